From an optimization exercise on the open Yosys and OpenROAD flow, aimed at small area; shortcuts taken in it are not production practice. Where RTL was checked, it was by simulation tests only, not by an equivalence proof against the original. The runs stand in the order in which they began. Some may have run side by side, so a run need not build on the results above it, and the first need not be the original design. Not every run is shown, and edits may drop behaviour that the tests do not exercise. For run 18, only the layout was checked, not whether the RTL still works. Power figures rest on the tool's default switching activity, not on a simulated workload.

[flow/design.v]
module dff #(
  parameter FLOP_WIDTH  = 3,
  parameter RESET_VALUE = 'b0
)(
  input logic  clk,
  input logic  reset_b,
  input logic  [FLOP_WIDTH-1 : 0]d,
  output logic [FLOP_WIDTH-1 : 0]q
);
  always @(posedge clk or negedge reset_b) begin
    if(~reset_b) begin
      q[FLOP_WIDTH-1 : 0] <= RESET_VALUE;
    end
    else begin
      q[FLOP_WIDTH-1 : 0] <= d[FLOP_WIDTH-1 : 0];
    end
  end
endmodule
module dffs #(
  parameter FLOP_WIDTH  = 3,
  parameter RESET_VALUE = 'b0
)(
  input logic  clk,
  input logic  reset_b,
  input logic  [FLOP_WIDTH-1 : 0]d,
  output logic [FLOP_WIDTH-1 : 0]q
);
  always @(posedge clk) begin
    if(~reset_b) begin
      q[FLOP_WIDTH-1 : 0] <= RESET_VALUE;
    end
    else begin
      q[FLOP_WIDTH-1 : 0] <= d[FLOP_WIDTH-1 : 0];
    end
  end
endmodule
module tff #(
	parameter 													RESET_VALUE = 1'b0
)(
  input logic  clk,
  input logic  reset_b,
  input logic  t,
  input logic  clear,
  output logic q
);
  always @(posedge clk or negedge reset_b) begin
    if(~reset_b) begin
      q <= RESET_VALUE;
    end
    else begin
      q <= clear ? 1'b0 : (t ? ~q : q);
    end
  end
endmodule
module counter #(
	parameter 													RESET_VALUE = 1'b0,
	parameter														COUNTER_WIDTH = 1
)(
	input logic 												clk,
	input logic 												reset_b,
	input logic 												clear,
	input logic                         en,
	output logic[COUNTER_WIDTH - 1 : 0] count
);
	always@(posedge clk or negedge reset_b) begin
		if(~reset_b)begin
			count[COUNTER_WIDTH-1 : 0] <= {COUNTER_WIDTH{RESET_VALUE}};
		end
		else begin
			count[COUNTER_WIDTH-1 : 0] <= clear ? {COUNTER_WIDTH{RESET_VALUE}} : count + en;
		end
	end
endmodule
module mod_n_counter #(
	parameter RESET_VALUE = 1'b0,
	parameter	COUNTER_WIDTH = 1
)(
	input logic 												clk,
	input logic 												reset_b,
	input logic[COUNTER_WIDTH - 1 : 0] 	n,
	input logic 												clear,
	output logic[COUNTER_WIDTH - 1 : 0] count
);
	always@(posedge clk or negedge reset_b) begin
		if(~reset_b)begin
			count[COUNTER_WIDTH-1 : 0] <= {COUNTER_WIDTH{RESET_VALUE}};
		end
		else begin
			count[COUNTER_WIDTH-1 : 0] <= clear | (count + 1'b1 == n) ? {COUNTER_WIDTH{RESET_VALUE}} : count + 1'b1;
		end
	end
endmodule
module mux8to1 (
  input logic  in0,
  input logic  in1,
  input logic  in2,
  input logic  in3,
  input logic  in4,
  input logic  in5,
  input logic  in6,
  input logic  in7, 
  input logic [2:0] sel,      
  output logic data_out        
);
  always @(*) begin
    casez (sel)
      3'b000: data_out = in0;
      3'b001: data_out = in1;
      3'b010: data_out = in2;
      3'b011: data_out = in3;
      3'b100: data_out = in4;
      3'b101: data_out = in5;
      3'b110: data_out = in6;
      3'b111: data_out = in7;
      default: data_out = 'bx;
    endcase
  end
endmodule
module updown_counter #(
	parameter 													RESET_VALUE = 1'b0,
	parameter														COUNTER_WIDTH = 1
)(
	input logic 												clk,
	input logic 												reset_b,
	input logic 												clear,
	input logic                         en,
	input logic                         dir,
	output logic[COUNTER_WIDTH - 1 : 0] count
);
	always@(posedge clk or negedge reset_b) begin
		if(~reset_b)begin
			count[COUNTER_WIDTH-1 : 0] <= {COUNTER_WIDTH{RESET_VALUE}};
		end
		else begin
			count[COUNTER_WIDTH-1 : 0] <= clear ? {COUNTER_WIDTH{RESET_VALUE}} :  (dir  ? count-en : count+en) ;
		end
	end
endmodule
module counter_ld #(
	parameter 													RESET_VALUE = 1'b0,
	parameter														COUNTER_WIDTH = 1
)(
	input logic 												clk,
	input logic 												reset_b,
	input logic 												clear,
	input logic                         load,
	input logic                         en,
	input logic[COUNTER_WIDTH - 1 : 0] load_data,
	output logic[COUNTER_WIDTH - 1 : 0] count
);
	always@(posedge clk or negedge reset_b) begin
		if(~reset_b)begin
			count[COUNTER_WIDTH-1 : 0] <= {COUNTER_WIDTH{RESET_VALUE}};
		end
		else begin
			count[COUNTER_WIDTH-1 : 0] <= clear ? {COUNTER_WIDTH{RESET_VALUE}} : load ? load_data : count - en;
		end
	end
endmodule
  module posedge_detector (
  input logic clk,
  input logic reset,
  input logic in,
  output logic pos_edge
);
  logic q;
  dff #(
    .FLOP_WIDTH ( 1     ),
    .RESET_VALUE( 1'b0 )
  )u_psr(  
    .clk     ( clk     ),
    .reset_b ( reset  ),
    .d       ( in  ),
    .q       ( q  )
  );
  assign pos_edge = in & ~q;
  endmodule
 module negedge_detector (
  input logic clk,
  input logic reset,
  input logic in,
  output logic neg_edge
);
  logic q;
  dff #(
    .FLOP_WIDTH ( 1     ),
    .RESET_VALUE( 1'b0 )
  )u_psr(  
    .clk     ( clk     ),
    .reset_b ( reset  ),
    .d       ( in  ),
    .q       ( q  )
  );
  assign neg_edge = ~in & q;
  endmodule
 module edge_detector (
  input logic clk,
  input logic reset_b,
  input logic in,
  output logic out
);
  logic q;
  dff #(
    .FLOP_WIDTH ( 1     ),
    .RESET_VALUE( 1'b0 )
  )u_psr(  
    .clk     ( clk     ),
    .reset_b ( reset_b ),
    .d       ( in      ),
    .q       ( q       )
  );
  assign out = in ^ q;
  endmodule
module right_shift_register #(
    parameter WIDTH = 8  
)(
    input logic              clk,              
    input logic              reset_b,            
    input logic              shift_en,            
    input logic              serial_in,        
    input logic  [WIDTH-1:0] load_data, 
    input logic              load_en,    
    output logic [WIDTH-1:0] q,
    output logic             serial_out
);
    always @(posedge clk or negedge reset_b) begin
        if (~reset_b) begin
            q[WIDTH-1 : 0] <= {WIDTH{1'b0}};  
        end 
        else begin
            q[WIDTH-1 : 0] <= load_en ? load_data[WIDTH-1 : 0] : ( shift_en ? {serial_in, q[WIDTH-1:1]} : q[WIDTH-1:0] ) ;  
        end
    end
    assign serial_out = q[0];
endmodule
module shift_reg #(
	parameter 													RESET_VALUE = 'b0,
	parameter														REG_WIDTH = 8
)(
	input logic 												clk,
	input logic 												reset_b,
	input logic 												clear,
	input logic                         shift_en,
	input logic                         dir,
	output logic[REG_WIDTH - 1 : 0] q
);
	always@(posedge clk or negedge reset_b) begin
		if(~reset_b)begin
			q[REG_WIDTH-1 : 0] <= {REG_WIDTH{RESET_VALUE}};
		end
		else begin
			q[REG_WIDTH-1 : 0] <= clear ? {REG_WIDTH{RESET_VALUE}} :  (dir  ? q << shift_en : q >> shift_en) ;
		end
	end
endmodule
module shift_reg_wload #(
	parameter 													RESET_VALUE = 'b0,
	parameter														REG_WIDTH = 8
)(
	input logic 												clk,
	input logic 												reset_b,
	input logic 												load,
	input logic                         shift_en,
	input logic                         dir,
	input logic       [REG_WIDTH-1 : 0] data_in,
	output logic    [REG_WIDTH - 1 : 0] q
);
	always@(posedge clk or negedge reset_b) begin
		if(~reset_b)begin
			q[REG_WIDTH-1 : 0] <= {REG_WIDTH{RESET_VALUE}};
		end
		else begin
			q[REG_WIDTH-1 : 0] <= load ? data_in[REG_WIDTH-1 : 0]  :  (dir  ? q << shift_en : q >> shift_en) ;
		end
	end
endmodule
module register #(
	parameter 													RESET_VALUE = 'b0,
	parameter														REG_WIDTH = 8
)(
	input logic 												clk,
	input logic 												reset_b,
	input logic 												load_en,
	input logic       [REG_WIDTH-1 : 0] load_data,
	output logic    [REG_WIDTH - 1 : 0] q
);
	always@(posedge clk or negedge reset_b) begin
		if(~reset_b)begin
			q[REG_WIDTH-1 : 0] <= {REG_WIDTH{RESET_VALUE}};
		end
		else begin
			q[REG_WIDTH-1 : 0] <= load_en ? load_data[REG_WIDTH-1:0] : q[REG_WIDTH-1:0]; 
    end
	end
endmodule
module two_flop_sync (
  input logic clk,
  input logic reset_b,
  input logic in,
  output logic out
);
  logic q1;
  dff #(                      
    .FLOP_WIDTH ( 1     ),
    .RESET_VALUE( 1'b0 )
  )u1(  
    .clk     ( clk     ),
    .reset_b ( reset_b ),
    .d       ( in      ),
    .q       ( q1      )
  );
  dff #(                      
    .FLOP_WIDTH ( 1     ),
    .RESET_VALUE( 1'b0 )
  )u2(  
    .clk     ( clk     ),
    .reset_b ( reset_b ),
    .d       ( q1      ),
    .q       ( out      )
  );   
endmodule
module full_adder #(
  parameter N = 4
)(
  input logic [N-1:0]a,
  input logic [N-1:0]b,
  input logic cin,
  output logic [N-1:0]sum,
  output logic cout,
  output logic [N:0] data_count
); 
 logic [N:0] total;
  assign total[N:0] = a[N-1:0] + b[N-1:0] ; 
  assign sum[N-1:0] = total[N-1:0];
  assign cout = total[N];
endmodule
module fifo_sync #( 
     parameter FIFO_DEPTH = 8,
	   parameter DATA_WIDTH = 32,
     parameter FIFO_DEPTH_LOG = 3
	   )(
	     input logic clk, 
       input logic rst_n,
       input logic wr_en, 
       input logic rd_en, 
       input logic clear,
       input logic [DATA_WIDTH-1:0] data_in, 
       output logic [DATA_WIDTH-1:0] data_out, 
       output logic [FIFO_DEPTH_LOG:0] data_count, 
	     output logic empty,
	     output logic full
	   ); 
  logic [DATA_WIDTH-1:0] fifo [0:FIFO_DEPTH-1]; 
  logic [FIFO_DEPTH_LOG-1:0] write_pointer; 
  logic [FIFO_DEPTH_LOG-1:0] read_pointer; 
  logic fifo_wr_en;
  logic fifo_rd_en;
  assign fifo_wr_en = ~full & wr_en;
  assign fifo_rd_en = ~empty & rd_en;
    always @(posedge clk or negedge rst_n) begin
      if(~rst_n) begin
        for (int i = 0; i < FIFO_DEPTH; i++) fifo[i] <= '0;
      end
      else if (fifo_wr_en && ~full) begin
        fifo[write_pointer[FIFO_DEPTH_LOG-1:0]] <= data_in;
      end
    end
    always @(posedge clk or negedge rst_n) begin
      if(~rst_n)
		    write_pointer <= 0;
      else  begin
	       write_pointer <= clear ? ( write_pointer <= 'b0 ) : ( (fifo_wr_en && ~full) ? ( write_pointer + 1'b1 ) :  write_pointer ) ;
      end
    end
	always @(posedge clk or negedge rst_n) begin
	    if(~rst_n) begin
		    read_pointer <= 0;
		  end
      else begin
	      read_pointer <= clear ? ( write_pointer <= 'b0 ) : ((fifo_rd_en && ~empty) ?  (read_pointer + 1'b1) : read_pointer) ;
      end
	end
  assign data_out[DATA_WIDTH-1:0] =  fifo[read_pointer[FIFO_DEPTH_LOG-1:0]] ;
  always @(posedge clk or negedge rst_n) begin
        if(~rst_n) begin
		      data_count[FIFO_DEPTH_LOG:0] <= 'b0;
		    end 
        else  begin
          if(clear) begin
            data_count[FIFO_DEPTH_LOG:0] <= 'b0;
          end
          else begin
            casez({fifo_wr_en,fifo_rd_en})
              2'b00   : data_count[FIFO_DEPTH_LOG:0] <= data_count[FIFO_DEPTH_LOG:0];
              2'b01   : data_count[FIFO_DEPTH_LOG:0] <= empty ? data_count[FIFO_DEPTH_LOG:0] : data_count[FIFO_DEPTH_LOG:0] - 1;
              2'b10   : data_count[FIFO_DEPTH_LOG:0] <= full ? data_count[FIFO_DEPTH_LOG:0] : data_count[FIFO_DEPTH_LOG:0] + 1;
              2'b11   : data_count[FIFO_DEPTH_LOG:0] <= data_count[FIFO_DEPTH_LOG:0]; 
              default : data_count[FIFO_DEPTH_LOG:0] <= 'bx;            
            endcase
          end
        end
  end
  assign empty             = data_count == 0;
  assign full              = data_count == FIFO_DEPTH;
endmodule
module counter_en #(
  parameter COUNTER_WIDTH = 16
)(
  input logic                        clk,
  input logic                        reset_b,
  input logic                        counter_clear,
  input logic                        en,
  output logic [COUNTER_WIDTH-1 : 0] count
);
  always @(posedge clk or negedge reset_b) begin
    if (~reset_b) begin
      count[COUNTER_WIDTH -1 : 0] <= 'b0;
    end
    else begin
      count[COUNTER_WIDTH -1 : 0] <= counter_clear ? 'b0 : (en ? (count [COUNTER_WIDTH -1 : 'b0] + 1'b1) : count);
    end
  end
endmodule
module universal_shift_reg #(
  parameter DATA_WIDTH = 8
)(
  input  logic                      clk, 
  input  logic                      rst, 
  input  logic                [1:0] select,                         
  input  logic [DATA_WIDTH - 1 : 0] p_din,                          
  input  logic                      s_left_din,                     
  input  logic                      s_right_din,                    
  output logic [DATA_WIDTH - 1 : 0] p_dout,                         
  output logic                      s_left_dout,                    
  output logic                      s_right_dout                    
);
  always@(posedge clk or negedge rst) begin
    if(~ rst) begin
      p_dout <= 'b0;
    end
    else begin
      casez (select)
        2'b00    : p_dout <= p_dout;                                     
        2'b01    : p_dout <= {s_right_din,p_dout[DATA_WIDTH - 1 : 1]};   
        2'b10    : p_dout <= {p_dout[DATA_WIDTH - 2 : 0], s_left_din};   
        2'b11    : p_dout <= p_din;                                      
        default  : p_dout <= 'bx; 
      endcase
    end
  end
  assign s_left_dout  = p_dout[0];
  assign s_right_dout = p_dout[DATA_WIDTH - 1];
endmodule
module mux4to1#(
  parameter LINE_WIDTH = 1
)(
  input  logic [1:0]sel,
  input  logic [LINE_WIDTH-1:0] in0,
  input  logic [LINE_WIDTH-1:0] in1,
  input  logic [LINE_WIDTH-1:0] in2,
  input  logic [LINE_WIDTH-1:0] in3,
  output logic [LINE_WIDTH-1:0] out
);
  always @(*) begin
    casez(sel)
      2'b00   : out = in0;
      2'b01   : out = in1;
      2'b10   : out = in2;
      2'b11   : out = in3;
      default : out = 'bx; 
    endcase
  end
endmodule
module fifo_syncs #( 
  parameter FIFO_DEPTH = 8,
  parameter DATA_WIDTH = 32,
  parameter FIFO_DEPTH_LOG = 3
  )(
  input logic clk, 
  input logic rst_n,
  input logic wr_en, 
  input logic rd_en, 
  input logic clear,
  input logic [DATA_WIDTH-1:0] data_in, 
  output logic [DATA_WIDTH-1:0] data_out, 
  output logic [FIFO_DEPTH_LOG:0] data_count, 
  output logic empty,
  output logic full
       ); 
  logic [DATA_WIDTH-1:0] fifo [0:FIFO_DEPTH-1]; 
  logic [FIFO_DEPTH_LOG-1:0] write_pointer; 
  logic [FIFO_DEPTH_LOG-1:0] read_pointer; 
  logic fifo_wr_en;
  logic fifo_rd_en;
  assign fifo_wr_en = ~full & wr_en;
  assign fifo_rd_en = ~empty & rd_en;
    always @(posedge clk or negedge rst_n) begin
      if(~rst_n)
            write_pointer <= 0;
      else  begin
         fifo[write_pointer[FIFO_DEPTH_LOG-1:0]] <= (fifo_wr_en && ~full) ?  data_in : fifo[write_pointer[FIFO_DEPTH_LOG-1:0]];
           write_pointer <= clear ? ( write_pointer <= 'b0 ) : ( (fifo_wr_en && ~full) ? ( write_pointer + 1'b1 ) :  write_pointer ) ;
      end
    end
    always @(posedge clk or negedge rst_n) begin
        if(~rst_n) begin
            read_pointer <= 0;
          end
      else begin        
          read_pointer <= clear ? ( write_pointer <= 'b0 ) : ((fifo_rd_en && ~empty) ?  (read_pointer + 1'b1) : read_pointer) ;
      end
    end
    assign data_out =  fifo[read_pointer[FIFO_DEPTH_LOG-1:0]] ;
  always @(posedge clk or negedge rst_n) begin
        if(~rst_n) begin
              data_count[FIFO_DEPTH_LOG:0] <= 'b0;
            end 
        else  begin
          if(clear) begin
            data_count[FIFO_DEPTH_LOG:0] <= 'b0;
          end
          else begin
            casez({fifo_wr_en,fifo_rd_en})
              2'b00   : data_count[FIFO_DEPTH_LOG:0] <= data_count[FIFO_DEPTH_LOG:0];
              2'b01   : data_count[FIFO_DEPTH_LOG:0] <= empty ? data_count[FIFO_DEPTH_LOG:0] : data_count[FIFO_DEPTH_LOG:0] - 1;
              2'b10   : data_count[FIFO_DEPTH_LOG:0] <= full ? data_count[FIFO_DEPTH_LOG:0] : data_count[FIFO_DEPTH_LOG:0] + 1;
              2'b11   : data_count[FIFO_DEPTH_LOG:0] <= data_count[FIFO_DEPTH_LOG:0]; 
              default : data_count[FIFO_DEPTH_LOG:0] <= 'bx;            
            endcase
          end
        end
  end
  assign empty             = data_count == 0;
  assign full              = data_count == FIFO_DEPTH;
endmodule
module fsm_apb_protocol (
  input  logic pclk,
  input  logic preset_n,
  input  logic psel,
  input  logic pwrite,
  input  logic penable,
  output logic pready,
  output logic rd_en,
  output logic wr_en
);
  localparam IDLE   = 1'b0,
             ACCESS = 1'b1;
  logic pstate;
  logic nstate;
  always@(*) begin
    case (pstate)
      IDLE   : nstate = psel ? ACCESS : IDLE;
      ACCESS : nstate = IDLE;
    endcase
  end
  assign rd_en  = (pstate == ACCESS) ? (penable & (~pwrite)) : 0;
  assign wr_en  = (pstate == ACCESS) ? (penable & (pwrite)) : 0;
  assign pready = 1'b1;
    dff #(
    .FLOP_WIDTH(1)
  )u_dff(
    .clk(pclk),
    .reset_b(preset_n),
    .q (pstate),
    .d (nstate)
  );
endmodule
module apb_intfc(
  input  logic        pclk,
  input  logic        presetn,
  input  logic        psel,
  input  logic        pwrite,
  input  logic        penable,
  input  logic[31:0]  paddr,
  input  logic[31:0]  pwdata,
  input  logic[10:0]  rbr,
  input  logic        parity_error,
  input  logic        frame_error,
  input  logic        error_check,
  input  logic        shift_cnt_eq,
  input  logic        rx_fifo_empty,
  input  logic        tsr_load,
  input  logic        receive_done,
  input  logic        tx_fifo_empty,
  input  logic        uart_intpt,
  input  logic        uart_break,
  input  logic        rx_fifo_full,
  input  logic        rbrf,
  output logic        loop,
  output logic        thr_wr_en,
  output logic        rbr_rd_en,
  output logic[1:0]   rxfiftl,
  output logic        txclr,
  output logic        rxclr,
  output logic        fifoen,
  output logic        sp,
  output logic        eps,
  output logic        pen,
  output logic        stb,
  output logic [1:0]  wls,
  output logic [7:0]  dll,
  output logic [7:0]  dlh,
  output logic        urrst,
  output logic        utrst,
  output logic        thre,
  output logic        etbei,
  output logic        pe,
  output logic        elsi,
  output logic        fe,
  output logic        bi,
  output logic        dr,
  output logic        erbi,
  output logic        pready,
  output logic[31:0]  prdata
);
  logic ier_wr_en;
  logic fcr_wr_en;
  logic lcr_wr_en;
  logic lsr_wr_en;
  logic dll_wr_en;
  logic dlh_wr_en;
  logic pwremu_mgmt_wr_en;
  logic wr_en;
  logic rd_en;
  fsm_apb_protocol i_fsm_apb_protocol (
    .pclk    (pclk    ),
    .preset_n(presetn),
    .psel    (psel    ),
    .pwrite  (pwrite  ),
    .penable (penable ),
    .pready  (pready  ),
    .rd_en   (rd_en   ),
    .wr_en   (wr_en   )
  );
  assign thr_wr_en = (paddr[7:0] == 8'b0) & wr_en;
  assign ier_wr_en = (paddr[7:0] == 8'h4) & wr_en;
  assign fcr_wr_en = (paddr[7:0] == 8'h8) & wr_en;
  assign lcr_wr_en = (paddr[7:0] == 8'hC) & wr_en;
  assign lsr_wr_en = (paddr[7:0] == 8'h14) & wr_en;
  assign dll_wr_en = (paddr[7:0] == 8'h20) & wr_en;
  assign dlh_wr_en = (paddr[7:0] == 8'h24) & wr_en;
  assign pwremu_mgmt_wr_en = (paddr[7:0] == 8'h30) & wr_en;
  logic[2:0] ier_d;
  logic[2:0] ier_q;
  assign ier_d = ier_wr_en ? pwdata[2:0] : ier_q;
  assign erbi  = ier_q[0];
  assign etbei = ier_q[1];
  assign elsi  = ier_q[2];
  dff #(
   .RESET_VALUE ( 1'b0    ),
   .FLOP_WIDTH  ( 3       )
  )u_ier(
   .clk         ( pclk    ),
   .reset_b     ( presetn ),
   .d           ( ier_d   ),
   .q           ( ier_q   )
  );
  logic[4:0] fcr_d;
  logic[4:0] fcr_q;
  assign fcr_d   = fcr_wr_en ? {pwdata[7:6], pwdata[2:0]} : fcr_q;
  assign fifoen  = fcr_q[0];
  assign rxclr   = fcr_q[1];
  assign txclr   = fcr_q[2];
  assign rxfiftl = fcr_q[4:3];
  dff #(
   .RESET_VALUE ( 1'b0    ),
   .FLOP_WIDTH  ( 5       )
  )u_fcr(
   .clk         ( pclk    ),
   .reset_b     ( presetn ),
   .d           ( fcr_d   ),
   .q           ( fcr_q   )
  );
  logic[7:0] lcr_q;
  logic[7:0] lcr_d;
  assign lcr_d = lcr_wr_en ? pwdata[7:0] : lcr_q ;
  assign wls   = lcr_q[1:0];
  assign stb   = lcr_q[2];
  assign pen   = lcr_q[3];
  assign eps   = lcr_q[4];
  assign sp    = lcr_q[5];
  assign bc    = lcr_q[6];
  assign loop  = lcr_q[7];
  dff #(
   .RESET_VALUE ( 1'b0    ),
   .FLOP_WIDTH  ( 8       )
  )u_lcr(
   .clk         ( pclk    ),
   .reset_b     ( presetn ),
   .d           ( lcr_d   ),
   .q           ( lcr_q   )
  );
  logic parity_st_d;
  logic frame_st_d;
  logic de_st_d;
  logic thre_st_d;
  logic temt_st_d;
  logic bi_st_d;
  logic oe_st_d;
  logic rxfifoe_st_d;
  logic temt;
  logic oe;
  logic paddr_eq_rbr_thr;
  logic[7:0] lsr_d;
  logic[7:0] lsr_q;
  assign rbr_rd_en        = (paddr_eq_rbr_thr & rd_en);  
  assign paddr_eq_rbr_thr = (paddr[7:0] == 8'b0);
  assign parity_st_d      = fifoen ? (((rbr[8]) | pe)  & ( ~ (rd_en & paddr_eq_rbr_thr))) : ((parity_error & error_check) | pe) & ( ~ (rd_en & paddr_eq_rbr_thr));
  assign frame_st_d       = fifoen ? ((rbr[9] | fe) & ( ~ (rd_en & paddr_eq_rbr_thr))) : ((frame_error & error_check) | fe) & ( ~ (rd_en & paddr_eq_rbr_thr));
  assign de_st_d          = fifoen ? ~rx_fifo_empty : ((receive_done | dr) & ( ~ (rd_en & paddr_eq_rbr_thr)));
  assign thre_st_d        = ~thr_wr_en & ((~fifoen & tsr_load) | ((fifoen & tx_fifo_empty) | thre));
  assign temt_st_d        = shift_cnt_eq ? thre : temt;
  assign bi_st_d          = fifoen ? (rbr[10] & ( ~ (rd_en & paddr_eq_rbr_thr))) : ((uart_break | bi) & ( ~ (rd_en & paddr_eq_rbr_thr)));
  assign oe_st_d          = fifoen ? (((rx_fifo_full & receive_done) | oe) & (~ (rd_en & paddr_eq_rbr_thr))) : (rbrf & receive_done);
  assign rxfifoe_st_d     = |(lsr_d[4:0]);
  assign lsr_d = {temt_st_d, thre_st_d, bi_st_d, frame_st_d, parity_st_d, oe_st_d ,de_st_d};
  assign bi    = lsr_q[4];
  assign oe    = lsr_q[1];
  assign pe    = lsr_q[2];
  assign fe    = lsr_q[3];
  assign temt  = lsr_q[6];
  assign thre  = lsr_q[5];
  assign dr    = lsr_q[0];
  dff #(
   .RESET_VALUE ( 7'b1100000),
   .FLOP_WIDTH  ( 7       )
  )u_lsr(
   .clk         ( pclk    ),
   .reset_b     ( presetn ),
   .d           ( lsr_d   ),
   .q           ( lsr_q   )
  );
  logic[7:0] dll_d;
  assign dll_d = dll_wr_en ? pwdata[7:0] : dll;
  dff #(
   .RESET_VALUE ( 1'b0    ),
   .FLOP_WIDTH  ( 8       )
  )u_dll(
   .clk         ( pclk    ),
   .reset_b     ( presetn ),
   .d           ( dll_d   ),
   .q           ( dll     )
  );
  logic[7:0] dlh_d;
  assign dlh_d = dlh_wr_en ? pwdata[7:0] : dlh;
  dff #(
   .RESET_VALUE ( 1'b0    ),
   .FLOP_WIDTH  ( 8       )
  )u_dlh(
   .clk         ( pclk    ),
   .reset_b     ( presetn ),
   .d           ( dlh_d   ),
   .q           ( dlh     )
  );
  logic[1:0] pwr_d;
  logic[1:0] pwr_q;
  assign pwr_d = pwremu_mgmt_wr_en ? pwdata[14:13] : pwr_q;
  assign utrst = pwr_q[1];
  assign urrst = pwr_q[0];
  dff #(
   .RESET_VALUE ( 1'b0    ),
   .FLOP_WIDTH  ( 2       )
  )u_pwr(
   .clk         ( pclk    ),
   .reset_b     ( presetn ),
   .d           ( pwr_d   ),
   .q           ( pwr_q   )
  );
  logic[31:0] rd_data;
  always@(*)begin
    case(paddr[5:0])
      6'h00   : rd_data = {21'b0, rbr};
      6'h04   : rd_data = {29'b0, ier_q[2:0]};
      6'h08   : rd_data = {24'b0, fifoen, fifoen, 5'b0, ~ uart_intpt};
      6'h0C   : rd_data = {26'b0, lcr_q [5:0]};
      6'h14   : rd_data = {25'b0, temt, thre, bi, fe, pe, oe, dr};
      6'h20   : rd_data = {24'b0, dll};
      6'h24   : rd_data = {24'b0, dlh};
      6'h30   : rd_data = {17'b0, pwr_q[1:0], 13'b0};
      default : rd_data = 32'b0;
    endcase
  end
  assign prdata = rd_en ? rd_data : 32'b0;
endmodule
module buffers(
  input  logic        pclk,
  input  logic        presetn,
  input  logic [7:0]  rsr_data,
  input  logic [31:0] pwdata,     
  input  logic        thr_wr_en,     
  input  logic        receive_done,      
  input  logic        tsr_load,       
  input  logic        rbr_rd_en,      
  input  logic        frame_error,
  input  logic        parity_error,
  input  logic        uart_break,
  input  logic        fifoen,
  input  logic        txclr,
  input  logic        rxclr,
  input  logic [1:0]  rxfiftl,
  input  logic        dr,
  output logic [7:0]  tx_data,
  output logic [10:0] rbr,
  output logic        tx_fifo_full,
  output logic        rx_fifo_full,
  output logic        tx_fifo_empty,
  output logic        rx_fifo_empty,
  output logic        rbrf,
  output logic        below_level    
);
    logic [7:0]  fifo_tx_data;
    logic [10:0] fifo_rbr;
    logic [7:0]  tx_fifo_data_in;
    logic [7:0]  thr_data_in;                
    logic [10:0] rx_fifo_data_in;                            
    logic [7:0]  thr_data;                                  
    logic [3:0]  rx_data_cnt;
    logic [3:0]  tx_data_cnt;                
    logic [3:0]  data_level;                
    logic        fifo_tx_full;
    logic        fifo_tx_empty;
    logic wr_en_tx_fifo;
    logic rd_en_tx_fifo; 
    logic wr_en_rx_fifo;
    logic rd_en_rx_fifo;
    assign wr_en_tx_fifo = thr_wr_en & fifoen;
    assign rd_en_tx_fifo = tsr_load & fifoen;
    assign wr_en_rx_fifo = receive_done & fifoen;
    assign rd_en_rx_fifo = rbr_rd_en & fifoen;
  fifo_sync  #(
    .FIFO_DEPTH(16),
    .DATA_WIDTH(8),
    .FIFO_DEPTH_LOG(4)
  ) u_tx_fifo (  
    .clk        ( pclk            ),
    .rst_n      ( presetn         ),
    .wr_en      ( wr_en_tx_fifo   ),                
    .rd_en      ( rd_en_tx_fifo   ),                
    .data_in    ( tx_fifo_data_in ),
    .clear      ( txclr           ),
    .data_out   ( fifo_tx_data    ),
    .empty      ( fifo_tx_empty   ),
    .data_count ( tx_data_cnt     ),
    .full       ( fifo_tx_full    )
  );
dff #(
    .FLOP_WIDTH  ( 8              ),
    .RESET_VALUE ( 8'b0000000000  )
  )u_thr(  
    .clk         ( pclk           ),
    .reset_b     ( presetn        ),
    .d           ( thr_data_in    ),
    .q           ( thr_data       )
  );   
  assign thr_data_in[7:0]     = ~fifoen & thr_wr_en ? pwdata[7:0] : thr_data;
  assign tx_fifo_data_in[7:0] = fifoen ? pwdata[7:0] : 8'b0; 
  assign tx_fifo_full         = fifo_tx_full;
  assign tx_fifo_empty        = fifo_tx_empty;
  assign tx_data[7:0]         = fifoen ? fifo_tx_data[7:0] : thr_data[7:0];
   logic [10:0] in_rbr;
  assign in_rbr[10:0]          = fifoen ? 11'b0 : {3'b000,rsr_data[7:0]};
  assign rx_fifo_data_in[10:0] = fifoen ? {uart_break,frame_error,parity_error,rsr_data[7:0]} : 11'b0; 
  fifo_sync  #(
    .FIFO_DEPTH(16),
    .DATA_WIDTH(11),
    .FIFO_DEPTH_LOG(4)
  ) u_rx_fifo (  
    .clk        ( pclk               ),
    .rst_n      ( presetn            ),
    .wr_en      ( wr_en_rx_fifo      ),                
    .rd_en      ( rd_en_rx_fifo      ),                
    .data_in    ( rx_fifo_data_in    ),
    .clear      ( rxclr              ),
    .data_out   ( fifo_rbr           ),
    .empty      ( fifo_rx_empty      ),
    .data_count ( rx_data_cnt        ),
    .full       ( fifo_rx_full       )
  );
  logic [10:0] d_just_rbr;
  logic [10:0] just_rbr;
  assign d_just_rbr[10:0] = (receive_done & ~rbrf & ~fifoen) ? in_rbr[10:0] : just_rbr[10:0];
  dff #(
    .FLOP_WIDTH ( 11    ),
    .RESET_VALUE( 11'b00000000000 )
  )u_rbr(  
    .clk     ( pclk       ),
    .reset_b ( presetn    ),
    .d       ( d_just_rbr ),
    .q       ( just_rbr   )
  );   
  assign rx_fifo_full  = fifo_rx_full;
  assign rx_fifo_empty = fifo_rx_empty;
  logic d_rbrf;
  assign d_rbrf = ( receive_done | rbrf ) & (~rbr_rd_en); 
  dff #(
    .FLOP_WIDTH ( 1    ),
    .RESET_VALUE( 0 )
  )u_rbrf(  
    .clk     ( pclk     ),
    .reset_b ( presetn  ),
    .d       ( d_rbrf   ),
    .q       ( rbrf     )
  );   
  assign rbr[10:0] = fifoen ?  (dr ? fifo_rbr[10:0] : 11'b0) : just_rbr[10:0];
  always @(*) begin
    casez(rxfiftl)
      2'b00   : data_level[3:0] = 4'b0001;
      2'b01   : data_level[3:0] = 4'b0100;
      2'b10   : data_level[3:0] = 4'b1000;
      2'b11   : data_level[3:0] = 4'b1110;
      default : data_level[3:0] = 'bx; 
    endcase
  end
  assign below_level =  (rx_data_cnt[3:0] < data_level[3:0]);
endmodule
module clock_gen(
  input  logic      pclk,
  input  logic      presetn,
  input  logic      sample_clk_clr,
  input  logic      transmit_clk_clr,
  input  logic[7:0] dlh,
  input  logic[7:0] dll,
  output logic      voting_edge,
  output logic      sample_edge,
  output logic      transmit_edge
);
  logic       comp_out_tx;
  logic       comp_out_rx;
  logic       bclk_tx;
  logic       bclk_rx;
  logic[3:0]  sample_edge_cnt;
  logic[3:0]  transmit_edge_cnt;
  logic[14:0] comp_value;
  logic[14:0] counter_rx;
  logic[14:0] counter_tx;
  logic[4:0]  d_edge_detection;
  logic[4:0]  q_edge_detection;
  dff #(
      .RESET_VALUE(1'b0),
      .FLOP_WIDTH(5)
  )u_flops(
   .clk     ( pclk             ),
   .reset_b ( presetn          ),
   .d       ( d_edge_detection ),
   .q       ( q_edge_detection )
  );
  always@(posedge pclk or negedge presetn)begin
    if(~presetn)begin
      bclk_tx           <= 1'b0;
      bclk_rx           <= 1'b0;
      sample_edge_cnt   <= 3'b0;
      transmit_edge_cnt <= 4'b0;
      counter_rx        <= 16'b1;
      counter_tx        <= 16'b1;
    end
    else begin
      bclk_tx           <= comp_out_tx ? ~bclk_tx : bclk_tx;
      bclk_rx           <= comp_out_rx ? ~bclk_rx : bclk_rx;
      sample_edge_cnt   <=  (bclk_rx & comp_out_rx) + sample_edge_cnt;
      transmit_edge_cnt <= (bclk_tx & comp_out_tx) + transmit_edge_cnt;
      counter_rx        <= (sample_clk_clr | comp_out_rx) ? 16'b1 : counter_rx + 1'b1;
      counter_tx        <= (transmit_clk_clr | comp_out_tx) ? 16'b1 : counter_tx + 1'b1;
    end
  end
  assign comp_out_rx = counter_rx == comp_value;
  assign comp_out_tx = counter_tx == comp_value;
  assign comp_value  = {dlh[7:0], dll[7:1]};
  assign d_edge_detection[0] = (sample_edge_cnt == 4'b0110);   
  assign d_edge_detection[1] = (sample_edge_cnt == 4'b0111);   
  assign d_edge_detection[2] = (sample_edge_cnt == 4'b1000);   
  assign d_edge_detection[3] = transmit_edge_cnt == 4'b1111;   
  assign d_edge_detection[4] = sample_edge_cnt == 4'b1001;     
  assign voting_edge    = ((~q_edge_detection[0] & d_edge_detection[0]) | (~q_edge_detection[1] & d_edge_detection[1]) | (~q_edge_detection[2] & d_edge_detection[2])) & ~sample_clk_clr;
  assign transmit_edge  = ~q_edge_detection[3] & d_edge_detection[3] & ~transmit_clk_clr;
  assign sample_edge    = ~q_edge_detection[4] & d_edge_detection[4] & ~sample_clk_clr;
endmodule
module parity_checker (
  input  logic [7:0] rsr_data,
  input  logic       received_parity,
  input  logic       pen,
  input  logic       eps,
  input  logic       sp,
  output logic       parity_error
);
  logic computed_parity;
  logic expected_parity;
  logic parity_match;
  assign computed_parity = ^ rsr_data;
  assign expected_parity = sp ? ~ eps : (eps ? computed_parity : ~ computed_parity);
  assign parity_match    = (received_parity == expected_parity);
  assign parity_error    = pen & (~parity_match);
endmodule
module receive_frame_detector (
  input  logic pclk,
  input  logic presetn,
  input  logic receive_frame_counter_en,
  input  logic receive_frame_counter_clear,
  input  logic sample_edge,
  input  logic [1:0] wls,
  input  logic       pen,
  output logic receive_done
); 
  logic [3:0] receive_cycle_count;
  counter_en #( 
   .COUNTER_WIDTH (4)
) u_frame_counter (
  .clk           ( pclk                       ),
  .reset_b       ( presetn                    ),
  .counter_clear ( receive_frame_counter_clear),
  .en            ( receive_frame_counter_en   ),
  .count         ( receive_cycle_count        )
  );
  logic [3:0] rx_data_width;
  always @ (*) begin
    casez (wls)
      2'b00   : rx_data_width = pen ? 4'd6 : 4'd5;
      2'b01   : rx_data_width = pen ? 4'd7 : 4'd6;
      2'b10   : rx_data_width = pen ? 4'd8 : 4'd7;
      2'b11   : rx_data_width = pen ? 4'd9 : 4'd8;
      default : rx_data_width = 4'bx;
    endcase
  end
  assign receive_done = (receive_cycle_count == rx_data_width) & sample_edge;
endmodule
module transmit_fsm (
  input  logic pclk,
	input  logic presetn,
  input  logic utrst,
  input  logic thre,
  input  logic shift_cnt_eq,
  input  logic data_cnt_eq,
  input  logic pen,
  input  logic transmit_edge,
  output logic transmit_clk_clr,
  output logic shift_en,
  output logic shift_count_en,
  output logic shift_count_clr,
  output logic par,
  output logic not_op,
  output logic tsr_load
);
  parameter STATE_WIDTH = 2;
  logic [STATE_WIDTH-1:0] pstate,
                          nstate;
  localparam  IDLE      = 2'b00,
              START     = 2'b01,
              TRANSMIT  = 2'b10,
              PARITY    = 2'b11;
  always @(*) begin : NSL
    case(pstate)
      IDLE     : nstate[STATE_WIDTH-1:0] = (utrst & ~thre)? START : IDLE ;
      START    : nstate[STATE_WIDTH-1:0] = utrst? ((transmit_edge)? TRANSMIT : START) : IDLE;
      TRANSMIT : nstate[STATE_WIDTH-1:0] = utrst? ((shift_cnt_eq)? (thre? (transmit_edge? IDLE : TRANSMIT) : (START)) : (data_cnt_eq & transmit_edge & pen)? PARITY : TRANSMIT) : IDLE ;
      PARITY   : nstate[STATE_WIDTH-1:0] = utrst? (transmit_edge? TRANSMIT : PARITY) : IDLE; 
      default  : nstate[STATE_WIDTH-1:0] = 2'bx ; 
    endcase
  end
  assign transmit_clk_clr = (pstate == IDLE);
  assign shift_en         = (pstate == TRANSMIT) & (transmit_edge & ~(data_cnt_eq|shift_cnt_eq)) | (pstate == PARITY) & transmit_edge  ;
  assign shift_count_en   = (pstate == START) & transmit_edge | (pstate == TRANSMIT) & (transmit_edge & ~shift_cnt_eq) | (pstate == PARITY) & transmit_edge ;
  assign par              = (pstate == PARITY);
  assign not_op           = (pstate == IDLE) | (pstate == START);
  assign shift_count_clr  = (pstate == TRANSMIT) & (thre? shift_cnt_eq & transmit_edge : shift_cnt_eq) ;
  assign tsr_load         = (pstate == START) & transmit_edge ;
  dff #(.RESET_VALUE(IDLE),
	      .FLOP_WIDTH(STATE_WIDTH)
  ) u_psr (
    .clk     ( pclk   ),
    .reset_b ( presetn),
    .d       ( nstate ),
    .q       ( pstate )
  );
endmodule
module uart_receive_fsm (
  input  logic pclk,
  input  logic presetn,
  input  logic utrrst,        
  input  logic uart_rxd,     
  input  logic all_zero,
  input  logic rx_data,
  input  logic sample_edge,
  input  logic voting_edge,
  input  logic receive_done,
  output logic receive_shift_en,
  output logic voting_shift_en,
  output logic error_check,
  output logic receive_frame_counter_en,
  output logic receive_frame_counter_clear,
  output logic uart_break,
  output logic receive_load_en
);
  localparam [2:0] IDLE    = 3'b000,
                   START   = 3'b001,
                   RECEIVE = 3'b010,
                   WAIT    = 3'b011,
                   BREAK   = 3'b100;
  logic [2:0] pstate;
  logic [2:0] nstate;
  logic receive_st;
  logic start_st;
  logic break_st;
  logic wait_st;
  assign receive_st  = pstate == RECEIVE;
  assign start_st    = pstate == START;
  assign break_st    = pstate == BREAK;
  assign wait_st     = pstate == WAIT;
  always@(*)begin
    casez (pstate)
      IDLE    : nstate = (utrrst) ? START : IDLE;
      START   : nstate = utrrst ? (sample_edge ? (rx_data ? IDLE : RECEIVE) : START) : IDLE;
      RECEIVE : nstate = utrrst ? (receive_done ? WAIT : RECEIVE) : IDLE;
      WAIT    : nstate = all_zero ? (sample_edge ? BREAK : WAIT) : (rx_data ? IDLE : WAIT);
      BREAK   : nstate = rx_data ? IDLE : BREAK;
      default : nstate = IDLE;
    endcase
  end
  assign receive_shift_en            = receive_st & sample_edge;
  assign error_check                 = (wait_st & (~ all_zero & rx_data)) | (break_st & rx_data); 
  assign receive_frame_counter_en    = receive_st & sample_edge;
  assign receive_frame_counter_clear = ~ receive_st;
  assign voting_shift_en             = (receive_st | start_st | wait_st | break_st) & voting_edge;
  assign uart_break                  = break_st & (~ rx_data);
  assign receive_load_en             = (wait_st & (~ all_zero & rx_data)) | (break_st & rx_data); 
  dff #(
    .FLOP_WIDTH(3)
  ) u_dff (
    .clk     ( pclk   ),
    .reset_b ( presetn),
    .d       ( nstate ),
    .q       ( pstate )
  );
endmodule
module uart_receiver_shift_block (
  input  logic       pclk,              
  input  logic       presetn,           
  input  logic       receive_shift_en,  
  input  logic       voting_shift_en,
  input  logic       uart_rxd,         
  input  logic       error_check,
  input  logic       loop_txd,
  input  logic       loop,
  input  logic [1:0] wls,
  input  logic       pen,
  output logic       received_parity,
  output logic       frame_error,        
  output logic [7:0] rsr_data,
  output logic       all_zero,
  output logic       rx_data
);
  logic [1:0] shift_mode_voting_reg;
  logic       serial_in;
  logic [2:0] rx_data_for_sample;
  assign shift_mode_voting_reg = voting_shift_en ? 2'b01 : 2'b00;
  assign serial_in  = loop ? loop_txd : uart_rxd; 
  universal_shift_reg #(
    .DATA_WIDTH(3)
  ) voting_shift_inst (
    .clk          ( pclk         ),
    .rst          ( presetn      ),      
    .select       ( shift_mode_voting_reg ),
    .p_din        ( 10'b0           ),
    .s_left_din   ( 1'b0           ),
    .s_right_din  ( serial_in    ),
    .p_dout       ( rx_data_for_sample),
    .s_left_dout  (              ), 
    .s_right_dout (              )
  );
  assign rx_data = (rx_data_for_sample[0] & rx_data_for_sample[1]) | (rx_data_for_sample[1] & rx_data_for_sample[2]) | (rx_data_for_sample[0] & rx_data_for_sample[2]);
  logic [9:0] shift_reg_out;
  assign shift_mode_rx_reg = receive_shift_en ? 2'b01 : 2'b00;
  universal_shift_reg #(
    .DATA_WIDTH(10)
  ) receiver_shift_inst (
    .clk          ( pclk         ),
    .rst          ( presetn      ),      
    .select       ( shift_mode_rx_reg   ),
    .p_din        ( 10'b0           ),
    .s_left_din   ( 1'b0           ),
    .s_right_din  ( rx_data    ),
    .p_dout       ( shift_reg_out),
    .s_left_dout  (              ), 
    .s_right_dout (              )
  );
  logic [7:0] data_with_parity;
  logic [7:0] data_without_parity;
  always @ (*) begin
    casez (wls)
      2'b00   : data_with_parity = {3'b0, shift_reg_out[7:3]};
      2'b01   : data_with_parity = {2'b0, shift_reg_out[7:2]};
      2'b10   : data_with_parity = {1'b0, shift_reg_out[7:1]};
      2'b11   : data_with_parity = {shift_reg_out[7:0]};
      default : data_with_parity = 8'bx;
    endcase
  end
  always @ (*) begin
    casez (wls)
      2'b00   : data_without_parity = {3'b0, shift_reg_out[8:4]};
      2'b01   : data_without_parity = {2'b0, shift_reg_out[8:3]};
      2'b10   : data_without_parity = {1'b0, shift_reg_out[8:2]};
      2'b11   : data_without_parity = {shift_reg_out[8:1]};
      default : data_without_parity = 8'bx;
    endcase
  end
  assign rsr_data        = pen ? data_with_parity : data_without_parity;
  assign received_parity = shift_reg_out[8];
  assign frame_error     = (error_check  & (~ shift_reg_out[9]));
  assign all_zero        = ~ (| shift_reg_out);
endmodule
module uart_receiver_top (
  input  logic       pclk,
  input  logic       presetn,
  input  logic       utrrst,
  input  logic       sample_edge,
  input  logic       voting_edge,
  input  logic       uart_rxd,
  input  logic       loop_txd,
  input  logic       loop,
  input  logic [1:0] wls,
  input  logic       pen,
  input  logic       eps,
  input  logic       sp,
  output logic [7:0] rsr_data,
  output logic       frame_error,
  output logic       parity_error,
  output logic       error_check,
  output logic       receive_load_en,
  output logic       uart_break
);
  logic received_parity;
  parity_checker u_parity_checker (
    .rsr_data        ( rsr_data       ),
    .received_parity ( received_parity),
    .pen             ( pen            ),
    .eps             ( eps            ),
    .sp              ( sp             ),
    .parity_error    ( parity_error   )
  );
  logic receive_shift_en;
  logic receive_frame_counter_en;
  logic receive_frame_counter_clear;
  logic voting_shift_en;
  logic receive_done;
  logic all_zero;
  logic rx_data;
  uart_receive_fsm u_uart_receive_fsm (
    .pclk                        ( pclk                        ),
    .presetn                     ( presetn                     ),
    .utrrst                      ( utrrst                      ),
    .uart_rxd                    ( uart_rxd                    ),
    .sample_edge                 ( sample_edge                 ),
    .voting_edge                 ( voting_edge                 ),
    .receive_done                ( receive_done                ),
    .all_zero                    ( all_zero                    ),
    .rx_data                     ( rx_data                     ),
    .receive_shift_en            ( receive_shift_en            ),
    .voting_shift_en             ( voting_shift_en             ),
    .error_check                 ( error_check                 ),
    .receive_frame_counter_en    ( receive_frame_counter_en    ),
    .receive_frame_counter_clear ( receive_frame_counter_clear ),
    .receive_load_en             ( receive_load_en             ),
    .uart_break                  ( uart_break                  )
  );
  receive_frame_detector u_receive_frame_detector (
    .pclk                        ( pclk                       ),
    .presetn                     ( presetn                    ),
    .receive_frame_counter_en    ( receive_frame_counter_en   ),
    .receive_frame_counter_clear ( receive_frame_counter_clear),
    .sample_edge                 ( sample_edge                ),
    .wls                         ( wls                        ),
    .pen                         ( pen                        ),
    .receive_done                ( receive_done               )
  );
  uart_receiver_shift_block u_uart_receiver_shift_block (
    .pclk             ( pclk             ),
    .presetn          ( presetn          ),
    .receive_shift_en ( receive_shift_en ),
    .voting_shift_en  ( voting_shift_en  ),
    .uart_rxd         ( uart_rxd         ),
    .error_check      ( error_check      ),
    .loop_txd         ( loop_txd         ),
    .loop             ( loop             ),
    .wls              ( wls              ),
    .pen              ( pen              ),
    .received_parity  ( received_parity  ),
    .frame_error      ( frame_error      ),
    .rsr_data         ( rsr_data         ),
    .all_zero         ( all_zero         ),
    .rx_data          ( rx_data          )
  );
endmodule
module uart_transmitter (
  input  logic       pclk,
	input  logic       presetn,
  input  logic       utrst,
  input  logic       thre,
  input  logic       pen,
  input  logic       eps,
  input  logic       sp,
  input  logic       stb,
  input  logic       loop,
  input  logic       transmit_edge,
  input  logic [7:0] tx_data,
  input  logic [1:0] wls,
  output logic       transmit_clk_clr,
  output logic       tsr_load,
  output logic       shift_cnt_eq,
  output logic       loop_txd,
  output logic       uart_txd  
);
  logic shift_en;
  logic shift_count_en;
  logic shift_count_clr;
  logic data_cnt_eq;
  logic par;
  logic not_op;
  logic parity;
  transmit_fsm u_tx_fsm (
    .pclk             ( pclk            ),
    .presetn          ( presetn         ),
    .utrst            ( utrst           ),
    .thre             ( thre            ),
    .shift_cnt_eq     ( shift_cnt_eq    ),
    .data_cnt_eq      ( data_cnt_eq     ),
    .pen              ( pen             ),
    .transmit_edge    ( transmit_edge   ),
    .transmit_clk_clr ( transmit_clk_clr),
    .shift_en         ( shift_en        ),
    .shift_count_en   ( shift_count_en  ),
    .shift_count_clr  ( shift_count_clr ),
    .par              ( par             ),
    .not_op           ( not_op          ),
    .tsr_load         ( tsr_load        )
	);
 logic [3:0] tx_cnt;
 logic [3:0] data_cnt;
 logic [3:0] shift_cnt;
 logic [3:0] shift_cnt_i0;
 logic [3:0] shift_cnt_i1;
 logic [3:0] shift_cnt_i2;
 logic [3:0] shift_cnt_i3; 
  counter #(.RESET_VALUE(0),
            .COUNTER_WIDTH(4)
  ) u_tx_counter (
    .clk     ( pclk           ),
    .reset_b ( presetn        ),
    .clear   ( shift_count_clr),
    .en      ( shift_count_en ),
    .count   ( tx_cnt         )
  );
  mux4to1 #(.LINE_WIDTH(4)
  ) u_data_cnt_mux (
    .sel ( wls     ),
    .in0 ( 4'b0110 ),
    .in1 ( 4'b0111 ),
    .in2 ( 4'b1000 ),
    .in3 ( 4'b1001 ),
    .out ( data_cnt)
  );
  assign shift_cnt_i0 = data_cnt + 1;
  assign shift_cnt_i1 = data_cnt + 2;
  assign shift_cnt_i2 = data_cnt + 2;
  assign shift_cnt_i3 = data_cnt + 3;
  mux4to1 #(.LINE_WIDTH(4)
  ) u_shift_cnt_mux (
    .sel ( {pen,stb}    ),
    .in0 ( shift_cnt_i0 ),
    .in1 ( shift_cnt_i1 ),
    .in2 ( shift_cnt_i2 ),
    .in3 ( shift_cnt_i3 ),
    .out ( shift_cnt    )
  );
  assign data_cnt_eq = (tx_cnt == data_cnt);
  assign shift_cnt_eq= (tx_cnt == shift_cnt);
  logic [7:0] data;
  logic odd_parity;
  logic even_parity;
  logic parity_gen;
  logic parity_d;
  mux4to1 #(.LINE_WIDTH(8)
  ) u_data_len_mux (
    .sel ( wls          ),
    .in0 ( {3'b0,tx_data[4:0]} ),
    .in1 ( {2'b0,tx_data[5:0]} ),
    .in2 ( {1'b0,tx_data[6:0]} ),
    .in3 ( tx_data[7:0]        ),
    .out ( data                )
  );
  assign odd_parity = ^{data,1'b1};
  assign even_parity= ^{data,1'b0};
  mux4to1 #(.LINE_WIDTH(1)
  ) u_par_type_mux (
    .sel ( {sp,eps}    ),
    .in0 ( odd_parity  ),
    .in1 ( even_parity ),
    .in2 ( 1'b1        ),
    .in3 ( 1'b0        ),
    .out ( parity_gen  )
  );
  assign parity_d = (tsr_load & pen)? parity_gen : parity;
  dff #( .RESET_VALUE(1'b0),
	       .FLOP_WIDTH(1)
  )u_par_flop(
   .clk     ( pclk    ),
   .reset_b ( presetn ),
   .d       ( parity_d),
   .q       ( parity  )
  );
  logic [10:0] shift_data;
  logic [10:0] rsr_data_d;
  logic [10:0] rsr_data;
  mux4to1 #(.LINE_WIDTH(11)
  ) u_tx_data_mux (
    .sel ( wls                          ),
    .in0 ( {3'b0,stb,1'b1,tx_data[4:0],1'b0} ),
    .in1 ( {2'b0,stb,1'b1,tx_data[5:0],1'b0} ),
    .in2 ( {1'b0,stb,1'b1,tx_data[6:0],1'b0} ),
    .in3 ( {stb,1'b1,tx_data[7:0],1'b0}      ),
    .out ( shift_data                        )
  );
  assign rsr_data_d = tsr_load? shift_data : shift_en? {1'b0,rsr_data[10:1]} : rsr_data;
   dff #( .RESET_VALUE(0),
	       .FLOP_WIDTH(11)
  )u_rsr_flop(
   .clk     ( pclk       ),
   .reset_b ( presetn    ),
   .d       ( rsr_data_d ),
   .q       ( rsr_data   )
  );
  assign uart_txd = (loop | not_op)? 1'b1 : par? parity : rsr_data[0];
  assign loop_txd = not_op? 1'b1 : par? parity : rsr_data[0];
endmodule
module uart_intpt_gen(
		input logic       thre,
    input logic       etbei,
    input logic       pe,
    input logic       elsi,
    input logic       fe,
    input logic       bi, 
    input logic       dr,
    input logic       erbi,
    input logic       below_level, 
    output logic uart_intpt
);
  logic thre_int;
  logic rx_line_st_int;
  logic dr_int;
  assign thre_int       = thre & etbei;
  assign rx_line_st_int = (pe|fe|bi)& elsi;
  assign dr_int         = dr & erbi & ~below_level;
   assign uart_intpt = thre_int | rx_line_st_int | dr_int ;
endmodule
module uart_top (
  input  logic        pclk,
  input  logic        presetn,
  input  logic        psel,
  input  logic        penable,
  input  logic        pwrite,
  input  logic [31:0] paddr,
  input  logic [31:0] pwdata,
  input  logic        uart_rxd,
  output logic        pready,
  output logic [31:0] prdata,
  output logic        uart_txd,
  output logic        uart_intpt
);
    logic [7:0]  rsr_data;
    logic        thr_wr_en;      
    logic        tsr_load;      
    logic        rbr_rd_en;      
    logic        fifoen;
    logic        txclr;
    logic        rxclr;
    logic [1:0]  rxfiftl;
    logic [7:0]  tx_data;
    logic [10:0] rbr;
    logic        tx_fifo_full;
    logic        rx_fifo_full;
    logic        tx_fifo_empty;
    logic        rx_fifo_empty;
    logic        bi;    
    logic        below_level;
    logic        frame_error;
    logic        parity_error;
    logic        receive_done;
    logic        rbrf;
    logic        uart_break;
  buffers u_buffers (
    .pclk          ( pclk          ),
    .presetn       ( presetn       ),
    .rsr_data      ( rsr_data      ),
    .pwdata        ( pwdata        ),
    .thr_wr_en     ( thr_wr_en     ),
    .receive_done  ( receive_done  ),
    .tsr_load      ( tsr_load      ),
    .rbr_rd_en     ( rbr_rd_en     ),
    .frame_error   ( frame_error   ),
    .parity_error  ( parity_error  ),
    .uart_break    ( uart_break    ),
    .fifoen        ( fifoen        ),
    .txclr         ( txclr         ),
    .rxclr         ( rxclr         ),
    .rxfiftl       ( rxfiftl       ),
    .dr            ( dr            ),
    .tx_data       ( tx_data       ),
    .rbr           ( rbr           ),
    .tx_fifo_full  ( tx_fifo_full  ),
    .rx_fifo_full  ( rx_fifo_full  ),
    .tx_fifo_empty ( tx_fifo_empty ),
    .rx_fifo_empty ( rx_fifo_empty ),
    .below_level   ( below_level   ),
    .rbrf          ( rbrf          )
  );
    logic       urrst;
    logic       sample_edge;
    logic       loop_txd;
    logic       loop;
    logic [1:0] wls;
    logic       pen;
    logic       eps;
    logic       sp;
    logic       error_check;
    logic       voting_edge;
  uart_receiver_top u_uart_receive_top (
    .pclk            ( pclk         ),
    .presetn         ( presetn      ),
    .utrrst          ( urrst        ),
    .sample_edge     ( sample_edge  ),
    .voting_edge     ( voting_edge  ),
    .uart_rxd        ( uart_rxd     ),
    .loop_txd        ( loop_txd     ),
    .loop            ( loop         ),
    .wls             ( wls          ),
    .pen             ( pen          ),
    .eps             ( eps          ),
    .sp              ( sp           ),
    .rsr_data        ( rsr_data     ),
    .frame_error     ( frame_error  ),
    .parity_error    ( parity_error ),
    .error_check     ( error_check  ),
    .receive_load_en ( receive_done ),
    .uart_break      ( uart_break   )
  );
    logic       utrst;
    logic       thre;
    logic       stb;
    logic       transmit_edge;
    logic       transmit_clk_clr;
    logic       shift_cnt_eq;
  uart_transmitter u_uart_transmitter (
    .pclk             ( pclk            ),
    .presetn          ( presetn         ),
    .utrst            ( utrst           ),
    .thre             ( thre            ),
    .pen (pen), 
    .eps              ( eps             ),
    .sp               ( sp              ),
    .stb              ( stb             ),
    .loop             ( loop            ),
    .transmit_edge    ( transmit_edge   ),
    .tx_data          ( tx_data         ),
    .wls              ( wls             ),
    .transmit_clk_clr ( transmit_clk_clr),
    .tsr_load         ( tsr_load        ),
    .shift_cnt_eq     ( shift_cnt_eq    ),
    .loop_txd         ( loop_txd        ),
    .uart_txd         ( uart_txd        )
  );
    logic [7:0] dlh;
    logic [7:0] dll;
  clock_gen u_clock_gen(
    .pclk             ( pclk            ),
    .presetn          ( presetn         ),
    .sample_clk_clr   ( ~urrst  ),
    .transmit_clk_clr ( transmit_clk_clr),
    .dlh              ( dlh             ),
    .dll              ( dll             ),
    .sample_edge   ( sample_edge   ),
    .voting_edge   ( voting_edge   ),
    .transmit_edge ( transmit_edge )
  );
  uart_intpt_gen u_uart_intpt_gen
  (
    .thre        ( thre        ),
    .etbei       ( etbei       ),
    .pe          ( pe          ),
    .elsi        ( elsi        ),
    .bi          ( bi          ),
    .fe          ( fe          ),
    .dr          ( dr          ),
    .erbi        ( erbi        ),
    .below_level ( below_level ),
    .uart_intpt ( uart_intpt )
  );
  apb_intfc u_apb_intfc (
    .pclk          ( pclk          ),
    .presetn       ( presetn       ),
    .psel          ( psel          ),
    .pwrite        ( pwrite        ),
    .penable       ( penable       ),
    .paddr         ( paddr         ),
    .pwdata        ( pwdata        ),
    .rbr           ( rbr           ),
    .parity_error  ( parity_error  ),
    .frame_error   ( frame_error   ),
    .error_check   ( error_check   ),
    .shift_cnt_eq  ( shift_cnt_eq  ),
    .tx_fifo_empty ( tx_fifo_empty ),
    .rx_fifo_empty ( rx_fifo_empty ),
    .tsr_load      ( tsr_load      ),
    .receive_done  ( receive_done  ),
    .uart_break    ( uart_break    ),
    .rx_fifo_full  ( rx_fifo_full  ),
    .rbrf          ( rbrf          ),
    .uart_intpt    ( uart_intpt    ),
    .loop          ( loop          ),
    .thr_wr_en     ( thr_wr_en     ),
    .rbr_rd_en     ( rbr_rd_en     ),
    .rxfiftl       ( rxfiftl       ),
    .txclr         ( txclr         ),
    .rxclr         ( rxclr         ),
    .fifoen        ( fifoen        ),
    .sp            ( sp            ),
    .eps           ( eps           ),
    .pen           ( pen           ),
    .stb           ( stb           ),
    .wls           ( wls           ),
    .dll           ( dll           ),
    .dlh           ( dlh           ),
    .urrst         ( urrst         ),
    .utrst         ( utrst         ),
    .thre          ( thre          ),
    .etbei         ( etbei         ),
    .pe            ( pe            ),
    .elsi          ( elsi          ),
    .bi            ( bi            ),
    .fe            ( fe            ),
    .dr            ( dr            ),
    .erbi          ( erbi          ),
    .pready        ( pready        ),
    .prdata        ( prdata        )
  ); 
endmodule
[flow/run.sh]
#!/bin/bash
# synth_recipe.tcl (not shown) runs the flow's synth.tcl, then flattens the netlist and writes it again
# the make line also repeats each setting of config.mk as NAME=value (left out here)
make -C /OpenROAD-flow-scripts/flow DESIGN_CONFIG=/design/flow/config.mk WORK_HOME=/design/flow/orfs CLKGATE_MAP_FILE= SYNTH_SCRIPT=/design/flow/synth_recipe.tcl finish
[flow/config.mk]
export PLATFORM = sky130hd
export DESIGN_NAME = uart_top
export DESIGN_NICKNAME = uart_top
export VERILOG_FILES = /design/flow/design.v
export SDC_FILE = /design/flow/constraint.sdc
export NUM_CORES = 4
export LEC_CHECK = 0
export CAP_MARGIN = 20
export CORE_MARGIN = 2
export CORE_UTILIZATION = 40
export SLEW_MARGIN = 20
[flow/constraint.sdc]
create_clock -name core_clock -period 10.0 [get_ports {pclk}]
set_input_delay 2.0000 -clock core_clock [delete_from_list [all_inputs] [get_ports {pclk}]]
set_output_delay 2.0000 -clock core_clock [all_outputs]
set_load 0.01 [all_outputs]
==> out/qor.yml, run 1 <==
fill_cells: 5290
tightestPinTransition_ps: 1080
layout.nets: 2421
clock_sinks: 471
top_usage_layer: "met2"
status: "complete, no violations"
finalHoldViolations: 0
routed_wl_um: 62900
synthFlopType: "dfrtp_1"
grtUsageTotal: 0.213
setup_tns_ps: 0
insertion_delay_ps: 600
synth_top_cell_by_area: "dfrtp_1"
grt_pass1_wl_um: 99000
peakVddDrop_v: 0.000121
core_region_area_sq_um: 56500
use_met1: 0.298
root_buffer: "clkbuf_16"
syn_area_per_cell_sq_um: 9.80
dieArea_sq_um: 59100
postCtsHoldBufs: 0
grtUsageMet2: 0.334
vias: 17400
synthTopCellsByArea: "dfrtp_1, o21ai_0, nand2_1, mux2_2, ha_1"
whs_path_depth: 1
worstPathArrival_ps: 4820
grt_overflow: 0
rows: 87
yosysTopAreaCellShare: 0.511
dpl_worst_slack_ps: 3280
start_util: 0.405
layout-drive-gt1-share: 0.0925
drc: 0
rsz0062_at_grt: "false"
synthTopCellsByCount: "dfrtp_1, nand2_1, o21ai_0, nor2_1, clkbuf_1"
criticalPathCategory: "in2out"
die_w_um: 243
dp_cells: 3010
slew_violations: 0
grt.met3_usage: 0.0372
switching_share: 0.233
via_per_inst: 5.61
fin_ws_ps: 3180
ctsResizeCount: 0
synth_most_common_cell: "dfrtp_1"
synth.distinct_cells: 86
io_buffers: 38
setup_viol: 0
drv_cap: 0
wl_per_cell_um: 20.3
pin_count: 105
power_density_nw_per_um2: 157
post-route-min-period_ps: 6820
hold_class: "reg2reg"
ant_nets: 0
critical_path_required_ps: 8000
critPathMaxFanout: 9
p_sw_mw: 0.928
dpl.hpwl_um: 41500
cts_max_path_buffers: 3
drtIter0Drc: 1479
antennaDiodeCount: 0
antenna_found_initial: 0
intPower_mw: 3.06
leakage_nw: 11.2
dpl_cell_area_sq_um: 23800
grt_pass1_vias: 17000
critPathCaptureType: "output port"
grt_max_degree: 162
p_comb_frac: 0.054
cts_tree: "yes"
syn-cell-area_sq_um: 22900
htree_levels: 2
synth-seq-cells: 471
fin_worst_skew_ps: 24.1
fin_crit_sh: 0.682
power_frac_seq: 0.487
cts_buffers: 49
finalNonFillerCells: 3102
max_freq_mhz: 147
utilization: 0.450
drtPass1Iterations: 6
syn_inst: 2334
async_reset_ff_frac: 1.00
relSlewSlack: 0.275
finalPower_mw: 3.99
p_clk_frac: 0.459
start_kind: "input pin"
reg2regPathDepth: 12
syn2layout_area_growth_pct: 11.0
gp_congestion: 0.888
clk_pin_slew_ps: 60
stdcell_area_sq_um: 25400
holdWs_ps: 436
dieHeight_um: 243
post_cts_buffers: 0
synth_warnings: 48
synth_seq_area_share: 0.515
synth-edff-count: 0
-- kinds of logic (layout without fill, tap and decap cells) --
kind of cell,after synthesis,in the layout,share of synthesized area
flops,471,471,0.515
buf+inv,209,203,0.0399
fa+ha+maj,45,45,0.0255
compound gates,603,603,0.161
other cells,2,20,0.000328
simple gates,774,774,0.151
xor+xnor,106,106,0.0434
mux,124,124,0.0636
-- critical path: stages --
cell             delay [ps]
clkdlybuf4s50_1         470
nor2_1                  270
nand2_1                  90
nor3_1                  850
a222oi_1                330
a31oi_1                 250
clkdlybuf4s50_1         570
-- routing by layer --
metal,part of all wire,vias up
li1,-,8111
met1,0.45,8635
met2,0.45,524
met3,0.066,121
met4,0.031,0
met5,0,-
-- flip-flops by register name, summed over array words and instances, names as in the netlist, 4 cells and up, named ones only --
register	cells
u_buffers.u_tx_fifo.data_count	5
u_clock_gen.counter_tx	15
u_buffers.u_thr.q	8
u_buffers.u_tx_fifo.fifo	128
u_buffers.u_rx_fifo.fifo	176
u_buffers.u_rx_fifo.data_count	5
u_clock_gen.transmit_edge_cnt	4
u_clock_gen.sample_edge_cnt	4
u_buffers.u_rbr.q	8
u_buffers.u_tx_fifo.read_pointer	4
u_apb_intfc.u_fcr.q	5
u_clock_gen.u_flops.q	5
u_apb_intfc.u_lcr.q	7
u_apb_intfc.u_dll.q	8
u_apb_intfc.u_lsr.q	7
u_clock_gen.counter_rx	15
u_uart_transmitter.u_tx_counter.count	4
u_uart_transmitter.u_rsr_flop.q	11
u_buffers.u_rx_fifo.read_pointer	4
u_apb_intfc.u_dlh.q	8
u_buffers.u_tx_fifo.write_pointer	4
u_buffers.u_rx_fifo.write_pointer	4
-- placed cells by master (no fill, tap or decap), types with 8 or more instances in the layout --
| cell | Yosys | layout |
|---|---|---|
| nor2b_1 | 15 | 15 |
| mux2_2 | 79 | 79 |
| a21oi_1 | 53 | 53 |
| nor4_1 | 13 | 12 |
| a211oi_1 | 8 | 8 |
| clkbuf_16 | 0 | 51 |
| and3_1 | 13 | 13 |
| a222oi_1 | 24 | 24 |
| clkbuf_8 | 0 | 11 |
| clkdlybuf4s50_1 | 0 | 37 |
| nand3_1 | 75 | 75 |
| xnor2_1 | 43 | 43 |
| ha_1 | 41 | 39 |
| or3_1 | 9 | 9 |
| nand4_1 | 23 | 23 |
| a22o_1 | 10 | 10 |
| mux2_1 | 9 | 9 |
| clkbuf_1 | 105 | 18 |
| dfrtp_1 | 467 | 466 |
| a22oi_1 | 51 | 51 |
| conb_1 | 2 | 20 |
| a221oi_1 | 14 | 14 |
| inv_1 | 43 | 43 |
| buf_4 | 20 | 27 |
| mux4_2 | 8 | 8 |
| mux2i_1 | 27 | 27 |
| nand2b_1 | 14 | 14 |
| nor3_1 | 28 | 27 |
| nand3b_1 | 9 | 9 |
| a31oi_1 | 16 | 16 |
| o21ai_0 | 340 | 340 |
| xor2_1 | 58 | 58 |
| nor2_1 | 110 | 109 |
| nand2_1 | 412 | 412 |
| and2_1 | 33 | 33 |
-- final timing paths --
| kind | end | slack, ps | startpoint |
|---|---|---|---|
| max | prdata[6] | 3180 | paddr[1] |
| min | u_apb_intfc.i_fsm_apb_protocol.u_dff.q$_DFF_PN0_ | 440 | u_apb_intfc.i_fsm_apb_protocol.u_dff.q$_DFF_PN0_ |
| max reg2reg | u_buffers.u_tx_fifo.data_count[4]$_DFFE_PN0P_ | 5960 | u_apb_intfc.u_fcr.q[0]$_DFFE_PN0P_ |
| min reg2reg | u_apb_intfc.i_fsm_apb_protocol.u_dff.q$_DFF_PN0_ | 440 | u_apb_intfc.i_fsm_apb_protocol.u_dff.q$_DFF_PN0_ |
| max in group asynchronous | u_clock_gen.counter_tx[1]$_DFF_PN0_ | 6960 | presetn |
| min in group asynchronous | u_buffers.u_rx_fifo.fifo[9][10]$_DFFE_PN0P_ | 1480 | presetn |
-- power by group through the flow --
stage | clock network (mW) | registers (mW) | logic (mW)
global route | 1.94 | 1.94 | 0.240
floorplan | 0 | 1.97 | 0.125
global placement | 0 | 1.97 | 0.214
CTS | 1.87 | 1.94 | 0.219
finish | 1.83 | 1.94 | 0.216
detailed placement | 0 | 1.98 | 0.217
-- layout make-up --
type / instances / area [sq um] / area share
Sequential cell: 471 / 11800 / 0.464
Multi-Input combinational cell: 1672 / 10300 / 0.405
Clock buffer: 80 / 1500 / 0.0588
Tap cell: 756 / 946 / 0.0372
Timing Repair Buffer: 67 / 619 / 0.0244
Inverter: 46 / 173 / 0.00680
Clock inverter: 10 / 104 / 0.00409
==> run 2: changes to the inputs <==
==> flow/design.v (replaced) <==
module uart_top (
  input  logic        pclk,
  input  logic        presetn,
  input  logic        psel,
  input  logic        penable,
  input  logic        pwrite,
  input  logic [31:0] paddr,
  input  logic [31:0] pwdata,
  input  logic        uart_rxd,
  output logic        pready,
  output logic [31:0] prdata,
  output logic        uart_txd,
  output logic        uart_intpt
);
  logic apb_acc;
  always_ff @(posedge pclk or negedge presetn)
    if (!presetn) apb_acc <= 1'b0;
    else          apb_acc <= ~apb_acc & psel;
  logic rd_en, wr_en;
  assign rd_en  = apb_acc & penable & ~pwrite;
  assign wr_en  = apb_acc & penable &  pwrite;
  assign pready = 1'b1;
  logic thr_wr_en, rbr_rd_en;
  assign thr_wr_en = wr_en & (paddr[7:0] == 8'h00);
  assign rbr_rd_en = rd_en & (paddr[7:0] == 8'h00);
  logic [2:0] ier;
  logic       fifoen, rxclr, txclr;
  logic [1:0] rxfiftl;
  logic [1:0] wls;
  logic       stb, pen, eps, sp, loop;
  logic [7:0] dll, dlh;
  logic       utrst, urrst;
  always_ff @(posedge pclk or negedge presetn)
    if (!presetn) begin
      ier     <= 3'b0;
      fifoen  <= 1'b0;
      rxclr   <= 1'b0;
      txclr   <= 1'b0;
      rxfiftl <= 2'b0;
      wls     <= 2'b0;
      stb     <= 1'b0;
      pen     <= 1'b0;
      eps     <= 1'b0;
      sp      <= 1'b0;
      loop    <= 1'b0;
      dll     <= 8'b0;
      dlh     <= 8'b0;
      utrst   <= 1'b0;
      urrst   <= 1'b0;
    end else if (wr_en) begin
      case (paddr[7:0])
        8'h04: ier <= pwdata[2:0];
        8'h08: {rxfiftl, txclr, rxclr, fifoen} <= {pwdata[7:6], pwdata[2:0]};
        8'h0C: {loop, sp, eps, pen, stb, wls} <= {pwdata[7], pwdata[5:0]};
        8'h20: dll <= pwdata[7:0];
        8'h24: dlh <= pwdata[7:0];
        8'h30: {utrst, urrst} <= pwdata[14:13];
        default: ;
      endcase
    end
  logic [14:0] comp_value;
  assign comp_value = {dlh, dll[7:1]};
  logic [14:0] cnt_rx, cnt_tx;
  logic [4:0]  bc_rx, bc_tx;      
  logic        inc_rx, inc_tx;    
  logic        comp_rx, comp_tx;
  logic        tx_idle;
  assign comp_rx = (cnt_rx == comp_value);
  assign comp_tx = (cnt_tx == comp_value);
  always_ff @(posedge pclk or negedge presetn)
    if (!presetn) begin
      cnt_rx <= 15'd1;
      cnt_tx <= 15'd1;
      bc_rx  <= 5'd0;
      bc_tx  <= 5'd0;
      inc_rx <= 1'b0;
      inc_tx <= 1'b0;
    end else begin
      cnt_rx <= (~urrst | comp_rx) ? 15'd1 : cnt_rx + 15'd1;
      cnt_tx <= (tx_idle | comp_tx) ? 15'd1 : cnt_tx + 15'd1;
      bc_rx  <= bc_rx + comp_rx;
      bc_tx  <= bc_tx + comp_tx;
      inc_rx <= comp_rx & bc_rx[0];
      inc_tx <= comp_tx & bc_tx[0];
    end
  logic [3:0] sc;
  assign sc = bc_rx[4:1];
  logic voting_edge, sample_edge, transmit_edge;
  assign voting_edge   = inc_rx & urrst & ((sc == 4'd6) | (sc == 4'd7) | (sc == 4'd8));
  assign sample_edge   = inc_rx & urrst & (sc == 4'd9);
  assign transmit_edge = inc_tx & ~tx_idle & (bc_tx[4:1] == 4'd15);
  logic dr, oe, pe, fe, bi, thre, temt;
  logic shift_cnt_eq, tsr_load;
  logic receive_done, parity_error, frame_error, uart_break;
  logic rx_fifo_empty, rx_fifo_full, tx_fifo_empty;
  logic [9:0] rx_head;
  logic [10:0] rbr;
  logic rbrf;
  always_ff @(posedge pclk or negedge presetn)
    if (!presetn) begin
      dr   <= 1'b0;
      oe   <= 1'b0;
      pe   <= 1'b0;
      fe   <= 1'b0;
      bi   <= 1'b0;
      thre <= 1'b1;
      temt <= 1'b1;
    end else begin
      if (fifoen) begin
        pe <= (rbr[8] | pe) & ~rbr_rd_en;
        fe <= (rbr[9] | fe) & ~rbr_rd_en;
        dr <= ~rx_fifo_empty;
        bi <= 1'b0;
        oe <= ((rx_fifo_full & receive_done) | oe) & ~rbr_rd_en;
      end else begin
        pe <= ((parity_error & receive_done) | pe) & ~rbr_rd_en;
        fe <= ((frame_error & receive_done) | fe) & ~rbr_rd_en;
        dr <= (receive_done | dr) & ~rbr_rd_en;
        bi <= (uart_break | bi) & ~rbr_rd_en;
        oe <= rbrf & receive_done;
      end
      thre <= ~thr_wr_en & ((~fifoen & tsr_load) | (fifoen & tx_fifo_empty) | thre);
      if (shift_cnt_eq) temt <= thre;
    end
  logic [7:0] thr;
  logic [7:0] txm [0:15];
  logic [4:0] twp, trp;
  logic       t_wr, t_rd;
  assign tx_fifo_empty = (twp == trp);
  assign t_wr = thr_wr_en & fifoen & ~((twp[3:0] == trp[3:0]) & (twp[4] ^ trp[4]));
  assign t_rd = tsr_load & fifoen & ~tx_fifo_empty;
  always_ff @(posedge pclk or negedge presetn)
    if (!presetn) thr <= 8'b0;
    else if (thr_wr_en & ~fifoen) thr <= pwdata[7:0];
  always_ff @(posedge pclk or negedge presetn)
    if (!presetn) begin
      for (int i = 0; i < 16; i++) txm[i] <= 8'b0;
    end else if (t_wr) begin
      txm[twp[3:0]] <= pwdata[7:0];
    end
  always_ff @(posedge pclk or negedge presetn)
    if (!presetn) begin
      twp <= 5'd0;
      trp <= 5'd0;
    end else if (txclr) begin
      twp <= {4'd0, twp[3:0] == 4'd0};
      trp <= {4'd0, twp[3:0] == 4'd0};
    end else begin
      twp <= twp + t_wr;
      trp <= trp + t_rd;
    end
  logic [7:0] tx_data;
  assign tx_data = fifoen ? txm[trp[3:0]] : thr;
  logic [9:0] rxm [0:15];
  logic [4:0] rwp, rrp;
  logic       r_wr, r_rd;
  logic [7:0] rsr_data;
  logic [7:0] just_rbr;
  assign rx_fifo_empty = (rwp == rrp);
  assign rx_fifo_full  = (rwp[3:0] == rrp[3:0]) & (rwp[4] ^ rrp[4]);
  assign r_wr = receive_done & fifoen & ~rx_fifo_full;
  assign r_rd = rbr_rd_en & fifoen & ~rx_fifo_empty;
  always_ff @(posedge pclk or negedge presetn)
    if (!presetn) begin
      for (int i = 0; i < 16; i++) rxm[i] <= 10'b0;
    end else if (r_wr) begin
      rxm[rwp[3:0]] <= {frame_error, parity_error, rsr_data};
    end
  always_ff @(posedge pclk or negedge presetn)
    if (!presetn) begin
      rwp <= 5'd0;
      rrp <= 5'd0;
    end else if (rxclr) begin
      rwp <= {4'd0, rwp[3:0] == 4'd0};
      rrp <= {4'd0, rwp[3:0] == 4'd0};
    end else begin
      rwp <= rwp + r_wr;
      rrp <= rrp + r_rd;
    end
  always_ff @(posedge pclk or negedge presetn)
    if (!presetn) begin
      just_rbr <= 8'b0;
      rbrf     <= 1'b0;
    end else begin
      if (receive_done & ~rbrf & ~fifoen) just_rbr <= rsr_data;
      rbrf <= (receive_done | rbrf) & ~rbr_rd_en;
    end
  assign rx_head = rxm[rrp[3:0]];
  assign rbr = fifoen ? (dr ? {1'b0, rx_head} : 11'b0) : {3'b0, just_rbr};
  logic [3:0] rx_cnt;
  logic       below_level;
  assign rx_cnt = rwp[3:0] - rrp[3:0];
  always_comb
    case (rxfiftl)
      2'b00:   below_level = (rx_cnt == 4'd0);
      2'b01:   below_level = (rx_cnt[3:2] == 2'b00);
      2'b10:   below_level = ~rx_cnt[3];
      default: below_level = (rx_cnt < 4'd14);
    endcase
  assign uart_intpt = (thre & ier[1]) | ((pe | fe | bi) & ier[2]) | (dr & ier[0] & ~below_level);
  localparam logic [1:0] T_IDLE = 2'b00, T_START = 2'b01, T_TRANSMIT = 2'b10, T_PARITY = 2'b11;
  logic [1:0]  tstate;
  logic [3:0]  tx_cnt;
  logic        parity;
  logic [10:0] tsr;
  logic [3:0] data_cnt, shift_cnt;
  logic       data_cnt_eq;
  assign data_cnt  = 4'd6 + {2'b0, wls};
  assign shift_cnt = data_cnt + ((pen & stb) ? 4'd3 : (pen | stb) ? 4'd2 : 4'd1);
  assign data_cnt_eq  = (tx_cnt == data_cnt);
  assign shift_cnt_eq = (tx_cnt == shift_cnt);
  logic st_idle, st_start, st_tx, st_par;
  assign st_idle  = (tstate == T_IDLE);
  assign st_start = (tstate == T_START);
  assign st_tx    = (tstate == T_TRANSMIT);
  assign st_par   = (tstate == T_PARITY);
  assign tx_idle  = st_idle;
  logic shift_en, shift_count_en, shift_count_clr;
  assign shift_en        = (st_tx & transmit_edge & ~(data_cnt_eq | shift_cnt_eq)) | (st_par & transmit_edge);
  assign shift_count_en  = (st_start & transmit_edge) | (st_tx & transmit_edge & ~shift_cnt_eq) | (st_par & transmit_edge);
  assign shift_count_clr = st_tx & shift_cnt_eq & (~thre | transmit_edge);
  assign tsr_load        = st_start & transmit_edge;
  logic [1:0] tnext;
  always_comb
    case (tstate)
      T_IDLE:     tnext = (utrst & ~thre) ? T_START : T_IDLE;
      T_START:    tnext = ~utrst ? T_IDLE : transmit_edge ? T_TRANSMIT : T_START;
      T_TRANSMIT: tnext = ~utrst ? T_IDLE :
                          shift_cnt_eq ? (thre ? (transmit_edge ? T_IDLE : T_TRANSMIT) : T_START) :
                          (data_cnt_eq & transmit_edge & pen) ? T_PARITY : T_TRANSMIT;
      default:    tnext = ~utrst ? T_IDLE : transmit_edge ? T_TRANSMIT : T_PARITY;
    endcase
  logic [7:0]  tdata_m;
  logic [10:0] shift_data;
  always_comb
    case (wls)
      2'b00:   begin tdata_m = {3'b0, tx_data[4:0]}; shift_data = {3'b0, stb, 1'b1, tx_data[4:0], 1'b0}; end
      2'b01:   begin tdata_m = {2'b0, tx_data[5:0]}; shift_data = {2'b0, stb, 1'b1, tx_data[5:0], 1'b0}; end
      2'b10:   begin tdata_m = {1'b0, tx_data[6:0]}; shift_data = {1'b0, stb, 1'b1, tx_data[6:0], 1'b0}; end
      default: begin tdata_m = tx_data;               shift_data = {stb, 1'b1, tx_data, 1'b0}; end
    endcase
  logic parity_gen;
  assign parity_gen = sp ? ~eps : (eps ? ^tdata_m : ~^tdata_m);
  always_ff @(posedge pclk or negedge presetn)
    if (!presetn) begin
      tstate <= T_IDLE;
      tx_cnt <= 4'd0;
      parity <= 1'b0;
      tsr    <= 11'b0;
    end else begin
      tstate <= tnext;
      tx_cnt <= shift_count_clr ? 4'd0 : tx_cnt + shift_count_en;
      if (tsr_load & pen) parity <= parity_gen;
      if (tsr_load)      tsr <= shift_data;
      else if (shift_en) tsr <= {1'b0, tsr[10:1]};
    end
  logic tx_bit;
  assign tx_bit   = st_par ? parity : tsr[0];
  assign uart_txd = loop | st_idle | st_start | tx_bit;
  logic loop_txd;
  assign loop_txd = st_idle | st_start | tx_bit;
  localparam logic [2:0] R_IDLE = 3'b000, R_START = 3'b001, R_RECEIVE = 3'b010, R_WAIT = 3'b011, R_BREAK = 3'b100;
  logic [2:0] rstate, rnext;
  logic [2:0] vote;
  logic [9:0] rsh;
  logic [3:0] fcnt;
  logic       rx_data, all_zero, receive_cnt_done;
  logic rs_idle, rs_start, rs_recv, rs_wait, rs_break;
  assign rs_idle  = (rstate == R_IDLE);
  assign rs_start = (rstate == R_START);
  assign rs_recv  = (rstate == R_RECEIVE);
  assign rs_wait  = (rstate == R_WAIT);
  assign rs_break = (rstate == R_BREAK);
  assign rx_data  = (vote[0] & vote[1]) | (vote[1] & vote[2]) | (vote[0] & vote[2]);
  assign all_zero = ~|rsh;
  assign receive_cnt_done = (fcnt == ({2'b0, wls} + 4'd5 + {3'b0, pen})) & sample_edge;
  always_comb
    case (rstate)
      R_IDLE:    rnext = urrst ? R_START : R_IDLE;
      R_START:   rnext = ~urrst ? R_IDLE : sample_edge ? (rx_data ? R_IDLE : R_RECEIVE) : R_START;
      R_RECEIVE: rnext = ~urrst ? R_IDLE : receive_cnt_done ? R_WAIT : R_RECEIVE;
      R_WAIT:    rnext = all_zero ? (sample_edge ? R_BREAK : R_WAIT) : (rx_data ? R_IDLE : R_WAIT);
      R_BREAK:   rnext = rx_data ? R_IDLE : R_BREAK;
      default:   rnext = R_IDLE;
    endcase
  assign receive_done = (rs_wait & ~all_zero & rx_data) | (rs_break & rx_data);
  assign uart_break   = rs_break & ~rx_data;
  logic serial_in;
  assign serial_in = loop ? loop_txd : uart_rxd;
  always_ff @(posedge pclk or negedge presetn)
    if (!presetn) begin
      rstate <= R_IDLE;
      vote   <= 3'b0;
      rsh    <= 10'b0;
      fcnt   <= 4'd0;
    end else begin
      rstate <= rnext;
      if (~rs_idle & voting_edge)   vote <= {serial_in, vote[2:1]};
      if (rs_recv & sample_edge)    rsh  <= {rx_data, rsh[9:1]};
      fcnt <= ~rs_recv ? 4'd0 : fcnt + sample_edge;
    end
  always_comb
    case ({pen, wls})
      3'b000: rsr_data = {3'b0, rsh[8:4]};
      3'b001: rsr_data = {2'b0, rsh[8:3]};
      3'b010: rsr_data = {1'b0, rsh[8:2]};
      3'b011: rsr_data = rsh[8:1];
      3'b100: rsr_data = {3'b0, rsh[7:3]};
      3'b101: rsr_data = {2'b0, rsh[7:2]};
      3'b110: rsr_data = {1'b0, rsh[7:1]};
      default: rsr_data = rsh[7:0];
    endcase
  logic expected_parity;
  assign expected_parity = sp ? ~eps : (eps ? ^rsr_data : ~^rsr_data);
  assign parity_error    = pen & (rsh[8] != expected_parity);
  assign frame_error     = receive_done & ~rsh[9];
  logic [31:0] rd_data;
  always_comb
    case (paddr[5:0])
      6'h00:   rd_data = {21'b0, rbr};
      6'h04:   rd_data = {29'b0, ier};
      6'h08:   rd_data = {24'b0, fifoen, fifoen, 5'b0, ~uart_intpt};
      6'h0C:   rd_data = {26'b0, sp, eps, pen, stb, wls};
      6'h14:   rd_data = {25'b0, temt, thre, bi, fe, pe, oe, dr};
      6'h20:   rd_data = {24'b0, dll};
      6'h24:   rd_data = {24'b0, dlh};
      6'h30:   rd_data = {17'b0, utrst, urrst, 13'b0};
      default: rd_data = 32'b0;
    endcase
  assign prdata = rd_en ? rd_data : 32'b0;
endmodule
==> out/qor.yml, run 2 <==
status: "complete, no violations"
synthFlopType: "dfrtp_1"
critPathCaptureType: "output port"
grt_max_degree: 169
vias: 16400
grt_pass1_wl_um: 97400
syn2layout_area_growth_pct: 11.8
root_buffer: "clkbuf_16"
peakVddDrop_v: 0.000135
synth_warnings: 3
antennaDiodeCount: 0
start_kind: "input pin"
post_cts_buffers: 0
cts_buffers: 50
synth_top_family_by_area: "multiplexers"
synth.distinct_cells: 83
syn-cell-area_sq_um: 22500
finalHoldViolations: 0
core_region_area_sq_um: 55300
fin_ws_ps: 3430
dieArea_sq_um: 58100
final_cell_mix: "dfrtp_1, mux2_2, nor2_1"
r2r_slack_ps: 5570
synthTopCellsByArea: "dfrtp_1, mux2_2, nor2_1, nand2_1, o21ai_0"
rsz0062_at_grt: "false"
holdWs_ps: 433
yosys.area_share.adder: 0.0173
dpl_worst_slack_ps: 3090
criticalPathCategory: "in2out"
clk_pin_slew_ps: 60
synth-seq-cells: 446
antenna_found_initial: 0
critPathMaxFanout: 9
fin_crit_sh: 0.657
via_per_inst: 5.69
synth_most_common_cell: "dfrtp_1"
grt_pass1_vias: 16500
drtPass1Iterations: 7
dpl.hpwl_um: 40400
io_buffers: 37
start_util: 0.407
synth_mux_area_frac: 0.153
async_reset_ff_frac: 1.00
rows: 86
syn_inst: 2112
dieHeight_um: 241
drv_cap: 0
grtUsageTotal: 0.216
leakage_nw: 11.4
utilization: 0.455
power_density_nw_per_um2: 162
gp_congestion: 0.885
wl_per_cell_um: 21.4
pin_count: 105
die_w_um: 241
cts_max_path_buffers: 3
ctsResizeCount: 0
synthTopCellsByCount: "dfrtp_1, mux2_2, nor2_1, nand2_1, o21ai_0"
insertion_delay_ps: 630
worstPathArrival_ps: 4570
layout.nets: 2192
drc: 0
fin_worst_skew_ps: 40.6
hold_class: "reg2reg"
tightestPinTransition_ps: 1140
relSlewSlack: 0.237
grt_overflow: 0
htree_levels: 2
synthSimpleGateAreaFrac: 0.130
layout-drive-gt1-share: 0.193
slew_violations: 0
syn_area_per_cell_sq_um: 10.6
cts_tree: "yes"
setup_viol: 0
max_freq_mhz: 152
ant_nets: 0
synth_xor_area_frac: 0.0417
critical_path_required_ps: 8000
largest_register_ffs: 160
fill_cells: 5200
yosysTopAreaCellShare: 0.492
setup_tns_ps: 0
routed_wl_um: 61700
post-route-min-period_ps: 6570
synth-edff-count: 0
clock_sinks: 446
layout_commonest_cell: "dfrtp_1"
postCtsHoldBufs: 0
drtIter0Drc: 1551
synth_seq_area_share: 0.497
finalPower_mw: 4.07
synth_top_cell_by_area: "dfrtp_1"
synth-compound-area-share: 0.123
-- run 2: stage by stage --
| stage | cell area [sq um] | instances |
|---|---|---|
| after global placement | 23400 | 2789 |
| after global routing | 25100 | 2883 |
| after CTS | 25100 | 2883 |
| after detailed placement | 23400 | 2789 |
| after floorplan | 22600 | 2131 |
| final | 25100 | 2883 |
-- run 2: cell type report --
class	count	area, sq um	area share
Clock buffer	81	1550	0.0616
Clock inverter	13	210	0.00836
Inverter	35	131	0.00523
Multi-Input combinational cell	1495	10500	0.419
Sequential cell	446	11200	0.444
Tap cell	748	936	0.0372
Timing Repair Buffer	65	602	0.0239
-- run 2: path summary, 6_finish.rpt --
| path | from | endpoint | cells after the start |
|---|---|---|---|
| hold reg to reg | apb_acc$_DFF_PN0_ | apb_acc$_DFF_PN0_ | 1 |
| min in group asynchronous | presetn | rxm[6][8]$_DFFE_PN0P_ | 1 |
| setup / recovery | paddr[3] | prdata[0] | 7 |
| setup reg to reg | pen$_DFFE_PN0P_ | tsr[8]$_DFFE_PN0P_ | 15 |
| hold / removal | apb_acc$_DFF_PN0_ | apb_acc$_DFF_PN0_ | 1 |
| max in group asynchronous | presetn | txm[8][6]$_DFFE_PN0P_ | 3 |
-- run 2: metal layers --
| metal | up-vias | GRT usage | part of all wire |
|---|---|---|---|
| li1 | 7462 | - | - |
| met1 | 8325 | 0.301 | 0.45 |
| met2 | 505 | 0.354 | 0.47 |
| met3 | 100 | 0.0272 | 0.049 |
| met4 | 0 | 0.0643 | 0.024 |
| met5 | - | 0 | 0 |
-- run 2: critical path, stage by stage --
cell and delay [ps]:
clkdlybuf4s50_1 480, nor3_1 310, nand2_1 150, nor2_1 500, a221oi_1 240, a31oi_1 290
clkdlybuf4s50_1 590
-- run 2: cell families (layout without fill, tap and decap cells) --
logic type               after synthesis  in the layout
AO/OA/AOI/OAI                        422            422
XOR/XNOR                             103            103
adder cells (fa/ha/maj)               30             30
buffers and inverters                190            194
flip-flops                           446            446
multiplexers                         302            302
other                                  2             21
AND/OR/NAND/NOR                      617            617
-- run 2: where the power goes --
group | leakage [nW] | switching [mW] | internal (mW)
combinational | 4.41 | 0.199 | 0.0811
clock | 0.856 | 0.788 | 1.14
sequential | 6.14 | 0.0315 | 1.83
total | 11.4 | 1.02 | 3.05
==> run 3: changes to the inputs <==
--- a/flow/design.v
+++ b/flow/design.v
@@ -133,10 +133,18 @@
     if (!presetn) thr <= 8'b0;
     else if (thr_wr_en & ~fifoen) thr <= pwdata[7:0];
+  always_ff @(posedge pclk)
+    if (t_wr) txm[twp[3:0]] <= pwdata[7:0];
+  logic       t_z;
+  logic [3:0] t_h;
+  logic       tx_valid;
   always_ff @(posedge pclk or negedge presetn)
     if (!presetn) begin
-      for (int i = 0; i < 16; i++) txm[i] <= 8'b0;
+      t_z <= 1'b0;
+      t_h <= 4'd0;
     end else if (t_wr) begin
-      txm[twp[3:0]] <= pwdata[7:0];
+      if (twp[3:0] == 4'd0) t_z <= 1'b1;
+      if (twp[3:0] > t_h)   t_h <= twp[3:0];
     end
+  assign tx_valid = (trp[3:0] == 4'd0) ? t_z : (trp[3:0] <= t_h);
   always_ff @(posedge pclk or negedge presetn)
     if (!presetn) begin
@@ -151,5 +159,5 @@
     end
   logic [7:0] tx_data;
-  assign tx_data = fifoen ? txm[trp[3:0]] : thr;
+  assign tx_data = fifoen ? (tx_valid ? txm[trp[3:0]] : 8'b0) : thr;
   logic [9:0] rxm [0:15];
   logic [4:0] rwp, rrp;
@@ -161,10 +169,18 @@
   assign r_wr = receive_done & fifoen & ~rx_fifo_full;
   assign r_rd = rbr_rd_en & fifoen & ~rx_fifo_empty;
+  always_ff @(posedge pclk)
+    if (r_wr) rxm[rwp[3:0]] <= {frame_error, parity_error, rsr_data};
+  logic       r_z;
+  logic [3:0] r_h;
+  logic       rx_valid;
   always_ff @(posedge pclk or negedge presetn)
     if (!presetn) begin
-      for (int i = 0; i < 16; i++) rxm[i] <= 10'b0;
+      r_z <= 1'b0;
+      r_h <= 4'd0;
     end else if (r_wr) begin
-      rxm[rwp[3:0]] <= {frame_error, parity_error, rsr_data};
+      if (rwp[3:0] == 4'd0) r_z <= 1'b1;
+      if (rwp[3:0] > r_h)   r_h <= rwp[3:0];
     end
+  assign rx_valid = (rrp[3:0] == 4'd0) ? r_z : (rrp[3:0] <= r_h);
   always_ff @(posedge pclk or negedge presetn)
     if (!presetn) begin
@@ -187,5 +203,5 @@
     end
   assign rx_head = rxm[rrp[3:0]];
-  assign rbr = fifoen ? (dr ? {1'b0, rx_head} : 11'b0) : {3'b0, just_rbr};
+  assign rbr = fifoen ? ((dr & rx_valid) ? {1'b0, rx_head} : 11'b0) : {3'b0, just_rbr};
   logic [3:0] rx_cnt;
   logic       below_level;
==> out/qor.yml, run 3 <==
crit_chain: "clkdlybuf4s50_1 > nand2b_1 > nor2_1 > a222oi_1 > a31oi_1 > clkdlybuf4s50_1"
antenna_found_initial: 2
utilization: 0.461
clock_sinks: 456
min_from: "apb_acc$_DFF_PN0_"
synth_top_cell_by_area: "edfxtp_1"
insertion_delay_ps: 620
finalNonFillerCells: 2282
fill_cells: 4589
dpl.hpwl_um: 31900
worstReg2RegStart: "pen$_DFFE_PN0P_"
antennaDiodeCount: 0
grt_pass1_vias: 12200
synth_xor_area_frac: 0.0455
relSlewSlack: 0.254
syn-cell-area_sq_um: 20900
synth-seq-cells: 456
dieHeight_um: 233
synthTopCellsByCount: "edfxtp_1, dfrtp_1, nor2_1, nand2_1, mux2_2"
layout.nets: 1677
criticalPathCategory: "in2out"
drc: 0
synth_most_common_cell: "edfxtp_1"
finalHoldViolations: 0
drv_cap: 0
rows: 83
setup_tns_ps: 0
io_buffers: 37
dieArea_sq_um: 54100
synth-compound-area-share: 0.0587
seq_area_sq_um: 12900
post_cts_buffers: 0
fin_crit_sh: 0.683
synth_warnings: 1
dp_cells: 2189
cts_tree: "yes"
leakage_nw: 8.75
synthSimpleGateAreaFrac: 0.0936
final_cell_mix: "edfxtp_1, dfrtp_1, nor2_1"
synth_mux_area_frac: 0.129
setup_viol: 0
power_density_nw_per_um2: 173
grt_max_degree: 104
layout-drive-gt1-share: 0.166
start_kind: "input pin"
cts_buffers: 49
grt_pass1_wl_um: 73800
multi_input_area_sq_um: 7550
cpMostUsedCell: "clkdlybuf4s50_1"
largest_register_ffs: 160
hold_class: "reg2reg"
yosys.area_share.adder: 0.0286
critical_path_required_ps: 8000
syn_inst: 1496
vias: 12500
synthFlopType: "edfxtp_1"
yosysTopAreaCellShare: 0.414
synth_top_family_by_area: "multiplexers"
peakVddDrop_v: 0.000143
cp_top_family: "buffers and inverters"
fin_worst_skew_ps: 50.7
start_util: 0.406
syn2layout_area_growth_pct: 13.6
slowest_delay_ps: 670
worst-path-buf-inv: 2
synth-edff-count: 288
grtUsageTotal: 0.182
routed_wl_um: 48600
root_buffer: "clkbuf_16"
pin_count: 105
syn_area_per_cell_sq_um: 14.0
rsz0062_at_grt: "false"
slew_violations: 0
clk_pin_slew_ps: 60
ant_nets: 0
critPathMaxFanout: 12
async_reset_ff_frac: 0.368
gp_congestion: 0.837
wl_per_cell_um: 21.3
min_to: "apb_acc$_DFF_PN0_"
status: "complete, no violations"
r2r_slack_ps: 5410
core_region_area_sq_um: 51500
max_freq_mhz: 146
via_per_inst: 5.46
crit_path_top_delay_cell: "clkdlybuf4s50_1"
synthTopCellsByArea: "edfxtp_1, dfrtp_1, mux4_2, mux2_2, ha_1"
grt_overflow: 0
reg2regPathDepth: 16
critPathCaptureType: "output port"
die_w_um: 233
whs_path_depth: 1
synth_seq_area_share: 0.615
htree_levels: 2
tightestPinTransition_ps: 1120
layout_commonest_cell: "edfxtp_1"
synth.distinct_cells: 75
r2r-end: "tsr[8]$_DFFE_PN0P_"
worstPathArrival_ps: 4830
drtIter0Drc: 1266
cts_max_path_buffers: 3
post-route-min-period_ps: 6830
ctsResizeCount: 0
postCtsHoldBufs: 0
drtPass1Iterations: 6
==> run 3: cells by family after synthesis <==
family,Yosys count
AOI/OAI and AO/OA,186
xor gates and xnor gates,107
adders and majority gates,47
buffers and inverters,129
DFF,456
muxes,168
other,2
and+or+nand+nor,401
==> run 3: area by class of cell <==
cell class,count,area share
timing repair buffer,77,0.0288
clock inverter,33,0.0144
multi-input combinational,930,0.318
clock buffer,58,0.0539
inverter,48,0.00759
sequential,456,0.542
tap,680,0.0358
==> run 3: through the flow <==
| step | instance area (sq um) | hold WS [ps] | setup WS, ps | power (mW) |
|---|---|---|---|---|
| 2_1_floorplan | 21000 | 403 | 4690 | 2.25 |
| 3_5_place_dp | 22100 | 417 | 3080 | 2.34 |
| 3_3_place_gp | 22100 | 421 | 3050 | 2.34 |
| 6_report | 23700 | 432 | 3170 | 4.11 |
| 4_1_cts | 23700 | 434 | 3070 | 4.16 |
| 5_1_grt | 23700 | 445 | 3160 | 4.26 |
==> run 3: worst max path at each step <==
stage | startpoint | to | depth (start not counted)
final | paddr[4] | prdata[0] | 6
after global routing | paddr[4] | prdata[0] | 6
after CTS | paddr[1] | prdata[0] | 7
after detailed placement | paddr[1] | prdata[0] | 7
after global placement | paddr[1] | prdata[0] | 7
after floorplan | paddr[1] | prdata[6] | 5
==> run 3: layer usage <==
metal  part of all wire  wire length (um)  vias to the layer above  track usage
met3              0.053              2600                       84       0.0286
met2               0.46             22500                      336        0.284
met1               0.46             22200                     6328        0.260
met4              0.027              1300                        0       0.0593
li1                   -                 -                     5711            -
met5                  0                 0                        -            0
==> run 3: power breakdown <==
group	leakage, nW	internal, mW	switching [mW]
Combinational	3.22	0.105	0.141
Sequential	4.75	2.03	0.0274
Clock	0.776	1.03	0.780
Total	8.75	3.17	0.949
==> run 4: changes to the inputs <==
--- a/flow/config.mk
+++ b/flow/config.mk
@@ -6,6 +6,9 @@
 export NUM_CORES = 4
 export LEC_CHECK = 0
-export CAP_MARGIN = 20
+export CAP_MARGIN = 0
 export CORE_MARGIN = 2
 export CORE_UTILIZATION = 40
-export SLEW_MARGIN = 20
+export CTS_BUF_LIST = sky130_fd_sc_hd__clkbuf_4
+export CTS_CLUSTER_DIAMETER = 40
+export CTS_CLUSTER_SIZE = 10
+export SLEW_MARGIN = 0
==> out/qor.yml, run 4 <==
status: "complete, no violations"
syn_area_per_cell_sq_um: 14.0
core_region_area_sq_um: 51500
criticalPathCategory: "in2out"
critPathMaxFanout: 10
drtIter0Drc: 1250
grt_max_degree: 104
dpl_cell_area_sq_um: 22100
synthTopCellsByCount: "edfxtp_1, dfrtp_1, nor2_1, nand2_1, mux2_2"
ctsResizeCount: 0
dieHeight_um: 233
grtUsageTotal: 0.182
critPathCaptureType: "output port"
yosysTopAreaCellShare: 0.414
drc: 0
grt_pass1_vias: 12400
start_util: 0.406
antenna_found_initial: 4
switching_share: 0.247
dieArea_sq_um: 54100
synth_mux_area_frac: 0.129
largest_register_ffs: 160
syn-cell-area_sq_um: 20900
grt_pass1_wl_um: 73900
p_sw_mw: 0.896
p_comb_frac: 0.067
synth-compound-area-share: 0.0587
routed_wl_um: 48400
utilization: 0.450
vias: 12600
power_frac_seq: 0.565
syn2layout_area_growth_pct: 10.9
layout_commonest_cell: "edfxtp_1"
insertion_delay_ps: 870
slew_violations: 0
synthTopCellsByArea: "edfxtp_1, dfrtp_1, mux4_2, mux2_2, ha_1"
via_per_inst: 5.43
clk_pin_slew_ps: 80
synth-edff-count: 288
post_cts_buffers: 0
peakVddDrop_v: 0.0000986
power_density_nw_per_um2: 157
worstPathArrival_ps: 4910
setup_viol: 0
finalHoldViolations: 0
dpl.hpwl_um: 31900
setup_tns_ps: 0
clock_sinks: 456
grt_overflow: 0
cts_max_path_buffers: 3
fin_worst_skew_ps: 87.5
synth_xor_area_frac: 0.0455
relSlewSlack: 0.199
fin_crit_sh: 0.691
synth_seq_area_share: 0.615
hold_class: "reg2reg"
critical_path_required_ps: 8000
synthFlopType: "edfxtp_1"
drv_cap: 0
synth_top_family_by_area: "multiplexers"
p_clk_frac: 0.368
layout.nets: 1701
tightestPinTransition_ps: 1190
gp_congestion: 0.837
final_cell_mix: "edfxtp_1, dfrtp_1, nor2_1"
root_buffer: "clkbuf_4"
synth_top_cell_by_area: "edfxtp_1"
synth-seq-cells: 456
yosys.area_share.adder: 0.0286
cts_tree: "yes"
leakage_nw: 8.53
intPower_mw: 2.74
wl_per_cell_um: 20.9
rsz0062_at_grt: "false"
post-route-min-period_ps: 6910
max_freq_mhz: 145
htree_levels: 3
stdcell_area_sq_um: 23200
rows: 83
synth_most_common_cell: "edfxtp_1"
io_buffers: 37
ant_nets: 0
async_reset_ff_frac: 0.368
layout-drive-gt1-share: 0.186
pin_count: 105
fill_cells: 4693
start_kind: "input pin"
cts_buffers: 75
die_w_um: 233
synthSimpleGateAreaFrac: 0.0936
synth.distinct_cells: 75
syn_inst: 1496
synth_warnings: 1
postCtsHoldBufs: 0
drtPass1Iterations: 5
[run 4: cell counts after synthesis]
Identical to the previous run, type by type.
[run 4: final cells by class]
| cell class | count | area (sq um) | area share |
|---|---|---|---|
| inverter | 48 | 180 | 0.00777 |
| timing repair buffer | 75 | 657 | 0.0283 |
| clock inverter | 46 | 453 | 0.0195 |
| multi-input combinational | 930 | 7540 | 0.325 |
| sequential | 456 | 12900 | 0.555 |
| antenna | 4 | 10.0 | 0.000432 |
| clock buffer | 83 | 623 | 0.0269 |
| tap | 680 | 851 | 0.0367 |
[run 4: metrics by stage]
step / setup WS, ps / total power [mW] / hold WS (ps) / instances
after floorplan: 4690 / 2.25 / 403 / 1515
after CTS: 3050 / 3.68 / 438 / 2318
after global routing: 2920 / 3.79 / 449 / 2321
after detailed placement: 3080 / 2.34 / 417 / 2189
after global placement: 3050 / 2.34 / 421 / 2189
final: 3090 / 3.63 / 436 / 2322
[run 4: routing by layer]
metal  routed length [um]  GRT usage  up-vias
met3                 2800     0.0404       94
li1                     -          -     5791
met2                22300      0.283      354
met4                 1280     0.0589        0
met1                22100      0.256     6373
met5                    0          0        -
[run 4: critical path: stages]
cell and delay [ps]:
clkdlybuf4s50_1 440, nor3_1 320, nand2_1 120, nor3_1 860
nand2_1 100, a21oi_1 430, clkdlybuf4s50_1 630
[run 4: power by group through the flow]
stage	logic, mW	registers, mW	clock network (mW)
2_1_floorplan	0.171	2.08	0
3_3_place_gp	0.242	2.09	0
3_5_place_dp	0.246	2.10	0
4_1_cts	0.247	2.05	1.38
5_1_grt	0.269	2.06	1.46
6_report	0.244	2.05	1.34
[run 4: kinds of logic after synthesis]
family,count (synthesis)
flops,456
buf+inv,129
mux,168
simple gates,401
xor+xnor,107
compound gates,186
other cells,2
fa+ha+maj,47
[run 4: path summary, 6_finish.rpt]
| kind | start | endpoint | slack, ps | depth (start not counted) |
|---|---|---|---|---|
| min in group asynchronous | presetn | rbrf$_DFF_PN0_ | 1240 | 1 |
| hold / removal | apb_acc$_DFF_PN0_ | apb_acc$_DFF_PN0_ | 440 | 1 |
| hold reg to reg | apb_acc$_DFF_PN0_ | apb_acc$_DFF_PN0_ | 440 | 1 |
| setup / recovery | paddr[1] | prdata[1] | 3090 | 7 |
| max in group asynchronous | presetn | trp[0]$_DFF_PN0_ | 7290 | 2 |
| setup reg to reg | pen$_DFFE_PN0P_ | tsr[8]$_DFFE_PN0P_ | 5400 | 16 |
==> run 5: changes to the inputs <==
--- a/flow/config.mk
+++ b/flow/config.mk
@@ -9,6 +9,6 @@
 export CORE_MARGIN = 2
 export CORE_UTILIZATION = 40
-export CTS_BUF_LIST = sky130_fd_sc_hd__clkbuf_4
-export CTS_CLUSTER_DIAMETER = 40
-export CTS_CLUSTER_SIZE = 10
+export CTS_BUF_LIST = sky130_fd_sc_hd__clkbuf_8
+export CTS_CLUSTER_DIAMETER = 50
+export CTS_CLUSTER_SIZE = 20
 export SLEW_MARGIN = 0
==> out/qor.yml, run 5 <==
synth_top_cell_by_area: "edfxtp_1"
async_reset_ff_frac: 0.368
drv_cap: 0
dieArea_sq_um: 54100
dpl.hpwl_um: 31900
drtPass1Iterations: 5
hold_class: "reg2reg"
cts_tree: "yes"
via_per_inst: 5.43
core_region_area_sq_um: 51500
syn-cell-area_sq_um: 20900
worstPathArrival_ps: 4930
r2r-end: "tsr[8]$_DFFE_PN0P_"
clk_pin_slew_ps: 80
criticalPathCategory: "in2out"
leakage_nw: 8.45
synth_warnings: 1
slew_violations: 0
htree_levels: 2
worst-path-buf-inv: 2
cp-endpoint: "prdata[0]"
synthFlopType: "edfxtp_1"
rsz0062_at_grt: "false"
syn2layout_area_growth_pct: 10.4
max_freq_mhz: 144
largest_register_ffs: 160
syn_area_per_cell_sq_um: 14.0
status: "complete, no violations"
drc: 0
rows: 83
critPathLaunch: "paddr[1]"
ctsResizeCount: 0
slowest_delay_ps: 890
dieHeight_um: 233
synth-seq-cells: 456
die_w_um: 233
path_depth: 7
synth-edff-count: 288
final_cell_mix: "edfxtp_1, dfrtp_1, nor2_1"
synth_most_common_cell: "edfxtp_1"
postCtsHoldBufs: 0
root_buffer: "clkbuf_8"
grt_overflow: 0
layout.nets: 1671
reg2regPathDepth: 16
crit_path_top_delay_cell: "nor3_1"
layout-drive-gt1-share: 0.167
synthTopCellsByArea: "edfxtp_1, dfrtp_1, mux4_2, mux2_2, ha_1"
io_buffers: 37
ant_nets: 0
finalHoldViolations: 0
cts_buffers: 45
finalPower_mw: 3.54
crit_chain: "clkdlybuf4s50_1 > nor3_1 > nand2_1 > nor3_1 > nand2_1 > a31oi_1 > clkdlybuf4s50_1"
post-route-min-period_ps: 6930
setup_tns_ps: 0
grt_pass1_vias: 12100
post_cts_buffers: 0
start_util: 0.406
layout_commonest_cell: "edfxtp_1"
fin_crit_sh: 0.693
synth_seq_area_share: 0.615
synth.distinct_cells: 75
vias: 12300
wl_per_cell_um: 21.1
worstReg2RegStart: "pen$_DFFE_PN0P_"
syn_inst: 1496
critPathCaptureType: "output port"
clock_sinks: 456
r2r_slack_ps: 5390
yosysTopAreaCellShare: 0.414
fin_worst_skew_ps: 34.6
routed_wl_um: 47900
start_kind: "input pin"
drtIter0Drc: 1066
relSlewSlack: 0.211
pin_count: 105
cts_max_path_buffers: 3
critPathMaxFanout: 10
grt_max_degree: 104
gp_congestion: 0.837
antenna_found_initial: 2
cp_top_family: "simple AND/OR/NAND/NOR gates"
setup_viol: 0
tightestPinTransition_ps: 1180
insertion_delay_ps: 650
critical_path_required_ps: 8000
peakVddDrop_v: 0.000123
synthTopCellsByCount: "edfxtp_1, dfrtp_1, nor2_1, nand2_1, mux2_2"
grt_pass1_wl_um: 73300
power_density_nw_per_um2: 153
grtUsageTotal: 0.180
## run 5: cell counts after synthesis
No cell type changed its count.
## run 5: cell families (layout without fill, tap and decap cells)
kind of cell,count (synthesis),in the layout,share of synthesized area
compound gates,186,186,0.0587
xor+xnor,107,107,0.0455
fa+ha+maj,47,47,0.0286
buf+inv,129,207,0.0288
flops,456,456,0.615
mux,168,168,0.129
other cells,2,22,0.000359
simple gates,401,401,0.0936
## run 5: how the worst min path moves through the flow
stage	cells after the start	end	startpoint	slack [ps]
5_1_grt	1	apb_acc$_DFF_PN0_	apb_acc$_DFF_PN0_	450
2_1_floorplan	1	apb_acc$_DFF_PN0_	apb_acc$_DFF_PN0_	400
3_3_place_gp	1	apb_acc$_DFF_PN0_	apb_acc$_DFF_PN0_	420
6_report	1	apb_acc$_DFF_PN0_	apb_acc$_DFF_PN0_	440
3_5_place_dp	1	apb_acc$_DFF_PN0_	apb_acc$_DFF_PN0_	420
4_1_cts	1	apb_acc$_DFF_PN0_	apb_acc$_DFF_PN0_	440
## run 5: routing by layer
layer	track usage	up-vias	share of wire
li1	-	5695	-
met1	0.256	6240	0.46
met2	0.284	334	0.46
met3	0.0289	70	0.057
met4	0.0549	0	0.025
met5	0	-	0
## run 5: final cells by class
class | count | area (sq um)
fillers | 4675 | 28400
flip-flops and latches | 456 | 12900
multi-input cells | 930 | 7540
well taps | 680 | 851
repair buffers | 75 | 657
clock buffers | 46 | 633
clock inverters | 38 | 347
inverters | 48 | 180
diodes | 1 | 2.50
## run 5: where the power goes
| group | internal, mW | switching [mW] | total (mW) |
|---|---|---|---|
| Clock | 0.488 | 0.750 | 1.24 |
| Combinational | 0.104 | 0.140 | 0.244 |
| Sequential | 2.03 | 0.0275 | 2.05 |
## run 5: metrics by stage
step	instances	cell area [sq um]	utilization	hold slack (ps)	setup slack, ps
6_report	2274	23100	0.448	435	3070
5_1_grt	2273	23100	0.448	448	2920
4_1_cts	2273	23100	0.448	437	3070
3_5_place_dp	2189	22100	0.429	417	3080
3_3_place_gp	2189	22100	0.429	421	3050
2_1_floorplan	1515	21000	-	403	4690
## run 5: worst reg2reg max path: cells and delay by family (launching register included)
family / cells / cell delay (ps)
xor+xnor: 1 / 180
simple gates: 4 / 930
fa+ha+maj: 3 / 930
compound gates: 4 / 790
buf+inv: 4 / 680
flops: 1 / 1040
==> run 6: changes to the inputs <==
--- a/flow/design.v
+++ b/flow/design.v
@@ -66,21 +66,24 @@
   logic        comp_rx, comp_tx;
   logic        tx_idle;
-  assign comp_rx = (cnt_rx == comp_value);
-  assign comp_tx = (cnt_tx == comp_value);
+  logic first_q;
+  assign comp_rx = (cnt_rx == comp_value) & ~first_q;
+  assign comp_tx = (cnt_tx == comp_value) & ~first_q;
+  always_ff @(posedge pclk) begin
+    cnt_rx <= (~urrst | comp_rx) ? 15'd1 : cnt_rx + 15'd1;
+    cnt_tx <= (tx_idle | comp_tx) ? 15'd1 : cnt_tx + 15'd1;
+  end
   always_ff @(posedge pclk or negedge presetn)
     if (!presetn) begin
-      cnt_rx <= 15'd1;
-      cnt_tx <= 15'd1;
-      bc_rx  <= 5'd0;
-      bc_tx  <= 5'd0;
-      inc_rx <= 1'b0;
-      inc_tx <= 1'b0;
-    end else begin
-      cnt_rx <= (~urrst | comp_rx) ? 15'd1 : cnt_rx + 15'd1;
-      cnt_tx <= (tx_idle | comp_tx) ? 15'd1 : cnt_tx + 15'd1;
-      bc_rx  <= bc_rx + comp_rx;
-      bc_tx  <= bc_tx + comp_tx;
-      inc_rx <= comp_rx & bc_rx[0];
-      inc_tx <= comp_tx & bc_tx[0];
+      first_q <= 1'b1;
+      bc_rx   <= 5'd0;
+      bc_tx   <= 5'd0;
+      inc_rx  <= 1'b0;
+      inc_tx  <= 1'b0;
+    end else begin
+      first_q <= 1'b0;
+      bc_rx   <= bc_rx + comp_rx;
+      bc_tx   <= bc_tx + comp_tx;
+      inc_rx  <= comp_rx & bc_rx[0];
+      inc_tx  <= comp_tx & bc_tx[0];
     end
   logic [3:0] sc;
@@ -263,12 +266,12 @@
       tx_cnt <= 4'd0;
       parity <= 1'b0;
-      tsr    <= 11'b0;
     end else begin
       tstate <= tnext;
       tx_cnt <= shift_count_clr ? 4'd0 : tx_cnt + shift_count_en;
       if (tsr_load & pen) parity <= parity_gen;
-      if (tsr_load)      tsr <= shift_data;
-      else if (shift_en) tsr <= {1'b0, tsr[10:1]};
     end
+  always_ff @(posedge pclk)
+    if (tsr_load)      tsr <= shift_data;
+    else if (shift_en) tsr <= {1'b0, tsr[10:1]};
   logic tx_bit;
   assign tx_bit   = st_par ? parity : tsr[0];
@@ -309,11 +312,11 @@
       vote   <= 3'b0;
       rsh    <= 10'b0;
-      fcnt   <= 4'd0;
     end else begin
       rstate <= rnext;
       if (~rs_idle & voting_edge)   vote <= {serial_in, vote[2:1]};
       if (rs_recv & sample_edge)    rsh  <= {rx_data, rsh[9:1]};
-      fcnt <= ~rs_recv ? 4'd0 : fcnt + sample_edge;
     end
+  always_ff @(posedge pclk)
+    fcnt <= ~rs_recv ? 4'd0 : fcnt + sample_edge;
   always_comb
     case ({pen, wls})
--- a/flow/config.mk
+++ b/flow/config.mk
@@ -8,5 +8,5 @@
 export CAP_MARGIN = 0
 export CORE_MARGIN = 2
-export CORE_UTILIZATION = 40
+export CORE_UTILIZATION = 65
 export CTS_BUF_LIST = sky130_fd_sc_hd__clkbuf_8
 export CTS_CLUSTER_DIAMETER = 50
==> out/qor.yml, run 6 <==
status: "complete, no violations"
fill_cells: 2149
antenna_found_initial: 1
drv_cap: 0
synth_seq_area_share: 0.617
clock_sinks: 457
slew_violations: 0
worstReg2RegStart: "pen$_DFFE_PN0P_"
criticalPathCategory: "in2out"
ctsResizeCount: 0
start_util: 0.658
reg2regPathDepth: 12
cts_tree: "yes"
grtUsageTotal: 0.268
syn_area_per_cell_sq_um: 14.4
dpl_worst_slack_ps: 3360
final_cell_mix: "edfxtp_1, nor2_1, dfrtp_1"
r2r-end: "tsr[2]$_DFFE_PP_"
finalPower_mw: 3.47
power_density_nw_per_um2: 156
layout.nets: 1587
synthTopCellsByCount: "edfxtp_1, dfrtp_1, nor2_1, mux2_2, mux4_2"
syn2layout_area_growth_pct: 7.88
leakage_nw: 8.03
ant_nets: 0
fin_ws_ps: 3280
pin_count: 105
holdWs_ps: 433
critical_path_required_ps: 8000
grt_pass1_vias: 11900
relSlewSlack: 0.243
setup_viol: 0
layout-drive-gt1-share: 0.170
synth-edff-count: 299
largest_register_ffs: 160
synth_warnings: 1
postCtsHoldBufs: 0
clk_pin_slew_ps: 100
post-route-min-period_ps: 6720
setup_tns_ps: 0
fin_crit_sh: 0.672
start_kind: "input pin"
via_per_inst: 6.17
min_from: "apb_acc$_DFF_PN0_"
io_buffers: 37
grt_max_degree: 72
synth.distinct_cells: 73
syn_inst: 1433
synthTopCellsByArea: "edfxtp_1, dfrtp_1, mux4_2, mux2_2, dfxtp_1"
synth_top_cell_by_area: "edfxtp_1"
rows: 65
finalHoldViolations: 0
critPathCaptureType: "output port"
insertion_delay_ps: 600
tightestPinTransition_ps: 1130
vias: 11800
synth_most_common_cell: "edfxtp_1"
core_region_area_sq_um: 31500
whs_path_depth: 1
routed_wl_um: 43200
dieHeight_um: 182
grt_overflow: 0
hold_class: "reg2reg"
htree_levels: 2
r2r_slack_ps: 5620
critPathLaunch: "paddr[4]"
dieArea_sq_um: 33300
drtPass1Iterations: 5
layout_commonest_cell: "edfxtp_1"
cts_max_path_buffers: 3
cts_buffers: 42
async_reset_ff_frac: 0.271
yosysTopAreaCellShare: 0.434
fin_worst_skew_ps: 34.6
drc: 0
rsz0062_at_grt: "false"
synth-seq-cells: 457
worstPathArrival_ps: 4720
peakVddDrop_v: 0.000159
post_cts_buffers: 0
synthFlopType: "edfxtp_1"
syn-cell-area_sq_um: 20700
drtIter0Drc: 801
dpl.hpwl_um: 29300
wl_per_cell_um: 22.6
gp_congestion: 0.907
die_w_um: 182
max_freq_mhz: 149
cp-endpoint: "prdata[3]"
root_buffer: "clkbuf_8"
grt_pass1_wl_um: 68000
critPathMaxFanout: 10
[run 6: cell count changes in the layout (fill, tap and decap cells not counted), sizes merged, moves of 8 or more]
cell,previous run,this run
dfxtp,0,34
o21ai,49,36
nand2,81,51
nor3,27,17
mux4,72,80
and3,21,13
dfrtp,164,121
a22oi,16,5
buf,39,20
mux2,67,77
nor2,112,120
edfxtp,288,299
a221oi,2,12
[run 6: worst max-delay path: stages]
cell	delay, ps
clkdlybuf4s50_1	640
nor2b_1	640
and2_1	390
a221oi_1	170
o22ai_1	280
clkdlybuf4s50_1	590
[run 6: cell type report]
class                           count  area (sq um)  share of cell area
Antenna cell                        1          2.50            0.000112
Clock buffer                       46           633              0.0284
Clock inverter                     31           309              0.0138
Inverter                           46           173             0.00773
Multi-Input combinational cell    869          7420               0.332
Sequential cell                   457         12800               0.572
Tap cell                          402           503              0.0225
Timing Repair Buffer               56           514              0.0230
[run 6: worst min path at each step]
stage / slack (ps) / to
6_report: 430 / apb_acc$_DFF_PN0_
2_1_floorplan: 400 / apb_acc$_DFF_PN0_
5_1_grt: 450 / apb_acc$_DFF_PN0_
3_5_place_dp: 430 / apb_acc$_DFF_PN0_
4_1_cts: 440 / apb_acc$_DFF_PN0_
3_3_place_gp: 420 / apb_acc$_DFF_PN0_
[run 6: logic make-up after synthesis]
group	share of synthesized area
DFF	0.617
AOI/OAI and AO/OA	0.0489
buffers and inverters	0.0288
muxes	0.143
other	0.000363
and+or+nand+nor	0.0885
adders and majority gates	0.0284
xor gates and xnor gates	0.0453
[run 6: power breakdown]
part           total [mW]  switching [mW]  leakage, nW  internal, mW
clock                1.20           0.686        0.491         0.516
combinational       0.231           0.134         3.13        0.0971
sequential           2.04          0.0154         4.42          2.02
[run 6: stage by stage]
stage / std cells / utilization / cell area [sq um]
after CTS: 1907 / 0.709 / 22300
after global routing: 1908 / 0.709 / 22300
after global placement: 1830 / 0.679 / 21400
final: 1908 / 0.709 / 22300
after floorplan: 1453 / - / 20800
after detailed placement: 1830 / 0.679 / 21400
[run 6: layer usage]
layer | track usage | wire length, um | part of all wire
met1 | 0.356 | 17900 | 0.41
met2 | 0.477 | 22500 | 0.52
met3 | 0.0297 | 1840 | 0.043
met4 | 0.0745 | 942 | 0.022
met5 | 0 | 0 | 0
==> run 7: changes to the inputs <==
==> flow/flow/run.sh (new file) <==
#!/bin/bash
set -euo pipefail
export BUFFER_PORTS_ARGS="-buffer_cell sky130_fd_sc_hd__buf_1"
export CTS_ARGS="-sink_clustering_enable -repair_clock_nets -sink_clustering_size 10 -sink_clustering_max_diameter 30 -buf_list sky130_fd_sc_hd__clkbuf_4 -dont_use_dummy_load"
bash standard.sh finish > standard.log 2>&1
==> flow/standard.sh (new file) <==
#!/bin/bash
# synth_recipe.tcl (not shown) runs the flow's synth.tcl, then flattens the netlist and writes it again
# the make line also repeats each setting of config.mk as NAME=value (left out here)
make -C /OpenROAD-flow-scripts/flow DESIGN_CONFIG=/design/flow/config.mk WORK_HOME=/design/flow/orfs CLKGATE_MAP_FILE= SYNTH_SCRIPT=/design/flow/synth_recipe.tcl "${@:-finish}"
removed: flow/run.sh
==> out/qor.yml, run 7 <==
status: "complete, no violations"
reg2regPathDepth: 12
die_w_um: 182
synth_top_cell_by_area: "edfxtp_1"
peakVddDrop_v: 0.000116
synth_seq_area_share: 0.617
synth-seq-cells: 457
layout_commonest_cell: "edfxtp_1"
synthFlopType: "edfxtp_1"
yosysTopAreaCellShare: 0.434
dieArea_sq_um: 33300
final_cell_mix: "edfxtp_1, nor2_1, dfrtp_1"
routed_wl_um: 43300
io_buffers: 37
cts_max_path_buffers: 3
cts_buffers: 86
syn-cell-area_sq_um: 20700
grt_pass1_vias: 12100
postCtsHoldBufs: 0
synth-edff-count: 299
cts_tree: "yes"
layout.nets: 1632
setup_viol: 0
wl_per_cell_um: 22.6
fin_worst_skew_ps: 96.1
layout-drive-gt1-share: 0.182
min_from: "apb_acc$_DFF_PN0_"
leakage_nw: 7.86
dpl_worst_slack_ps: 4160
synth_most_common_cell: "edfxtp_1"
rsz0062_at_grt: "false"
syn_inst: 1433
post_cts_buffers: 0
grt_overflow: 0
vias: 12000
clock_sinks: 457
start_util: 0.658
worst-path-buf-inv: 2
drtIter0Drc: 856
ant_nets: 0
core_region_area_sq_um: 31500
antenna_found_initial: 2
fin_ws_ps: 4070
cp_top_family: "simple AND/OR/NAND/NOR gates"
drc: 0
dieHeight_um: 182
relSlewSlack: 0.189
rows: 65
min_to: "apb_acc$_DFF_PN0_"
start_kind: "input pin"
htree_levels: 3
crit_chain: "buf_1 > nor2b_1 > and2_1 > a221oi_1 > a31oi_1 > buf_1"
r2r_slack_ps: 5610
cpMostUsedCell: "buf_1"
slowest_delay_ps: 590
gp_congestion: 0.919
synthTopCellsByArea: "edfxtp_1, dfrtp_1, mux4_2, mux2_2, dfxtp_1"
synth_warnings: 1
finalPower_mw: 3.25
worstPathArrival_ps: 3930
synth.distinct_cells: 73
r2r-end: "tsr[10]$_SDFFCE_PN0P_"
largest_register_ffs: 160
grtUsageTotal: 0.271
critical_path_required_ps: 8000
drtPass1Iterations: 6
drv_cap: 0
root_buffer: "clkbuf_4"
max_freq_mhz: 169
synthTopCellsByCount: "edfxtp_1, dfrtp_1, nor2_1, mux2_2, mux4_2"
dpl.hpwl_um: 29100
clk_pin_slew_ps: 70
post-route-min-period_ps: 5930
holdWs_ps: 443
critPathMaxFanout: 10
power_density_nw_per_um2: 149
criticalPathCategory: "in2out"
finalHoldViolations: 0
via_per_inst: 6.23
setup_tns_ps: 0
async_reset_ff_frac: 0.271
ctsResizeCount: 0
insertion_delay_ps: 780
syn2layout_area_growth_pct: 5.44
hold_class: "reg2reg"
tightestPinTransition_ps: 1210
grt_max_degree: 64
whs_path_depth: 1
pin_count: 105
fin_crit_sh: 0.593
worstReg2RegStart: "pen$_DFFE_PN0P_"
critPathCaptureType: "output port"
slew_violations: 0
grt_pass1_wl_um: 68000
syn_area_per_cell_sq_um: 14.4
crit_path_top_delay_cell: "nor2b_1"
==> run 7: worst register-to-register path, cell delays in order, from the launching register on <==
cell and delay [ps]:
dfrtp_1 860, inv_1 380, ha_1 380, inv_1 60, ha_1 160, inv_1 60
fa_1 400, xor2_1 180, and3_1 180, o211ai_1 290, and2_1 240, a21oi_1 80
nor2_1 710
==> run 7: cell type report <==
type	instances	area, sq um
Inverter	46	173
Clock buffer	86	646
Timing Repair Buffer	57	293
Sequential cell	457	12800
Tap cell	402	503
Multi-Input combinational cell	869	7430
Fill cell	2176	9650
Antenna cell	2	5.00
==> run 7: cell families after synthesis <==
| kind of cell | Yosys count | synth area share |
|---|---|---|
| flops | 457 | 0.617 |
| simple gates | 366 | 0.0885 |
| mux | 180 | 0.143 |
| compound gates | 151 | 0.0489 |
| buf+inv | 127 | 0.0288 |
| xor+xnor | 104 | 0.0453 |
| fa+ha+maj | 46 | 0.0284 |
| other cells | 2 | 0.000363 |
==> run 7: layer usage <==
metal  GRT usage  wire length [um]
met3      0.0463              2120
met4      0.0977               906
met2       0.459             22200
met1       0.359             18100
met5           0                 0
==> run 7: how the worst max path moves through the flow <==
stage | start | to | slack [ps] | cells past startpoint
floorplan | paddr[5] | prdata[0] | 4570 | 7
global placement | paddr[5] | prdata[3] | 4200 | 6
detailed placement | paddr[5] | prdata[0] | 4160 | 6
CTS | rrp[1]$_DFF_PN0_ | prdata[0] | 4090 | 8
global route | rrp[0]$_DFF_PN0_ | prdata[0] | 3980 | 12
finish | paddr[5] | prdata[0] | 4070 | 6
==> run 7: metrics by stage <==
step | area, sq um | instances | util
after floorplan | 20800 | 1453 | -
after global placement | 21200 | 1831 | 0.673
after detailed placement | 21200 | 1831 | 0.673
final | 21800 | 1919 | 0.693
after global routing | 21800 | 1919 | 0.693
after CTS | 21800 | 1917 | 0.693
==> run 7: power by group <==
part / total, mW / internal [mW] / switching (mW)
clock: 0.980 / 0.392 / 0.588
combinational: 0.226 / 0.0916 / 0.135
sequential: 2.04 / 2.03 / 0.0144
==> run 8: changes to the inputs <==
==> flow/flow/run.sh (replaced) <==
#!/bin/bash
set -euo pipefail
export BUFFER_PORTS_ARGS="-buffer_cell sky130_fd_sc_hd__buf_1"
export CTS_ARGS="-sink_clustering_enable -repair_clock_nets -sink_clustering_size 40 -sink_clustering_max_diameter 60 -buf_list sky130_fd_sc_hd__clkbuf_16 -dont_use_dummy_load"
bash standard.sh finish > standard.log 2>&1
==> out/qor.yml, run 8 <==
cts_max_path_buffers: 3
critical_path_required_ps: 8000
ctsResizeCount: 0
switching_share: 0.211
max_freq_mhz: 169
critPathMaxFanout: 10
synth_top_family_by_area: "multiplexers"
routed_wl_um: 42700
async_reset_ff_frac: 0.271
dpl_cell_area_sq_um: 21200
fill_cells: 2122
drtPass1Iterations: 5
dieArea_sq_um: 33300
syn-cell-area_sq_um: 20700
hold_class: "reg2reg"
start_util: 0.658
layout-drive-gt1-share: 0.152
syn_area_per_cell_sq_um: 14.4
synth-seq-cells: 457
status: "complete, no violations"
yosys.area_share.adder: 0.0284
io_buffers: 37
synth-compound-area-share: 0.0489
setup_tns_ps: 0
syn2layout_area_growth_pct: 6.42
wl_per_cell_um: 22.9
grt_overflow: 0
clock_sinks: 457
setup_viol: 0
grt_pass1_wl_um: 67300
finalPower_mw: 3.45
fin_crit_sh: 0.592
vias: 11600
start_kind: "input pin"
leakage_nw: 7.88
stdcell_area_sq_um: 22000
synthSimpleGateAreaFrac: 0.0885
largest_register_ffs: 160
synth_warnings: 1
synth_top_cell_by_area: "edfxtp_1"
cts_tree: "yes"
synth_most_common_cell: "edfxtp_1"
p_clk_frac: 0.342
synthTopCellsByArea: "edfxtp_1, dfrtp_1, mux4_2, mux2_2, dfxtp_1"
antenna_found_initial: 1
drtIter0Drc: 793
syn_inst: 1433
fin_worst_skew_ps: 33.6
crit_chain: "buf_1 > nor2b_1 > and2_1 > a221oi_1 > o22ai_1 > buf_1"
synth_mux_area_frac: 0.143
yosysTopAreaCellShare: 0.434
power_frac_seq: 0.592
synth_xor_area_frac: 0.0453
post_cts_buffers: 0
finalHoldViolations: 0
layout.nets: 1580
pin_count: 105
ant_nets: 0
drv_cap: 0
slowest_delay_ps: 580
cts_buffers: 34
critPathCaptureType: "output port"
dpl.hpwl_um: 29100
crit_path_top_delay_cell: "nor2b_1"
postCtsHoldBufs: 0
clk_pin_slew_ps: 50
rows: 65
post-route-min-period_ps: 5920
synth-edff-count: 299
htree_levels: 2
rsz0062_at_grt: "false"
core_region_area_sq_um: 31500
relSlewSlack: 0.183
grt_max_degree: 64
cpMostUsedCell: "buf_1"
layout_commonest_cell: "edfxtp_1"
die_w_um: 182
intPower_mw: 2.72
worstPathArrival_ps: 3920
dieHeight_um: 182
via_per_inst: 6.23
p_sw_mw: 0.726
criticalPathCategory: "in2out"
synthFlopType: "edfxtp_1"
root_buffer: "clkbuf_16"
drc: 0
gp_congestion: 0.919
grt_pass1_vias: 11800
power_density_nw_per_um2: 156
tightestPinTransition_ps: 1220
slew_violations: 0
insertion_delay_ps: 520
synth_seq_area_share: 0.617
p_comb_frac: 0.066
synth.distinct_cells: 73
final_cell_mix: "edfxtp_1, nor2_1, dfrtp_1"
synthTopCellsByCount: "edfxtp_1, dfrtp_1, nor2_1, mux2_2, mux4_2"
grtUsageTotal: 0.267
peakVddDrop_v: 0.000139
[run 8: cell counts after synthesis]
Identical to the previous run, type by type.
[run 8: power groups by stage]
stage | registers (mW) | clock network [mW] | logic (mW)
floorplan | 2.07 | 0 | 0.165
global placement | 2.08 | 0 | 0.225
detailed placement | 2.08 | 0 | 0.229
CTS | 2.04 | 1.21 | 0.230
global route | 2.04 | 1.27 | 0.250
finish | 2.04 | 1.18 | 0.226
[run 8: cell families (layout without fill, tap and decap cells)]
| logic type | after synthesis | count (layout) |
|---|---|---|
| mux | 180 | 180 |
| simple gates | 366 | 366 |
| fa+ha+maj | 46 | 46 |
| flops | 457 | 457 |
| buf+inv | 127 | 137 |
| other cells | 2 | 23 |
| xor+xnor | 104 | 104 |
| compound gates | 151 | 151 |
[run 8: critical path: cells and delay by family]
| kind | cells | cell delay, ps |
|---|---|---|
| AO/OA/AOI/OAI | 2 | 460 |
| buffers and inverters | 2 | 500 |
| AND/OR/NAND/NOR | 2 | 950 |
[run 8: path summary, 6_finish.rpt]
| kind | startpoint | endpoint | slack [ps] | cells after the start |
|---|---|---|---|---|
| worst max-delay path | paddr[5] | prdata[3] | 4080 | 6 |
| worst min-delay path | apb_acc$_DFF_PN0_ | apb_acc$_DFF_PN0_ | 440 | 1 |
| worst max register to register | pen$_DFFE_PN0P_ | tsr[4]$_DFFE_PP_ | 5580 | 12 |
| worst min register to register | apb_acc$_DFF_PN0_ | apb_acc$_DFF_PN0_ | 440 | 1 |
| max in group asynchronous | presetn | dll[6]$_DFFE_PN0P_ | 6980 | 2 |
| min in group asynchronous | presetn | rwp[4]$_DFF_PN0_ | 1620 | 1 |
[run 8: per-layer routing]
| metal | vias up | GRT usage | routed length (um) |
|---|---|---|---|
| li1 | 5385 | - | - |
| met4 | 0 | 0.0752 | 990 |
| met5 | - | 0 | 0 |
| met3 | 67 | 0.0265 | 1630 |
| met2 | 291 | 0.467 | 22100 |
| met1 | 5890 | 0.361 | 18000 |
[run 8: area by class of cell]
cell class              count  area [sq um]  share of cell area
clock buffers              34           851              0.0386
well taps                 402           503              0.0228
repair buffers             57           293              0.0133
diodes                      1          2.50            0.000114
inverters                  46           173             0.00784
flip-flops and latches    457         12800               0.580
multi-input cells         869          7430               0.337
[run 8: through the flow]
step,hold slack [ps],util,worst slack [ps],std cells
after detailed placement,434,0.673,4160,1831
final,442,0.700,4080,1866
after global placement,414,0.673,4200,1831
after global routing,447,0.700,3990,1866
after CTS,440,0.700,4150,1865
after floorplan,403,-,4570,1453
==> run 9: changes to the inputs <==
==> flow/flow/run.sh (replaced) <==
#!/bin/bash
set -euo pipefail
export BUFFER_PORTS_ARGS="-buffer_cell sky130_fd_sc_hd__buf_1"
export CTS_ARGS="-sink_clustering_enable -repair_clock_nets -buf_list sky130_fd_sc_hd__clkbuf_8 -dont_use_dummy_load"
bash standard.sh finish > standard.log 2>&1
==> out/qor.yml, run 9 <==
dieArea_sq_um: 33300
r2r_slack_ps: 5610
yosysTopAreaCellShare: 0.434
insertion_delay_ps: 590
reg2regPathDepth: 12
synth-seq-cells: 457
worstPathArrival_ps: 3940
critPathMaxFanout: 10
critPathCaptureType: "output port"
layout-drive-gt1-share: 0.175
crit_chain: "buf_1 > nor2b_1 > and2_1 > a221oi_1 > a31oi_1 > buf_1"
slowest_delay_ps: 580
syn_inst: 1433
synthTopCellsByArea: "edfxtp_1, dfrtp_1, mux4_2, mux2_2, dfxtp_1"
stdcell_area_sq_um: 22200
synthTopCellsByCount: "edfxtp_1, dfrtp_1, nor2_1, mux2_2, mux4_2"
antenna_found_initial: 1
hold_class: "reg2reg"
wl_per_cell_um: 22.8
criticalPathCategory: "in2out"
grt_max_degree: 64
min_to: "apb_acc$_DFF_PN0_"
worstReg2RegStart: "pen$_DFFE_PN0P_"
drv_cap: 0
utilization: 0.705
cts_max_path_buffers: 3
whs_path_depth: 1
max_freq_mhz: 168
post-route-min-period_ps: 5940
synth-edff-count: 299
leakage_nw: 7.99
dpl.hpwl_um: 29100
gp_congestion: 0.919
layout.nets: 1620
ant_nets: 0
r2r-end: "tsr[10]$_SDFFCE_PN0P_"
cpMostUsedCell: "buf_1"
fin_crit_sh: 0.594
holdWs_ps: 440
clk_pin_slew_ps: 40
critPathLaunch: "paddr[5]"
cts_buffers: 74
min_from: "apb_acc$_DFF_PN0_"
postCtsHoldBufs: 0
cts_tree: "yes"
start_util: 0.658
pin_count: 105
final_cell_mix: "edfxtp_1, nor2_1, dfrtp_1"
root_buffer: "clkbuf_8"
synth_warnings: 1
start_kind: "input pin"
drtIter0Drc: 868
drtPass1Iterations: 5
critical_path_required_ps: 8000
clock_sinks: 457
peakVddDrop_v: 0.000126
async_reset_ff_frac: 0.271
grt_pass1_vias: 12100
dpl_cell_area_sq_um: 21200
status: "complete, no violations"
synth_top_cell_by_area: "edfxtp_1"
tightestPinTransition_ps: 1220
routed_wl_um: 43400
via_per_inst: 6.21
fill_cells: 2117
seq_area_sq_um: 12800
relSlewSlack: 0.182
vias: 11800
setup_viol: 0
largest_register_ffs: 160
grt_overflow: 0
post_cts_buffers: 0
synth_most_common_cell: "edfxtp_1"
htree_levels: 3
finalNonFillerCells: 1906
synth.distinct_cells: 73
layout_commonest_cell: "edfxtp_1"
finalHoldViolations: 0
die_w_um: 182
dp_cells: 1831
syn_area_per_cell_sq_um: 14.4
dieHeight_um: 182
slew_violations: 0
drc: 0
ctsResizeCount: 0
crit_path_top_delay_cell: "nor2b_1"
rsz0062_at_grt: "false"
synthFlopType: "edfxtp_1"
power_density_nw_per_um2: 160
grt_pass1_wl_um: 68000
syn-cell-area_sq_um: 20700
multi_input_area_sq_um: 7430
io_buffers: 37
setup_tns_ps: 0
core_region_area_sq_um: 31500
grtUsageTotal: 0.271
fin_worst_skew_ps: 49.8
synth_seq_area_share: 0.617
syn2layout_area_growth_pct: 7.23
rows: 65
==> run 9: cell count changes in the layout (fill, tap and decap cells not counted) <==
cell,change
clkbuf_8,+74
clkbuf_16,-34
==> run 9: worst max-delay path, delay by kind of cell <==
| family | cells | cell delay, ps |
|---|---|---|
| compound gates | 2 | 470 |
| buf+inv | 2 | 500 |
| simple gates | 2 | 960 |
==> run 9: area by class of cell <==
cell class / instances / area share
Tap cell: 402 / 0.0227
Antenna cell: 1 / 0.000113
Sequential cell: 457 / 0.575
Timing Repair Buffer: 57 / 0.0132
Inverter: 46 / 0.00778
Multi-Input combinational cell: 869 / 0.335
Clock buffer: 74 / 0.0459
==> run 9: logic make-up after synthesis <==
| family | synth area share |
|---|---|
| fa+ha+maj | 0.0284 |
| other cells | 0.000363 |
| mux | 0.143 |
| buf+inv | 0.0288 |
| compound gates | 0.0489 |
| simple gates | 0.0885 |
| flops | 0.617 |
| xor+xnor | 0.0453 |
==> run 9: report_power, final <==
part	switching (mW)	internal, mW
clock	0.633	0.652
combinational	0.135	0.0916
sequential	0.0146	2.03
total	0.782	2.77
==> run 9: routing by layer <==
layer	wire (um)	track usage	up-vias
met5	0	0	-
met4	1230	0.101	0
met3	1960	0.0413	102
met2	22000	0.460	335
met1	18200	0.359	5936
li1	-	-	5458
==> run 9: stage by stage <==
step | worst slack, ps | total power, mW
floorplan | 4570 | 2.24
global placement | 4200 | 2.31
detailed placement | 4160 | 2.31
CTS | 4150 | 3.59
global route | 3990 | 3.68
finish | 4060 | 3.56
==> run 9: worst max-delay path by stage <==
stage,end,depth (start not counted)
detailed placement,prdata[0],6
global placement,prdata[3],6
finish,prdata[0],6
CTS,prdata[0],6
global route,prdata[0],6
floorplan,prdata[0],7
==> run 10: changes to the inputs <==
==> flow/flow/run.sh (replaced) <==
#!/bin/bash
set -euo pipefail
export BUFFER_PORTS_ARGS="-buffer_cell sky130_fd_sc_hd__buf_1"
export CTS_ARGS="-sink_clustering_enable -repair_clock_nets -sink_clustering_size 30 -sink_clustering_max_diameter 45 -buf_list sky130_fd_sc_hd__clkbuf_8 -dont_use_dummy_load"
bash standard.sh finish > standard.log 2>&1
==> out/qor.yml, run 10 <==
status: "complete, no violations"
finalHoldViolations: 0
p_sw_mw: 0.721
layout.nets: 1591
synth-seq-cells: 457
critPathMaxFanout: 10
cts_buffers: 45
dieHeight_um: 182
htree_levels: 2
synthTopCellsByCount: "edfxtp_1, dfrtp_1, nor2_1, mux2_2, mux4_2"
ctsResizeCount: 0
syn2layout_area_growth_pct: 5.30
fin_crit_sh: 0.594
synth_top_cell_by_area: "edfxtp_1"
drv_cap: 0
switching_share: 0.223
critPathCaptureType: "output port"
routed_wl_um: 42900
grtUsageTotal: 0.267
start_kind: "input pin"
pin_count: 105
async_reset_ff_frac: 0.271
post-route-min-period_ps: 5940
slew_violations: 0
drtIter0Drc: 905
largest_register_ffs: 160
rsz0062_at_grt: "false"
die_w_um: 182
dpl_worst_slack_ps: 4160
io_buffers: 37
crit_path_top_delay_cell: "nor2b_1"
fill_cells: 2151
slowest_delay_ps: 590
peakVddDrop_v: 0.000156
layout-drive-gt1-share: 0.159
antenna_found_initial: 1
setup_viol: 0
ant_nets: 0
synth_seq_area_share: 0.617
synth_warnings: 1
synthTopCellsByArea: "edfxtp_1, dfrtp_1, mux4_2, mux2_2, dfxtp_1"
via_per_inst: 6.24
syn_area_per_cell_sq_um: 14.4
drtPass1Iterations: 5
final_cell_mix: "edfxtp_1, nor2_1, dfrtp_1"
worstPathArrival_ps: 3940
max_freq_mhz: 168
grt_pass1_vias: 11700
cpMostUsedCell: "buf_1"
crit_chain: "buf_1 > nor2b_1 > and2_1 > a221oi_1 > a31oi_1 > buf_1"
tightestPinTransition_ps: 1220
post_cts_buffers: 0
syn_inst: 1433
p_clk_frac: 0.300
grt_max_degree: 64
fin_worst_skew_ps: 89.1
rows: 65
p_comb_frac: 0.070
stdcell_area_sq_um: 21800
layout_commonest_cell: "edfxtp_1"
core_region_area_sq_um: 31500
clk_pin_slew_ps: 40
finalPower_mw: 3.24
insertion_delay_ps: 610
leakage_nw: 7.79
dieArea_sq_um: 33300
synth.distinct_cells: 73
dpl_cell_area_sq_um: 21200
relSlewSlack: 0.184
root_buffer: "clkbuf_8"
cts_max_path_buffers: 3
synthFlopType: "edfxtp_1"
critical_path_required_ps: 8000
setup_tns_ps: 0
hold_class: "reg2reg"
cts_tree: "yes"
power_density_nw_per_um2: 149
postCtsHoldBufs: 0
wl_per_cell_um: 22.9
clock_sinks: 457
grt_pass1_wl_um: 67100
intPower_mw: 2.52
synth_most_common_cell: "edfxtp_1"
synth-edff-count: 299
vias: 11700
start_util: 0.658
yosysTopAreaCellShare: 0.434
gp_congestion: 0.919
holdWs_ps: 439
fin_ws_ps: 4060
drc: 0
syn-cell-area_sq_um: 20700
dpl.hpwl_um: 29100
grt_overflow: 0
criticalPathCategory: "in2out"
power_frac_seq: 0.630
[run 10: cell counts after synthesis]
Identical to the previous run, type by type.
[run 10: cell type report]
type | instances | area, sq um | share of cell area
Sequential cell | 457 | 12800 | 0.586
Multi-Input combinational cell | 869 | 7430 | 0.341
Clock buffer | 45 | 619 | 0.0284
Tap cell | 402 | 503 | 0.0231
Timing Repair Buffer | 57 | 293 | 0.0134
Inverter | 46 | 173 | 0.00792
Antenna cell | 1 | 2.50 | 0.000115
[run 10: layer usage]
| layer | vias up | track usage | part of all wire | wire length, um |
|---|---|---|---|---|
| met5 | - | 0 | 0 | 0 |
| met1 | 5887 | 0.357 | 0.42 | 18000 |
| met3 | 91 | 0.0379 | 0.047 | 2020 |
| met4 | 0 | 0.0810 | 0.025 | 1090 |
| li1 | 5392 | - | - | - |
| met2 | 338 | 0.460 | 0.51 | 21800 |
[run 10: cell families after synthesis]
logic type	count (synthesis)	share of synthesized area
muxes	180	0.143
DFF	457	0.617
buffers and inverters	127	0.0288
xor gates and xnor gates	104	0.0453
other	2	0.000363
adders and majority gates	46	0.0284
and+or+nand+nor	366	0.0885
AOI/OAI and AO/OA	151	0.0489
[run 10: power by group through the flow]
stage | logic [mW] | registers [mW] | clock network [mW]
floorplan | 0.165 | 2.07 | 0
global placement | 0.225 | 2.08 | 0
detailed placement | 0.229 | 2.08 | 0
CTS | 0.230 | 2.04 | 0.997
global route | 0.250 | 2.04 | 1.06
finish | 0.226 | 2.04 | 0.973
[run 10: path summary, 6_finish.rpt]
kind | from | to | slack, ps | cells after the start
hold reg to reg | apb_acc$_DFF_PN0_ | apb_acc$_DFF_PN0_ | 440 | 1
max in group asynchronous | presetn | dlh[6]$_DFFE_PN0P_ | 7040 | 2
setup / recovery | paddr[5] | prdata[0] | 4060 | 6
setup reg to reg | pen$_DFFE_PN0P_ | tsr[10]$_SDFFCE_PN0P_ | 5590 | 12
hold / removal | apb_acc$_DFF_PN0_ | apb_acc$_DFF_PN0_ | 440 | 1
min in group asynchronous | presetn | rxfiftl[0]$_DFFE_PN0P_ | 1530 | 1
[run 10: per-stage QoR]
step                std cells   util
floorplan                1453      -
global placement         1831  0.673
detailed placement       1831  0.673
CTS                      1876  0.692
global route             1877  0.692
finish                   1877  0.692
[run 10: critical path, delay by kind of cell]
family,cells,cell delay [ps]
simple gates,2,970
buf+inv,2,500
compound gates,2,460
==> run 11: changes to the inputs <==
==> flow/flow/run.sh (replaced) <==
#!/bin/bash
set -euo pipefail
export BUFFER_PORTS_ARGS="-buffer_cell sky130_fd_sc_hd__buf_1"
export CTS_ARGS="-sink_clustering_enable -repair_clock_nets -sink_clustering_size 24 -sink_clustering_max_diameter 50 -buf_list sky130_fd_sc_hd__clkbuf_8 -dont_use_dummy_load"
bash standard.sh finish > standard.log 2>&1
==> out/qor.yml, run 11 <==
fill_cells: 2164
criticalPathCategory: "in2out"
fin_worst_skew_ps: 69.1
clock_sinks: 457
peakVddDrop_v: 0.000157
die_w_um: 182
layout-drive-gt1-share: 0.155
grt_overflow: 0
slew_violations: 0
synthTopCellsByArea: "edfxtp_1, dfrtp_1, mux4_2, mux2_2, dfxtp_1"
rows: 65
hold_class: "reg2reg"
synth.distinct_cells: 73
drtPass1Iterations: 5
clk_pin_slew_ps: 60
cts_tree: "yes"
dieArea_sq_um: 33300
drv_cap: 0
postCtsHoldBufs: 0
critPathMaxFanout: 10
core_region_area_sq_um: 31500
io_buffers: 37
synth-seq-cells: 457
insertion_delay_ps: 620
synth_top_cell_by_area: "edfxtp_1"
synth_seq_area_share: 0.617
vias: 11700
gp_congestion: 0.919
root_buffer: "clkbuf_8"
ctsResizeCount: 0
tightestPinTransition_ps: 1200
max_freq_mhz: 168
synth-edff-count: 299
finalPower_mw: 3.17
antenna_found_initial: 1
fin_crit_sh: 0.595
cts_max_path_buffers: 3
finalHoldViolations: 0
via_per_inst: 6.24
dieHeight_um: 182
async_reset_ff_frac: 0.271
htree_levels: 2
syn-cell-area_sq_um: 20700
worstPathArrival_ps: 3950
start_kind: "input pin"
ant_nets: 0
power_density_nw_per_um2: 146
syn2layout_area_growth_pct: 4.90
start_util: 0.658
synthTopCellsByCount: "edfxtp_1, dfrtp_1, nor2_1, mux2_2, mux4_2"
yosysTopAreaCellShare: 0.434
wl_per_cell_um: 22.9
syn_area_per_cell_sq_um: 14.4
synth_most_common_cell: "edfxtp_1"
syn_inst: 1433
layout_commonest_cell: "edfxtp_1"
grt_max_degree: 64
routed_wl_um: 42800
largest_register_ffs: 160
pin_count: 105
grtUsageTotal: 0.267
synth_warnings: 1
post-route-min-period_ps: 5950
dpl.hpwl_um: 29100
setup_tns_ps: 0
relSlewSlack: 0.197
setup_viol: 0
synthFlopType: "edfxtp_1"
critical_path_required_ps: 8000
final_cell_mix: "edfxtp_1, nor2_1, dfrtp_1"
cts_buffers: 39
rsz0062_at_grt: "false"
layout.nets: 1585
status: "complete, no violations"
grt_pass1_wl_um: 67000
leakage_nw: 7.74
post_cts_buffers: 0
drc: 0
drtIter0Drc: 917
critPathCaptureType: "output port"
grt_pass1_vias: 11700
run 11: cells by family after synthesis:
| family | count (synthesis) | synth area share |
|---|---|---|
| other | 2 | 0.000363 |
| muxes | 180 | 0.143 |
| DFF | 457 | 0.617 |
| AOI/OAI and AO/OA | 151 | 0.0489 |
| buffers and inverters | 127 | 0.0288 |
| adders and majority gates | 46 | 0.0284 |
| xor gates and xnor gates | 104 | 0.0453 |
| and+or+nand+nor | 366 | 0.0885 |
run 11: metal layers:
layer,global-route usage,routed length [um],vias to the layer above,share of wire
li1,-,-,5393,-
met2,0.460,21800,291,0.51
met5,0,0,-,0
met4,0.0832,1130,0,0.026
met3,0.0367,1850,79,0.043
met1,0.357,18100,5905,0.42
run 11: worst paths after layout:
path                                   startpoint                    end  slack, ps  depth (start not counted)
worst max-delay path                     paddr[5]              prdata[0]       4050                          6
worst min-delay path            apb_acc$_DFF_PN0_      apb_acc$_DFF_PN0_        440                          1
worst max register to register    pen$_DFFE_PN0P_  tsr[10]$_SDFFCE_PN0P_       5590                         12
worst min register to register  apb_acc$_DFF_PN0_      apb_acc$_DFF_PN0_        440                          1
max in group asynchronous                 presetn     dlh[6]$_DFFE_PN0P_       7020                          2
min in group asynchronous                 presetn           dr$_DFF_PN0_       1530                          1
run 11: power by group:
part | internal (mW) | switching (mW)
logic | 0.0916 | 0.135
clock network | 0.350 | 0.555
registers | 2.02 | 0.0148
run 11: layout make-up:
type | instances | area [sq um] | area share
inverter | 46 | 173 | 0.00795
clock buffer | 39 | 537 | 0.0247
antenna | 1 | 2.50 | 0.000115
multi-input combinational | 869 | 7430 | 0.342
timing repair buffer | 57 | 293 | 0.0135
tap | 402 | 503 | 0.0232
sequential | 457 | 12800 | 0.588
run 11: per-stage QoR:
| stage | cell area (sq um) | hold WS, ps | setup slack, ps | utilization | instances |
|---|---|---|---|---|---|
| 2_1_floorplan | 20800 | 403 | 4570 | - | 1453 |
| 3_3_place_gp | 21200 | 414 | 4200 | 0.673 | 1831 |
| 3_5_place_dp | 21200 | 434 | 4160 | 0.673 | 1831 |
| 4_1_cts | 21700 | 443 | 4150 | 0.690 | 1870 |
| 5_1_grt | 21700 | 450 | 3990 | 0.690 | 1871 |
| 6_report | 21700 | 441 | 4050 | 0.690 | 1871 |
run 11: worst max-delay path: stages:
cell and delay (ps):
buf_1 320, nor2b_1 590, and2_1 380, a221oi_1 150, a31oi_1 310, buf_1 190
==> run 12: changes to the inputs <==
==> flow/flow/run.sh (replaced) <==
#!/bin/bash
set -euo pipefail
export BUFFER_PORTS_ARGS="-buffer_cell sky130_fd_sc_hd__buf_1"
export CTS_ARGS="-sink_clustering_enable -repair_clock_nets -sink_clustering_size 20 -sink_clustering_max_diameter 50 -buf_list sky130_fd_sc_hd__clkbuf_8 -dont_use_dummy_load"
bash standard.sh finish > standard.log 2>&1
==> out/qor.yml, run 12 <==
rsz0062_at_grt: "false"
synth_top_family_by_area: "multiplexers"
synth_xor_area_frac: 0.0453
grt_pass1_vias: 11700
wl_per_cell_um: 22.8
slew_violations: 0
fin_worst_skew_ps: 58.3
synthSimpleGateAreaFrac: 0.0885
via_per_inst: 6.24
synth_most_common_cell: "edfxtp_1"
syn2layout_area_growth_pct: 4.90
clk_pin_slew_ps: 70
core_region_area_sq_um: 31500
drtPass1Iterations: 5
layout.nets: 1585
max_freq_mhz: 169
final_cell_mix: "edfxtp_1, nor2_1, dfrtp_1"
critical_path_required_ps: 8000
synthTopCellsByArea: "edfxtp_1, dfrtp_1, mux4_2, mux2_2, dfxtp_1"
grt_overflow: 0
status: "complete, no violations"
worstPathArrival_ps: 3930
synth.distinct_cells: 73
die_w_um: 182
syn_inst: 1433
criticalPathCategory: "in2out"
async_reset_ff_frac: 0.271
fill_cells: 2162
finalHoldViolations: 0
drc: 0
vias: 11700
synth-seq-cells: 457
power_density_nw_per_um2: 146
critPathMaxFanout: 10
clock_sinks: 457
leakage_nw: 7.74
syn_area_per_cell_sq_um: 14.4
hold_class: "reg2reg"
start_kind: "input pin"
cts_tree: "yes"
dpl_cell_area_sq_um: 21200
synthTopCellsByCount: "edfxtp_1, dfrtp_1, nor2_1, mux2_2, mux4_2"
drv_cap: 0
cts_buffers: 39
layout_commonest_cell: "edfxtp_1"
tightestPinTransition_ps: 1220
dieArea_sq_um: 33300
htree_levels: 2
setup_viol: 0
dieHeight_um: 182
synth_warnings: 1
fin_crit_sh: 0.593
ctsResizeCount: 0
setup_tns_ps: 0
gp_congestion: 0.919
rows: 65
dpl.hpwl_um: 29100
synth-edff-count: 299
grtUsageTotal: 0.266
start_util: 0.658
synth_top_cell_by_area: "edfxtp_1"
syn-cell-area_sq_um: 20700
postCtsHoldBufs: 0
yosysTopAreaCellShare: 0.434
post_cts_buffers: 0
ant_nets: 0
layout-drive-gt1-share: 0.155
largest_register_ffs: 160
grt_pass1_wl_um: 67000
antenna_found_initial: 1
post-route-min-period_ps: 5930
grt_max_degree: 64
yosys.area_share.adder: 0.0284
relSlewSlack: 0.183
pin_count: 105
synth-compound-area-share: 0.0489
io_buffers: 37
synthFlopType: "edfxtp_1"
stdcell_area_sq_um: 21700
peakVddDrop_v: 0.000170
cts_max_path_buffers: 3
synth_seq_area_share: 0.617
routed_wl_um: 42700
drtIter0Drc: 872
root_buffer: "clkbuf_8"
synth_mux_area_frac: 0.143
critPathCaptureType: "output port"
insertion_delay_ps: 580
[run 12: cell counts in the layout (fill, tap and decap cells not counted)]
Identical to the previous run, type by type.
[run 12: logic make-up (layout without fill, tap and decap cells)]
family / after synthesis / after routing
compound gates: 151 / 151
xor+xnor: 104 / 104
fa+ha+maj: 46 / 46
buf+inv: 127 / 142
flops: 457 / 457
mux: 180 / 180
other cells: 2 / 23
simple gates: 366 / 366
[run 12: area by class of cell]
class | count | area (sq um) | area share
clock buffer | 39 | 537 | 0.0247
antenna | 1 | 2.50 | 0.000115
multi-input combinational | 869 | 7430 | 0.342
timing repair buffer | 57 | 293 | 0.0135
tap | 402 | 503 | 0.0232
inverter | 46 | 173 | 0.00795
sequential | 457 | 12800 | 0.588
[run 12: through the flow]
step / std cells / util / power [mW] / setup WS [ps] / hold WS [ps]
after floorplan: 1453 / - / 2.24 / 4570 / 403
after global placement: 1831 / 0.673 / 2.31 / 4200 / 414
after detailed placement: 1831 / 0.673 / 2.31 / 4160 / 434
after CTS: 1870 / 0.690 / 3.20 / 4150 / 444
after global routing: 1871 / 0.690 / 3.29 / 3990 / 452
final: 1871 / 0.690 / 3.17 / 4070 / 443
[run 12: worst max-delay path, stage by stage]
cell      delay (ps)
buf_1            310
nor2b_1          590
and2_1           380
a221oi_1         150
a31oi_1          310
buf_1            190
[run 12: final timing paths]
path | from | to | slack [ps] | cells past startpoint
max in group asynchronous | presetn | dlh[6]$_DFFE_PN0P_ | 7020 | 2
setup / recovery | paddr[5] | prdata[0] | 4070 | 6
setup reg to reg | pen$_DFFE_PN0P_ | tsr[10]$_SDFFCE_PN0P_ | 5620 | 12
hold / removal | apb_acc$_DFF_PN0_ | apb_acc$_DFF_PN0_ | 440 | 1
hold reg to reg | apb_acc$_DFF_PN0_ | apb_acc$_DFF_PN0_ | 440 | 1
min in group asynchronous | presetn | rrp[3]$_DFF_PN0_ | 1560 | 1
[run 12: power by group]
part	total [mW]	switching (mW)	internal, mW
sequential	2.04	0.0146	2.02
clock	0.902	0.552	0.350
combinational	0.226	0.135	0.0916
total	3.17	0.701	2.47
[run 12: routing by layer]
layer	GRT usage	vias up	wire, um
li1	-	5382	-
met1	0.358	5901	17800
met2	0.461	310	21900
met3	0.0359	75	1960
met4	0.0774	0	1010
met5	0	-	0
==> run 13: changes to the inputs <==
==> flow/flow/run.sh (replaced) <==
#!/bin/bash
set -euo pipefail
export BUFFER_PORTS_ARGS="-buffer_cell sky130_fd_sc_hd__buf_2"
export CTS_ARGS="-sink_clustering_enable -repair_clock_nets -sink_clustering_size 20 -sink_clustering_max_diameter 50 -buf_list sky130_fd_sc_hd__clkbuf_8 -dont_use_dummy_load"
bash standard.sh finish > standard.log 2>&1
==> out/qor.yml, run 13 <==
status: "complete, no violations"
synth_warnings: 1
synthTopCellsByCount: "edfxtp_1, dfrtp_1, nor2_1, mux2_2, mux4_2"
synth-edff-count: 299
grt_pass1_wl_um: 67000
post-route-min-period_ps: 6230
grtUsageTotal: 0.267
hold_class: "reg2reg"
synth_top_cell_by_area: "edfxtp_1"
root_buffer: "clkbuf_8"
worstReg2RegStart: "pen$_DFFE_PN0P_"
dieHeight_um: 182
whs_path_depth: 1
die_w_um: 182
syn_area_per_cell_sq_um: 14.4
power_density_nw_per_um2: 147
dpl_worst_slack_ps: 4290
grt_overflow: 0
clk_pin_slew_ps: 60
dieArea_sq_um: 33300
finalPower_mw: 3.20
min_to: "apb_acc$_DFF_PN0_"
async_reset_ff_frac: 0.271
pin_count: 105
ant_nets: 0
criticalPathCategory: "reg2out"
cts_tree: "yes"
ctsResizeCount: 0
synth.distinct_cells: 73
holdWs_ps: 433
grt_max_degree: 71
r2r_slack_ps: 5620
drv_cap: 0
synthFlopType: "edfxtp_1"
start_util: 0.658
fin_crit_sh: 0.623
rsz0062_at_grt: "false"
drtPass1Iterations: 5
finalNonFillerCells: 1868
worstPathArrival_ps: 4230
peakVddDrop_v: 0.000133
final_cell_mix: "edfxtp_1, nor2_1, dfrtp_1"
finalHoldViolations: 0
layout-drive-gt1-share: 0.178
wl_per_cell_um: 22.9
synthTopCellsByArea: "edfxtp_1, dfrtp_1, mux4_2, mux2_2, dfxtp_1"
critical_path_required_ps: 8000
syn_inst: 1433
yosysTopAreaCellShare: 0.434
antenna_found_initial: 1
layout_commonest_cell: "edfxtp_1"
synth_seq_area_share: 0.617
htree_levels: 2
synth-seq-cells: 457
drc: 0
slew_violations: 0
vias: 11700
dpl.hpwl_um: 29300
reg2regPathDepth: 12
layout.nets: 1582
max_freq_mhz: 160
drtIter0Drc: 734
io_buffers: 37
post_cts_buffers: 0
cts_max_path_buffers: 3
syn2layout_area_growth_pct: 5.09
synth_most_common_cell: "edfxtp_1"
core_region_area_sq_um: 31500
tightestPinTransition_ps: 1190
syn-cell-area_sq_um: 20700
postCtsHoldBufs: 0
dp_cells: 1826
setup_viol: 0
cts_buffers: 41
setup_tns_ps: 0
fin_worst_skew_ps: 63.4
via_per_inst: 6.28
fin_ws_ps: 3770
min_from: "apb_acc$_DFF_PN0_"
gp_congestion: 0.877
critPathCaptureType: "output port"
largest_register_ffs: 160
routed_wl_um: 42900
insertion_delay_ps: 610
critPathMaxFanout: 45
grt_pass1_vias: 11700
relSlewSlack: 0.207
rows: 65
r2r-end: "tsr[10]$_SDFFCE_PN0P_"
clock_sinks: 457
leakage_nw: 7.85
start_kind: "flop"
==> run 13: layer usage <==
metal | part of all wire | global-route usage | routed length [um]
met1 | 0.41 | 0.356 | 17400
met2 | 0.51 | 0.458 | 22000
met3 | 0.048 | 0.0351 | 2040
met4 | 0.032 | 0.0919 | 1370
met5 | 0 | 0 | 0
==> run 13: through the flow <==
step	cell area [sq um]	utilization
5_1_grt	21700	0.691
4_1_cts	21700	0.691
3_3_place_gp	21200	0.673
3_5_place_dp	21200	0.673
6_report	21700	0.691
2_1_floorplan	20800	-
==> run 13: power breakdown <==
part           total, mW  switching, mW  internal [mW]
combinational      0.223          0.131         0.0923
clock              0.930          0.564          0.367
sequential          2.04         0.0171           2.02
==> run 13: cell type report <==
type / count / area, sq um
antenna: 1 / 2.50
clock buffer: 41 / 564
fill: 2215 / 9730
inverter: 46 / 173
multi-input combinational: 869 / 7430
sequential: 457 / 12800
tap: 402 / 503
timing repair buffer: 52 / 304
==> run 13: worst max-delay path by stage <==
stage,start,end,slack (ps)
4_1_cts,rrp[1]$_DFF_PN0_,prdata[1],3660
2_1_floorplan,paddr[5],prdata[0],4570
6_report,rrp[1]$_DFF_PN0_,prdata[0],3770
5_1_grt,rrp[1]$_DFF_PN0_,prdata[1],3480
3_5_place_dp,paddr[2],prdata[5],4290
3_3_place_gp,rrp[1]$_DFF_PN0_,prdata[1],4270
==> run 13: cells by family (layout without fill, tap and decap cells) <==
family          Yosys count  after routing  share of synthesized area
flops                   457            457                      0.617
other cells               2             23                   0.000363
buf+inv                 127            139                     0.0288
mux                     180            180                      0.143
fa+ha+maj                46             46                     0.0284
compound gates          151            151                     0.0489
xor+xnor                104            104                     0.0453
simple gates            366            366                     0.0885
==> run 13: worst max-delay path, cell delays in order (launching register included) <==
cell	delay, ps
dfrtp_2	1080
ha_1	390
nor2b_1	130
o21a_1	160
o21a_1	160
o211ai_1	240
o2111ai_1	510
o2bb2ai_1	500
nand2_1	100
a31oi_1	220
buf_2	180
==> run 14: changes to the inputs <==
==> flow/flow/run.sh (replaced) <==
#!/bin/bash
set -euo pipefail
export BUFFER_PORTS_ARGS="-buffer_cell sky130_fd_sc_hd__buf_1"
export CTS_ARGS="-sink_clustering_enable -repair_clock_nets -sink_clustering_size 32 -sink_clustering_max_diameter 70 -buf_list sky130_fd_sc_hd__clkbuf_16 -dont_use_dummy_load"
bash standard.sh finish > standard.log 2>&1
==> out/qor.yml, run 14 <==
synth_top_cell_by_area: "edfxtp_1"
yosysTopAreaCellShare: 0.434
worstPathArrival_ps: 3940
synth.distinct_cells: 73
postCtsHoldBufs: 0
dpl_cell_area_sq_um: 21200
synth_warnings: 1
setup_tns_ps: 0
layout.nets: 1574
clk_pin_slew_ps: 70
die_w_um: 182
insertion_delay_ps: 590
power_density_nw_per_um2: 152
start_kind: "input pin"
pin_count: 105
layout_commonest_cell: "edfxtp_1"
grt_max_degree: 64
routed_wl_um: 42700
drv_cap: 0
layout-drive-gt1-share: 0.149
drtPass1Iterations: 5
synth_seq_area_share: 0.617
synthTopCellsByCount: "edfxtp_1, dfrtp_1, nor2_1, mux2_2, mux4_2"
clock_sinks: 457
critPathCaptureType: "output port"
dieArea_sq_um: 33300
cts_tree: "yes"
synthTopCellsByArea: "edfxtp_1, dfrtp_1, mux4_2, mux2_2, dfxtp_1"
largest_register_ffs: 160
start_util: 0.658
cts_max_path_buffers: 3
synthFlopType: "edfxtp_1"
relSlewSlack: 0.206
rows: 65
stdcell_area_sq_um: 21900
synth-edff-count: 299
synth_most_common_cell: "edfxtp_1"
via_per_inst: 6.27
syn_inst: 1433
fill_cells: 2135
htree_levels: 1
syn2layout_area_growth_pct: 5.70
setup_viol: 0
synth-seq-cells: 457
leakage_nw: 7.81
grt_pass1_wl_um: 66900
cts_buffers: 28
critical_path_required_ps: 8000
dieHeight_um: 182
ctsResizeCount: 0
grt_overflow: 0
slew_violations: 0
finalNonFillerCells: 1860
finalHoldViolations: 0
io_buffers: 37
rsz0062_at_grt: "false"
antenna_found_initial: 1
dpl.hpwl_um: 29100
drc: 0
dp_cells: 1831
final_cell_mix: "edfxtp_1, nor2_1, dfrtp_1"
criticalPathCategory: "in2out"
status: "complete, no violations"
ant_nets: 0
wl_per_cell_um: 22.9
peakVddDrop_v: 0.000149
max_freq_mhz: 168
tightestPinTransition_ps: 1190
async_reset_ff_frac: 0.271
hold_class: "reg2reg"
vias: 11700
drtIter0Drc: 845
post-route-min-period_ps: 5940
grtUsageTotal: 0.264
grt_pass1_vias: 11700
critPathMaxFanout: 10
core_region_area_sq_um: 31500
root_buffer: "clkbuf_16"
syn-cell-area_sq_um: 20700
gp_congestion: 0.919
r2r_slack_ps: 5660
syn_area_per_cell_sq_um: 14.4
fin_worst_skew_ps: 54.2
post_cts_buffers: 0
fin_crit_sh: 0.594
## run 14: changes by cell type in the layout (fill, tap and decap cells not counted)
cell	before	now
buf_6	1	0
buf_2	36	0
clkbuf_8	41	0
clkbuf_16	0	28
clkbuf_4	0	1
buf_1	0	36
buf_4	15	20
## run 14: cell type report
| class | count | area, sq um | area share |
|---|---|---|---|
| well taps | 402 | 503 | 0.0230 |
| multi-input cells | 869 | 7430 | 0.340 |
| diodes | 1 | 2.50 | 0.000114 |
| repair buffers | 57 | 293 | 0.0134 |
| flip-flops and latches | 457 | 12800 | 0.584 |
| inverters | 46 | 173 | 0.00789 |
| clock buffers | 28 | 701 | 0.0320 |
## run 14: worst paths after layout
path                                         end  cells after the start              start
max                                    prdata[0]                      6           paddr[5]
min                            apb_acc$_DFF_PN0_                      1  apb_acc$_DFF_PN0_
max reg2reg                tsr[10]$_SDFFCE_PN0P_                     12    pen$_DFFE_PN0P_
min reg2reg                    apb_acc$_DFF_PN0_                      1  apb_acc$_DFF_PN0_
max in group asynchronous     thr[7]$_DFFE_PN0P_                      2            presetn
min in group asynchronous       rwp[0]$_DFF_PN0_                      1            presetn
## run 14: per-stage QoR
step	hold WS, ps	total power [mW]	util	setup WS (ps)
final	447	3.33	0.695	4060
after global routing	451	3.43	0.695	3990
after CTS	444	3.35	0.695	4150
after detailed placement	434	2.31	0.673	4160
after global placement	414	2.31	0.673	4200
after floorplan	403	2.24	-	4570
## run 14: power by group
group / internal, mW / leakage [nW] / switching, mW / total (mW)
clock network: 0.494 / 0.345 / 0.566 / 1.06
registers: 2.03 / 4.42 / 0.0146 / 2.04
logic: 0.0916 / 3.05 / 0.134 / 0.226
## run 14: worst max-delay path, cell delays in order
cell      delay [ps]
buf_1            310
nor2b_1          580
and2_1           380
a221oi_1         150
a31oi_1          320
buf_1            190
## run 14: routing by layer
layer / vias to the layer above / wire [um] / GRT usage
met1: 5911 / 18000 / 0.360
met5: - / 0 / 0
met3: 77 / 1650 / 0.0231
li1: 5368 / - / -
met4: 0 / 1140 / 0.0710
met2: 298 / 21900 / 0.462
## run 14: cells by family after synthesis
family,Yosys count,share of synthesized area
AOI/OAI and AO/OA,151,0.0489
xor gates and xnor gates,104,0.0453
adders and majority gates,46,0.0284
buffers and inverters,127,0.0288
DFF,457,0.617
muxes,180,0.143
other,2,0.000363
and+or+nand+nor,366,0.0885
==> run 15: changes to the inputs <==
==> flow/flow/run.sh (replaced) <==
#!/bin/bash
set -euo pipefail
export BUFFER_PORTS_ARGS="-buffer_cell sky130_fd_sc_hd__buf_1"
export CTS_ARGS="-sink_clustering_enable -repair_clock_nets -sink_clustering_size 30 -sink_clustering_max_diameter 100 -buf_list sky130_fd_sc_hd__clkbuf_16 -dont_use_dummy_load"
bash standard.sh finish > standard.log 2>&1
==> out/qor.yml, run 15 <==
dpl_cell_area_sq_um: 21200
layout.nets: 1565
drtIter0Drc: 919
holdWs_ps: 449
synth.distinct_cells: 73
post-route-min-period_ps: 5940
synth_warnings: 1
grt_max_degree: 64
insertion_delay_ps: 550
wl_per_cell_um: 23.0
worstPathArrival_ps: 3940
fin_crit_sh: 0.594
drc: 0
finalPower_mw: 3.14
critPathLaunch: "paddr[5]"
leakage_nw: 7.70
grt_pass1_wl_um: 66700
synth_seq_area_share: 0.617
slowest_delay_ps: 610
syn_inst: 1433
stdcell_area_sq_um: 21600
criticalPathCategory: "in2out"
largest_register_ffs: 160
root_buffer: "clkbuf_16"
power_density_nw_per_um2: 145
cts_max_path_buffers: 3
core_region_area_sq_um: 31500
dpl.hpwl_um: 29100
antenna_found_initial: 1
ctsResizeCount: 0
die_w_um: 182
dpl_worst_slack_ps: 4160
min_from: "apb_acc$_DFF_PN0_"
fin_worst_skew_ps: 53.2
via_per_inst: 6.25
drv_cap: 0
routed.top_layer: "met4"
wl_met1_um: 17900
slew_violations: 0
dr_wl_met3_um: 1930
dr_wl_met2_um: 21800
grt_pass1_vias: 11600
rows: 65
grt_overflow: 0
critPathCaptureType: "output port"
start_kind: "input pin"
cts_tree: "yes"
io_buffers: 37
clock_sinks: 457
cp_top_family: "simple AND/OR/NAND/NOR gates"
setup_viol: 0
hold_class: "reg2reg"
cts_buffers: 19
htree_levels: 1
fin_ws_ps: 4060
start_util: 0.658
peakVddDrop_v: 0.000146
synth-seq-cells: 457
ant_nets: 0
crit_chain: "buf_1 > nor2b_1 > and2_1 > a221oi_1 > a31oi_1 > buf_1"
vias: 11600
synthFlopType: "edfxtp_1"
finalHoldViolations: 0
synth_most_common_cell: "edfxtp_1"
cpMostUsedCell: "buf_1"
final_cell_mix: "edfxtp_1, nor2_1, dfrtp_1"
pin_count: 105
setup_tns_ps: 0
gp_congestion: 0.919
syn-cell-area_sq_um: 20700
tightestPinTransition_ps: 1210
postCtsHoldBufs: 0
worstReg2RegStart: "pen$_DFFE_PN0P_"
max_freq_mhz: 168
post_cts_buffers: 0
clk_pin_slew_ps: 110
async_reset_ff_frac: 0.271
layout-drive-gt1-share: 0.144
critical_path_required_ps: 8000
synthTopCellsByCount: "edfxtp_1, dfrtp_1, nor2_1, mux2_2, mux4_2"
status: "complete, no violations"
routed_wl_um: 42500
synthTopCellsByArea: "edfxtp_1, dfrtp_1, mux4_2, mux2_2, dfxtp_1"
grtUsageTotal: 0.263
rsz0062_at_grt: "false"
worst-path-buf-inv: 2
synth_top_cell_by_area: "edfxtp_1"
yosysTopAreaCellShare: 0.434
relSlewSlack: 0.191
dieArea_sq_um: 33300
syn2layout_area_growth_pct: 4.61
drtPass1Iterations: 5
syn_area_per_cell_sq_um: 14.4
synth-edff-count: 299
critPathMaxFanout: 10
crit_path_top_delay_cell: "nor2b_1"
layout_commonest_cell: "edfxtp_1"
dieHeight_um: 182
run 15: worst reg2reg max path: stages, from the launching register on:
cell and delay [ps]:
dfrtp_1 890, inv_1 380, ha_1 380, inv_1 70, ha_1 160, inv_1 60
fa_1 410, xor2_1 180, and3_1 180, o211ai_1 280, and2_1 240, a21oi_1 80
nor2_1 720
run 15: logic make-up (layout without fill, tap and decap cells):
group	Yosys count	in the layout	synth area share
adders and majority gates	46	46	0.0284
other	2	23	0.000363
buffers and inverters	127	122	0.0288
xor gates and xnor gates	104	104	0.0453
muxes	180	180	0.143
DFF	457	457	0.617
and+or+nand+nor	366	366	0.0885
AOI/OAI and AO/OA	151	151	0.0489
run 15: path summary, 6_finish.rpt:
kind                                         endpoint  slack, ps  cells after the start
worst max-delay path                        prdata[0]       4060                      6
worst min-delay path                apb_acc$_DFF_PN0_        450                      1
worst max register to register  tsr[10]$_SDFFCE_PN0P_       5610                     12
worst min register to register      apb_acc$_DFF_PN0_        450                      1
max in group asynchronous          wls[1]$_DFFE_PN0P_       7050                      2
min in group asynchronous            rwp[1]$_DFF_PN0_       1550                      1
run 15: power breakdown:
part	total (mW)	leakage, nW	switching, mW	internal [mW]
Sequential	2.04	4.42	0.0146	2.02
Combinational	0.226	3.05	0.134	0.0917
Clock	0.878	0.234	0.534	0.344
Total	3.14	7.70	0.682	2.46
run 15: layer usage:
layer  GRT usage  vias to the layer above
li1            -                     5343
met1       0.360                     5876
met2       0.462                      294
met3      0.0271                       62
met4      0.0626                        0
met5           0                        -
run 15: final cells by class:
| type | count | area (sq um) |
|---|---|---|
| sequential | 457 | 12800 |
| fill | 2158 | 9830 |
| multi-input combinational | 869 | 7430 |
| tap | 402 | 503 |
| clock buffer | 19 | 475 |
| timing repair buffer | 57 | 293 |
| inverter | 46 | 173 |
| antenna | 1 | 2.50 |
run 15: per-stage QoR:
step | instances | utilization
floorplan | 1453 | -
global placement | 1831 | 0.673
detailed placement | 1831 | 0.673
CTS | 1850 | 0.688
global route | 1851 | 0.688
finish | 1851 | 0.688
==> run 16: changes to the inputs <==
--- a/flow/config.mk
+++ b/flow/config.mk
@@ -8,5 +8,5 @@
 export CAP_MARGIN = 0
 export CORE_MARGIN = 2
-export CORE_UTILIZATION = 65
+export CORE_UTILIZATION = 78
 export CTS_BUF_LIST = sky130_fd_sc_hd__clkbuf_8
 export CTS_CLUSTER_DIAMETER = 50
==> out/qor.yml, run 16 <==
tightestPinTransition_ps: 1380
setup_viol: 0
grtUsageTotal: 0.332
synthFlopType: "edfxtp_1"
grt_pass1_vias: 12300
peakVddDrop_v: 0.000189
synth_seq_area_share: 0.617
leakage_nw: 7.69
synth_top_cell_by_area: "edfxtp_1"
ant_nets: 0
cts_buffers: 19
pin_count: 105
rsz0062_at_grt: "false"
dieHeight_um: 167
hold_class: "reg2reg"
die_w_um: 167
slew_violations: 0
start_util: 0.794
status: "complete, no violations"
synth-compound-area-share: 0.0489
grt_max_degree: 72
root_buffer: "clkbuf_16"
crit_path_top_delay_cell: "nor2b_1"
synth-edff-count: 299
async_reset_ff_frac: 0.271
core_region_area_sq_um: 26100
layout_commonest_cell: "edfxtp_1"
worstPathArrival_ps: 3950
cts_tree: "yes"
dp_cells: 1765
finalHoldViolations: 0
fin_crit_sh: 0.595
power_density_nw_per_um2: 146
routed_wl_um: 44900
relSlewSlack: 0.0779
antenna_found_initial: 1
postCtsHoldBufs: 0
setup_tns_ps: 0
final_cell_mix: "edfxtp_1, nor2_1, dfrtp_1"
clock_sinks: 457
synth_most_common_cell: "edfxtp_1"
grt_overflow: 0
largest_register_ffs: 160
rows: 59
synthTopCellsByArea: "edfxtp_1, dfrtp_1, mux4_2, mux2_2, dfxtp_1"
insertion_delay_ps: 540
gp_congestion: 0.934
synth_xor_area_frac: 0.0453
dieArea_sq_um: 27900
grt_pass1_wl_um: 70700
ctsResizeCount: 0
fin_worst_skew_ps: 56.5
synth_top_family_by_area: "multiplexers"
max_freq_mhz: 168
htree_levels: 1
synth_mux_area_frac: 0.143
synth.distinct_cells: 73
clk_pin_slew_ps: 100
layout.nets: 1566
io_buffers: 37
syn_area_per_cell_sq_um: 14.4
vias: 12200
drc: 0
synth-seq-cells: 457
critical_path_required_ps: 8000
synthSimpleGateAreaFrac: 0.0885
yosys.area_share.adder: 0.0284
finalNonFillerCells: 1784
critPathMaxFanout: 10
syn-cell-area_sq_um: 20700
synthTopCellsByCount: "edfxtp_1, dfrtp_1, nor2_1, mux2_2, mux4_2"
post-route-min-period_ps: 5950
dpl.hpwl_um: 30300
start_kind: "input pin"
wl_per_cell_um: 25.2
antennaDiodeCount: 0
crit_chain: "buf_1 > nor2b_1 > and2_1 > a221oi_1 > a31oi_1 > buf_1"
drtIter0Drc: 1399
slowest_delay_ps: 580
syn2layout_area_growth_pct: 4.13
criticalPathCategory: "in2out"
yosysTopAreaCellShare: 0.434
post_cts_buffers: 0
layout-drive-gt1-share: 0.141
via_per_inst: 6.85
synth_warnings: 1
critPathCaptureType: "output port"
syn_inst: 1433
cpMostUsedCell: "buf_1"
drv_cap: 0
drtPass1Iterations: 5
cts_max_path_buffers: 3
## run 16: worst max-delay path, delay by kind of cell
kind | cells | cell delay [ps]
buf+inv | 2 | 490
compound gates | 2 | 500
simple gates | 2 | 960
## run 16: logic make-up after synthesis
logic type	after synthesis
flip-flops	457
AND/OR/NAND/NOR	366
buffers and inverters	127
AO/OA/AOI/OAI	151
adder cells (fa/ha/maj)	46
other	2
multiplexers	180
XOR/XNOR	104
## run 16: path summary, 6_finish.rpt
kind	slack (ps)	depth (start not counted)	end	startpoint
worst max-delay path	4050	6	prdata[0]	paddr[5]
worst min-delay path	450	1	apb_acc$_DFF_PN0_	apb_acc$_DFF_PN0_
worst max register to register	5570	12	tsr[2]$_DFFE_PP_	pen$_DFFE_PN0P_
worst min register to register	450	1	apb_acc$_DFF_PN0_	apb_acc$_DFF_PN0_
max in group asynchronous	6910	2	trp[0]$_DFF_PN0_	presetn
min in group asynchronous	1560	1	r_h[1]$_DFFE_PN0P_	presetn
## run 16: stage by stage
| stage | util | worst slack, ps | power, mW | hold WS [ps] | cell area, sq um |
|---|---|---|---|---|---|
| 2_1_floorplan | - | 4570 | 2.24 | 403 | 20800 |
| 3_3_place_gp | 0.809 | 4190 | 2.30 | 415 | 21100 |
| 3_5_place_dp | 0.809 | 4150 | 2.31 | 443 | 21100 |
| 4_1_cts | 0.827 | 4100 | 3.14 | 458 | 21500 |
| 5_1_grt | 0.827 | 3890 | 3.22 | 471 | 21500 |
| 6_report | 0.827 | 4050 | 3.14 | 455 | 21500 |
## run 16: report_power, final
part           switching [mW]  total [mW]  internal, mW
Combinational           0.130       0.221        0.0909
Clock                   0.527       0.871         0.344
Sequential             0.0196        2.04          2.02
## run 16: layout make-up
| type | instances | area (sq um) |
|---|---|---|
| Sequential cell | 457 | 12800 |
| Multi-Input combinational cell | 869 | 7410 |
| Fill cell | 1320 | 4510 |
| Clock buffer | 19 | 475 |
| Tap cell | 335 | 419 |
| Timing Repair Buffer | 58 | 300 |
| Inverter | 46 | 173 |
## run 16: layer usage
metal  track usage  vias to the layer above  part of all wire
li1              -                     5353                 -
met1         0.450                     6185              0.39
met2         0.573                      579              0.52
met3        0.0454                       96             0.067
met4         0.100                        0             0.031
met5             0                        -                 0
==> run 17: changes to the inputs <==
==> flow/flow/run.sh (replaced) <==
#!/bin/bash
set -euo pipefail
export BUFFER_PORTS_ARGS="-buffer_cell sky130_fd_sc_hd__buf_1"
export CTS_ARGS="-sink_clustering_enable -repair_clock_nets -sink_clustering_size 18 -sink_clustering_max_diameter 100 -buf_list sky130_fd_sc_hd__clkbuf_8 -dont_use_dummy_load"
bash standard.sh finish > standard.log 2>&1
--- a/flow/config.mk
+++ b/flow/config.mk
@@ -8,5 +8,5 @@
 export CAP_MARGIN = 0
 export CORE_MARGIN = 2
-export CORE_UTILIZATION = 78
+export CORE_UTILIZATION = 65
 export CTS_BUF_LIST = sky130_fd_sc_hd__clkbuf_8
 export CTS_CLUSTER_DIAMETER = 50
==> out/qor.yml, run 17 <==
min_from: "apb_acc$_DFF_PN0_"
reg2regPathDepth: 12
whs_path_depth: 1
crit_chain: "buf_1 > nor2b_1 > and2_1 > a221oi_1 > o22ai_1 > buf_1"
synthSimpleGateAreaFrac: 0.0885
async_reset_ff_frac: 0.271
peakVddDrop_v: 0.000130
clk_pin_slew_ps: 120
finalHoldViolations: 0
synth_seq_area_share: 0.617
root_buffer: "clkbuf_8"
dpl.hpwl_um: 29100
vias: 11600
grt_pass1_vias: 11700
fin_ws_ps: 4040
fin_worst_skew_ps: 47.6
stdcell_area_sq_um: 21600
drtPass1Iterations: 5
routed_wl_um: 42500
dpl_worst_slack_ps: 4160
drtIter0Drc: 864
dpl_cell_area_sq_um: 21200
synth_mux_area_frac: 0.143
postCtsHoldBufs: 0
grt_overflow: 0
hold_class: "reg2reg"
htree_levels: 1
synthTopCellsByCount: "edfxtp_1, dfrtp_1, nor2_1, mux2_2, mux4_2"
layout.nets: 1575
cpMostUsedCell: "buf_1"
start_kind: "input pin"
p_sw_mw: 0.680
slowest_delay_ps: 610
start_util: 0.658
r2r-end: "tsr[3]$_DFFE_PP_"
io_buffers: 37
synth-edff-count: 299
cts_buffers: 29
wl_per_cell_um: 22.8
core_region_area_sq_um: 31500
final_cell_mix: "edfxtp_1, nor2_1, dfrtp_1"
clock_sinks: 457
use_met1: 0.361
synth.distinct_cells: 73
post_cts_buffers: 0
synth_top_cell_by_area: "edfxtp_1"
r2r_slack_ps: 5580
ant_nets: 0
synthTopCellsByArea: "edfxtp_1, dfrtp_1, mux4_2, mux2_2, dfxtp_1"
max_freq_mhz: 168
min_to: "apb_acc$_DFF_PN0_"
yosysTopAreaCellShare: 0.434
ctsResizeCount: 0
grtUsageTotal: 0.264
syn2layout_area_growth_pct: 4.24
worst-path-buf-inv: 2
synth_xor_area_frac: 0.0453
cts_tree: "yes"
switching_share: 0.222
synth_top_family_by_area: "multiplexers"
rsz0062_at_grt: "false"
drv_cap: 0
critPathLaunch: "paddr[5]"
cts_max_path_buffers: 3
syn-cell-area_sq_um: 20700
die_w_um: 182
intPower_mw: 2.38
dieHeight_um: 182
worstPathArrival_ps: 3960
synth_warnings: 1
via_per_inst: 6.22
layout_commonest_cell: "edfxtp_1"
grtUsageMet2: 0.461
status: "complete, no violations"
grt_pass1_wl_um: 66900
post-route-min-period_ps: 5960
grt.met3_usage: 0.0267
setup_viol: 0
pin_count: 105
antenna_found_initial: 1
slew_violations: 0
fin_crit_sh: 0.596
rows: 65
drc: 0
gp_congestion: 0.919
synth-seq-cells: 457
p_comb_frac: 0.074
power_frac_seq: 0.667
critPathMaxFanout: 10
yosys.area_share.adder: 0.0284
largest_register_ffs: 160
insertion_delay_ps: 620
relSlewSlack: 0.195
power_density_nw_per_um2: 142
leakage_nw: 7.67
p_clk_frac: 0.259
synth-compound-area-share: 0.0489
synth_most_common_cell: "edfxtp_1"
tightestPinTransition_ps: 1200
criticalPathCategory: "in2out"
syn_inst: 1433
cp_top_family: "simple AND/OR/NAND/NOR gates"
syn_area_per_cell_sq_um: 14.4
crit_path_top_delay_cell: "nor2b_1"
dieArea_sq_um: 33300
worstReg2RegStart: "pen$_DFFE_PN0P_"
setup_tns_ps: 0
critPathCaptureType: "output port"
critical_path_required_ps: 8000
grt_max_degree: 64
layout-drive-gt1-share: 0.150
synthFlopType: "edfxtp_1"
top_usage_layer: "met2"
## run 17: cell counts after synthesis
No cell type changed its count.
## run 17: worst max path at each step
stage,end,cells after the start
after floorplan,prdata[0],7
after global placement,prdata[3],6
after detailed placement,prdata[0],6
after CTS,prdata[0],6
after global routing,prdata[0],6
final,prdata[3],6
## run 17: kinds of logic (layout without fill, tap and decap cells)
kind of cell               count (synthesis)  in the layout
other                                      2             23
buffers and inverters                    127            132
adders and majority gates                 46             46
and+or+nand+nor                          366            366
DFF                                      457            457
xor gates and xnor gates                 104            104
AOI/OAI and AO/OA                        151            151
muxes                                    180            180
## run 17: final cells by class
| type | instances | area [sq um] |
|---|---|---|
| inverter | 46 | 173 |
| fill | 2174 | 9900 |
| sequential | 457 | 12800 |
| antenna | 1 | 2.50 |
| timing repair buffer | 57 | 293 |
| tap | 402 | 503 |
| multi-input combinational | 869 | 7430 |
| clock buffer | 29 | 399 |
## run 17: stage by stage
stage | utilization | hold slack (ps) | total power [mW] | cells
floorplan | - | 403 | 2.24 | 1453
global placement | 0.673 | 414 | 2.31 | 1831
detailed placement | 0.673 | 434 | 2.31 | 1831
CTS | 0.685 | 450 | 3.09 | 1860
global route | 0.685 | 459 | 3.18 | 1861
finish | 0.685 | 449 | 3.06 | 1861
## run 17: power by group through the flow
| stage | sequential, mW | combinational (mW) | clock (mW) |
|---|---|---|---|
| floorplan | 2.07 | 0.165 | 0 |
| global placement | 2.08 | 0.225 | 0 |
| detailed placement | 2.08 | 0.229 | 0 |
| CTS | 2.04 | 0.230 | 0.820 |
| global route | 2.04 | 0.250 | 0.885 |
| finish | 2.04 | 0.226 | 0.791 |
## run 17: routing by layer
layer | share of wire | vias to the layer above
met5 | 0 | -
met4 | 0.021 | 0
met3 | 0.043 | 67
met2 | 0.51 | 302
met1 | 0.42 | 5842
li1 | - | 5366
==> run 18: changes to the inputs <==
--- a/flow/design.v
+++ b/flow/design.v
@@ -32,31 +32,21 @@
   logic       utrst, urrst;
   always_ff @(posedge pclk or negedge presetn)
-    if (!presetn) begin
-      ier     <= 3'b0;
-      fifoen  <= 1'b0;
-      rxclr   <= 1'b0;
-      txclr   <= 1'b0;
-      rxfiftl <= 2'b0;
-      wls     <= 2'b0;
-      stb     <= 1'b0;
-      pen     <= 1'b0;
-      eps     <= 1'b0;
-      sp      <= 1'b0;
-      loop    <= 1'b0;
-      dll     <= 8'b0;
-      dlh     <= 8'b0;
-      utrst   <= 1'b0;
-      urrst   <= 1'b0;
-    end else if (wr_en) begin
-      case (paddr[7:0])
-        8'h04: ier <= pwdata[2:0];
-        8'h08: {rxfiftl, txclr, rxclr, fifoen} <= {pwdata[7:6], pwdata[2:0]};
-        8'h0C: {loop, sp, eps, pen, stb, wls} <= {pwdata[7], pwdata[5:0]};
-        8'h20: dll <= pwdata[7:0];
-        8'h24: dlh <= pwdata[7:0];
-        8'h30: {utrst, urrst} <= pwdata[14:13];
-        default: ;
-      endcase
-    end
+    if (!presetn)                         ier <= 3'b0;
+    else if (wr_en & (paddr[7:0] == 8'h04)) ier <= pwdata[2:0];
+  logic [14:0] pw;
+  assign pw = pwdata[14:0] & {15{presetn}};
+  logic fcr_ld, lcr_ld, dll_ld, dlh_ld, pwr_ld;
+  assign fcr_ld = ~presetn | (wr_en & (paddr[7:0] == 8'h08));
+  assign lcr_ld = ~presetn | (wr_en & (paddr[7:0] == 8'h0C));
+  assign dll_ld = ~presetn | (wr_en & (paddr[7:0] == 8'h20));
+  assign dlh_ld = ~presetn | (wr_en & (paddr[7:0] == 8'h24));
+  assign pwr_ld = ~presetn | (wr_en & (paddr[7:0] == 8'h30));
+  always_ff @(posedge pclk) begin
+    if (fcr_ld) {rxfiftl, txclr, rxclr, fifoen} <= {pw[7:6], pw[2:0]};
+    if (lcr_ld) {loop, sp, eps, pen, stb, wls} <= {pw[7], pw[5:0]};
+    if (dll_ld) dll <= pw[7:0];
+    if (dlh_ld) dlh <= pw[7:0];
+    if (pwr_ld) {utrst, urrst} <= pw[14:13];
+  end
   logic [14:0] comp_value;
   assign comp_value = {dlh, dll[7:1]};
@@ -66,14 +56,12 @@
   logic        comp_rx, comp_tx;
   logic        tx_idle;
-  logic first_q;
-  assign comp_rx = (cnt_rx == comp_value) & ~first_q;
-  assign comp_tx = (cnt_tx == comp_value) & ~first_q;
+  assign comp_rx = (cnt_rx == comp_value);
+  assign comp_tx = (cnt_tx == comp_value);
   always_ff @(posedge pclk) begin
-    cnt_rx <= (~urrst | comp_rx) ? 15'd1 : cnt_rx + 15'd1;
+    cnt_rx <= (~presetn | ~urrst | comp_rx) ? 15'd1 : cnt_rx + 15'd1;
     cnt_tx <= (tx_idle | comp_tx) ? 15'd1 : cnt_tx + 15'd1;
   end
   always_ff @(posedge pclk or negedge presetn)
     if (!presetn) begin
-      first_q <= 1'b1;
       bc_rx   <= 5'd0;
       bc_tx   <= 5'd0;
@@ -81,5 +69,4 @@
       inc_tx  <= 1'b0;
     end else begin
-      first_q <= 1'b0;
       bc_rx   <= bc_rx + comp_rx;
       bc_tx   <= bc_tx + comp_tx;
@@ -103,10 +90,8 @@
     if (!presetn) begin
       dr   <= 1'b0;
-      oe   <= 1'b0;
       pe   <= 1'b0;
       fe   <= 1'b0;
       bi   <= 1'b0;
       thre <= 1'b1;
-      temt <= 1'b1;
     end else begin
       if (fifoen) begin
@@ -115,5 +100,4 @@
         dr <= ~rx_fifo_empty;
         bi <= 1'b0;
-        oe <= ((rx_fifo_full & receive_done) | oe) & ~rbr_rd_en;
       end else begin
         pe <= ((parity_error & receive_done) | pe) & ~rbr_rd_en;
@@ -121,9 +105,12 @@
         dr <= (receive_done | dr) & ~rbr_rd_en;
         bi <= (uart_break | bi) & ~rbr_rd_en;
-        oe <= rbrf & receive_done;
       end
       thre <= ~thr_wr_en & ((~fifoen & tsr_load) | (fifoen & tx_fifo_empty) | thre);
-      if (shift_cnt_eq) temt <= thre;
     end
+  always_ff @(posedge pclk) begin
+    oe   <= presetn & (fifoen ? (((rx_fifo_full & receive_done) | oe) & ~rbr_rd_en)
+                              : (rbrf & receive_done));
+    temt <= ~presetn | (shift_cnt_eq ? thre : temt);
+  end
   logic [7:0] thr;
   logic [7:0] txm [0:15];
@@ -133,22 +120,11 @@
   assign t_wr = thr_wr_en & fifoen & ~((twp[3:0] == trp[3:0]) & (twp[4] ^ trp[4]));
   assign t_rd = tsr_load & fifoen & ~tx_fifo_empty;
-  always_ff @(posedge pclk or negedge presetn)
-    if (!presetn) thr <= 8'b0;
-    else if (thr_wr_en & ~fifoen) thr <= pwdata[7:0];
   always_ff @(posedge pclk)
-    if (t_wr) txm[twp[3:0]] <= pwdata[7:0];
-  logic       t_z;
-  logic [3:0] t_h;
-  logic       tx_valid;
-  always_ff @(posedge pclk or negedge presetn)
-    if (!presetn) begin
-      t_z <= 1'b0;
-      t_h <= 4'd0;
-    end else if (t_wr) begin
-      if (twp[3:0] == 4'd0) t_z <= 1'b1;
-      if (twp[3:0] > t_h)   t_h <= twp[3:0];
-    end
-  assign tx_valid = (trp[3:0] == 4'd0) ? t_z : (trp[3:0] <= t_h);
-  always_ff @(posedge pclk or negedge presetn)
+    if (~presetn | (thr_wr_en & ~fifoen)) thr <= pw[7:0];
+  for (genvar i = 0; i < 16; i++) begin : g_txm
+    always_ff @(posedge pclk)
+      if (~presetn | (t_wr & (twp[3:0] == i))) txm[i] <= pw[7:0];
+  end
+  always_ff @(posedge pclk)
     if (!presetn) begin
       twp <= 5'd0;
@@ -162,5 +138,5 @@
     end
   logic [7:0] tx_data;
-  assign tx_data = fifoen ? (tx_valid ? txm[trp[3:0]] : 8'b0) : thr;
+  assign tx_data = fifoen ? txm[trp[3:0]] : thr;
   logic [9:0] rxm [0:15];
   logic [4:0] rwp, rrp;
@@ -172,19 +148,11 @@
   assign r_wr = receive_done & fifoen & ~rx_fifo_full;
   assign r_rd = rbr_rd_en & fifoen & ~rx_fifo_empty;
+  logic [9:0] rx_din;
+  assign rx_din = {frame_error, parity_error, rsr_data} & {10{presetn}};
+  for (genvar i = 0; i < 16; i++) begin : g_rxm
+    always_ff @(posedge pclk)
+      if (~presetn | (r_wr & (rwp[3:0] == i))) rxm[i] <= rx_din;
+  end
   always_ff @(posedge pclk)
-    if (r_wr) rxm[rwp[3:0]] <= {frame_error, parity_error, rsr_data};
-  logic       r_z;
-  logic [3:0] r_h;
-  logic       rx_valid;
-  always_ff @(posedge pclk or negedge presetn)
-    if (!presetn) begin
-      r_z <= 1'b0;
-      r_h <= 4'd0;
-    end else if (r_wr) begin
-      if (rwp[3:0] == 4'd0) r_z <= 1'b1;
-      if (rwp[3:0] > r_h)   r_h <= rwp[3:0];
-    end
-  assign rx_valid = (rrp[3:0] == 4'd0) ? r_z : (rrp[3:0] <= r_h);
-  always_ff @(posedge pclk or negedge presetn)
     if (!presetn) begin
       rwp <= 5'd0;
@@ -197,14 +165,10 @@
       rrp <= rrp + r_rd;
     end
-  always_ff @(posedge pclk or negedge presetn)
-    if (!presetn) begin
-      just_rbr <= 8'b0;
-      rbrf     <= 1'b0;
-    end else begin
-      if (receive_done & ~rbrf & ~fifoen) just_rbr <= rsr_data;
-      rbrf <= (receive_done | rbrf) & ~rbr_rd_en;
-    end
+  always_ff @(posedge pclk)
+    rbrf <= presetn & (receive_done | rbrf) & ~rbr_rd_en;
+  always_ff @(posedge pclk)
+    if (~presetn | (receive_done & ~rbrf & ~fifoen)) just_rbr <= rx_din[7:0];
   assign rx_head = rxm[rrp[3:0]];
-  assign rbr = fifoen ? ((dr & rx_valid) ? {1'b0, rx_head} : 11'b0) : {3'b0, just_rbr};
+  assign rbr = fifoen ? (dr ? {1'b0, rx_head} : 11'b0) : {3'b0, just_rbr};
   logic [3:0] rx_cnt;
   logic       below_level;
@@ -264,11 +228,11 @@
     if (!presetn) begin
       tstate <= T_IDLE;
-      tx_cnt <= 4'd0;
-      parity <= 1'b0;
     end else begin
       tstate <= tnext;
-      tx_cnt <= shift_count_clr ? 4'd0 : tx_cnt + shift_count_en;
-      if (tsr_load & pen) parity <= parity_gen;
     end
+  always_ff @(posedge pclk) begin
+    tx_cnt <= (~presetn | shift_count_clr) ? 4'd0 : tx_cnt + shift_count_en;
+    if (~presetn | (tsr_load & pen)) parity <= parity_gen & presetn;
+  end
   always_ff @(posedge pclk)
     if (tsr_load)      tsr <= shift_data;
==> flow/flow/run.sh (replaced) <==
#!/bin/bash
set -euo pipefail
export BUFFER_PORTS_ARGS="-buffer_cell sky130_fd_sc_hd__buf_1"
export CTS_ARGS="-sink_clustering_enable -repair_clock_nets -sink_clustering_size 30 -sink_clustering_max_diameter 100 -buf_list sky130_fd_sc_hd__clkbuf_16 -dont_use_dummy_load"
bash standard.sh finish > standard.log 2>&1
==> out/qor.yml, run 18 <==
layout_commonest_cell: "edfxtp_1"
syn_inst: 1660
worst-path-buf-inv: 2
root_buffer: "clkbuf_16"
grt_pass1_vias: 12700
io_buffers: 37
synth_seq_area_share: 0.617
synth_top_cell_by_area: "edfxtp_1"
ant_nets: 0
syn-cell-area_sq_um: 20400
syn2layout_area_growth_pct: 4.68
clock_sinks: 446
drc: 0
synth_most_common_cell: "edfxtp_1"
status: "complete, no violations"
synth-edff-count: 346
insertion_delay_ps: 540
worstPathArrival_ps: 4420
cpMostUsedCell: "buf_1"
post-route-min-period_ps: 6420
antenna_found_initial: 1
post_cts_buffers: 0
finalHoldViolations: 0
grt_pass1_wl_um: 76200
vias: 13600
fin_worst_skew_ps: 28.9
setup_viol: 0
utilization: 0.694
power_density_nw_per_um2: 154
setup_tns_ps: 0
hold_class: "reg2reg"
gp_congestion: 0.865
grtUsageTotal: 0.307
final_cell_mix: "edfxtp_1, nor2_1, nand2_1"
cts_buffers: 18
synth_warnings: 3
rows: 64
rsz0062_at_grt: "false"
crit_path_top_delay_cell: "nor4_2"
critical_path_required_ps: 8000
synth-seq-cells: 446
layout-drive-gt1-share: 0.0747
dieHeight_um: 181
peakVddDrop_v: 0.000149
grt_overflow: 0
slowest_delay_ps: 780
critPathMaxFanout: 7
wl_per_cell_um: 24.5
max_freq_mhz: 156
synthTopCellsByArea: "edfxtp_1, dfxtp_1, dfrtp_1, mux2i_1, o21ai_0"
start_kind: "input pin"
leakage_nw: 7.38
yosysTopAreaCellShare: 0.509
pin_count: 105
cts_tree: "yes"
die_w_um: 181
cts_max_path_buffers: 3
tightestPinTransition_ps: 1300
core_region_area_sq_um: 30700
ctsResizeCount: 0
largest_register_ffs: 160
syn_area_per_cell_sq_um: 12.3
dpl.hpwl_um: 33800
synthFlopType: "edfxtp_1"
routed_wl_um: 50500
cp_top_family: "simple AND/OR/NAND/NOR gates"
synth.distinct_cells: 91
critPathCaptureType: "output port"
fin_crit_sh: 0.642
holdWs_ps: 470
dieArea_sq_um: 32800
clk_pin_slew_ps: 110
drtPass1Iterations: 7
synthTopCellsByCount: "edfxtp_1, nor2_1, o21ai_0, nand2_1, nand3_1"
drv_cap: 0
drtIter0Drc: 1733
slew_violations: 0
htree_levels: 1
postCtsHoldBufs: 0
crit_chain: "buf_1 > nor4_2 > nand2_1 > nor2_1 > a222oi_1 > a21boi_0 > o22ai_1 > buf_1"
grt_max_degree: 60
criticalPathCategory: "in2out"
async_reset_ff_frac: 0.0874
via_per_inst: 6.59
relSlewSlack: 0.124
start_util: 0.663
layout.nets: 1762
[run 18: cell types whose count changed in the layout (fill, tap and decap cells not counted), sizes merged, moves of 35 or more]
cell    before  now
dfrtp      121   38
mux4        80    3
o21ai       36  107
edfxtp     299  346
nand2       51   93
mux2        77   37
mux2i       23   58
[run 18: stage by stage]
step	total power [mW]	cells	setup slack, ps	area (sq um)
floorplan	2.37	1679	4620	20500
global placement	2.47	2039	3740	20900
detailed placement	2.48	2039	3720	20900
CTS	3.30	2057	3730	21300
global route	3.39	2057	3500	21300
finish	3.29	2059	3580	21300
[run 18: cells by family (layout without fill, tap and decap cells)]
| kind of cell | Yosys count | after routing | share of synthesized area |
|---|---|---|---|
| AOI/OAI and AO/OA | 341 | 341 | 0.111 |
| xor gates and xnor gates | 100 | 100 | 0.0443 |
| adders and majority gates | 31 | 31 | 0.0196 |
| buffers and inverters | 160 | 142 | 0.0347 |
| DFF | 446 | 446 | 0.617 |
| muxes | 98 | 98 | 0.0526 |
| other | 2 | 23 | 0.000368 |
| and+or+nand+nor | 482 | 482 | 0.120 |
[run 18: final cells by class]
type / count / area, sq um
timing repair buffer: 78 / 450
tap: 396 / 495
multi-input combinational: 1073 / 7180
antenna: 2 / 5.00
sequential: 446 / 12600
clock buffer: 18 / 450
inverter: 46 / 173
fill: 2231 / 9400
[run 18: report_power, final]
group / switching (mW) / total, mW / leakage [nW] / internal, mW
clock: 0.523 / 0.851 / 0.222 / 0.328
sequential: 0.0476 / 2.15 / 4.42 / 2.10
combinational: 0.192 / 0.291 / 2.73 / 0.0985
total: 0.763 / 3.29 / 7.38 / 2.53
[run 18: path summary, 6_finish.rpt]
path	end	slack (ps)	startpoint	depth (start not counted)
worst min register to register	apb_acc$_DFF_PN0_	470	apb_acc$_DFF_PN0_	1
worst min-delay path	apb_acc$_DFF_PN0_	470	apb_acc$_DFF_PN0_	1
max in group asynchronous	rsh[8]$_DFFE_PN0P_	7570	presetn	2
min in group asynchronous	vote[2]$_DFFE_PN0P_	1520	presetn	1
worst max-delay path	prdata[6]	3580	paddr[3]	8
worst max register to register	parity$_DFFE_PP_	6280	trp[0]$_SDFF_PN0_	10
[run 18: worst reg2reg max path, stage by stage, from the launching register on]
cell and delay [ps]:
dfxtp_1 320, buf_4 410, nor2b_1 790, nand3_1 150, o211a_1 180, o32ai_1 280
a211oi_1 210, o22ai_1 310, xnor3_1 420, mux2i_1 200, mux2i_1 270
[run 18: layer usage]
metal / GRT usage / share of wire / wire length, um / up-vias
met5: 0 / 0 / 0 / -
met4: 0.0891 / 0.026 / 1300 / 0
met3: 0.0337 / 0.079 / 3990 / 91
met2: 0.521 / 0.50 / 25200 / 622
met1: 0.424 / 0.40 / 20000 / 6714
li1: - / - / - / 6146
==> run 19: changes to the inputs <==
--- a/flow/design.v
+++ b/flow/design.v
@@ -90,8 +90,10 @@
     if (!presetn) begin
       dr   <= 1'b0;
+      oe   <= 1'b0;
       pe   <= 1'b0;
       fe   <= 1'b0;
       bi   <= 1'b0;
       thre <= 1'b1;
+      temt <= 1'b1;
     end else begin
       if (fifoen) begin
@@ -100,4 +102,5 @@
         dr <= ~rx_fifo_empty;
         bi <= 1'b0;
+        oe <= ((rx_fifo_full & receive_done) | oe) & ~rbr_rd_en;
       end else begin
         pe <= ((parity_error & receive_done) | pe) & ~rbr_rd_en;
@@ -105,12 +108,9 @@
         dr <= (receive_done | dr) & ~rbr_rd_en;
         bi <= (uart_break | bi) & ~rbr_rd_en;
+        oe <= rbrf & receive_done;
       end
       thre <= ~thr_wr_en & ((~fifoen & tsr_load) | (fifoen & tx_fifo_empty) | thre);
+      if (shift_cnt_eq) temt <= thre;
     end
-  always_ff @(posedge pclk) begin
-    oe   <= presetn & (fifoen ? (((rx_fifo_full & receive_done) | oe) & ~rbr_rd_en)
-                              : (rbrf & receive_done));
-    temt <= ~presetn | (shift_cnt_eq ? thre : temt);
-  end
   logic [7:0] thr;
   logic [7:0] txm [0:15];
@@ -126,5 +126,5 @@
       if (~presetn | (t_wr & (twp[3:0] == i))) txm[i] <= pw[7:0];
   end
-  always_ff @(posedge pclk)
+  always_ff @(posedge pclk or negedge presetn)
     if (!presetn) begin
       twp <= 5'd0;
@@ -154,5 +154,5 @@
       if (~presetn | (r_wr & (rwp[3:0] == i))) rxm[i] <= rx_din;
   end
-  always_ff @(posedge pclk)
+  always_ff @(posedge pclk or negedge presetn)
     if (!presetn) begin
       rwp <= 5'd0;
@@ -165,6 +165,7 @@
       rrp <= rrp + r_rd;
     end
-  always_ff @(posedge pclk)
-    rbrf <= presetn & (receive_done | rbrf) & ~rbr_rd_en;
+  always_ff @(posedge pclk or negedge presetn)
+    if (!presetn) rbrf <= 1'b0;
+    else          rbrf <= (receive_done | rbrf) & ~rbr_rd_en;
   always_ff @(posedge pclk)
     if (~presetn | (receive_done & ~rbrf & ~fifoen)) just_rbr <= rx_din[7:0];
@@ -228,11 +229,11 @@
     if (!presetn) begin
       tstate <= T_IDLE;
+      tx_cnt <= 4'd0;
+      parity <= 1'b0;
     end else begin
       tstate <= tnext;
+      tx_cnt <= shift_count_clr ? 4'd0 : tx_cnt + shift_count_en;
+      if (tsr_load & pen) parity <= parity_gen;
     end
-  always_ff @(posedge pclk) begin
-    tx_cnt <= (~presetn | shift_count_clr) ? 4'd0 : tx_cnt + shift_count_en;
-    if (~presetn | (tsr_load & pen)) parity <= parity_gen & presetn;
-  end
   always_ff @(posedge pclk)
     if (tsr_load)      tsr <= shift_data;
==> out/qor.yml, run 19 <==
synth.distinct_cells: 86
utilization: 0.693
seq_area_sq_um: 12700
finalHoldViolations: 0
routed_wl_um: 49500
stdcell_area_sq_um: 21300
layout_commonest_cell: "edfxtp_1"
drc: 0
critPathLaunch: "paddr[5]"
max_freq_mhz: 163
syn_inst: 1612
synth-seq-cells: 446
grt_overflow: 0
htree_levels: 1
criticalPathCategory: "in2out"
leakage_nw: 7.47
rows: 64
dpl_cell_area_sq_um: 20800
drtIter0Drc: 1593
syn-cell-area_sq_um: 20300
p_sw_mw: 0.852
synth_most_common_cell: "edfxtp_1"
dieArea_sq_um: 32700
multi_input_area_sq_um: 7020
critical_path_required_ps: 8000
largest_register_ffs: 160
async_reset_ff_frac: 0.150
insertion_delay_ps: 560
syn2layout_area_growth_pct: 4.51
drtPass1Iterations: 8
path_depth: 7
antenna_found_initial: 0
dieHeight_um: 181
fin_ws_ps: 3860
worst-path-buf-inv: 2
synthTopCellsByCount: "edfxtp_1, nor2_1, o21ai_0, nand2_1, dfrtp_1"
cts_buffers: 18
fill_cells: 2219
post-route-min-period_ps: 6140
p_clk_frac: 0.250
crit_chain: "buf_1 > nor4_1 > and2_1 > o2111ai_1 > a31o_2 > a21oi_1 > buf_1"
reg2regPathDepth: 9
root_buffer: "clkbuf_16"
peakVddDrop_v: 0.000176
setup_viol: 0
p_comb_frac: 0.118
r2r-end: "rxm[13][6]$_DFFE_PP_"
slowest_delay_ps: 710
grt_pass1_vias: 12600
cpMostUsedCell: "buf_1"
start_util: 0.663
synth_seq_area_share: 0.625
tightestPinTransition_ps: 1220
critPathCaptureType: "output port"
cts_max_path_buffers: 3
final_cell_mix: "edfxtp_1, nor2_1, nand2_1"
core_region_area_sq_um: 30700
drv_cap: 0
ant_nets: 0
clk_pin_slew_ps: 110
cp-endpoint: "prdata[6]"
fin_crit_sh: 0.614
r2r_slack_ps: 5710
slew_violations: 0
rsz0062_at_grt: "false"
worstPathArrival_ps: 4140
grtUsageTotal: 0.302
yosysTopAreaCellShare: 0.509
synth-edff-count: 345
postCtsHoldBufs: 0
crit_path_top_delay_cell: "nor4_1"
relSlewSlack: 0.182
start_kind: "input pin"
synthFlopType: "edfxtp_1"
power_density_nw_per_um2: 161
setup_tns_ps: 0
layout-drive-gt1-share: 0.0767
grt_pass1_wl_um: 75700
wl_per_cell_um: 24.6
layout.nets: 1717
grt_max_degree: 73
cts_tree: "yes"
synth_warnings: 3
synthTopCellsByArea: "edfxtp_1, dfrtp_1, dfxtp_1, o21ai_0, xnor2_1"
antennaDiodeCount: 0
switching_share: 0.248
clock_sinks: 446
post_cts_buffers: 0
power_frac_seq: 0.632
dpl.hpwl_um: 32400
intPower_mw: 2.58
io_buffers: 37
critPathMaxFanout: 10
gp_congestion: 0.961
cp_top_family: "simple AND/OR/NAND/NOR gates"
syn_area_per_cell_sq_um: 12.6
dpl_worst_slack_ps: 3960
pin_count: 105
fin_worst_skew_ps: 62.6
synth_top_cell_by_area: "edfxtp_1"
vias: 13400
worstReg2RegStart: "rrp[2]$_DFF_PN0_"
ctsResizeCount: 0
status: "complete, no violations"
hold_class: "reg2reg"
die_w_um: 181
via_per_inst: 6.68
-- run 19: logic make-up after synthesis --
family,Yosys count,synth area share
AOI/OAI and AO/OA,349,0.117
xor gates and xnor gates,102,0.0439
muxes,78,0.0448
adders and majority gates,30,0.0191
buffers and inverters,148,0.0345
DFF,446,0.625
other,2,0.000369
and+or+nand+nor,457,0.115
-- run 19: layout make-up --
class                      count  area share
clock buffer                  18      0.0212
sequential                   446       0.598
tap                          396      0.0233
timing repair buffer          75      0.0201
multi-input combinational   1037       0.330
inverter                      40     0.00706
-- run 19: layer usage --
layer	wire length (um)	part of all wire	track usage	up-vias
met5	0	0	0	-
met3	5090	0.10	0.0599	84
met1	20500	0.41	0.447	6614
met2	22800	0.46	0.467	712
met4	1150	0.023	0.0716	0
li1	-	-	-	6028
-- run 19: through the flow --
| step | total power, mW | instances | hold WS [ps] |
|---|---|---|---|
| 2_1_floorplan | 2.47 | 1631 | 402 |
| 3_3_place_gp | 2.59 | 1994 | 432 |
| 3_5_place_dp | 2.61 | 1994 | 443 |
| 4_1_cts | 3.44 | 2012 | 470 |
| 5_1_grt | 3.54 | 2012 | 496 |
| 6_report | 3.43 | 2012 | 468 |
-- run 19: how the worst min path moves through the flow --
stage / end / slack, ps / depth (start not counted) / from
2_1_floorplan: rrp[1]$_DFF_PN0_ / 400 / 1 / rxclr$_DFFE_PP_
3_3_place_gp: cnt_tx[0]$_SDFF_PP1_ / 430 / 1 / cnt_tx[0]$_SDFF_PP1_
3_5_place_dp: cnt_tx[0]$_SDFF_PP1_ / 440 / 1 / cnt_tx[0]$_SDFF_PP1_
4_1_cts: cnt_tx[0]$_SDFF_PP1_ / 470 / 1 / cnt_tx[0]$_SDFF_PP1_
5_1_grt: cnt_tx[0]$_SDFF_PP1_ / 500 / 1 / cnt_tx[0]$_SDFF_PP1_
6_report: cnt_tx[0]$_SDFF_PP1_ / 470 / 1 / cnt_tx[0]$_SDFF_PP1_
-- run 19: power by group through the flow --
stage / combinational [mW] / clock [mW] / sequential, mW
4_1_cts: 0.400 / 0.871 / 2.17
3_3_place_gp: 0.391 / 0 / 2.20
3_5_place_dp: 0.398 / 0 / 2.21
5_1_grt: 0.438 / 0.921 / 2.18
6_report: 0.404 / 0.857 / 2.17
2_1_floorplan: 0.279 / 0 / 2.19
==> run 20: changes to the inputs <==
--- a/flow/config.mk
+++ b/flow/config.mk
@@ -8,7 +8,4 @@
 export CAP_MARGIN = 0
 export CORE_MARGIN = 2
-export CORE_UTILIZATION = 65
-export CTS_BUF_LIST = sky130_fd_sc_hd__clkbuf_8
-export CTS_CLUSTER_DIAMETER = 50
-export CTS_CLUSTER_SIZE = 20
+export CORE_UTILIZATION = 72
 export SLEW_MARGIN = 0
==> out/qor.yml, run 20 <==
whs_path_depth: 1
grt_max_degree: 74
critPathCaptureType: "output port"
grt_pass1_vias: 12700
syn_inst: 1612
leakage_nw: 7.47
drc: 0
multi_input_area_sq_um: 7010
pin_count: 105
worstPathArrival_ps: 4150
async_reset_ff_frac: 0.150
synth-edff-count: 345
synthFlopType: "edfxtp_1"
peakVddDrop_v: 0.000166
layout_commonest_cell: "edfxtp_1"
root_buffer: "clkbuf_16"
syn2layout_area_growth_pct: 4.41
critical_path_required_ps: 8000
critPathMaxFanout: 40
antennaDiodeCount: 0
dpl.hpwl_um: 31700
r2r-end: "rxm[7][5]$_DFFE_PP_"
power_density_nw_per_um2: 161
hold_class: "reg2reg"
htree_levels: 1
drv_cap: 0
max_freq_mhz: 163
rows: 61
ctsResizeCount: 0
slew_violations: 0
synth.distinct_cells: 86
status: "complete, no violations"
setup_viol: 0
synth_top_cell_by_area: "edfxtp_1"
drtPass1Iterations: 7
cts_buffers: 18
worstReg2RegStart: "rrp[2]$_DFF_PN0_"
vias: 13700
die_w_um: 172
synth-seq-cells: 446
largest_register_ffs: 160
synth_seq_area_share: 0.625
crit_chain: "buf_4 > clkinv_1 > nor2_1 > a32o_1 > a31oi_1 > o21ai_0 > a22oi_1 > a211oi_1 > o21ai_0 > a31oi_1 > buf_1"
grt_overflow: 0
start_kind: "flop"
core_region_area_sq_um: 27800
ant_nets: 0
finalPower_mw: 3.42
via_per_inst: 6.85
layout.nets: 1718
grt_pass1_wl_um: 73700
fin_crit_sh: 0.615
relSlewSlack: 0.182
post-route-min-period_ps: 6150
io_buffers: 37
criticalPathCategory: "reg2out"
layout-drive-gt1-share: 0.0767
syn_area_per_cell_sq_um: 12.6
fin_worst_skew_ps: 64.5
synth_most_common_cell: "edfxtp_1"
gp_congestion: 0.957
post_cts_buffers: 0
dieArea_sq_um: 29600
seq_area_sq_um: 12700
setup_tns_ps: 0
clock_sinks: 446
min_from: "cnt_tx[0]$_SDFF_PP1_"
crit_path_top_delay_cell: "nor2_1"
synth_warnings: 3
routed_wl_um: 48800
r2r_slack_ps: 6070
synthTopCellsByCount: "edfxtp_1, nor2_1, o21ai_0, nand2_1, dfrtp_1"
yosysTopAreaCellShare: 0.509
cts_max_path_buffers: 3
syn-cell-area_sq_um: 20300
final_cell_mix: "edfxtp_1, nor2_1, nand2_1"
finalHoldViolations: 0
slowest_delay_ps: 670
grtUsageTotal: 0.332
insertion_delay_ps: 560
antenna_found_initial: 1
rsz0062_at_grt: "false"
postCtsHoldBufs: 0
fill_cells: 1790
dieHeight_um: 172
cts_tree: "yes"
min_to: "cnt_tx[0]$_SDFF_PP1_"
reg2regPathDepth: 9
wl_per_cell_um: 24.5
tightestPinTransition_ps: 1220
synthTopCellsByArea: "edfxtp_1, dfrtp_1, dfxtp_1, o21ai_0, xnor2_1"
clk_pin_slew_ps: 120
start_util: 0.732
drtIter0Drc: 1921
-- run 20: worst max-delay path by stage --
stage | slack (ps) | endpoint | cells after the start | start
floorplan | 4440 | prdata[6] | 6 | paddr[1]
global placement | 4000 | prdata[6] | 7 | paddr[5]
detailed placement | 4000 | prdata[6] | 7 | paddr[5]
CTS | 3990 | prdata[6] | 7 | paddr[5]
global route | 3780 | prdata[6] | 10 | rrp[2]$_DFF_PN0_
finish | 3850 | prdata[1] | 11 | rrp[2]$_DFF_PN0_
-- run 20: final cells by class --
| cell class | count | area share |
|---|---|---|
| clock buffers | 18 | 0.0212 |
| inverters | 40 | 0.00707 |
| multi-input cells | 1037 | 0.330 |
| flip-flops and latches | 446 | 0.599 |
| well taps | 378 | 0.0223 |
| repair buffers | 76 | 0.0205 |
-- run 20: stage by stage --
stage,hold slack [ps],setup slack [ps],instance area (sq um),utilization,std cells
after floorplan,402,4440,20400,-,1631
after global placement,432,4000,20800,0.748,1977
after detailed placement,434,4000,20800,0.748,1977
after CTS,459,3990,21200,0.765,1995
after global routing,484,3780,21200,0.765,1995
final,459,3850,21200,0.765,1995
-- run 20: power by group --
group	switching [mW]	total (mW)	internal, mW
registers	0.0540	2.17	2.12
logic	0.273	0.406	0.133
clock network	0.517	0.843	0.327
-- run 20: worst max-delay path, delay by kind of cell, from the launching register on --
| family | cells | cell delay, ps |
|---|---|---|
| and+or+nand+nor | 1 | 670 |
| DFF | 1 | 350 |
| buffers and inverters | 3 | 1180 |
| AOI/OAI and AO/OA | 7 | 1440 |
-- run 20: per-layer routing --
metal / GRT usage / wire (um) / part of all wire
met2: 0.514 / 22300 / 0.46
met3: 0.0552 / 5620 / 0.12
met5: 0 / 13 / 0.00027
met1: 0.491 / 19400 / 0.40
met4: 0.101 / 1500 / 0.031
-- run 20: cell families after synthesis --
family                   share of synthesized area
AO/OA/AOI/OAI                                0.117
XOR/XNOR                                    0.0439
adder cells (fa/ha/maj)                     0.0191
buffers and inverters                       0.0345
flip-flops                                   0.625
multiplexers                                0.0448
other                                     0.000369
AND/OR/NAND/NOR                              0.115
==> run 21: changes to the inputs <==
==> flow/flow/run.sh (replaced) <==
#!/bin/bash
# The standard layout (standard.sh) with these changes:
#  - port buffers are buf_1 cells;
#  - before global placement, cells are swapped for same-area variants with more drive
#    (flow/same_area_upsize.tcl);
#  - clock tree synthesis uses clkbuf_16 cells on clusters of up to 30 sinks and inserts no
#    dummy loads.
# The full output of the flow goes to standard.log.
set -euo pipefail
export BUFFER_PORTS_ARGS="-buffer_cell sky130_fd_sc_hd__buf_1"
export PRE_GLOBAL_PLACE_TCL="$PWD/flow/same_area_upsize.tcl"
export CTS_ARGS="-sink_clustering_enable -repair_clock_nets -sink_clustering_size 30 -sink_clustering_max_diameter 100 -buf_list sky130_fd_sc_hd__clkbuf_16 -dont_use_dummy_load"
bash standard.sh finish > standard.log 2>&1
==> flow/flow/same_area_upsize.tcl (new file) <==
# Swap cells for the variant of the same area with the larger drive (and max capacitance),
# so that fewer nets need repair buffers. Registers are not touched.
set swaps {
  sky130_fd_sc_hd__o21ai_0   sky130_fd_sc_hd__o21ai_1
  sky130_fd_sc_hd__a21boi_0  sky130_fd_sc_hd__a21boi_1
  sky130_fd_sc_hd__and2_0    sky130_fd_sc_hd__and2_1
  sky130_fd_sc_hd__o311ai_0  sky130_fd_sc_hd__o311ai_1
  sky130_fd_sc_hd__or2_0     sky130_fd_sc_hd__or2_1
}
set n 0
foreach inst [get_cells *] {
  set ref [get_property $inst ref_name]
  set i [lsearch -exact $swaps $ref]
  if { $i >= 0 && $i % 2 == 0 } {
    replace_cell $inst [lindex $swaps [expr {$i + 1}]]
    incr n
  }
}
puts "same_area_upsize: swapped $n cells"
--- a/flow/config.mk
+++ b/flow/config.mk
@@ -8,4 +8,4 @@
 export CAP_MARGIN = 0
 export CORE_MARGIN = 2
-export CORE_UTILIZATION = 72
+export CORE_UTILIZATION = 65
 export SLEW_MARGIN = 0
==> out/qor.yml, run 21 <==
criticalPathCategory: "reg2out"
rsz0062_at_grt: "false"
dpl.hpwl_um: 32200
setup_viol: 0
via_per_inst: 6.69
max_freq_mhz: 161
synthTopCellsByCount: "edfxtp_1, nor2_1, o21ai_0, nand2_1, dfrtp_1"
use_met1: 0.461
syn-cell-area_sq_um: 20300
cts_buffers: 18
grt_overflow: 0
final_cell_mix: "edfxtp_1, nor2_1, o21ai_1"
synth_seq_area_share: 0.625
grt.met3_usage: 0.0447
worst-path-buf-inv: 3
layout.nets: 1711
syn_inst: 1612
critical_path_required_ps: 8000
largest_register_ffs: 160
fin_worst_skew_ps: 59.8
dpl_cell_area_sq_um: 20800
post-route-min-period_ps: 6220
post_cts_buffers: 0
root_buffer: "clkbuf_16"
synth-edff-count: 345
synthTopCellsByArea: "edfxtp_1, dfrtp_1, dfxtp_1, o21ai_0, xnor2_1"
synth.distinct_cells: 86
dieArea_sq_um: 32700
synth-seq-cells: 446
core_region_area_sq_um: 30700
crit_chain: "buf_4 > clkinv_1 > nor2_1 > a32o_1 > a31oi_1 > o21ai_1 > a22oi_1 > a211oi_1 > o21ai_1 > a31oi_1 > buf_1"
vias: 13400
drtPass1Iterations: 8
die_w_um: 181
fin_crit_sh: 0.622
synth_top_cell_by_area: "edfxtp_1"
tightestPinTransition_ps: 1220
leakage_nw: 7.44
grt_pass1_vias: 12400
power_density_nw_per_um2: 162
critPathMaxFanout: 40
syn_area_per_cell_sq_um: 12.6
grt_max_degree: 66
syn2layout_area_growth_pct: 4.31
clock_sinks: 446
ant_nets: 0
status: "complete, no violations"
rows: 64
start_kind: "flop"
clk_pin_slew_ps: 120
drtIter0Drc: 1680
worstPathArrival_ps: 4220
synthFlopType: "edfxtp_1"
hold_class: "reg2reg"
finalHoldViolations: 0
dieHeight_um: 181
grt_pass1_wl_um: 75300
htree_levels: 1
insertion_delay_ps: 550
cts_tree: "yes"
drv_cap: 0
ctsResizeCount: 0
crit_path_top_delay_cell: "nor2_1"
fill_cells: 2277
synth_most_common_cell: "edfxtp_1"
antennaDiodeCount: 0
slowest_delay_ps: 690
cts_max_path_buffers: 3
slew_violations: 0
synth_warnings: 3
async_reset_ff_frac: 0.150
wl_per_cell_um: 24.7
pin_count: 105
layout_commonest_cell: "edfxtp_1"
peakVddDrop_v: 0.000164
postCtsHoldBufs: 0
gp_congestion: 0.966
grtUsageMet2: 0.456
io_buffers: 37
grtUsageTotal: 0.301
layout-drive-gt1-share: 0.0745
setup_tns_ps: 0
drc: 0
top_usage_layer: "met1"
routed_wl_um: 49600
cp_top_family: "compound AO/OA/AOI/OAI gates"
relSlewSlack: 0.168
antenna_found_initial: 0
stdcell_area_sq_um: 21200
start_util: 0.663
critPathCaptureType: "output port"
yosysTopAreaCellShare: 0.509
==> run 21: cell counts after synthesis <==
Identical to the previous run, type by type.
==> run 21: worst reg2reg max path, delay by kind of cell (launching register included) <==
family	cells	cell delay (ps)
fa+ha+maj	1	510
buf+inv	2	1020
flops	1	340
simple gates	4	890
compound gates	1	1000
==> run 21: worst paths after layout <==
check,startpoint,to,slack [ps],cells past startpoint
setup / recovery,rrp[2]$_DFF_PN0_,prdata[1],3780,11
hold / removal,cnt_tx[0]$_SDFF_PP1_,cnt_tx[0]$_SDFF_PP1_,470,1
setup reg to reg,rrp[2]$_DFF_PN0_,rxm[5][8]$_DFFE_PP_,5860,8
hold reg to reg,cnt_tx[0]$_SDFF_PP1_,cnt_tx[0]$_SDFF_PP1_,470,1
max in group asynchronous,presetn,trp[3]$_DFF_PN0_,7240,2
min in group asynchronous,presetn,bc_tx[2]$_DFF_PN0_,1550,1
==> run 21: power breakdown <==
part / internal [mW] / total, mW / switching [mW]
registers: 2.12 / 2.17 / 0.0512
logic: 0.134 / 0.411 / 0.277
clock network: 0.327 / 0.853 / 0.525
==> run 21: routing by layer <==
metal,vias to the layer above,part of all wire
li1,6029,-
met1,6611,0.42
met2,690,0.45
met3,98,0.096
met4,0,0.030
met5,-,0
==> run 21: cell families after synthesis <==
| kind of cell | after synthesis | share of synthesized area |
|---|---|---|
| and+or+nand+nor | 457 | 0.115 |
| DFF | 446 | 0.625 |
| AOI/OAI and AO/OA | 349 | 0.117 |
| buffers and inverters | 148 | 0.0345 |
| xor gates and xnor gates | 102 | 0.0439 |
| muxes | 78 | 0.0448 |
| adders and majority gates | 30 | 0.0191 |
| other | 2 | 0.000369 |
==> run 21: metrics by stage <==
stage	total power, mW	instances	utilization	setup WS (ps)	hold slack, ps
2_1_floorplan	2.47	1631	-	4440	402
3_3_place_gp	2.60	1988	0.677	4000	437
3_5_place_dp	2.61	1988	0.677	3950	445
4_1_cts	3.43	2006	0.692	3910	470
5_1_grt	3.53	2006	0.692	3660	504
6_report	3.43	2006	0.692	3780	466
==> run 21: final cells by class <==
cell class                 count  area, sq um  area share
sequential                   446        12700       0.599
clock buffer                  18          450      0.0212
inverter                      40          150     0.00707
tap                          396          495      0.0233
timing repair buffer          69          383      0.0180
multi-input combinational   1037         7020       0.331
==> run 22: changes to the inputs <==
--- a/flow/flow/run.sh
+++ b/flow/flow/run.sh
@@ -10,4 +10,5 @@
 export BUFFER_PORTS_ARGS="-buffer_cell sky130_fd_sc_hd__buf_1"
 export PRE_GLOBAL_PLACE_TCL="$PWD/flow/same_area_upsize.tcl"
+export RECOVER_POWER=100
 export CTS_ARGS="-sink_clustering_enable -repair_clock_nets -sink_clustering_size 30 -sink_clustering_max_diameter 100 -buf_list sky130_fd_sc_hd__clkbuf_16 -dont_use_dummy_load"
 bash standard.sh finish > standard.log 2>&1
==> out/qor.yml, run 22 <==
cts_buffers: 18
routed_wl_um: 49600
core_region_area_sq_um: 30700
root_buffer: "clkbuf_16"
htree_levels: 1
worstReg2RegStart: "rrp[1]$_DFF_PN0_"
power_density_nw_per_um2: 162
seq_area_sq_um: 12700
finalHoldViolations: 0
drc: 0
dieArea_sq_um: 32700
clock_sinks: 446
io_buffers: 37
peakVddDrop_v: 0.000164
critPathLaunch: "rrp[1]$_DFF_PN0_"
drtIter0Drc: 1610
syn2layout_area_growth_pct: 3.71
multi_input_area_sq_um: 6980
critical_path_required_ps: 8000
synth_top_cell_by_area: "edfxtp_1"
synth-edff-count: 345
start_kind: "flop"
syn-cell-area_sq_um: 20300
largest_register_ffs: 160
final_cell_mix: "edfxtp_1, nor2_1, nand2_1"
setup_viol: 0
holdWs_ps: 466
leakage_nw: 7.34
synth-seq-cells: 446
criticalPathCategory: "reg2out"
slew_violations: 271
drtPass1Iterations: 7
fill_cells: 2307
max_freq_mhz: 131
relSlewSlack: -1.12
antenna_found_initial: 0
grt_max_degree: 66
critPathMaxFanout: 32
vias: 13400
synth_most_common_cell: "edfxtp_1"
syn_area_per_cell_sq_um: 12.6
layout_commonest_cell: "edfxtp_1"
clk_pin_slew_ps: 120
layout.nets: 1711
grt_pass1_wl_um: 75300
insertion_delay_ps: 550
fin_crit_sh: 0.763
gp_congestion: 0.966
yosysTopAreaCellShare: 0.509
syn_inst: 1612
wl_per_cell_um: 24.7
synth.distinct_cells: 86
rows: 64
cts_tree: "yes"
hold_class: "reg2reg"
synthTopCellsByCount: "edfxtp_1, nor2_1, o21ai_0, nand2_1, dfrtp_1"
finalPower_mw: 3.43
antennaDiodeCount: 0
drv_cap: 17
cts_max_path_buffers: 3
synthFlopType: "edfxtp_1"
critPathCaptureType: "output port"
pin_count: 105
layout-drive-gt1-share: 0.0547
status: "finished with violations"
worstPathArrival_ps: 5630
tightestPinTransition_ps: 3170
check.faults: "capacitance limit, slew limit"
grtUsageTotal: 0.301
dieHeight_um: 181
fin_worst_skew_ps: 60.9
dpl.hpwl_um: 32200
synth_warnings: 3
die_w_um: 181
grt_pass1_vias: 12400
synthTopCellsByArea: "edfxtp_1, dfrtp_1, dfxtp_1, o21ai_0, xnor2_1"
synth_seq_area_share: 0.625
via_per_inst: 6.68
async_reset_ff_frac: 0.150
postCtsHoldBufs: 0
post_cts_buffers: 0
start_util: 0.663
min_from: "cnt_tx[0]$_SDFF_PP1_"
ant_nets: 0
rsz0062_at_grt: "false"
post-route-min-period_ps: 7630
setup_tns_ps: 0
ctsResizeCount: 0
grt_overflow: 0
-- run 22: cell counts after synthesis --
Identical to the previous run, type by type.
-- run 22: final timing paths --
kind | to | slack [ps] | depth (start not counted)
max in group asynchronous | trp[3]$_DFF_PN0_ | 5750 | 2
min in group asynchronous | bc_tx[0]$_DFF_PN0_ | 2370 | 1
hold / removal | cnt_tx[0]$_SDFF_PP1_ | 470 | 1
setup / recovery | prdata[9] | 2370 | 11
setup reg to reg | rxm[4][8]$_DFFE_PP_ | 3840 | 8
hold reg to reg | cnt_tx[0]$_SDFF_PP1_ | 470 | 1
-- run 22: through the flow --
stage	utilization	cells	cell area, sq um	setup WS [ps]
CTS	0.692	2006	21200	3910
global placement	0.677	1988	20800	4000
finish	0.688	2006	21100	2370
detailed placement	0.677	1988	20800	3950
floorplan	-	1631	20400	4440
global route	0.688	2006	21100	2160
-- run 22: kinds of logic after synthesis --
group / Yosys count / share of synthesized area
buf+inv: 148 / 0.0345
xor+xnor: 102 / 0.0439
simple gates: 457 / 0.115
fa+ha+maj: 30 / 0.0191
other cells: 2 / 0.000369
flops: 446 / 0.625
mux: 78 / 0.0448
compound gates: 349 / 0.117
-- run 22: report_power, final --
group	leakage [nW]	switching (mW)	internal (mW)
clock	0.222	0.526	0.327
sequential	4.55	0.0509	2.12
combinational	2.57	0.275	0.128
-- run 22: metal layers --
metal,wire length [um],share of wire,global-route usage
met5,0,0,0
met4,1350,0.027,0.0755
met3,4780,0.096,0.0447
met2,22300,0.45,0.456
met1,21200,0.43,0.461
-- run 22: area by class of cell --
type                    count  area share
multi-input cells        1037       0.331
repair buffers             69      0.0142
flip-flops and latches    446       0.603
well taps                 396      0.0235
clock buffers              18      0.0213
inverters                  40     0.00712
-- run 22: worst max-delay path: stages (launching register included) --
cell and delay (ps):
dfrtp_1 340, clkbuf_1 1320, inv_1 930, nor2_1 880, a22o_1 260, a221oi_1 80
o21ai_1 140, a21oi_1 70, o21ai_0 290, o2111ai_1 350, nor3_1 270, buf_1 200
==> run 23: changes to the inputs <==
--- a/flow/design.v
+++ b/flow/design.v
@@ -60,5 +60,5 @@
   always_ff @(posedge pclk) begin
     cnt_rx <= (~presetn | ~urrst | comp_rx) ? 15'd1 : cnt_rx + 15'd1;
-    cnt_tx <= (tx_idle | comp_tx) ? 15'd1 : cnt_tx + 15'd1;
+    cnt_tx <= (~presetn | tx_idle | comp_tx) ? 15'd1 : cnt_tx + 15'd1;
   end
   always_ff @(posedge pclk or negedge presetn)
--- a/flow/flow/run.sh
+++ b/flow/flow/run.sh
@@ -10,5 +10,4 @@
 export BUFFER_PORTS_ARGS="-buffer_cell sky130_fd_sc_hd__buf_1"
 export PRE_GLOBAL_PLACE_TCL="$PWD/flow/same_area_upsize.tcl"
-export RECOVER_POWER=100
 export CTS_ARGS="-sink_clustering_enable -repair_clock_nets -sink_clustering_size 30 -sink_clustering_max_diameter 100 -buf_list sky130_fd_sc_hd__clkbuf_16 -dont_use_dummy_load"
 bash standard.sh finish > standard.log 2>&1
==> out/qor.yml, run 23 <==
core_region_area_sq_um: 30800
synth-seq-cells: 446
start_kind: "flop"
dieArea_sq_um: 32900
post_cts_buffers: 0
drv_cap: 0
worstPathArrival_ps: 4130
reg2regPathDepth: 9
async_reset_ff_frac: 0.150
cts_tree: "yes"
fill_cells: 2218
tightestPinTransition_ps: 1290
synth-edff-count: 345
layout_commonest_cell: "edfxtp_1"
synth.distinct_cells: 90
synth_seq_area_share: 0.621
layout.nets: 1741
syn-cell-area_sq_um: 20500
wl_per_cell_um: 23.7
cp-endpoint: "prdata[9]"
grt_overflow: 0
r2r_slack_ps: 5320
grtUsageTotal: 0.296
clock_sinks: 446
dieHeight_um: 181
power_density_nw_per_um2: 160
grt_max_degree: 66
peakVddDrop_v: 0.000153
cts_max_path_buffers: 3
seq_area_sq_um: 12700
hold_class: "reg2reg"
cts_buffers: 18
root_buffer: "clkbuf_16"
grt_pass1_vias: 12700
critPathCaptureType: "output port"
via_per_inst: 6.63
post-route-min-period_ps: 6130
pin_count: 105
finalPower_mw: 3.42
dpl.hpwl_um: 31900
clk_pin_slew_ps: 120
ctsResizeCount: 0
syn_area_per_cell_sq_um: 12.4
drtPass1Iterations: 6
criticalPathCategory: "reg2out"
rows: 64
drtIter0Drc: 1624
grt_pass1_wl_um: 74200
relSlewSlack: 0.132
final_cell_mix: "edfxtp_1, nor2_1, o21ai_1"
critical_path_required_ps: 8000
yosysTopAreaCellShare: 0.506
worstReg2RegStart: "rrp[2]$_DFF_PN0_"
finalHoldViolations: 0
status: "complete, no violations"
r2r-end: "rxm[8][5]$_DFFE_PP_"
critPathLaunch: "rrp[2]$_DFF_PN0_"
vias: 13500
antenna_found_initial: 0
start_util: 0.664
dpl_worst_slack_ps: 4060
syn2layout_area_growth_pct: 4.22
synthTopCellsByCount: "edfxtp_1, nor2_1, o21ai_0, nand2_1, xor2_1"
max_freq_mhz: 163
synth_most_common_cell: "edfxtp_1"
gp_congestion: 0.876
setup_viol: 0
drc: 0
insertion_delay_ps: 560
die_w_um: 181
multi_input_area_sq_um: 7110
synth_top_cell_by_area: "edfxtp_1"
fin_crit_sh: 0.613
slew_violations: 0
synth_warnings: 3
setup_tns_ps: 0
syn_inst: 1646
routed_wl_um: 48300
postCtsHoldBufs: 0
layout-drive-gt1-share: 0.0720
rsz0062_at_grt: "false"
htree_levels: 1
synthTopCellsByArea: "edfxtp_1, dfrtp_1, dfxtp_1, xor2_1, o21ai_0"
fin_worst_skew_ps: 72.0
fin_ws_ps: 3870
largest_register_ffs: 160
synthFlopType: "edfxtp_1"
holdWs_ps: 464
critPathMaxFanout: 42
io_buffers: 37
leakage_nw: 7.67
ant_nets: 0
==> run 23: per-stage QoR <==
stage | utilization | cells | instance area (sq um)
finish | 0.692 | 2037 | 21300
global route | 0.692 | 2036 | 21300
CTS | 0.692 | 2036 | 21300
detailed placement | 0.677 | 2018 | 20900
global placement | 0.677 | 2018 | 20900
floorplan | - | 1665 | 20500
==> run 23: worst min-delay path by stage <==
stage,startpoint,end,slack [ps],depth (start not counted)
final,apb_acc$_DFF_PN0_,apb_acc$_DFF_PN0_,460,1
after global routing,apb_acc$_DFF_PN0_,apb_acc$_DFF_PN0_,510,1
after CTS,apb_acc$_DFF_PN0_,apb_acc$_DFF_PN0_,470,1
after detailed placement,apb_acc$_DFF_PN0_,apb_acc$_DFF_PN0_,450,1
after global placement,apb_acc$_DFF_PN0_,apb_acc$_DFF_PN0_,440,1
after floorplan,rxclr$_DFFE_PP_,rrp[1]$_DFF_PN0_,400,1
==> run 23: layer usage <==
metal  track usage  wire [um]
met1         0.448      21000
met2         0.462      22200
met3        0.0357       3900
met4        0.0748       1190
met5             0          0
==> run 23: area by class of cell <==
type | count | share of cell area
flip-flops and latches | 446 | 0.596
multi-input cells | 1059 | 0.333
diodes | 1 | 0.000117
well taps | 396 | 0.0232
repair buffers | 68 | 0.0176
clock buffers | 18 | 0.0211
inverters | 49 | 0.00862
==> run 23: where the power goes <==
part           internal, mW  switching, mW  leakage (nW)
logic                 0.140          0.265          2.91
registers              2.12         0.0524          4.55
clock network         0.327          0.523         0.222
==> run 23: kinds of logic (layout without fill, tap and decap cells) <==
| group | Yosys count | in the layout | share of synthesized area |
|---|---|---|---|
| buf+inv | 160 | 135 | 0.0363 |
| mux | 82 | 82 | 0.0465 |
| compound gates | 345 | 345 | 0.112 |
| fa+ha+maj | 30 | 30 | 0.0189 |
| xor+xnor | 101 | 101 | 0.0449 |
| flops | 446 | 446 | 0.621 |
| other cells | 2 | 22 | 0.000367 |
| simple gates | 480 | 480 | 0.120 |
==> run 23: worst max-delay path: stages, from the launching register on <==
cell       delay (ps)
dfrtp_1           340
buf_4             430
clkinv_1          680
nor2_1            590
nand2_1           110
o21ai_1           110
a221oi_1          100
o22ai_1           370
o2111ai_1         260
nor3_1            330
buf_1             210
==> run 24: changes to the inputs <==
--- a/flow/design.v
+++ b/flow/design.v
@@ -90,10 +90,8 @@
     if (!presetn) begin
       dr   <= 1'b0;
-      oe   <= 1'b0;
       pe   <= 1'b0;
       fe   <= 1'b0;
       bi   <= 1'b0;
       thre <= 1'b1;
-      temt <= 1'b1;
     end else begin
       if (fifoen) begin
@@ -102,5 +100,4 @@
         dr <= ~rx_fifo_empty;
         bi <= 1'b0;
-        oe <= ((rx_fifo_full & receive_done) | oe) & ~rbr_rd_en;
       end else begin
         pe <= ((parity_error & receive_done) | pe) & ~rbr_rd_en;
@@ -108,9 +105,12 @@
         dr <= (receive_done | dr) & ~rbr_rd_en;
         bi <= (uart_break | bi) & ~rbr_rd_en;
-        oe <= rbrf & receive_done;
       end
       thre <= ~thr_wr_en & ((~fifoen & tsr_load) | (fifoen & tx_fifo_empty) | thre);
-      if (shift_cnt_eq) temt <= thre;
     end
+  always_ff @(posedge pclk) begin
+    oe   <= presetn & (fifoen ? (((rx_fifo_full & receive_done) | oe) & ~rbr_rd_en)
+                              : (rbrf & receive_done));
+    temt <= ~presetn | (shift_cnt_eq ? thre : temt);
+  end
   logic [7:0] thr;
   logic [7:0] txm [0:15];
@@ -126,5 +126,5 @@
       if (~presetn | (t_wr & (twp[3:0] == i))) txm[i] <= pw[7:0];
   end
-  always_ff @(posedge pclk or negedge presetn)
+  always_ff @(posedge pclk)
     if (!presetn) begin
       twp <= 5'd0;
@@ -154,5 +154,5 @@
       if (~presetn | (r_wr & (rwp[3:0] == i))) rxm[i] <= rx_din;
   end
-  always_ff @(posedge pclk or negedge presetn)
+  always_ff @(posedge pclk)
     if (!presetn) begin
       rwp <= 5'd0;
@@ -165,7 +165,6 @@
       rrp <= rrp + r_rd;
     end
-  always_ff @(posedge pclk or negedge presetn)
-    if (!presetn) rbrf <= 1'b0;
-    else          rbrf <= (receive_done | rbrf) & ~rbr_rd_en;
+  always_ff @(posedge pclk)
+    rbrf <= presetn & (receive_done | rbrf) & ~rbr_rd_en;
   always_ff @(posedge pclk)
     if (~presetn | (receive_done & ~rbrf & ~fifoen)) just_rbr <= rx_din[7:0];
@@ -229,11 +228,11 @@
     if (!presetn) begin
       tstate <= T_IDLE;
-      tx_cnt <= 4'd0;
-      parity <= 1'b0;
     end else begin
       tstate <= tnext;
-      tx_cnt <= shift_count_clr ? 4'd0 : tx_cnt + shift_count_en;
-      if (tsr_load & pen) parity <= parity_gen;
     end
+  always_ff @(posedge pclk) begin
+    tx_cnt <= (~presetn | shift_count_clr) ? 4'd0 : tx_cnt + shift_count_en;
+    if (~presetn | (tsr_load & pen)) parity <= parity_gen & presetn;
+  end
   always_ff @(posedge pclk)
     if (tsr_load)      tsr <= shift_data;
==> out/qor.yml, run 24 <==
status: "complete, no violations"
layout-drive-gt1-share: 0.0749
die_w_um: 180
synth-seq-cells: 446
synth_seq_area_share: 0.624
cts_buffers: 18
via_per_inst: 6.49
synth-edff-count: 346
utilization: 0.689
routed_wl_um: 48200
hold_class: "reg2reg"
grt_max_degree: 57
p_clk_frac: 0.259
gp_congestion: 0.965
seq_area_sq_um: 12600
drtPass1Iterations: 7
drv_cap: 0
insertion_delay_ps: 560
fin_crit_sh: 0.615
post_cts_buffers: 0
fill_cells: 2206
max_freq_mhz: 163
worstPathArrival_ps: 4150
syn-cell-area_sq_um: 20200
start_kind: "flop"
htree_levels: 1
post-route-min-period_ps: 6150
finalHoldViolations: 0
slew_violations: 0
synth_top_cell_by_area: "edfxtp_1"
drc: 0
ctsResizeCount: 0
power_density_nw_per_um2: 156
critical_path_required_ps: 8000
rsz0062_at_grt: "false"
layout_commonest_cell: "edfxtp_1"
syn_inst: 1629
synth_most_common_cell: "edfxtp_1"
antenna_found_initial: 0
p_sw_mw: 0.765
async_reset_ff_frac: 0.0874
stdcell_area_sq_um: 21100
root_buffer: "clkbuf_16"
grt_pass1_wl_um: 73600
holdWs_ps: 464
syn_area_per_cell_sq_um: 12.4
tightestPinTransition_ps: 1300
start_util: 0.660
dieArea_sq_um: 32500
synthFlopType: "edfxtp_1"
antennaDiodeCount: 0
cts_tree: "yes"
setup_viol: 0
power_frac_seq: 0.654
rows: 64
grt_overflow: 0
relSlewSlack: 0.129
intPower_mw: 2.53
synthTopCellsByCount: "edfxtp_1, nor2_1, nand2_1, o21ai_0, xor2_1"
grtUsageTotal: 0.293
layout.nets: 1730
fin_worst_skew_ps: 55.2
leakage_nw: 7.40
ant_nets: 0
p_comb_frac: 0.087
postCtsHoldBufs: 0
dieHeight_um: 180
dp_cells: 2007
drtIter0Drc: 1578
yosysTopAreaCellShare: 0.515
synth_warnings: 3
cts_max_path_buffers: 3
multi_input_area_sq_um: 6960
finalNonFillerCells: 2025
core_region_area_sq_um: 30600
io_buffers: 37
dpl_cell_area_sq_um: 20600
synth.distinct_cells: 82
synthTopCellsByArea: "edfxtp_1, dfxtp_1, dfrtp_1, xor2_1, nor2_1"
largest_register_ffs: 160
clk_pin_slew_ps: 110
critPathMaxFanout: 36
vias: 13200
criticalPathCategory: "reg2out"
dpl.hpwl_um: 31400
wl_per_cell_um: 23.8
setup_tns_ps: 0
final_cell_mix: "edfxtp_1, nor2_1, nand2_1, o21ai_1, xor2_1"
peakVddDrop_v: 0.000145
grt_pass1_vias: 12400
clock_sinks: 446
pin_count: 105
syn2layout_area_growth_pct: 4.44
switching_share: 0.232
critPathCaptureType: "output port"
==> run 24: cell count changes after synthesis, sizes merged, moves of 11 or more <==
| cell | previous run | this run |
|---|---|---|
| dfrtp | 65 | 38 |
| dfxtp | 34 | 61 |
| mux2 | 35 | 47 |
| nand2 | 103 | 92 |
| nor2 | 110 | 133 |
| nor2b | 30 | 16 |
| o21ai | 107 | 94 |
| xnor2 | 25 | 36 |
==> run 24: layout make-up <==
class,count,area share
multi-input cells,1042,0.330
repair buffers,69,0.0182
clock buffers,18,0.0214
well taps,396,0.0235
inverters,54,0.00961
flip-flops and latches,446,0.597
==> run 24: cells by family after synthesis <==
kind of cell | count (synthesis) | synth area share
and+or+nand+nor | 462 | 0.112
DFF | 446 | 0.624
AOI/OAI and AO/OA | 331 | 0.110
buffers and inverters | 160 | 0.0358
xor gates and xnor gates | 107 | 0.0471
muxes | 91 | 0.0519
adders and majority gates | 30 | 0.0192
other | 2 | 0.000372
==> run 24: power groups by stage <==
stage / logic [mW] / registers (mW) / clock network [mW]
floorplan: 0.200 / 2.18 / 0
global placement: 0.280 / 2.19 / 0
detailed placement: 0.284 / 2.20 / 0
CTS: 0.286 / 2.16 / 0.869
global route: 0.312 / 2.17 / 0.929
finish: 0.287 / 2.16 / 0.853
==> run 24: worst max-delay path, cell delays in order (launching register included) <==
cell       delay, ps
dfxtp_1          320
buf_4            430
inv_1            500
nor2_1           830
a32oi_1          210
o21ai_1          290
o2111ai_1        160
o21ai_1          220
nand2_1          150
a31oi_1          310
buf_1            190
==> run 24: worst paths after layout <==
kind                                 startpoint                   end  slack (ps)  cells past startpoint
setup / recovery              rrp[2]$_SDFF_PP0_             prdata[1]        3850                     10
hold / removal             cnt_tx[0]$_SDFF_PP1_  cnt_tx[0]$_SDFF_PP1_         460                      1
setup reg to reg                  pen$_DFFE_PP_      tsr[4]$_DFFE_PP_        5940                     13
hold reg to reg            cnt_tx[0]$_SDFF_PP1_  cnt_tx[0]$_SDFF_PP1_         460                      1
max in group asynchronous               presetn          dr$_DFF_PN0_        7470                      2
min in group asynchronous               presetn    bc_tx[3]$_DFF_PN0_        1480                      1
==> run 24: metal layers <==
layer | part of all wire | GRT usage | up-vias
li1 | - | - | 6016
met1 | 0.42 | 0.427 | 6428
met2 | 0.48 | 0.476 | 622
met3 | 0.074 | 0.0354 | 84
met4 | 0.027 | 0.0765 | 0
met5 | 0 | 0 | -
==> run 24: metrics by stage <==
| step | power (mW) | setup slack [ps] |
|---|---|---|
| after floorplan | 2.38 | 4580 |
| after global placement | 2.47 | 4110 |
| after detailed placement | 2.48 | 4060 |
| after CTS | 3.31 | 3940 |
| after global routing | 3.41 | 3700 |
| final | 3.30 | 3850 |
==> run 25: changes to the inputs <==
--- a/flow/design.v
+++ b/flow/design.v
@@ -62,16 +62,10 @@
     cnt_tx <= (~presetn | tx_idle | comp_tx) ? 15'd1 : cnt_tx + 15'd1;
   end
-  always_ff @(posedge pclk or negedge presetn)
-    if (!presetn) begin
-      bc_rx   <= 5'd0;
-      bc_tx   <= 5'd0;
-      inc_rx  <= 1'b0;
-      inc_tx  <= 1'b0;
-    end else begin
-      bc_rx   <= bc_rx + comp_rx;
-      bc_tx   <= bc_tx + comp_tx;
-      inc_rx  <= comp_rx & bc_rx[0];
-      inc_tx  <= comp_tx & bc_tx[0];
-    end
+  always_ff @(posedge pclk) begin
+    bc_rx  <= presetn ? bc_rx + comp_rx : 5'd0;
+    bc_tx  <= presetn ? bc_tx + comp_tx : 5'd0;
+    inc_rx <= comp_rx & bc_rx[0];
+    inc_tx <= comp_tx & bc_tx[0];
+  end
   logic [3:0] sc;
   assign sc = bc_rx[4:1];
@@ -273,14 +267,14 @@
   always_ff @(posedge pclk or negedge presetn)
     if (!presetn) begin
-      rstate <= R_IDLE;
       vote   <= 3'b0;
       rsh    <= 10'b0;
     end else begin
-      rstate <= rnext;
       if (~rs_idle & voting_edge)   vote <= {serial_in, vote[2:1]};
       if (rs_recv & sample_edge)    rsh  <= {rx_data, rsh[9:1]};
     end
-  always_ff @(posedge pclk)
-    fcnt <= ~rs_recv ? 4'd0 : fcnt + sample_edge;
+  always_ff @(posedge pclk) begin
+    rstate <= presetn ? rnext : R_IDLE;
+    fcnt   <= ~rs_recv ? 4'd0 : fcnt + sample_edge;
+  end
   always_comb
     case ({pen, wls})
==> out/qor.yml, run 25 <==
p_comb_frac: 0.087
intPower_mw: 2.53
max_freq_mhz: 171
synth_most_common_cell: "edfxtp_1"
dieHeight_um: 181
power_density_nw_per_um2: 156
root_buffer: "clkbuf_16"
worstReg2RegStart: "wls[0]$_DFFE_PP_"
layout_commonest_cell: "edfxtp_1"
async_reset_ff_frac: 0.0538
critical_path_required_ps: 8000
dpl.hpwl_um: 32800
die_w_um: 181
cp-endpoint: "prdata[6]"
grt_pass1_vias: 13000
leakage_nw: 7.37
largest_register_ffs: 160
tightestPinTransition_ps: 1320
io_buffers: 37
drtPass1Iterations: 5
wl_per_cell_um: 24.2
antenna_found_initial: 0
synth-edff-count: 346
syn_inst: 1650
core_region_area_sq_um: 30700
routed_wl_um: 49400
criticalPathCategory: "reg2out"
finalHoldViolations: 0
drtIter0Drc: 1738
p_clk_frac: 0.260
via_per_inst: 6.60
rows: 64
synthFlopType: "edfxtp_1"
fin_crit_sh: 0.585
peakVddDrop_v: 0.000164
critPathLaunch: "rrp[1]$_SDFF_PP0_"
rsz0062_at_grt: "false"
grt_pass1_wl_um: 76100
synth.distinct_cells: 92
clock_sinks: 446
fill_cells: 2269
grt_overflow: 0
synth_warnings: 3
dieArea_sq_um: 32600
finalPower_mw: 3.29
drv_cap: 0
slew_violations: 0
r2r_slack_ps: 5980
drc: 0
htree_levels: 1
vias: 13500
synth_seq_area_share: 0.618
insertion_delay_ps: 540
dpl_cell_area_sq_um: 20600
p_sw_mw: 0.765
ant_nets: 0
synthTopCellsByArea: "edfxtp_1, dfxtp_1, xor2_1, dfrtp_1, o21ai_0"
critPathMaxFanout: 36
grt_max_degree: 79
synthTopCellsByCount: "edfxtp_1, nor2_1, o21ai_0, nand2_1, dfxtp_1"
critPathCaptureType: "output port"
reg2regPathDepth: 9
postCtsHoldBufs: 0
gp_congestion: 0.905
layout.nets: 1748
synth_top_cell_by_area: "edfxtp_1"
pin_count: 105
fin_worst_skew_ps: 21.0
fin_ws_ps: 4150
post_cts_buffers: 0
multi_input_area_sq_um: 7060
power_frac_seq: 0.653
grtUsageTotal: 0.303
switching_share: 0.232
seq_area_sq_um: 12500
yosysTopAreaCellShare: 0.513
antennaDiodeCount: 0
syn_area_per_cell_sq_um: 12.3
start_util: 0.660
relSlewSlack: 0.111
synth-seq-cells: 446
layout-drive-gt1-share: 0.0698
cts_max_path_buffers: 3
holdWs_ps: 461
final_cell_mix: "edfxtp_1, nor2_1, o21ai_1"
hold_class: "reg2reg"
status: "complete, no violations"
setup_viol: 0
ctsResizeCount: 0
start_kind: "flop"
dpl_worst_slack_ps: 4240
syn-cell-area_sq_um: 20300
whs_path_depth: 1
setup_tns_ps: 0
r2r-end: "rxm[6][8]$_DFFE_PP_"
syn2layout_area_growth_pct: 4.07
worstPathArrival_ps: 3850
cts_buffers: 18
post-route-min-period_ps: 5850
stdcell_area_sq_um: 21100
cts_tree: "yes"
clk_pin_slew_ps: 110
==> run 25: changes by cell type in the layout (fill, tap and decap cells not counted), sizes merged, moves of 9 or more <==
cell,change
mux2,-18
o21ai,+16
dfrtp,-15
dfxtp,+15
inv,-12
nand2,+12
a21oi,+9
==> run 25: logic make-up (layout without fill, tap and decap cells) <==
kind of cell / count (synthesis) / count (layout) / synth area share
fa+ha+maj: 30 / 30 / 0.0191
compound gates: 360 / 360 / 0.118
simple gates: 488 / 488 / 0.120
buf+inv: 153 / 131 / 0.0383
xor+xnor: 102 / 102 / 0.0469
mux: 69 / 69 / 0.0396
other cells: 2 / 21 / 0.000371
flops: 446 / 446 / 0.618
==> run 25: area by class of cell <==
cell class | count | share of cell area
Sequential cell | 446 | 0.594
Tap cell | 396 | 0.0235
Timing Repair Buffer | 71 | 0.0189
Clock buffer | 18 | 0.0214
Multi-Input combinational cell | 1070 | 0.335
Inverter | 42 | 0.00748
==> run 25: per-layer routing <==
layer  up-vias  part of all wire  GRT usage
met1      6616              0.41      0.415
li1       6099                 -          -
met3       125             0.080     0.0461
met5         -                 0          0
met2       640              0.47      0.491
met4         0             0.042      0.122
==> run 25: worst max-delay path: stages (launching register included) <==
cell and delay (ps):
dfxtp_1 310, buf_4 260, inv_1 560, nor2_1 240, a221oi_1 490, nor3_1 100
a221oi_1 510, a21oi_1 260, o21ai_1 230, a41oi_1 170, buf_1 180
==> run 25: power by group through the flow <==
| stage | Sequential (mW) | Combinational, mW | Clock, mW |
|---|---|---|---|
| global route | 2.16 | 0.310 | 0.914 |
| finish | 2.15 | 0.287 | 0.855 |
| CTS | 2.15 | 0.285 | 0.863 |
| detailed placement | 2.19 | 0.284 | 0 |
| floorplan | 2.17 | 0.200 | 0 |
| global placement | 2.19 | 0.278 | 0 |
==> run 25: metrics by stage <==
step,instances,util
2_1_floorplan,1669,-
3_3_place_gp,2025,0.673
3_5_place_dp,2025,0.673
4_1_cts,2043,0.687
5_1_grt,2043,0.687
6_report,2043,0.687
==> run 25: worst min path at each step <==
stage	from	to	slack, ps
floorplan	cnt_tx[0]$_SDFF_PP1_	cnt_tx[0]$_SDFF_PP1_	410
global placement	cnt_tx[0]$_SDFF_PP1_	cnt_tx[0]$_SDFF_PP1_	430
detailed placement	cnt_tx[0]$_SDFF_PP1_	cnt_tx[0]$_SDFF_PP1_	440
CTS	cnt_tx[0]$_SDFF_PP1_	cnt_tx[0]$_SDFF_PP1_	460
global route	cnt_tx[0]$_SDFF_PP1_	cnt_tx[0]$_SDFF_PP1_	500
finish	cnt_tx[0]$_SDFF_PP1_	cnt_tx[0]$_SDFF_PP1_	460
==> run 26: changes to the inputs <==
--- a/flow/flow/run.sh
+++ b/flow/flow/run.sh
@@ -10,4 +10,4 @@
 export BUFFER_PORTS_ARGS="-buffer_cell sky130_fd_sc_hd__buf_1"
 export PRE_GLOBAL_PLACE_TCL="$PWD/flow/same_area_upsize.tcl"
-export CTS_ARGS="-sink_clustering_enable -repair_clock_nets -sink_clustering_size 30 -sink_clustering_max_diameter 100 -buf_list sky130_fd_sc_hd__clkbuf_16 -dont_use_dummy_load"
+export CTS_ARGS="-sink_clustering_enable -repair_clock_nets -sink_clustering_size 24 -sink_clustering_max_diameter 100 -buf_list {sky130_fd_sc_hd__clkbuf_8 sky130_fd_sc_hd__clkbuf_16} -dont_use_dummy_load"
 bash standard.sh finish > standard.log 2>&1
==> out/qor.yml, run 26 <==
status: "complete, no violations"
via_per_inst: 6.59
setup_tns_ps: 0
async_reset_ff_frac: 0.0538
tightestPinTransition_ps: 1300
start_util: 0.660
post_cts_buffers: 0
synth_warnings: 3
routed_wl_um: 49700
insertion_delay_ps: 570
start_kind: "flop"
dieArea_sq_um: 32600
seq_area_sq_um: 12500
drtIter0Drc: 1736
synth_top_cell_by_area: "edfxtp_1"
grtUsageTotal: 0.305
finalHoldViolations: 0
final_cell_mix: "edfxtp_1, nor2_1, o21ai_1"
crit_chain: "buf_4 > inv_1 > nor2_1 > a221oi_1 > nor3_1 > a221oi_1 > a21oi_1 > o21ai_1 > a41oi_1 > buf_1"
dpl_cell_area_sq_um: 20600
critical_path_required_ps: 8000
worstReg2RegStart: "wls[0]$_DFFE_PP_"
worstPathArrival_ps: 3900
htree_levels: 1
cts_buffers: 22
cts_tree: "yes"
synth.distinct_cells: 92
dpl.hpwl_um: 32800
post-route-min-period_ps: 5900
synth-edff-count: 346
layout_commonest_cell: "edfxtp_1"
postCtsHoldBufs: 0
fin_crit_sh: 0.590
drc: 0
critPathCaptureType: "output port"
drtPass1Iterations: 6
criticalPathCategory: "reg2out"
synthTopCellsByArea: "edfxtp_1, dfxtp_1, xor2_1, dfrtp_1, o21ai_0"
fin_ws_ps: 4100
cts_max_path_buffers: 3
crit_path_top_delay_cell: "inv_1"
syn_inst: 1650
setup_viol: 0
vias: 13500
fill_cells: 2257
wl_per_cell_um: 24.3
synthFlopType: "edfxtp_1"
synth-seq-cells: 446
largest_register_ffs: 160
syn2layout_area_growth_pct: 4.56
rsz0062_at_grt: "false"
ant_nets: 0
grt_pass1_vias: 13000
ctsResizeCount: 0
gp_congestion: 0.905
rows: 64
multi_input_area_sq_um: 7060
grt_max_degree: 79
layout.nets: 1752
drv_cap: 0
syn-cell-area_sq_um: 20300
fin_worst_skew_ps: 62.5
synth_most_common_cell: "edfxtp_1"
relSlewSlack: 0.133
peakVddDrop_v: 0.000206
pin_count: 105
stdcell_area_sq_um: 21200
hold_class: "reg2reg"
grt_pass1_wl_um: 76500
antenna_found_initial: 0
root_buffer: "clkbuf_16"
dieHeight_um: 181
slew_violations: 0
grt_overflow: 0
antennaDiodeCount: 0
core_region_area_sq_um: 30700
clock_sinks: 446
leakage_nw: 7.42
io_buffers: 37
synth_seq_area_share: 0.618
critPathMaxFanout: 36
min_from: "cnt_tx[0]$_SDFF_PP1_"
die_w_um: 181
utilization: 0.691
clk_pin_slew_ps: 100
cpMostUsedCell: "a221oi_1"
dpl_worst_slack_ps: 4240
max_freq_mhz: 170
power_density_nw_per_um2: 159
layout-drive-gt1-share: 0.0721
slowest_delay_ps: 560
critPathLaunch: "rrp[1]$_SDFF_PP0_"
synthTopCellsByCount: "edfxtp_1, nor2_1, o21ai_0, nand2_1, dfxtp_1"
yosysTopAreaCellShare: 0.513
syn_area_per_cell_sq_um: 12.3
==> run 26: critical path: cells and delay by family (launching register included) <==
kind | cells | cell delay [ps]
buffers and inverters | 3 | 1000
AOI/OAI and AO/OA | 5 | 1720
DFF | 1 | 310
and+or+nand+nor | 2 | 340
==> run 26: kinds of logic (layout without fill, tap and decap cells) <==
group | Yosys count | after routing | synth area share
xor+xnor | 102 | 102 | 0.0469
fa+ha+maj | 30 | 30 | 0.0191
simple gates | 488 | 488 | 0.120
mux | 69 | 69 | 0.0396
buf+inv | 153 | 135 | 0.0383
other cells | 2 | 21 | 0.000371
flops | 446 | 446 | 0.618
compound gates | 360 | 360 | 0.118
==> run 26: metrics by stage <==
| step | cells | total power, mW | hold slack, ps |
|---|---|---|---|
| 5_1_grt | 2047 | 3.48 | 498 |
| 3_3_place_gp | 2025 | 2.47 | 434 |
| 6_report | 2047 | 3.38 | 456 |
| 4_1_cts | 2047 | 3.38 | 460 |
| 3_5_place_dp | 2025 | 2.48 | 440 |
| 2_1_floorplan | 1669 | 2.37 | 410 |
==> run 26: path summary, 6_finish.rpt <==
| check | to | slack, ps | cells past startpoint |
|---|---|---|---|
| setup / recovery | prdata[6] | 4100 | 10 |
| hold / removal | cnt_tx[0]$_SDFF_PP1_ | 460 | 1 |
| setup reg to reg | rxm[2][8]$_DFFE_PP_ | 5890 | 9 |
| hold reg to reg | cnt_tx[0]$_SDFF_PP1_ | 460 | 1 |
| max in group asynchronous | apb_acc$_DFF_PN0_ | 7680 | 2 |
| min in group asynchronous | rsh[1]$_DFFE_PN0P_ | 1340 | 1 |
==> run 26: cell type report <==
| cell class | count | area share |
|---|---|---|
| inverters | 42 | 0.00744 |
| repair buffers | 71 | 0.0188 |
| multi-input cells | 1070 | 0.334 |
| flip-flops and latches | 446 | 0.591 |
| well taps | 396 | 0.0234 |
| clock buffers | 22 | 0.0260 |
==> run 26: report_power, final <==
part | switching [mW] | internal, mW | leakage [nW]
Combinational | 0.192 | 0.0950 | 2.78
Sequential | 0.0460 | 2.11 | 4.37
Clock | 0.544 | 0.394 | 0.271
==> run 26: metal layers <==
metal	wire length, um	global-route usage
met3	3810	0.0457
met1	20100	0.419
met2	23700	0.495
met5	0	0
met4	2040	0.119
==> run 27: changes to the inputs <==
--- a/flow/flow/run.sh
+++ b/flow/flow/run.sh
@@ -10,4 +10,5 @@
 export BUFFER_PORTS_ARGS="-buffer_cell sky130_fd_sc_hd__buf_1"
 export PRE_GLOBAL_PLACE_TCL="$PWD/flow/same_area_upsize.tcl"
-export CTS_ARGS="-sink_clustering_enable -repair_clock_nets -sink_clustering_size 24 -sink_clustering_max_diameter 100 -buf_list {sky130_fd_sc_hd__clkbuf_8 sky130_fd_sc_hd__clkbuf_16} -dont_use_dummy_load"
+export SKIP_REPAIR_TIE_FANOUT=1
+export CTS_ARGS="-sink_clustering_enable -repair_clock_nets -sink_clustering_size 30 -sink_clustering_max_diameter 100 -buf_list sky130_fd_sc_hd__clkbuf_16 -dont_use_dummy_load"
 bash standard.sh finish > standard.log 2>&1
==> out/qor.yml, run 27 <==
status: "complete, no violations"
finalHoldViolations: 0
ctsResizeCount: 0
syn2layout_area_growth_pct: 3.64
grt_pass1_wl_um: 75400
setup_tns_ps: 0
largest_register_ffs: 160
ant_nets: 0
synth.distinct_cells: 92
crit_chain: "buf_4 > inv_1 > nor2_1 > a221oi_1 > nor3_1 > a221oi_1 > a21oi_1 > o21ai_1 > a41oi_1 > buf_1"
switching_share: 0.231
synth_warnings: 3
hold_class: "reg2reg"
syn_inst: 1650
r2r_slack_ps: 5550
layout_commonest_cell: "edfxtp_1"
gp_congestion: 0.895
min_from: "cnt_tx[0]$_SDFF_PP1_"
start_kind: "flop"
cp_top_family: "compound AO/OA/AOI/OAI gates"
tightestPinTransition_ps: 1210
vias: 13400
final_cell_mix: "edfxtp_1, nor2_1, o21ai_1"
cpMostUsedCell: "a221oi_1"
async_reset_ff_frac: 0.0538
peakVddDrop_v: 0.000155
synthTopCellsByArea: "edfxtp_1, dfxtp_1, xor2_1, dfrtp_1, o21ai_0"
grt_pass1_vias: 12700
cts_tree: "yes"
synth_seq_area_share: 0.618
utilization: 0.685
relSlewSlack: 0.190
grt_max_degree: 63
dieArea_sq_um: 32600
htree_levels: 1
syn_area_per_cell_sq_um: 12.3
worstReg2RegStart: "wls[1]$_DFFE_PP_"
pin_count: 105
finalNonFillerCells: 2021
core_region_area_sq_um: 30700
postCtsHoldBufs: 0
grt_overflow: 0
insertion_delay_ps: 550
antenna_found_initial: 0
synthTopCellsByCount: "edfxtp_1, nor2_1, o21ai_0, nand2_1, dfxtp_1"
clk_pin_slew_ps: 120
path_depth: 10
min_to: "cnt_tx[0]$_SDFF_PP1_"
post_cts_buffers: 0
drv_cap: 0
layout.nets: 1726
slowest_delay_ps: 640
grtUsageTotal: 0.301
p_comb_frac: 0.086
routed_wl_um: 49200
synth_top_cell_by_area: "edfxtp_1"
p_sw_mw: 0.759
critPathMaxFanout: 36
drtIter0Drc: 1334
leakage_nw: 7.29
r2r-end: "rxm[12][8]$_DFFE_PP_"
rsz0062_at_grt: "false"
reg2regPathDepth: 9
cts_max_path_buffers: 3
synthFlopType: "edfxtp_1"
slew_violations: 0
worst-path-buf-inv: 3
fin_worst_skew_ps: 51.0
multi_input_area_sq_um: 7000
synth-edff-count: 346
cts_buffers: 18
syn-cell-area_sq_um: 20300
dpl.hpwl_um: 32400
critPathCaptureType: "output port"
max_freq_mhz: 170
clock_sinks: 446
start_util: 0.660
fill_cells: 2280
intPower_mw: 2.53
fin_crit_sh: 0.589
post-route-min-period_ps: 5890
wl_per_cell_um: 24.3
root_buffer: "clkbuf_16"
worstPathArrival_ps: 3890
p_clk_frac: 0.259
whs_path_depth: 1
yosysTopAreaCellShare: 0.513
layout-drive-gt1-share: 0.0702
seq_area_sq_um: 12500
die_w_um: 181
via_per_inst: 6.61
io_buffers: 37
rows: 64
antennaDiodeCount: 0
crit_path_top_delay_cell: "a221oi_1"
criticalPathCategory: "reg2out"
dieHeight_um: 181
synth_most_common_cell: "edfxtp_1"
synth-seq-cells: 446
drc: 0
power_density_nw_per_um2: 157
dp_cells: 2003
drtPass1Iterations: 6
critical_path_required_ps: 8000
setup_viol: 0
power_frac_seq: 0.655
run 27: cells by family after synthesis:
group / after synthesis / share of synthesized area
AOI/OAI and AO/OA: 360 / 0.118
muxes: 69 / 0.0396
and+or+nand+nor: 488 / 0.120
DFF: 446 / 0.618
buffers and inverters: 153 / 0.0383
xor gates and xnor gates: 102 / 0.0469
other: 2 / 0.000371
adders and majority gates: 30 / 0.0191
run 27: cell type report:
cell class,instances,area share
Multi-Input combinational cell,1051,0.333
Timing Repair Buffer,68,0.0179
Inverter,42,0.00751
Tap cell,396,0.0236
Sequential cell,446,0.596
Clock buffer,18,0.0215
run 27: routing by layer:
metal  GRT usage  up-vias  wire length [um]
li1            -     6076                 -
met1       0.428     6644             20400
met5           0        -                 0
met2       0.497      554             23600
met3      0.0301       90              3720
met4      0.0897        0              1440
run 27: power groups by stage:
stage                     Clock, mW  Sequential [mW]  Combinational, mW
after floorplan                   0             2.17              0.200
after global placement            0             2.19              0.276
after detailed placement          0             2.19              0.281
after CTS                     0.859             2.15              0.283
after global routing          0.917             2.16              0.307
final                         0.850             2.15              0.284
run 27: per-stage QoR:
stage | power [mW] | cell area, sq um | hold slack [ps] | setup WS [ps]
after floorplan | 2.37 | 20300 | 410 | 4620
after global placement | 2.46 | 20500 | 442 | 4200
after detailed placement | 2.47 | 20500 | 452 | 4200
after CTS | 3.29 | 21000 | 475 | 4160
after global routing | 3.39 | 21000 | 503 | 3950
final | 3.29 | 21000 | 480 | 4110
run 27: worst max-delay path by stage:
stage	startpoint	end	slack [ps]
2_1_floorplan	paddr[4]	prdata[6]	4620
3_3_place_gp	paddr[1]	prdata[6]	4200
3_5_place_dp	paddr[1]	prdata[6]	4200
4_1_cts	rrp[1]$_SDFF_PP0_	prdata[0]	4160
5_1_grt	rrp[1]$_SDFF_PP0_	prdata[0]	3950
6_report	rrp[1]$_SDFF_PP0_	prdata[6]	4110
==> run 28: changes to the inputs <==
--- a/flow/flow/run.sh
+++ b/flow/flow/run.sh
@@ -4,4 +4,5 @@
 #  - before global placement, cells are swapped for same-area variants with more drive
 #    (flow/same_area_upsize.tcl);
+#  - the tie cells of constant outputs are not duplicated per output (SKIP_REPAIR_TIE_FANOUT);
 #  - clock tree synthesis uses clkbuf_16 cells on clusters of up to 30 sinks and inserts no
 #    dummy loads.
==> out/qor.yml, run 28 <==
min_to: "cnt_tx[0]$_SDFF_PP1_"
synth_seq_area_share: 0.618
syn_area_per_cell_sq_um: 12.3
synthFlopType: "edfxtp_1"
r2r_slack_ps: 5550
critPathMaxFanout: 36
die_w_um: 181
criticalPathCategory: "reg2out"
post-route-min-period_ps: 5890
fin_worst_skew_ps: 51.0
finalNonFillerCells: 2021
insertion_delay_ps: 550
ant_nets: 0
synth-edff-count: 346
via_per_inst: 6.61
hold_class: "reg2reg"
dpl.hpwl_um: 32400
grtUsageTotal: 0.301
max_freq_mhz: 170
utilization: 0.685
dp_cells: 2003
root_buffer: "clkbuf_16"
io_buffers: 37
reg2regPathDepth: 9
stdcell_area_sq_um: 21000
synthTopCellsByArea: "edfxtp_1, dfxtp_1, xor2_1, dfrtp_1, o21ai_0"
worstReg2RegStart: "wls[1]$_DFFE_PP_"
layout-drive-gt1-share: 0.0702
pin_count: 105
antennaDiodeCount: 0
peakVddDrop_v: 0.000155
cts_buffers: 18
wl_per_cell_um: 24.3
layout_commonest_cell: "edfxtp_1"
drv_cap: 0
dpl_cell_area_sq_um: 20500
fin_crit_sh: 0.589
gp_congestion: 0.895
synth_top_cell_by_area: "edfxtp_1"
leakage_nw: 7.29
clock_sinks: 446
postCtsHoldBufs: 0
critical_path_required_ps: 8000
syn2layout_area_growth_pct: 3.64
grt_overflow: 0
routed_wl_um: 49200
drtIter0Drc: 1334
dieArea_sq_um: 32600
grt_pass1_vias: 12700
drtPass1Iterations: 6
holdWs_ps: 480
setup_viol: 0
dieHeight_um: 181
final_cell_mix: "edfxtp_1, nor2_1, o21ai_1"
drc: 0
start_util: 0.660
start_kind: "flop"
yosysTopAreaCellShare: 0.513
antenna_found_initial: 0
synth.distinct_cells: 92
fin_ws_ps: 4110
htree_levels: 1
worstPathArrival_ps: 3890
synth_most_common_cell: "edfxtp_1"
synth_warnings: 3
synthTopCellsByCount: "edfxtp_1, nor2_1, o21ai_0, nand2_1, dfxtp_1"
r2r-end: "rxm[12][8]$_DFFE_PP_"
status: "complete, no violations"
grt_max_degree: 63
core_region_area_sq_um: 30700
relSlewSlack: 0.190
finalHoldViolations: 0
tightestPinTransition_ps: 1210
power_density_nw_per_um2: 157
synth-seq-cells: 446
async_reset_ff_frac: 0.0538
layout.nets: 1726
cts_max_path_buffers: 3
critPathCaptureType: "output port"
grt_pass1_wl_um: 75400
vias: 13400
fill_cells: 2280
whs_path_depth: 1
rsz0062_at_grt: "false"
slew_violations: 0
ctsResizeCount: 0
cts_tree: "yes"
largest_register_ffs: 160
dpl_worst_slack_ps: 4200
min_from: "cnt_tx[0]$_SDFF_PP1_"
clk_pin_slew_ps: 120
syn-cell-area_sq_um: 20300
syn_inst: 1650
rows: 64
finalPower_mw: 3.29
setup_tns_ps: 0
post_cts_buffers: 0
[run 28: cell counts after synthesis]
Identical to the previous run, type by type.
[run 28: power breakdown]
| part | total (mW) | leakage (nW) | internal [mW] | switching, mW |
|---|---|---|---|---|
| combinational | 0.284 | 2.70 | 0.0944 | 0.190 |
| clock | 0.850 | 0.222 | 0.327 | 0.523 |
| sequential | 2.15 | 4.37 | 2.11 | 0.0464 |
| total | 3.29 | 7.29 | 2.53 | 0.759 |
[run 28: logic make-up (layout without fill, tap and decap cells)]
logic type,after synthesis,in the layout,synth area share
AND/OR/NAND/NOR,488,488,0.120
flip-flops,446,446,0.618
AO/OA/AOI/OAI,360,360,0.118
buffers and inverters,153,128,0.0383
XOR/XNOR,102,102,0.0469
multiplexers,69,69,0.0396
adder cells (fa/ha/maj),30,30,0.0191
other,2,2,0.000371
[run 28: worst max path at each step]
stage | start | endpoint | slack, ps | depth (start not counted)
CTS | rrp[1]$_SDFF_PP0_ | prdata[0] | 4160 | 10
floorplan | paddr[4] | prdata[6] | 4620 | 6
global placement | paddr[1] | prdata[6] | 4200 | 6
detailed placement | paddr[1] | prdata[6] | 4200 | 6
global route | rrp[1]$_SDFF_PP0_ | prdata[0] | 3950 | 10
finish | rrp[1]$_SDFF_PP0_ | prdata[6] | 4110 | 10
[run 28: routing by layer]
| layer | track usage | part of all wire |
|---|---|---|
| met3 | 0.0301 | 0.076 |
| met4 | 0.0897 | 0.029 |
| met2 | 0.497 | 0.48 |
| met5 | 0 | 0 |
| met1 | 0.428 | 0.41 |
[run 28: cell type report]
cell class                      count  area [sq um]  area share
Sequential cell                   446         12500       0.596
Multi-Input combinational cell   1051          7000       0.333
Tap cell                          396           495      0.0236
Clock buffer                       18           450      0.0215
Timing Repair Buffer               68           375      0.0179
Inverter                           42           158     0.00751
[run 28: worst max-delay path, stage by stage (launching register included)]
cell and delay, ps:
dfxtp_1 310, buf_4 270, inv_1 550, nor2_1 250, a221oi_1 390, nor3_1 90
a221oi_1 640, a21oi_1 250, o21ai_1 240, a41oi_1 190, buf_1 180
==> run 29: changes to the inputs <==
--- a/flow/flow/run.sh
+++ b/flow/flow/run.sh
@@ -3,6 +3,5 @@
 #  - port buffers are buf_1 cells;
 #  - before global placement, cells are swapped for same-area variants with more drive
-#    (flow/same_area_upsize.tcl);
-#  - the tie cells of constant outputs are not duplicated per output (SKIP_REPAIR_TIE_FANOUT);
+#    (flow/same_area_upsize.tcl), and drivers of FIFO row enables get their _2 variant;
 #  - clock tree synthesis uses clkbuf_16 cells on clusters of up to 30 sinks and inserts no
 #    dummy loads.
--- a/flow/flow/same_area_upsize.tcl
+++ b/flow/flow/same_area_upsize.tcl
@@ -18,2 +18,23 @@
 }
 puts "same_area_upsize: swapped $n cells"
+
+set m 0
+foreach inst [get_cells *] {
+  set ref [get_property $inst ref_name]
+  if { ![regexp {^(sky130_fd_sc_hd__[a-z0-9]+)_[01]$} $ref -> base] } { continue }
+  if { [string match "*df*" $ref] } { continue }
+  set up "${base}_2"
+  if { [llength [get_lib_cells */$up]] == 0 } { continue }
+  foreach pin [get_pins -of_objects $inst -filter "direction == output"] {
+    set net [get_nets -of_objects $pin]
+    set de 0
+    foreach load [get_pins -of_objects $net -filter "direction == input"] {
+      if { [get_property $load name] eq "DE" } { incr de }
+    }
+    if { $de >= 6 } {
+      replace_cell $inst $up
+      incr m
+    }
+  }
+}
+puts "same_area_upsize: $m row-enable drivers upsized"
==> out/qor.yml, run 29 <==
grt_pass1_wl_um: 75600
worstPathArrival_ps: 3910
slowest_delay_ps: 700
grtUsageTotal: 0.301
post-route-min-period_ps: 5910
synth_seq_area_share: 0.618
relSlewSlack: 0.0788
dpl_worst_slack_ps: 4210
start_kind: "input pin"
layout_commonest_cell: "edfxtp_1"
synthTopCellsByArea: "edfxtp_1, dfxtp_1, xor2_1, dfrtp_1, o21ai_0"
peakVddDrop_v: 0.000142
dp_cells: 1995
worst-path-buf-inv: 2
layout.nets: 1718
final_cell_mix: "edfxtp_1, nor2_1, nand2_1"
cts_max_path_buffers: 3
crit_chain: "buf_1 > nor4_1 > and3_1 > a22oi_1 > a31oi_1 > buf_1"
routed_wl_um: 49100
start_util: 0.660
p_comb_frac: 0.088
drv_cap: 0
ctsResizeCount: 0
fill_cells: 2269
fin_crit_sh: 0.591
synth-seq-cells: 446
power_density_nw_per_um2: 156
status: "complete, no violations"
multi_input_area_sq_um: 7130
cts_tree: "yes"
layout-drive-gt1-share: 0.0866
critPathCaptureType: "output port"
grt_pass1_vias: 12700
fin_ws_ps: 4090
hold_class: "reg2reg"
core_region_area_sq_um: 30700
tightestPinTransition_ps: 1380
synth_warnings: 3
antennaDiodeCount: 0
dpl.hpwl_um: 32500
io_buffers: 37
syn_area_per_cell_sq_um: 12.3
yosysTopAreaCellShare: 0.513
pin_count: 105
die_w_um: 181
seq_area_sq_um: 12500
dieArea_sq_um: 32600
setup_viol: 0
vias: 13400
syn2layout_area_growth_pct: 3.97
root_buffer: "clkbuf_16"
clk_pin_slew_ps: 110
power_frac_seq: 0.652
p_sw_mw: 0.765
critPathMaxFanout: 7
setup_tns_ps: 0
async_reset_ff_frac: 0.0538
grt_overflow: 0
finalNonFillerCells: 2013
finalHoldViolations: 0
cp_top_family: "simple AND/OR/NAND/NOR gates"
drtIter0Drc: 1515
intPower_mw: 2.53
leakage_nw: 7.30
crit_path_top_delay_cell: "nor4_1"
via_per_inst: 6.64
slew_violations: 0
syn-cell-area_sq_um: 20300
drtPass1Iterations: 6
dieHeight_um: 181
gp_congestion: 0.908
critical_path_required_ps: 8000
utilization: 0.687
ant_nets: 0
syn_inst: 1650
finalPower_mw: 3.29
htree_levels: 1
synthTopCellsByCount: "edfxtp_1, nor2_1, o21ai_0, nand2_1, dfxtp_1"
fin_worst_skew_ps: 26.5
cts_buffers: 18
p_clk_frac: 0.260
switching_share: 0.232
clock_sinks: 446
wl_per_cell_um: 24.4
drc: 0
insertion_delay_ps: 540
cpMostUsedCell: "buf_1"
antenna_found_initial: 0
synth_most_common_cell: "edfxtp_1"
largest_register_ffs: 160
rsz0062_at_grt: "false"
synthFlopType: "edfxtp_1"
criticalPathCategory: "in2out"
rows: 64
synth.distinct_cells: 92
synth-edff-count: 346
post_cts_buffers: 0
max_freq_mhz: 169
postCtsHoldBufs: 0
grt_max_degree: 64
synth_top_cell_by_area: "edfxtp_1"
[run 29: cell count changes in the layout (fill, tap and decap cells not counted), sizes merged]
cell,change
buf,-8
[run 29: cells by family (layout without fill, tap and decap cells)]
family          after synthesis  after routing  share of synthesized area
buf+inv                     153            120                     0.0383
other cells                   2              2                   0.000371
xor+xnor                    102            102                     0.0469
simple gates                488            488                      0.120
mux                          69             69                     0.0396
fa+ha+maj                    30             30                     0.0191
flops                       446            446                      0.618
compound gates              360            360                      0.118
[run 29: final timing paths]
check                                          start                   end  slack (ps)  cells after the start
worst max-delay path                        paddr[3]             prdata[7]        4090                      6
worst min-delay path            cnt_tx[0]$_SDFF_PP1_  cnt_tx[0]$_SDFF_PP1_         470                      1
worst max register to register     trp[3]$_SDFF_PP0_      parity$_DFFE_PP_        6270                      9
worst min register to register  cnt_tx[0]$_SDFF_PP1_  cnt_tx[0]$_SDFF_PP1_         470                      1
max in group asynchronous                    presetn          fe$_DFF_PN0_        7400                      2
min in group asynchronous                    presetn    rsh[6]$_DFFE_PN0P_        1410                      1
[run 29: area by class of cell]
| type | instances | area share |
|---|---|---|
| Sequential cell | 446 | 0.594 |
| Timing Repair Buffer | 60 | 0.0150 |
| Tap cell | 396 | 0.0235 |
| Inverter | 42 | 0.00749 |
| Clock buffer | 18 | 0.0214 |
| Multi-Input combinational cell | 1051 | 0.338 |
[run 29: layer usage]
metal | share of wire | global-route usage
met5 | 0 | 0
met4 | 0.037 | 0.105
met3 | 0.075 | 0.0352
met2 | 0.47 | 0.485
met1 | 0.41 | 0.428
[run 29: per-stage QoR]
step	cell area, sq um	hold slack [ps]
after floorplan	20300	410
after global placement	20600	446
after detailed placement	20600	448
after CTS	21100	476
after global routing	21100	511
final	21100	469
[run 29: power groups by stage]
stage / logic (mW) / clock network, mW / registers (mW)
after floorplan: 0.200 / 0 / 2.17
after global placement: 0.282 / 0 / 2.18
after detailed placement: 0.287 / 0 / 2.19
after CTS: 0.288 / 0.864 / 2.15
after global routing: 0.315 / 0.924 / 2.15
final: 0.290 / 0.856 / 2.15
[run 29: worst reg2reg max path: stages, from the launching register on]
cell,delay [ps]
dfxtp_2,520
buf_4,330
nor2_1,680
nand3_1,440
o22a_1,300
o21ai_1,140
xnor3_1,450
xnor2_1,220
mux2i_1,310
mux2i_1,210

[afterwards: timing with drivers on the ports]
The flow's constraints put no driver on any port. The routed layouts listed below were extracted and timed again, unchanged, in two steps. Step 1 (the two cells are an assumption about what drives the block):
set clk [get_ports {pclk}]
set_driving_cell -lib_cell sky130_fd_sc_hd__clkbuf_16 $clk
set_driving_cell -lib_cell sky130_fd_sc_hd__buf_2 [delete_from_list [all_inputs] $clk]
Step 2 moves the port delays by t, midway between the first and last clock arrival at a register: inputs arrive t later, outputs are due t later. That takes back most of the time a late clock gives input paths. Slacks: no drivers / after step 1 / after step 2; pairs: no drivers / after step 1.
run | shift t [ns] | slack for setup (ns) | hold slack, ns | worst setup path at the end
run 1 | 0.650 | 3.179 / 3.157 / 3.157 | 0.436 / 0.436 / 0.436 | input to output
run 2 | 0.672 | 3.433 / 3.380 / 3.411 | 0.433 / 0.433 / 0.433 | input to output
run 3 | 0.649 | 3.170 / 3.145 / 3.145 | 0.432 / 0.432 / 0.432 | input to output
run 4 | 0.877 | 3.091 / 3.067 / 3.067 | 0.436 / 0.436 / 0.436 | input to output
run 5 | 0.688 | 3.066 / 3.042 / 3.042 | 0.435 / 0.435 / 0.435 | input to output
run 6 | 0.629 | 3.281 / 3.216 / 3.216 | 0.433 / 0.433 / 0.433 | input to output
run 7 | 0.781 | 4.066 / 4.026 / 4.026 | 0.443 / 0.443 / 0.443 | input to output
run 8 | 0.558 | 4.084 / 4.044 / 4.044 | 0.442 / 0.442 / 0.442 | input to output
run 9 | 0.613 | 4.058 / 4.021 / 4.021 | 0.440 / 0.440 / 0.440 | input to output
run 10 | 0.619 | 4.056 / 4.018 / 4.018 | 0.439 / 0.439 / 0.439 | input to output
run 11 | 0.619 | 4.048 / 4.009 / 4.009 | 0.441 / 0.441 / 0.441 | input to output
run 12 | 0.603 | 4.066 / 4.025 / 4.025 | 0.443 / 0.443 / 0.443 | input to output
run 13 | 0.627 | 3.768 / 3.719 / 4.211 | 0.433 / 0.433 / 0.433 | input to output
run 14 | 0.613 | 4.065 / 4.027 / 4.027 | 0.447 / 0.447 / 0.447 | input to output
run 15 | 0.579 | 4.065 / 4.026 / 4.026 | 0.449 / 0.449 / 0.449 | input to output
run 16 | 0.565 | 4.052 / 4.009 / 4.009 | 0.455 / 0.455 / 0.455 | input to output
run 17 | 0.649 | 4.040 / 4.002 / 4.002 | 0.449 / 0.449 / 0.449 | input to output
run 18 | 0.581 | 3.575 / 3.549 / 3.549 | 0.470 / 0.470 / 0.470 | input to output
run 19 | 0.586 | 3.865 / 3.827 / 3.842 | 0.468 / 0.468 / 0.468 | input to output
run 20 | 0.575 | 3.849 / 3.797 / 3.914 | 0.459 / 0.459 / 0.459 | input to output
run 21 | 0.580 | 3.778 / 3.721 / 3.877 | 0.466 / 0.466 / 0.466 | input to output
run 22 | 0.577 | 2.368 / 2.314 / 2.891 | 0.466 / 0.466 / 0.466 | register to output
run 23 | 0.584 | 3.874 / 3.817 / 4.054 | 0.464 / 0.464 / 0.464 | input to output
run 24 | 0.582 | 3.854 / 3.802 / 3.913 | 0.464 / 0.464 / 0.464 | input to output
run 25 | 0.581 | 4.146 / 4.094 / 4.130 | 0.461 / 0.461 / 0.461 | input to output
run 26 | 0.587 | 4.101 / 4.049 / 4.131 | 0.456 / 0.456 / 0.456 | input to output
run 27 | 0.582 | 4.115 / 4.061 / 4.124 | 0.480 / 0.480 / 0.480 | input to output
run 28 | 0.582 | 4.115 / 4.061 / 4.124 | 0.480 / 0.480 / 0.480 | input to output
run 29 | 0.582 | 4.090 / 4.068 / 4.070 | 0.469 / 0.469 / 0.469 | input to output
The setup slack of run 6, which loses most, moves by -0.065 ns with the drivers and by -0.065 ns with both steps.
